Source: an optimization exercise on an open RTL-to-GDS flow (aim: small area). Production flows keep margins and buffers that such runs may drop.
At most, simulation tests tie the RTL to the original design; equivalence was not proved.
Order is by start time. A run may have started before the one above it ended, and the first run may already hold edits.
The series may have gaps, and a smaller design here may also do less where the tests do not look.
The RTL of runs 1 and 4 was laid out without a check of its function.
No activity file was given, so power comes from the tool's default toggle rates.

==> flow/design.v <==
module multiplier3 (
    input           clk,
    input           rst,
    input [15:0]    instr,
    input [15:0]    A,
    input [15:0]    B,
    output [15:0]   product,
    output [1:0]    mul_status,
    output [15:0]   ex_instr_out
);
    reg [15:0]      m2_instr;
    reg [20:0]      m2_pp [3:0];
    reg [15:0]      ex_instr;
    reg [31:0]      ex_sum;
    assign mul_status[1] = (m2_instr != 16'd0);
    assign mul_status[0] = (ex_instr != 16'd0);
    assign ex_instr_out = ex_instr;
    assign product = (ex_sum > 16'hffff ? 16'hffff : ex_sum[15:0]);
    always @(posedge clk) begin
        if (rst == 1'b1) begin
            m2_instr <= 16'd0;
            ex_instr <= 16'd0;
        end else begin
            m2_instr <= instr;
            ex_instr <= m2_instr;
        end
        m2_pp[3] <= (((A & {16{B[15]}}) << 3) 
                    + ((A & {16{B[14]}}) << 2)
                    + ((A & {16{B[13]}}) << 1)
                    + ((A & {16{B[12]}})));
        m2_pp[2] <= (((A & {16{B[11]}}) << 3) 
                    + ((A & {16{B[10]}}) << 2)
                    + ((A & {16{B[9]}}) << 1)
                    + ((A & {16{B[8]}})));
        m2_pp[1] <= (((A & {16{B[7]}}) << 3) 
                    + ((A & {16{B[6]}}) << 2)
                    + ((A & {16{B[5]}}) << 1)
                    + ((A & {16{B[4]}})));
        m2_pp[0] <= (((A & {16{B[3]}}) << 3) 
                    + ((A & {16{B[2]}}) << 2)
                    + ((A & {16{B[1]}}) << 1)
                    + ((A & {16{B[0]}})));
        ex_sum <= (m2_pp[3] << 12) + (m2_pp[2] << 8)
                   + (m2_pp[1] << 4) + m2_pp[0];
    end
endmodule
module alu (
    input           clk,
    input           rst,
    input [15:0]    rs1_data,
    input [15:0]    rs2_data,
    input [15:0]    instr,
    input [15:0]    pc,
    output reg [15:0]   out,
    output [1:0]    alu_status,
    output [15:0]   ex_instr_out,
    output reg      br_taken,
    output reg [15:0]   br_target
);
    reg [15:0] alu_instr;
    wire [15:0] mul_instr;
    reg [15:0] A;
    reg [15:0] B;
    reg [3:0] opcode;
    reg sel;
    wire [15:0] mul_out;
    wire [1:0] mul_status;
    multiplier3 mul(
        .clk (clk),
        .rst (rst),
        .instr (mul_instr),
        .A (rs1_data),
        .B (rs2_data),
        .product (mul_out),
        .mul_status (mul_status),
        .ex_instr_out (ex_instr_out)
    );
    assign alu_status = mul_status;
    assign mul_instr = (instr[15:12] == 4'h5 ? instr : 4'd0);
    always @(*) begin
        sel = (alu_status != 2'b00 || instr[15:12] == 4'h5);
        alu_instr = instr;
        A = rs1_data;
        B = rs2_data;
        if (sel == 1'b1)  begin
            alu_instr = ex_instr_out;
        end
        opcode = alu_instr[15:12];
        if (opcode > 4'h5) begin
            B = alu_instr[7:4];
        end
        br_taken = 1'b0;
        br_target = 16'd0;
        out = 16'd0;
        if (opcode == 4'h0 || opcode == 4'h6 || opcode == 4'hb || opcode == 4'hc) begin
            out = A + B;
        end else if (opcode == 4'h1) begin
            out = A - B;
        end else if (opcode == 4'h2 || opcode == 4'h7) begin
            out = A & B;
        end else if (opcode == 4'h3 || opcode == 4'h8) begin
            out = A | B;
        end else if (opcode == 4'h4) begin
            out = A ^ B;
        end else if (opcode == 4'h9) begin
            out = A << B;
        end else if (opcode == 4'ha) begin
            out = A >> B;
        end else if (opcode == 4'h5) begin
            out = mul_out;
        end else if (opcode == 4'hd) begin
            out = 16'd0;
            if (rs1_data != rs2_data)
                br_taken = 1'b1;
            br_target = pc + {{12{instr[7]}}, instr[7:4]};
        end else if (opcode == 4'he) begin
            out = pc + 16'd1;
            br_taken = 1'b1;
            br_target = pc + {{8{instr[11]}}, instr[11:4]};
        end else if (opcode == 4'hf) begin
            out = pc + 16'd1;
            br_taken = 1'b1;
            br_target = A + {{12{instr[7]}}, instr[7:4]};
        end
    end
endmodule
module register_file(
    input clk,
    input rst,
    input [3:0]    rd_1,
    input [3:0]    rd_2,
    input [3:0]    wr,
    input [15:0]    wr_data,
    input           wr_en,
    output reg [15:0] rd_1_data,
    output reg [15:0] rd_2_data
);
    reg [15:0] gpr [15:0];
    integer i;
    always @(posedge clk) begin
        if (rst == 1'b1) begin
            rd_1_data <= 16'd0;
            rd_2_data <= 16'd0;
            for (i = 0; i < 16; i = i + 1) begin
                gpr[i] <= 16'd0;
            end
        end else begin
            rd_1_data <= gpr[rd_1];
            rd_2_data <= gpr[rd_2];
            if (wr_en == 1'b1 && wr != 4'd0) begin
                gpr[wr] <= wr_data;
            end
            gpr[4'd0] <= 16'd0;
        end
    end
endmodule
module hazard_control(
    input [15:0]   id_instr,
    input [3:0]    ex_rd,
    input [3:0]    mem_rd,
    input [3:0]    wb_rd,
    input [1:0]    alu_status,
    input [3:0]    m1_opcode,    
    input          fwd_r1_en,
    input          fwd_r2_en,
    output reg if_id_stall,
    output reg id_ex_stall
);
    wire [3:0] id_rs1;
    wire [3:0] id_rs2;
    assign id_rs1 = (id_instr[15:12] != 4'he ? id_instr[11:8] : 4'd0);
    assign id_rs2 = (id_instr[15:12] < 4'h6 ? id_instr[7:4] : (id_instr[15:13] == 3'b110 ? id_instr[3:0] : 4'd0));
    assign rs1_hazard = (id_rs1 != 4'd0 && (id_rs1 == ex_rd || id_rs1 == mem_rd || id_rs1 == wb_rd));
    assign rs2_hazard = (id_rs2 != 4'd0 && (id_rs2 == ex_rd || id_rs2 == mem_rd || id_rs2 == wb_rd));
    always @(*) begin
        if_id_stall = 1'b0;
        id_ex_stall = 1'b0;
        if (alu_status > 2'b01 || m1_opcode == 4'h5) begin
            if_id_stall = 1'b1;
            id_ex_stall = 1'b1;
        end else if ((rs1_hazard && fwd_r1_en == 1'b0) || (rs2_hazard && fwd_r2_en == 1'b0)) begin
            if_id_stall = 1'b1;
            id_ex_stall = 1'b1;
        end
        if (id_instr[15:12] == 4'hd || id_instr[15:12] == 4'he ||id_instr[15:12] == 4'hf) begin
            if_id_stall = 1'b1;
        end
    end
endmodule
module forward_control(
    input [15:0]   id_instr,
    input [15:0]   ex_instr,
    input [15:0]   mem_instr,
    input [3:0]   wb_dest,
    input          wb_en,
    input [15:0]   ex_data,
    input [15:0]   mem_data,
    input [15:0]   wb_data,
    output reg [15:0]   fwd_r1_data,
    output reg          fwd_r1_en,
    output reg [15:0]   fwd_r2_data,
    output reg          fwd_r2_en
);
    wire [3:0] id_rs1;
    wire [3:0] id_rs2;
    assign id_rs1 = (id_instr[15:12] != 4'he ? id_instr[11:8] : 4'd0);
    assign id_rs2 = (id_instr[15:12] < 4'h6 ? id_instr[7:4] : (id_instr[15:13] == 3'b110 ? id_instr[3:0] : 4'd0));
    wire [3:0] ex_dest;
    wire       ex_rdy;
    wire [3:0] mem_dest;
    wire       mem_rdy;
    assign ex_dest = (ex_instr[15:13] != 3'b110 ? ex_instr[3:0] : 4'd0);
    assign ex_rdy = (ex_instr[15:12] != 4'hb);
    assign mem_dest = (mem_instr[15:13] != 3'b110 ? mem_instr[3:0] : 4'd0);
    assign mem_rdy = (mem_instr[15:12] != 4'hb);
    always @(*) begin
        fwd_r1_en = 1'b0;
        fwd_r1_data = 4'd0;
        if (id_rs1 != 4'd0) begin
            if (id_rs1 == wb_dest && wb_en == 1'b1 && id_rs1 != mem_dest && id_rs1 != ex_dest) begin
                fwd_r1_data = wb_data;
                fwd_r1_en = 1'b1;
            end else if (id_rs1 == mem_dest && mem_rdy == 1'b1 && id_rs1 != ex_dest) begin
                fwd_r1_data = mem_data;
                fwd_r1_en = 1'b1;
            end else if (id_rs1 == ex_dest && ex_rdy == 1'b1) begin
                fwd_r1_data = ex_data;
                fwd_r1_en = 1'b1;
            end
        end
        fwd_r2_en = 1'b0;
        fwd_r2_data = 4'd0;
        if (id_rs2 != 4'd0) begin
            if (id_rs2 == wb_dest && wb_en == 1'b1 && id_rs2 != mem_dest && id_rs2 != ex_dest) begin
                fwd_r2_data = wb_data;
                fwd_r2_en = 1'b1;
            end else if (id_rs2 == mem_dest && mem_rdy == 1'b1 && id_rs2 != ex_dest) begin
                fwd_r2_data = mem_data;
                fwd_r2_en = 1'b1;
            end else if (id_rs2 == ex_dest && ex_rdy == 1'b1) begin
                fwd_r2_data = ex_data;
                fwd_r2_en = 1'b1;
            end
        end
    end
endmodule
module i_cache (
    input clk,
    input rst,
    input [15:0] rd_dest,
    input rd_en,
    input nop,
    input [15:0] imem_rdata,
    output reg [15:0] rd_out,
    output reg [15:0] pc_out
);
    always @(posedge clk) begin
        if (rst == 1'b1) begin
            rd_out <= 16'd0;
            pc_out <= 16'hffff;
        end else begin
            if (rd_en == 1'b1) begin
                rd_out <= imem_rdata;
                pc_out <= rd_dest;
            end
            if (nop == 1'b1) begin
                rd_out <= 16'd0;
            end
        end
    end
endmodule
module d_cache (
    input clk,
    input rst,
    input           rd_en,
    input [15:0]    dmem_rdata,
    output reg [15:0] rd_out
);
    always @(posedge clk) begin
        if (rst == 1'b1) begin
            rd_out <= 16'd0;
        end else if (rd_en == 1'b1) begin
            rd_out <= dmem_rdata;
        end
    end
endmodule
module manta_style (
    input clk,
    input rst,
    output [15:0] imem_addr,
    output        imem_re,
    input  [15:0] imem_rdata,
    output [15:0] dmem_addr,
    output        dmem_re,
    output        dmem_we,
    output [15:0] dmem_wdata,
    input  [15:0] dmem_rdata
);
    reg [15:0] pc;
    reg [15:0] id_instr;
    reg [15:0] id_pc;
    reg [3:0] id_rs1;
    reg [3:0] id_rs2;
    reg [3:0] id_wr;
    reg [15:0] id_wr_data;
    reg        id_wr_en;
    reg [15:0] ex_instr;
    reg [15:0] ex_pc;
    reg [15:0] ex_fwd_r1_data;
    reg        ex_fwd_r1_en;
    reg [15:0] ex_fwd_r2_data;
    reg        ex_fwd_r2_en;
    reg [15:0] ex_rs1_data;
    reg [15:0] ex_rs2_data;
    reg [15:0] ex_alu_out;
    reg [1:0]  alu_status;
    reg [15:0] alu_ex_instr;
    reg        br_taken;
    reg [15:0] br_target;
    reg [15:0] mem_instr;
    reg [15:0] mem_pc;
    reg [15:0] mem_rd_dest;
    reg        mem_rd_en;
    reg [15:0] mem_wr_dest;
    reg [15:0] mem_wr_data;
    reg        mem_wr_en;
    reg  [15:0] mem_alu_out;
    reg [15:0] mem_r2_data;
    reg [15:0] wb_instr;
    reg [15:0] wb_pc;
    reg [15:0] wb_mem_out;
    reg [15:0] wb_alu_out;
    reg [3:0]    hc_ex_rd;
    reg [3:0]    hc_mem_rd;
    reg [3:0]    hc_wb_rd;
    reg [3:0]    hc_m1_opcode;
    reg        if_id_stall;
    reg        id_ex_stall;
    wire        if_id_stall_wire;
    wire        id_ex_stall_wire;
    wire [15:0] id_instr_wire;
    wire [15:0] id_pc_wire;
    wire [15:0] ex_rs1_data_wire;
    wire [15:0] ex_rs2_data_wire;
    wire [15:0] ex_alu_out_wire;
    wire [1:0] alu_status_wire;
    wire [15:0] alu_ex_instr_wire;
    wire        br_taken_wire;
    wire [15:0] br_target_wire;
    wire [15:0] wb_mem_out_wire;
    wire [15:0] fwd_r1_data_wire;
    wire        fwd_r1_en_wire;
    wire [15:0] fwd_r2_data_wire;
    wire        fwd_r2_en_wire;
    hazard_control hc(
        .id_instr (id_instr),
        .ex_rd (hc_ex_rd),
        .mem_rd (hc_mem_rd),
        .wb_rd (hc_wb_rd),
        .alu_status (alu_status),
        .m1_opcode (ex_instr[15:12]),        
        .fwd_r1_en (fwd_r1_en_wire),
        .fwd_r2_en (fwd_r2_en_wire),
        .if_id_stall (if_id_stall_wire),
        .id_ex_stall (id_ex_stall_wire)
    );
    forward_control fc(
        .id_instr (id_instr),
        .ex_instr ((alu_status == 2'b00 && ex_instr[15:12] != 4'h5) ? ex_instr : alu_ex_instr),
        .mem_instr (mem_instr),
        .wb_dest (id_wr),
        .wb_en (id_wr_en),
        .ex_data (ex_alu_out_wire),
        .mem_data (mem_alu_out),
        .wb_data (id_wr_data),
        .fwd_r1_data (fwd_r1_data_wire),
        .fwd_r1_en (fwd_r1_en_wire),
        .fwd_r2_data (fwd_r2_data_wire),
        .fwd_r2_en (fwd_r2_en_wire)
    );
    i_cache icache(
        .clk (clk),
        .rst (rst),
        .rd_dest (pc),
        .rd_en (~if_id_stall),
        .nop (if_id_stall == 1'b1 && id_ex_stall == 1'b0),
        .imem_rdata (imem_rdata),
        .rd_out (id_instr_wire),
        .pc_out (id_pc_wire)
    );
    register_file rf(
        .clk (clk),
        .rst (rst),
        .rd_1 (id_rs1),
        .rd_2 (id_rs2),
        .wr (id_wr),
        .wr_data (id_wr_data),
        .wr_en (id_wr_en),
        .rd_1_data (ex_rs1_data_wire),
        .rd_2_data (ex_rs2_data_wire)
    );
    alu alu(
        .clk (clk),
        .rst (rst),
        .rs1_data (ex_rs1_data),
        .rs2_data (ex_rs2_data),
        .instr (ex_instr),
        .pc (ex_pc),
        .out (ex_alu_out_wire),
        .alu_status (alu_status_wire),
        .ex_instr_out (alu_ex_instr_wire),
        .br_taken (br_taken_wire),
        .br_target (br_target_wire)
    );
    d_cache dcache(
        .clk (clk),
        .rst (rst),
        .rd_en (mem_rd_en),
        .dmem_rdata (dmem_rdata),
        .rd_out (wb_mem_out_wire)
    );
    assign imem_addr = pc;
    assign imem_re = ~if_id_stall;
    assign dmem_addr = mem_rd_dest;
    assign dmem_re = mem_rd_en;
    assign dmem_we = mem_wr_en;
    assign dmem_wdata = mem_wr_data;
    always @(*) begin
        if_id_stall = if_id_stall_wire;
        id_ex_stall = id_ex_stall_wire;
        id_instr = id_instr_wire;
        id_pc = id_pc_wire;
        ex_rs1_data = ex_rs1_data_wire;
        ex_rs2_data = ex_rs2_data_wire;
        ex_alu_out = ex_alu_out_wire;
        alu_status = alu_status_wire;
        alu_ex_instr = alu_ex_instr_wire;
        br_taken = br_taken_wire;
        br_target = br_target_wire;
        if (if_id_stall != 1'b1) begin
            pc = id_pc + 1;
            if (br_taken == 1'b1) begin
                pc = br_target;
            end
        end else begin
            pc = id_pc;
        end
        id_rs1 = id_instr[11:8];
        id_rs2 = (id_instr[15:12] < 4'h6 ? id_instr[7:4] : (id_instr[15:13] == 3'b110 ? id_instr[3:0] : 4'd0));
        id_wr = wb_instr[3:0];
        id_wr_data = (wb_instr[15:12] != 4'hb ? wb_alu_out : wb_mem_out_wire);
        id_wr_en = (wb_instr[15:12] != 4'hc && wb_instr[15:12] != 4'hd ? 1'b1 : 1'b0);
        if (ex_fwd_r1_en == 1'b1) begin
            ex_rs1_data = ex_fwd_r1_data;
        end
        if (ex_fwd_r2_en == 1'b1) begin
            ex_rs2_data = ex_fwd_r2_data;
        end
        mem_rd_dest = mem_alu_out;
        mem_wr_dest = mem_alu_out;
        mem_wr_data = mem_r2_data;
        mem_rd_en = 1'b0;
        mem_wr_en = 1'b0;
        if (mem_instr[15:12] == 4'hb) begin
            mem_rd_en = 1'b1;
        end else if (mem_instr[15:12] == 4'hc) begin
            mem_wr_en = 1'b1;
        end
        hc_mem_rd = (mem_instr[15:13] != 3'b110 ? mem_instr[3:0] : 4'd0);
        hc_wb_rd = (wb_instr[15:13] != 3'b110 ? wb_instr[3:0] : 4'd0);
        hc_ex_rd = (alu_ex_instr[15:13] != 3'b110 ? alu_ex_instr[3:0] : 4'd0);
        if (alu_status == 2'b00 && ex_instr[15:12] != 4'h5) begin
            hc_ex_rd = (ex_instr[15:13] != 3'b110 ? ex_instr[3:0] : 4'd0);
        end
    end
    always @(posedge clk) begin
        if (rst == 1'b1) begin
            ex_pc <= 16'd0;
            ex_instr <= 16'd0;
            ex_fwd_r1_data <= 16'd0;
            ex_fwd_r1_en <= 1'b0;
            ex_fwd_r2_data <= 16'd0;
            ex_fwd_r2_en <= 1'b0;
            mem_instr <= 16'd0;
            mem_alu_out <= 16'd0;
            mem_r2_data <= 16'd0;
            wb_instr <= 16'd0;
            wb_alu_out <= 16'd0;
        end else begin
            ex_pc <= id_pc_wire;
            if (id_ex_stall != 1'b1) begin
                ex_instr <= id_instr;
            end else begin
                ex_instr <= 4'h0;
            end
            ex_fwd_r1_data <= fwd_r1_data_wire;
            ex_fwd_r1_en <= fwd_r1_en_wire;
            ex_fwd_r2_data <= fwd_r2_data_wire;
            ex_fwd_r2_en <= fwd_r2_en_wire;
            if (alu_status == 2'b00 && ex_instr[15:12] != 4'h5) begin
                mem_instr <= ex_instr;
            end else begin
                mem_instr <= alu_ex_instr;
            end
            mem_alu_out <= ex_alu_out;
            mem_r2_data <= ex_rs2_data;
            wb_instr <= mem_instr;
            wb_alu_out <= mem_alu_out;
        end
    end
endmodule
==> flow/run.sh <==
#!/bin/bash
# synth_recipe.tcl (not shown) runs the flow's synth.tcl, then flattens the netlist and writes it again
# the make line also repeats each setting of config.mk as NAME=value (left out here)
make -C /OpenROAD-flow-scripts/flow DESIGN_CONFIG=/design/flow/config.mk WORK_HOME=/design/flow/orfs CLKGATE_MAP_FILE= SYNTH_SCRIPT=/design/flow/synth_recipe.tcl finish
==> flow/config.mk <==
export PLATFORM = sky130hd
export DESIGN_NAME = manta_style
export DESIGN_NICKNAME = manta_style
export VERILOG_FILES = /design/flow/design.v
export SDC_FILE = /design/flow/constraint.sdc
export NUM_CORES = 4
export LEC_CHECK = 0
export CAP_MARGIN = 20
export CORE_MARGIN = 2
export CORE_UTILIZATION = 40
export PLACE_DENSITY = 0.6
export SLEW_MARGIN = 20
==> flow/constraint.sdc <==
create_clock -name core_clock -period 8.0 [get_ports {clk}]
set_input_delay 1.6000 -clock core_clock [delete_from_list [all_inputs] [get_ports {clk}]]
set_output_delay 1.6000 -clock core_clock [all_outputs]
set_load 0.01 [all_outputs]
==> impl_results.rst, run 1 <==
.. list-table::
   :header-rows: 1

   * - Metric
     - Value
   * - Clock transition at the registers of the reported paths
     - 0.06 ns
   * - CP Class
     - reg -> out
   * - Largest delay share family, worst path
     - buffers and inverters
   * - Master of the slowest instance on the critical path
     - sky130_fd_sc_hd__mux2i_1
   * - # DRC
     - 0
   * - Final hold slack
     - about 0.32 ns
   * - Buffer and inverter count on the worst path
     - 4
   * - # Post-CTS Setup Buffers
     - 0
   * - Tightest Pin Transition
     - 1.196 ns
   * - Final worst slack
     - just under 0.7 ns
   * - Aggregate negative setup slack
     - 0 ns
   * - Core region area
     - 99860 µm²
   * - Placement row count
     - 116
   * - Critical Path RT
     - 6.40 ns
   * - Total grt overflow
     - 0
   * - Synthesized netlist cell count
     - 4385
   * - Avg WL per Cell
     - 24.53 µm
   * - Num CTS Buffers
     - 72
   * - Top flop regs
     - rf.gpr x256, alu.mul.m2_pp x83, alu.mul.ex_sum x32
   * - Worst Setup SP
     - ex_fwd_r2_en$_SDFF_PP0_
   * - Number of flops mapped to enable cells by yosys
     - 240
   * - Highest ir drop seen on vdd
     - 0.1717 mV
   * - Crit path arrival time
     - 5.73 ns
   * - Destination of the worst register-to-register timing path
     - ex_fwd_r1_data[15]$_SDFF_PP0_
   * - Leak
     - 18.50 nW
   * - Cell types occupying the most area after synthesis
     - sky130_fd_sc_hd__dfxtp_1 (19%), sky130_fd_sc_hd__edfxtp_1 (18%), sky130_fd_sc_hd__ha_1 (7.6%), sky130_fd_sc_hd__fa_1 (7.3%), sky130_fd_sc_hd__nand2_1 (6.0%)
   * - Worst slack at placement
     - 1.462 ns
   * - Number of cells on the worst reg-to-reg path
     - 19
   * - Hold_buf cts
     - 0
   * - Count of buffers inserted at the top-level ports
     - 84
   * - Launch point of the worst reg-to-reg path
     - ex_fwd_r2_en$_SDFF_PP0_
   * - Predominant post-synthesis flop cell
     - sky130_fd_sc_hd__dfxtp_1
   * - Area of the die
     - 102900 µm²
   * - Register ranked first by flip-flop count
     - rf.gpr
   * - Min-Delay Startpoint
     - alu.mul.m2_pp[0][3]$_DFF_P_
   * - Maximum number of pins on one net before global-route repair
     - 71
   * - Hold-critical path endpoint
     - alu.mul.ex_sum[3]$_DFF_P_
   * - Clock latency reported for the late side of the worst-skew pair
     - 0.68 ns
   * - Async set-or-reset flop fraction in the synthesized netlist
     - 0%
   * - Most frequent CP cell
     - sky130_fd_sc_hd__nand2_1
   * - Run status
     - finished clean
   * - Synth-to-layout area growth
     - 12.28%
   * - Initial drt markers
     - 4009
   * - Relative slew slack
     - 20.07%
   * - Number of vias in the routed layout
     - 34150
   * - Number of routed nets with antenna violations
     - 0
   * - Wire length of the first global-routing pass
     - 212.3 mm
   * - Final period util
     - 91.57%
   * - Setup repair after global routing missed its margin
     - false
   * - Max-cap violations
     - 0
   * - Top cell type's share of synthesized area
     - between 10% and 20%
   * - Initial antenna violation count
     - 2
   * - Initial core utilization
     - 40.21%
   * - Drt total wl
     - 141.6 mm
   * - Final setup vio count
     - 0
   * - Number of max-slew violations in the final report
     - 0
   * - Worst hold path stage count
     - 0
   * - Final Hold Viols
     - 0
   * - Register bit count reported by yosys
     - a little over 600
   * - Number of gates on the worst path with buffers counted
     - 14
   * - Commonest cells after routing, fill and taps aside
     - sky130_fd_sc_hd__nand2_1 (640), sky130_fd_sc_hd__nor2_1 (538), sky130_fd_sc_hd__dfxtp_1 (371)
   * - Leading cell type in the layout, fill and taps excluded
     - sky130_fd_sc_hd__nand2_1
   * - Depth of the CTS H-tree
     - 3
   * - Worst Setup End Kind
     - output port
   * - Sequential element share of the synthesized area
     - 36.55%
   * - Areal power density over the cells
     - 227.5 nW/µm²
   * - Met1 capacity usage during global routing
     - 36.50%
   * - TritonCTS clock tree
     - built
   * - Hold Path Class
     - reg -> reg
   * - Total global-route track usage
     - 27.26%
   * - # resized after CTS
     - 0
   * - Area of the mapped netlist
     - ~40000 µm²
   * - Clock Sinks
     - 613
   * - Cell at the root of the clock tree
     - sky130_fd_sc_hd__clkbuf_16
   * - CP cell instances
     - buf_4 > mux2i_1 > inv_1 > ha_1 > nor4_1 > nand4_1 > nand2_1 > nand2_1 > nand2_1 > buf_4 > a221o_1 > o21ai_0 > a21oi_1 > clkdlybuf4s50_1
   * - Routed vias/inst
     - 5.917
   * - Most used routing layer
     - met2
   * - Global-route track usage on met2
     - between 40% and 50%
   * - Startpoint class of the critical path
     - flop
   * - Total I/O pin count
     - 85
   * - Slowest Stage Delay on Critical Path
     - 0.88 ns
   * - Number of warnings reported in the yosys synthesis log
     - 11
   * - Final critical delay including setup and external delays
     - approximately 7.3 ns
   * - Grt met3 use
     - 4.924%
   * - Vias in the first global route
     - 33180
   * - Number of distinct library cells after synthesis
     - ~120
   * - Fraction of layout instances using a drive strength above 1
     - 9.081%
   * - Cell type with the highest aggregate area in the netlist
     - sky130_fd_sc_hd__dfxtp_1
   * - # nets final
     - 4836
   * - Number of optimization iterations in the first detailed-route pass
     - 8
   * - Die outline width
     - 320.8 µm
   * - Post-synthesis average cell area
     - 9.156 µm²
   * - R2R setup slack
     - 1.18 ns
   * - Final GP Congestion
     - 0.9986
   * - DPL Wire Length
     - about 100 mm
   * - Clock skew after layout
     - 0.03448 ns
   * - Floorplan die height
     - 320.8 µm
   * - Crit-path max FO
     - 20
   * - Highest achievable clock rate
     - roughly 0.14 GHz
   * - Deepest clock path buffer count
     - 3
   * - Max reg flops
     - 256
## Yosys cell counts (80+ instances only)
cell type and instances:
sky130_fd_sc_hd__xnor2_1 105, sky130_fd_sc_hd__nand2_1 641, sky130_fd_sc_hd__mux4_2 80, sky130_fd_sc_hd__dfxtp_1 373
sky130_fd_sc_hd__edfxtp_1 240, sky130_fd_sc_hd__o21ai_0 130, sky130_fd_sc_hd__ha_1 243, sky130_fd_sc_hd__fa_1 147
sky130_fd_sc_hd__inv_1 239, sky130_fd_sc_hd__clkbuf_1 189, sky130_fd_sc_hd__a21oi_1 226, sky130_fd_sc_hd__nand3_1 134
sky130_fd_sc_hd__nor2_1 538
## metrics by stage
stage / power, mW / std cells / utilization (%) / instance area [µm²]
final: 10.26 / 5771 / 45.14 / 45080
after global routing: 10.74 / 5769 / 45.14 / 45070
after CTS: 10.29 / 5769 / 45.13 / 45070
after detailed placement: 6.752 / 5636 / 42.56 / 42500
after global placement: 6.744 / 5636 / 42.55 / 42490
after floorplan: 5.692 / 4402 / - / 40210
## report_power, final
group	internal, mW	leakage, nW	total, mW	switching, mW
Clock	2.07	1.26	3.52	1.44
Combinational	1.10	11.7	2.97	1.87
Sequential	3.55	5.54	3.76	0.215
Total	6.72	18.5	10.3	3.53
## logic make-up (layout without fill, tap and decap cells)
kind of cell               Yosys count  in the layout  synth area share, %
AOI/OAI and AO/OA                  870            870                15.06
xor gates and xnor gates           146            146                3.185
adders and majority gates          390            390                14.90
buffers and inverters              509            578                5.036
DFF                                613            613                36.55
muxes                              142            142                6.052
other                                1             20             0.009341
and+or+nand+nor                   1714           1714                19.20
## per-layer routing
metal,vias up,wire length (µm)
met5,-,23
met4,4,6348
met3,360,11490
met2,1592,64540
met1,16680,59150
li1,15520,-
## cell type report
type,count,area (µm²)
inverters,247,927.1
clock buffers,99,2150
repair buffers,198,1698
flip-flops and latches,613,14680
diodes,2,5.005
fillers,9610,54780
well taps,1298,1624
multi-input cells,3280,23570
clock inverters,34,422.9
## worst max-delay path by stage
stage | to
CTS | imem_addr[14]
global route | imem_addr[14]
floorplan | imem_addr[15]
detailed placement | imem_addr[14]
finish | imem_addr[14]
global placement | imem_addr[14]
## worst register-to-register path, stage by stage, from the launching register on
cell and delay, ns:
sky130_fd_sc_hd__dfxtp_1 0.41, sky130_fd_sc_hd__buf_4 0.32, sky130_fd_sc_hd__mux2i_1 0.89, sky130_fd_sc_hd__inv_1 0.61
sky130_fd_sc_hd__nand3_1 0.20, sky130_fd_sc_hd__o21a_1 0.64, sky130_fd_sc_hd__buf_4 0.33, sky130_fd_sc_hd__clkinv_1 0.11
sky130_fd_sc_hd__ha_1 0.30, sky130_fd_sc_hd__a211oi_1 0.26, sky130_fd_sc_hd__nor2_1 0.12, sky130_fd_sc_hd__o41a_1 0.38
sky130_fd_sc_hd__a311o_1 0.42, sky130_fd_sc_hd__o31ai_1 0.36, sky130_fd_sc_hd__o21ai_0 0.24, sky130_fd_sc_hd__a31oi_1 0.32
sky130_fd_sc_hd__o22ai_1 0.12, sky130_fd_sc_hd__o21ai_0 0.43, sky130_fd_sc_hd__a21o_1 0.18, sky130_fd_sc_hd__a21oi_1 0.06
==> run 2, diff against run 1 <==
==> flow/design.v (replaced) <==
module manta_style (
    input clk,
    input rst,
    output [15:0] imem_addr,
    output        imem_re,
    input  [15:0] imem_rdata,
    output [15:0] dmem_addr,
    output        dmem_re,
    output        dmem_we,
    output [15:0] dmem_wdata,
    input  [15:0] dmem_rdata
);
    reg [15:0] id_instr;
    reg [15:0] id_pc;
    reg [15:0] ex_instr;
    reg [1:0]  mul_cnt;      
    reg [15:0] mem_res;      
    reg [15:0] mem_wd;       
    reg [3:0]  mem_dest;     
    reg        mem_ld;
    reg        mem_st;
    reg [15:0] gpr [1:15];
    wire [3:0] id_op = id_instr[15:12];
    wire [3:0] id_a  = id_instr[11:8];
    wire [3:0] id_b  = id_instr[7:4];
    wire [3:0] id_c  = id_instr[3:0];
    wire [3:0] ex_op = ex_instr[15:12];
    wire [3:0] ex_a  = ex_instr[11:8];
    wire [3:0] ex_b  = ex_instr[7:4];
    wire [3:0] ex_c  = ex_instr[3:0];
    wire ex_mul   = (ex_op == 4'h5);
    wire mul_busy = ex_mul & ~mul_cnt[1];           
    wire ex_cd    = (ex_op[3:1] == 3'b110);         
    wire [3:0] ex_dest = ex_cd ? 4'd0 : ex_c;
    wire ex_ld    = (ex_op == 4'hb);
    wire ex_stw   = (ex_op == 4'hc);
    wire [3:0] hz_rs1 = (id_op != 4'he) ? id_a : 4'd0;
    wire [3:0] hz_rs2 = (id_op < 4'h6) ? id_b : ((id_op[3:1] == 3'b110) ? id_c : 4'd0);
    wire hz1 = (hz_rs1 != 4'd0) &&
               ((hz_rs1 == ex_dest && ex_ld) || (hz_rs1 == mem_dest && mem_ld && hz_rs1 != ex_dest));
    wire hz2 = (hz_rs2 != 4'd0) &&
               ((hz_rs2 == ex_dest && ex_ld) || (hz_rs2 == mem_dest && mem_ld && hz_rs2 != ex_dest));
    wire id_ex_stall = mul_busy | hz1 | hz2;
    wire id_branch   = (id_op == 4'hd) | (id_op == 4'he) | (id_op == 4'hf);
    wire if_id_stall = id_ex_stall | id_branch;
    wire [3:0] rs1 = ex_a;
    wire [3:0] rs2 = ex_op[3] ? ex_c : ex_b;
    wire [15:0] rf1 = (rs1 == 4'd0) ? 16'd0 : gpr[rs1];
    wire [15:0] rf2 = (rs2 == 4'd0) ? 16'd0 : gpr[rs2];
    wire [15:0] A = (mem_dest != 4'd0 && rs1 == mem_dest) ? mem_res : rf1;
    wire [15:0] B = (mem_dest != 4'd0 && rs2 == mem_dest) ? mem_res : rf2;
    wire [15:0] imm = {12'd0, ex_b};
    wire        is_sub = (ex_op == 4'h1);
    wire        pc_rel = (ex_op == 4'hd) | (ex_op == 4'he);
    reg  [15:0] add_b;
    always @(*) begin
        case (ex_op)
            4'h0:    add_b = B;
            4'h1:    add_b = ~B;
            4'hd:    add_b = {{12{ex_b[3]}}, ex_b};
            4'he:    add_b = {{8{ex_a[3]}}, ex_a, ex_b};
            4'hf:    add_b = {{12{ex_b[3]}}, ex_b};
            default: add_b = imm;
        endcase
    end
    wire [15:0] add_a = pc_rel ? id_pc : A;
    wire [15:0] sum = add_a + add_b + {15'd0, is_sub};
    wire [15:0] pc_inc = id_pc + 16'd1;
    wire [15:0] L = (ex_op < 4'h6) ? B : imm;
    wire [16:0] prod_lo = A * B;
    wire [15:0] b_ge;
    genvar gi;
    generate
        for (gi = 0; gi < 16; gi = gi + 1) begin : g_bge
            assign b_ge[gi] = |B[15:gi];
        end
    endgenerate
    wire [15:1] ovf_terms;
    generate
        for (gi = 1; gi < 16; gi = gi + 1) begin : g_ovf
            assign ovf_terms[gi] = A[gi] & b_ge[16 - gi];
        end
    endgenerate
    wire ovf = (|ovf_terms) | prod_lo[16];
    wire [15:0] mul_res = ovf ? 16'hffff : prod_lo[15:0];
    reg [15:0] res;
    always @(*) begin
        case (ex_op)
            4'h0, 4'h1, 4'h6, 4'hb, 4'hc: res = sum;
            4'h2, 4'h7: res = A & L;
            4'h3, 4'h8: res = A | L;
            4'h4:       res = A ^ B;
            4'h5:       res = mul_res;
            4'h9:       res = A << ex_b;
            4'ha:       res = A >> ex_b;
            default:    res = pc_inc;         
        endcase
    end
    wire br_taken = ((ex_op == 4'hd) && (A != B)) | (ex_op == 4'he) | (ex_op == 4'hf);
    assign imem_re   = ~if_id_stall;
    assign imem_addr = br_taken ? sum : pc_inc;
    assign dmem_addr  = mem_res;
    assign dmem_re    = mem_ld;
    assign dmem_we    = mem_st;
    assign dmem_wdata = mem_wd;
    wire [15:0] wr_data = mem_ld ? dmem_rdata : mem_res;
    always @(posedge clk) begin
        if (rst) begin
            id_instr <= 16'd0;
            id_pc    <= 16'hffff;
        end else begin
            if (!if_id_stall) begin
                id_instr <= imem_rdata;
                id_pc    <= imem_addr;
            end else if (!id_ex_stall) begin
                id_instr <= 16'd0;
            end
        end
    end
    always @(posedge clk) begin
        if (rst) begin
            ex_instr <= 16'd0;
            mul_cnt  <= 2'd0;
        end else if (mul_busy) begin
            mul_cnt  <= mul_cnt + 2'd1;
        end else begin
            ex_instr <= id_ex_stall ? 16'd0 : id_instr;
            mul_cnt  <= 2'd0;
        end
    end
    always @(posedge clk) begin
        mem_res <= res;
        mem_wd  <= B;
        if (rst || mul_busy) begin
            mem_dest <= 4'd0;
            mem_ld   <= 1'b0;
            mem_st   <= 1'b0;
        end else begin
            mem_dest <= ex_dest;
            mem_ld   <= ex_ld;
            mem_st   <= ex_stw;
        end
    end
    integer i;
    always @(posedge clk) begin
        for (i = 1; i < 16; i = i + 1) begin
            if (rst)
                gpr[i] <= 16'd0;
            else if (mem_dest == i[3:0])
                gpr[i] <= wr_data;
        end
    end
endmodule
==> run 2 against run 1 <==
Largest cell class unchanged; combinational power grew 23%; largest power group is now combinational logic; sequential power fell by 48%; first-iteration DRC count down 14%; cell count shrank 26%.
==> impl_results.rst, run 2 <==
.. list-table::
   :header-rows: 1

   * - Metric
     - Value
   * - Run status
     - finished clean
   * - Critical Path RT
     - 8.44 ns
   * - Clock skew after layout
     - 0.02506 ns
   * - Initial core utilization
     - 40.44%
   * - Sequential element share of the synthesized area
     - 26.31%
   * - Drt total wl
     - around 130 mm
   * - Number of optimization iterations in the first detailed-route pass
     - 6
   * - Clock transition at the registers of the reported paths
     - about 0.070 ns
   * - Top cell type's share of synthesized area
     - 26.31%
   * - Post-synthesis average cell area
     - 8.145 µm²
   * - Synth cell count leaders
     - sky130_fd_sc_hd__nor2_1 (427), sky130_fd_sc_hd__dfxtp_1 (328), sky130_fd_sc_hd__a211oi_1 (255), sky130_fd_sc_hd__nand2_1 (214), sky130_fd_sc_hd__clkbuf_1 (206)
   * - Share of power burned in the clock network
     - 25.4%
   * - Register bit count reported by yosys
     - around 330
   * - Leading cell type in the layout, fill and taps excluded
     - sky130_fd_sc_hd__buf_4
   * - Routed vias/inst
     - 6.273
   * - Max reg flops
     - 240
   * - Floorplan die height
     - 253.8 µm
   * - Depth of the CTS H-tree
     - 2
   * - Predominant post-synthesis flop cell
     - sky130_fd_sc_hd__dfxtp_1
   * - Initial drt markers
     - roughly 3400
   * - Total global-route track usage
     - 38.63%
   * - Crit-path max FO
     - 10
   * - Final GP Congestion
     - between 1 and 1.5
   * - Final setup vio count
     - 0
   * - Synth-to-layout area growth
     - 25.70%
   * - Cell at the root of the clock tree
     - sky130_fd_sc_hd__clkbuf_16
   * - Register ranked first by flip-flop count
     - gpr
   * - Startpoint class of the critical path
     - flop
   * - DPL Wire Length
     - 97.57 mm
   * - Max-cap violations
     - 0
   * - Cell type with the highest aggregate area in the netlist
     - sky130_fd_sc_hd__dfxtp_1
   * - Areal power density over the cells
     - between 200 and 250 nW/µm²
   * - Worst Setup End Kind
     - flop
   * - Synthesized netlist cell count
     - ~3100
   * - Number of max-slew violations in the final report
     - 0
   * - Total I/O pin count
     - 85
   * - Master of the slowest instance on the critical path
     - sky130_fd_sc_hd__fa_1
   * - Highest ir drop seen on vdd
     - around 0.16 mV
   * - Worst slack at placement
     - -0.4099 ns
   * - # DRC
     - 0
   * - Number of routed nets with antenna violations
     - 0
   * - Internal power contribution
     - 4.301 mW
   * - Hold Path Class
     - reg -> reg
   * - Setup repair after global routing missed its margin
     - true
   * - Number of distinct library cells after synthesis
     - 93
   * - Clock latency reported for the late side of the worst-skew pair
     - approximately 0.6 ns
   * - Final Hold Viols
     - 0
   * - Slowest Stage Delay on Critical Path
     - 0.57 ns
   * - Post-layout util
     - about half
   * - Largest delay share family, worst path
     - adder cells
   * - Number of vias in the routed layout
     - 26630
   * - Highest achievable clock rate
     - 0.1274 GHz
   * - Hold_buf cts
     - 0
   * - Num CTS Buffers
     - 41
   * - Overall power consumption
     - 7.498 mW
   * - Count of buffers inserted at the top-level ports
     - 84
   * - Tightest Pin Transition
     - 0.9972 ns
   * - CP Class
     - reg -> reg
   * - TritonCTS clock tree
     - built
   * - Relative slew slack
     - roughly 32%
   * - Area of the die
     - roughly 64000 µm²
   * - Number of warnings reported in the yosys synthesis log
     - 18
   * - Part of the total power dissipated in combinational logic
     - 48.7%
   * - Aggregate negative setup slack
     - 0 ns
   * - Final critical delay including setup and external delays
     - 7.848 ns
   * - Area of the mapped netlist
     - approximately 25000 µm²
   * - Clock Sinks
     - 328
   * - Wire length of the first global-routing pass
     - 180.1 mm
   * - Buffer and inverter count on the worst path
     - 5
   * - Maximum number of pins on one net before global-route repair
     - roughly 110
   * - Switching part of the total power
     - 42.63%
   * - Most frequent CP cell
     - sky130_fd_sc_hd__fa_1
   * - Die outline width
     - 253.8 µm
   * - Sequential power share
     - about a quarter
   * - Final period util
     - roughly 98%
   * - Placement row count
     - 91
   * - Crit path arrival time
     - ~8.3 ns
   * - Deepest clock path buffer count
     - 3
   * - Cell types occupying the most area after synthesis
     - sky130_fd_sc_hd__dfxtp_1 (26%), sky130_fd_sc_hd__fa_1 (7.7%), sky130_fd_sc_hd__a211oi_1 (7.7%), sky130_fd_sc_hd__nor2_1 (6.4%), sky130_fd_sc_hd__mux2i_1 (4.2%)
   * - Core region area
     - 61710 µm²
   * - Avg WL per Cell
     - 29.97 µm
   * - Initial antenna violation count
     - 2
   * - Number of flops mapped to enable cells by yosys
     - 0
   * - Final hold slack
     - 0.4103 ns
   * - Total grt overflow
     - 0
   * - Async set-or-reset flop fraction in the synthesized netlist
     - 0%
   * - Cell with the most instances after synthesis
     - sky130_fd_sc_hd__nor2_1
   * - Commonest cells after routing, fill and taps aside
     - sky130_fd_sc_hd__buf_4 (415), sky130_fd_sc_hd__nor2_1 (413), sky130_fd_sc_hd__dfxtp_1 (320)
   * - Leak
     - 12.00 nW
   * - Fraction of layout instances using a drive strength above 1
     - between 20% and 30%
   * - # nets final
     - 3581
   * - Vias in the first global route
     - 25320
   * - Final worst slack
     - 0.1517 ns
   * - Net Sw Power
     - 3.196 mW
## run 2: metal layers
layer  track usage [%]  share of wire, %  up-vias
met3             8.717                11      272
met1             54.95                44    13040
li1                  -                 -    11760
met5                 0                 0        -
met2             56.32                41     1554
met4             15.06               4.2        0
## run 2: final timing paths
path,startpoint,end,slack (ns),depth (start not counted)
max,ex_instr[15]$_SDFFE_PP0N_,mem_res[10]$_DFF_P_,0.15,29
min,mul_cnt[0]$_SDFF_PP0_,mul_cnt[0]$_SDFF_PP0_,0.41,1
max reg2reg,ex_instr[15]$_SDFFE_PP0N_,mem_res[10]$_DFF_P_,0.15,29
min reg2reg,mul_cnt[0]$_SDFF_PP0_,mul_cnt[0]$_SDFF_PP0_,0.41,1
## run 2: logic make-up after synthesis
kind of cell | share of synthesized area, %
AO/OA/AOI/OAI | 26.00
AND/OR/NAND/NOR | 17.99
XOR/XNOR | 3.484
adder cells (fa/ha/maj) | 11.65
flip-flops | 26.31
buffers and inverters | 6.973
multiplexers | 7.595
## run 2: power by group through the flow
stage / Sequential (mW) / Combinational, mW / Clock (mW)
finish: 1.94 / 3.65 / 1.90
detailed placement: 1.97 / 3.43 / 0
CTS: 1.94 / 3.47 / 1.92
global route: 1.95 / 3.86 / 1.99
global placement: 1.97 / 3.42 / 0
floorplan: 1.89 / 1.78 / 0
## run 2: through the flow
| step | cells | instance area [µm²] |
|---|---|---|
| floorplan | 3064 | 24960 |
| global placement | 4156 | 29480 |
| detailed placement | 4156 | 29480 |
| CTS | 4230 | 30960 |
| global route | 4244 | 31370 |
| finish | 4245 | 31370 |
## run 2: final cells by class
class                      instances  area (µm²)
fill                            6068       30340
multi-input combinational       2296       17120
sequential                       328        6586
timing repair buffer             535        4589
clock buffer                      54        1135
tap                              837        1047
inverter                         175       664.4
clock inverter                    19       225.2
antenna                            1       2.502
## run 2: repair_timing
item	in CTS	in global routing
setup buffers	1	13
setup endpoints to repair	24	24
gates cloned	0	1
gates resized for setup	36	73
pin swaps	4	27
==> run 3, diff against run 2 <==
--- a/flow/config.mk
+++ b/flow/config.mk
@@ -5,6 +5,7 @@
 export SDC_FILE = /design/flow/constraint.sdc
 export NUM_CORES = 4
 export LEC_CHECK = 0
+export ABC_AREA = 1
 export CAP_MARGIN = 20
 export CORE_MARGIN = 2
 export CORE_UTILIZATION = 40
==> run 3 against run 2 <==
Critical path depth increased by 4; fmax is 0.64% higher; global-route usage is 4.2 points lower; cell count is 7.6% higher; count of clock-buffer cells in the layout increased by 4; power is 50% higher; first-iteration DRC count shrank 12%; sequential power rose by 6%; die area shrank 2.8%; sequential share of layout area up 2.6 points; critical path type unchanged; critical endpoint is now mem_res[3]$_DFF_P_; largest cell class unchanged.
==> impl_results.rst, run 3 <==
.. list-table::
   :header-rows: 1

   * - Metric
     - Value
   * - Sequential element share of the synthesized area
     - 27.08%
   * - Clock latency reported for the late side of the worst-skew pair
     - around 0.60 ns
   * - Startpoint class of the critical path
     - flop
   * - Post-synthesis average cell area
     - 6.578 µm²
   * - Worst Setup End Kind
     - flop
   * - Number of optimization iterations in the first detailed-route pass
     - 14
   * - Deepest clock path buffer count
     - 3
   * - Part of the total power dissipated in combinational logic
     - 63.7%
   * - Predominant post-synthesis flop cell
     - sky130_fd_sc_hd__dfxtp_1
   * - Critical Path RT
     - 8.47 ns
   * - Leading cell type in the layout, fill and taps excluded
     - sky130_fd_sc_hd__nand2_1
   * - Max-cap violations
     - 0
   * - Total I/O pin count
     - 85
   * - Number of distinct library cells after synthesis
     - 59
   * - Commonest cells after routing, fill and taps aside
     - sky130_fd_sc_hd__nand2_1 (773), sky130_fd_sc_hd__inv_1 (489), sky130_fd_sc_hd__o21ai_0 (387)
   * - Grt met3 use
     - between 6 and 7%
   * - Aggregate negative setup slack
     - 0 ns
   * - Initial antenna violation count
     - 0
   * - Depth of the CTS H-tree
     - 2
   * - Synthesized netlist cell count
     - 3686
   * - Number of flops mapped to enable cells by yosys
     - 0
   * - Synth cell count leaders
     - sky130_fd_sc_hd__nand2_1 (779), sky130_fd_sc_hd__inv_1 (489), sky130_fd_sc_hd__o21ai_0 (400), sky130_fd_sc_hd__nor2_1 (364), sky130_fd_sc_hd__a21oi_1 (333)
   * - Floorplan die height
     - 250.2 µm
   * - Initial drt markers
     - 3020
   * - Initial core utilization
     - 40.32%
   * - Top cell type's share of synthesized area
     - 27.08%
   * - Die outline width
     - 250.2 µm
   * - Crit path arrival time
     - 8.27 ns
   * - Switching part of the total power
     - 53.38%
   * - Final setup vio count
     - 0
   * - Cell at the root of the clock tree
     - sky130_fd_sc_hd__clkbuf_16
   * - Final worst slack
     - 0.2015 ns
   * - # nets final
     - ~4000
   * - Hold Path Class
     - reg -> reg
   * - Areal power density over the cells
     - 403.2 nW/µm²
   * - Drt total wl
     - around 110 mm
   * - Setup repair after global routing missed its margin
     - true
   * - Met1 capacity usage during global routing
     - 46.40%
   * - Leak
     - 11.50 nW
   * - Core region area
     - 60130 µm²
   * - Internal power contribution
     - 5.233 mW
   * - Final GP Congestion
     - between 1 and 1.5
   * - # DRC
     - 0
   * - Highest ir drop seen on vdd
     - 0.2944 mV
   * - Clock transition at the registers of the reported paths
     - roughly 0.060 ns
   * - Final critical delay including setup and external delays
     - 7.799 ns
   * - Number of warnings reported in the yosys synthesis log
     - 18
   * - Avg WL per Cell
     - 24.02 µm
   * - Overall power consumption
     - 11.22 mW
   * - Register cell area after layout
     - 6569 µm²
   * - Share of power burned in the clock network
     - around 18%
   * - Run status
     - finished clean
   * - Global-route track usage on met2
     - 52.84%
   * - Master of the slowest instance on the critical path
     - sky130_fd_sc_hd__fa_1
   * - Area of the multi-input gates
     - 14970 µm²
   * - Count of buffers inserted at the top-level ports
     - between 80 and 90
   * - Number of routed nets with antenna violations
     - 0
   * - Highest achievable clock rate
     - between 0.1 and 0.15 GHz
   * - Relative slew slack
     - 22.67%
   * - Synth-to-layout area growth
     - 14.82%
   * - Clock skew after layout
     - 0.02517 ns
   * - Max reg flops
     - 240
   * - Vias in the first global route
     - 24360
   * - Routed vias/inst
     - approximately 5.7
   * - CP Class
     - reg -> reg
   * - Tightest Pin Transition
     - 1.160 ns
   * - Maximum number of pins on one net before global-route repair
     - 241
   * - Total grt overflow
     - 0
   * - Crit-path max FO
     - 16
   * - TritonCTS clock tree
     - built
   * - Cell with the most instances after synthesis
     - sky130_fd_sc_hd__nand2_1
   * - Num CTS Buffers
     - 41
   * - Clock Sinks
     - 328
   * - Slowest Stage Delay on Critical Path
     - 0.56 ns
   * - Area of the mapped netlist
     - around 24000 µm²
   * - Register bit count reported by yosys
     - 328
   * - Register ranked first by flip-flop count
     - gpr
   * - Async set-or-reset flop fraction in the synthesized netlist
     - 0%
   * - Worst slack at placement
     - 0.08061 ns
   * - Total global-route track usage
     - 34.46%
   * - Cell types occupying the most area after synthesis
     - sky130_fd_sc_hd__dfxtp_1 (27%), sky130_fd_sc_hd__nand2_1 (12%), sky130_fd_sc_hd__o21ai_0 (8.3%), sky130_fd_sc_hd__fa_1 (7.9%), sky130_fd_sc_hd__inv_1 (7.6%)
   * - Post-detailed-placement cell area
     - around 26000 µm²
   * - Placement row count
     - 90
   * - Number of vias in the routed layout
     - 26190
   * - Area of the die
     - 62600 µm²
   * - DPL Wire Length
     - about 84 mm
   * - Summed area of non-filler cells in the final layout
     - ~28000 µm²
   * - Final period util
     - 97.48%
   * - Count of non-filler cells in the finished layout
     - 4567
   * - Most used routing layer
     - met2
   * - Number of inserted filler cells in the final layout
     - 6377
   * - Fraction of layout instances using a drive strength above 1
     - under 10%
   * - Cell type with the highest aggregate area in the netlist
     - sky130_fd_sc_hd__dfxtp_1
   * - Net Sw Power
     - 5.992 mW
   * - Sequential power share
     - 18.3%
   * - Inst Count DP
     - 4490
   * - Wire length of the first global-routing pass
     - between 150 and 200 mm
   * - Number of max-slew violations in the final report
     - 0
   * - Final Hold Viols
     - 0
   * - Antenna diodes
     - 0
[run 3: final cells by class]
cell class / count / area share, %
multi-input combinational: 2640 / 53.76
sequential: 328 / 23.60
inverter: 525 / 7.106
timing repair buffer: 219 / 6.850
clock buffer: 58 / 4.310
tap: 782 / 3.515
clock inverter: 15 / 0.8630
[run 3: power groups by stage]
stage	registers, mW	logic (mW)	clock network, mW
after floorplan	1.99	4.29	0
after CTS	2.04	6.87	2.04
after detailed placement	2.07	6.83	0
final	2.05	7.15	2.02
after global routing	2.06	7.63	2.10
after global placement	2.07	6.85	0
[run 3: what timing repair did]
item / in CTS / in global routing
cloned: 0 / 0
gates resized for setup: 6 / 23
setup buffers: 0 / 2
hold buffers: 0 / 0
pin swaps: 0 / 2
setup endpoints to repair: 5 / 21
[run 3: final timing paths]
kind / startpoint / to / slack, ns / cells after the start
setup / recovery: ex_instr[9]$_SDFFE_PP0N_ / mem_res[3]$_DFF_P_ / 0.20 / 33
hold / removal: mul_cnt[0]$_SDFF_PP0_ / mul_cnt[0]$_SDFF_PP0_ / 0.42 / 1
setup reg to reg: ex_instr[9]$_SDFFE_PP0N_ / mem_res[3]$_DFF_P_ / 0.20 / 33
hold reg to reg: mul_cnt[0]$_SDFF_PP0_ / mul_cnt[0]$_SDFF_PP0_ / 0.42 / 1
[run 3: logic make-up after synthesis]
logic type	Yosys count	share of synthesized area [%]
AND/OR/NAND/NOR	1421	24.66
AO/OA/AOI/OAI	975	22.10
buffers and inverters	718	11.68
flip-flops	328	27.08
adder cells (fa/ha/maj)	170	11.75
XOR/XNOR	68	2.456
multiplexers	6	0.2786
[run 3: worst max-delay path, delay by kind of cell (launching register included)]
family                     cells  cell delay [ns]
adders and majority gates      7             3.26
and+or+nand+nor               13             2.15
AOI/OAI and AO/OA              6             0.98
buffers and inverters          7             0.85
DFF                            1             0.38
[run 3: per-layer routing]
metal / share of wire [%] / vias to the layer above
met2: 43 / 1437
met5: 0 / -
met4: 5.8 / 0
li1: - / 12170
met1: 42 / 12290
met3: 9.6 / 297
[run 3: metrics by stage]
step	utilization [%]	hold slack (ns)
floorplan	-	0.3925
global placement	43.67	0.3984
detailed placement	43.67	0.4040
CTS	46.09	0.4141
global route	46.29	0.4538
finish	46.29	0.4165
==> run 4, diff against run 3 <==
--- a/flow/design.v
+++ b/flow/design.v
@@ -141,13 +141,12 @@
             mem_st   <= ex_stw;
         end
     end
+    wire [15:0] wr_d = wr_data & {16{~rst}};
     integer i;
     always @(posedge clk) begin
         for (i = 1; i < 16; i = i + 1) begin
-            if (rst)
-                gpr[i] <= 16'd0;
-            else if (mem_dest == i[3:0])
-                gpr[i] <= wr_data;
+            if (rst || mem_dest == i[3:0])
+                gpr[i] <= wr_d;
         end
     end
 endmodule
==> run 4 against run 3 <==
Flip-flop and latch count unchanged; still clean; area after synthesis down 2.8%; sequential power up 24%; first-iteration DRC count down 7.5%; fmax up 0.39%; synthesized cell count down 19%; largest cell class unchanged; non-clock buffer count down 6; critical path type is now reg -> out; critical endpoint is now imem_addr[15].
==> impl_results.rst, run 4 <==
.. list-table::
   :header-rows: 1

   * - Metric
     - Value
   * - Run status
     - finished clean
   * - Synth-to-layout area growth
     - 16.02%
   * - Number of max-slew violations in the final report
     - 0
   * - Register bit count reported by yosys
     - 328
   * - Avg WL per Cell
     - between 20 and 30 µm
   * - CP Class
     - reg -> out
   * - Clock transition at the registers of the reported paths
     - 0.06 ns
   * - Final GP Congestion
     - 1.010
   * - Max reg flops
     - 240
   * - Initial drt markers
     - 2792
   * - Leading cell type in the layout, fill and taps excluded
     - sky130_fd_sc_hd__nand2_1
   * - Async set-or-reset flop fraction in the synthesized netlist
     - 0%
   * - Vias in the first global route
     - roughly 22000
   * - # DRC
     - 0
   * - Initial core utilization
     - 40.68%
   * - Part of the total power dissipated in combinational logic
     - 67.9%
   * - Met3 wire length
     - roughly 12 mm
   * - Number of warnings reported in the yosys synthesis log
     - 18
   * - Register ranked first by flip-flop count
     - gpr
   * - Synth cell count leaders
     - sky130_fd_sc_hd__nand2_1 (797), sky130_fd_sc_hd__inv_1 (400), sky130_fd_sc_hd__nor2_1 (340), sky130_fd_sc_hd__edfxtp_1 (240), sky130_fd_sc_hd__o21ai_0 (190)
   * - # nets final
     - 3357
   * - Area of the mapped netlist
     - 23560 µm²
   * - Crit path arrival time
     - 6.17 ns
   * - Number of optimization iterations in the first detailed-route pass
     - 6
   * - Num CTS Buffers
     - 39
   * - Sequential element share of the synthesized area
     - 38.07%
   * - R2R setup slack
     - 0.33 ns
   * - Final hold slack
     - 0.4171 ns
   * - Cell type with the highest aggregate area in the netlist
     - sky130_fd_sc_hd__edfxtp_1
   * - TritonCTS clock tree
     - built
   * - Clock skew after layout
     - between 0.02 and 0.025 ns
   * - Final Hold Viols
     - 0
   * - Deepest clock path buffer count
     - 3
   * - Slowest Stage Delay on Critical Path
     - 0.55 ns
   * - Top cell type's share of synthesized area
     - 30.59%
   * - Post-synthesis average cell area
     - 7.853 µm²
   * - Predominant post-synthesis flop cell
     - sky130_fd_sc_hd__edfxtp_1
   * - Clock latency reported for the late side of the worst-skew pair
     - 0.58 ns
   * - Worst Setup End Kind
     - output port
   * - Total grt overflow
     - 0
   * - Max layer used
     - met4
   * - Routed vias/inst
     - 5.764
   * - Routed length on met1
     - 47.72 mm
   * - Post-layout util
     - 47.19%
   * - Switching part of the total power
     - 54.87%
   * - Max-cap violations
     - 0
   * - Number of distinct library cells after synthesis
     - 61
   * - Areal power density over the cells
     - 507.1 nW/µm²
   * - Final period util
     - 97.11%
   * - Master of the slowest instance on the critical path
     - sky130_fd_sc_hd__clkdlybuf4s50_1
   * - Area of the die
     - 60850 µm²
   * - Share of power burned in the clock network
     - 13.8%
   * - Min-Delay Startpoint
     - mul_cnt[0]$_SDFF_PP0_
   * - Initial antenna violation count
     - 4
   * - Total global-route track usage
     - 34.83%
   * - Final setup vio count
     - 0
   * - Hold Path Class
     - reg -> reg
   * - Placement row count
     - 88
   * - Startpoint class of the critical path
     - flop
   * - Cell at the root of the clock tree
     - sky130_fd_sc_hd__clkbuf_16
   * - Routed wire length on met2
     - 43.37 mm
   * - Launch point of the worst reg-to-reg path
     - ex_instr[10]$_SDFFE_PP0N_
   * - Sequential power share
     - 18.3%
   * - Floorplan die height
     - 246.7 µm
   * - Number of cells on the worst reg-to-reg path
     - 33
   * - Number of flops mapped to enable cells by yosys
     - 240
   * - Die outline width
     - around 250 µm
   * - Worst hold path stage count
     - 1
   * - DPL Wire Length
     - 83.15 mm
   * - Net Sw Power
     - about 7.6 mW
   * - Tightest Pin Transition
     - 1.126 ns
   * - Drt total wl
     - 106.4 mm
   * - Post-detailed-placement cell area
     - 25840 µm²
   * - Fraction of layout instances using a drive strength above 1
     - 10.97%
   * - Number of routed nets with antenna violations
     - 0
   * - Clock Sinks
     - 328
   * - Wire length of the first global-routing pass
     - 151.5 mm
   * - Internal power contribution
     - roughly 6.3 mW
   * - Synthesized netlist cell count
     - 3000
   * - Number of vias in the routed layout
     - 22760
   * - Summed area of non-filler cells in the final layout
     - 27330 µm²
   * - Crit-path max FO
     - 9
   * - Relative slew slack
     - about a quarter
   * - Core region area
     - 57920 µm²
   * - Hold-critical path endpoint
     - mul_cnt[0]$_SDFF_PP0_
   * - Cell with the most instances after synthesis
     - sky130_fd_sc_hd__nand2_1
   * - Highest achievable clock rate
     - 0.1287 GHz
   * - Final critical delay including setup and external delays
     - 7.768 ns
   * - Cell types occupying the most area after synthesis
     - sky130_fd_sc_hd__edfxtp_1 (31%), sky130_fd_sc_hd__nand2_1 (13%), sky130_fd_sc_hd__fa_1 (8.2%), sky130_fd_sc_hd__dfxtp_1 (7.5%), sky130_fd_sc_hd__inv_1 (6.4%)
   * - Maximum number of pins on one net before global-route repair
     - 54
   * - Count of buffers inserted at the top-level ports
     - 84
   * - Most frequent CP cell
     - sky130_fd_sc_hd__nand2_1
   * - Destination of the worst register-to-register timing path
     - mem_res[7]$_DFF_P_
   * - Depth of the CTS H-tree
     - 2
   * - Commonest cells after routing, fill and taps aside
     - sky130_fd_sc_hd__nand2_1 (792), sky130_fd_sc_hd__inv_1 (398), sky130_fd_sc_hd__nor2_1 (334)
   * - Critical Path RT
     - 6.40 ns
   * - Hold_buf cts
     - 0
   * - Leak
     - 11.68 nW
   * - Total I/O pin count
     - 85
   * - Highest ir drop seen on vdd
     - 0.2200 mV
[run 4: stage by stage]
step / cells / total power [mW] / TNS [ns] / worst slack (ns)
6_report: 3949 / 13.86 / 0 / 0.2315
5_1_grt: 3947 / 14.61 / -0.001726 / -0.001726
4_1_cts: 3943 / 13.60 / 0 / 0.01329
3_5_place_dp: 3872 / 11.63 / 0 / 0.08568
3_3_place_gp: 3871 / 11.63 / 0 / 0.1192
2_1_floorplan: 3000 / 7.936 / 0 / 1.303
[run 4: critical path: cells and delay by family, from the launching register on]
family	cells	cell delay [ns]
and+or+nand+nor	16	2.20
DFF	1	0.41
buffers and inverters	4	1.10
adders and majority gates	1	0.43
AOI/OAI and AO/OA	7	1.19
xor gates and xnor gates	1	0.27
[run 4: repair_timing]
action,CTS,global route
resized for setup,10,17
endpoints found under the setup margin,3,20
pin swaps,1,2
setup buffers,1,2
[run 4: how the worst max path moves through the flow]
stage                     endpoint                 startpoint  depth (start not counted)  slack, ns
2_1_floorplan   mem_res[8]$_DFF_P_  ex_instr[15]$_SDFFE_PP0N_                         38       1.30
3_3_place_gp   mem_res[12]$_DFF_P_   ex_instr[8]$_SDFFE_PP0N_                         32       0.12
3_5_place_dp    mem_res[7]$_DFF_P_  ex_instr[15]$_SDFFE_PP0N_                         32       0.09
4_1_cts              imem_addr[14]  ex_instr[15]$_SDFFE_PP0N_                         31       0.01
5_1_grt              imem_addr[15]  ex_instr[15]$_SDFFE_PP0N_                         31     -0.002
6_report             imem_addr[15]  ex_instr[15]$_SDFFE_PP0N_                         29       0.23
[run 4: area by class of cell]
type,count,area (µm²)
well taps,765,957.2
inverters,437,1647
repair buffers,213,1846
multi-input cells,2134,12560
flip-flops and latches,328,8970
diodes,2,5.005
clock buffers,52,1115
fillers,5893,30580
clock inverters,18,234.0
[run 4: routing by layer]
layer | vias up | global-route usage, %
met3 | 180 | 8.248
li1 | 10150 | -
met4 | 0 | 10.40
met5 | - | 0
met2 | 1316 | 49.79
met1 | 11110 | 51.74
[run 4: cells by family (layout without fill, tap and decap cells)]
family / count (synthesis) / count (layout) / synth area share (%)
other: 0 / 2 / 0
AND/OR/NAND/NOR: 1382 / 1382 / 25.02
XOR/XNOR: 65 / 65 / 2.417
multiplexers: 2 / 2 / 0.08498
adder cells (fa/ha/maj): 170 / 170 / 12.09
buffers and inverters: 538 / 720 / 9.332
flip-flops: 328 / 328 / 38.07
AO/OA/AOI/OAI: 515 / 515 / 12.99
[run 4: power by group through the flow]
stage	registers, mW	clock network (mW)	logic (mW)
floorplan	2.44	0	5.50
global placement	2.55	0	9.07
detailed placement	2.56	0	9.08
CTS	2.52	1.93	9.14
global route	2.56	1.99	10.1
finish	2.54	1.91	9.42
==> run 5, diff against run 4 <==
--- a/flow/design.v
+++ b/flow/design.v
@@ -141,12 +141,13 @@
             mem_st   <= ex_stw;
         end
     end
-    wire [15:0] wr_d = wr_data & {16{~rst}};
     integer i;
     always @(posedge clk) begin
         for (i = 1; i < 16; i = i + 1) begin
-            if (rst || mem_dest == i[3:0])
-                gpr[i] <= wr_d;
+            if (rst)
+                gpr[i] <= 16'd0;
+            else if (mem_dest == i[3:0])
+                gpr[i] <= wr_data;
         end
     end
 endmodule
--- a/flow/config.mk
+++ b/flow/config.mk
@@ -8,6 +8,7 @@
 export ABC_AREA = 1
 export CAP_MARGIN = 20
 export CORE_MARGIN = 2
-export CORE_UTILIZATION = 40
-export PLACE_DENSITY = 0.6
+export CORE_UTILIZATION = 55
+export CTS_BUF_LIST = sky130_fd_sc_hd__clkbuf_4 sky130_fd_sc_hd__clkbuf_8
+export PLACE_DENSITY = 0.7
 export SLEW_MARGIN = 20
==> run 5 against run 4 <==
Design area up 0.17%; first-iteration DRC count up 62%; setup slack better by 0.015 ns; critical path depth down 2; fmax up 0.19%; via count up 21%; sequential share of layout area down 8.8 points; cell count up 11%; non-clock buffer count down 11; wire length about the same; largest power group unchanged.
==> impl_results.rst, run 5 <==
.. list-table::
   :header-rows: 1

   * - Metric
     - Value
   * - Run status
     - finished clean
   * - Internal power contribution
     - 5.089 mW
   * - Placement row count
     - between 70 and 80
   * - Switching part of the total power
     - between 50% and 60%
   * - TritonCTS clock tree
     - built
   * - Core region area
     - around 43000 µm²
   * - Hold Path Class
     - reg -> reg
   * - Clock transition at the registers of the reported paths
     - 0.06 ns
   * - Total grt overflow
     - 0
   * - Synthesized netlist cell count
     - 3686
   * - Total I/O pin count
     - 85
   * - Commonest cells after routing, fill and taps aside
     - sky130_fd_sc_hd__nand2_1 (768), sky130_fd_sc_hd__inv_1 (488), sky130_fd_sc_hd__o21ai_0 (389)
   * - Post-detailed-placement cell area
     - 25850 µm²
   * - Final critical delay including setup and external delays
     - 7.754 ns
   * - Final hold slack
     - 0.4130 ns
   * - Tightest Pin Transition
     - 1.133 ns
   * - Depth of the CTS H-tree
     - 2
   * - Worst slack at placement
     - 0.2242 ns
   * - Cell type with the highest aggregate area in the netlist
     - sky130_fd_sc_hd__dfxtp_1
   * - Inst Count DP
     - around 4300
   * - Die outline width
     - 214.0 µm
   * - Cell at the root of the clock tree
     - sky130_fd_sc_hd__clkbuf_8
   * - Register ranked first by flip-flop count
     - gpr
   * - Critical Path RT
     - roughly 6.4 ns
   * - Number of flops mapped to enable cells by yosys
     - 0
   * - Clock skew after layout
     - 0.03097 ns
   * - Sequential power share
     - 18.3%
   * - Deepest clock path buffer count
     - 3
   * - DPL Wire Length
     - 81.30 mm
   * - Clock Sinks
     - 328
   * - # DRC
     - 0
   * - Final worst slack
     - 0.2464 ns
   * - Area of the mapped netlist
     - ~24000 µm²
   * - Antenna diodes
     - 0
   * - Slowest Stage Delay on Critical Path
     - 0.61 ns
   * - Sequential element share of the synthesized area
     - 27.08%
   * - Number of routed nets with antenna violations
     - 0
   * - Fraction of layout instances using a drive strength above 1
     - a little under 10%
   * - Leading cell type in the layout, fill and taps excluded
     - sky130_fd_sc_hd__nand2_1
   * - Highest achievable clock rate
     - 0.1290 GHz
   * - Number of max-slew violations in the final report
     - 0
   * - Highest ir drop seen on vdd
     - 0.4224 mV
   * - Most frequent CP cell
     - sky130_fd_sc_hd__nand2_1
   * - Max-cap violations
     - 0
   * - Final Hold Viols
     - 0
   * - Startpoint class of the critical path
     - flop
   * - Relative slew slack
     - 24.29%
   * - Initial core utilization
     - 56.04%
   * - Share of power burned in the clock network
     - 16.2%
   * - Count of buffers inserted at the top-level ports
     - 84
   * - Number of vias in the routed layout
     - 27430
   * - Number of optimization iterations in the first detailed-route pass
     - 6
   * - Aggregate negative setup slack
     - 0 ns
   * - CP Class
     - reg -> out
   * - Clock latency reported for the late side of the worst-skew pair
     - approximately 0.68 ns
   * - Cell with the most instances after synthesis
     - sky130_fd_sc_hd__nand2_1
   * - Routed vias/inst
     - 6.261
   * - Post-layout util
     - 63.28%
   * - Vias in the first global route
     - about 26000
   * - Wire length of the first global-routing pass
     - 157.5 mm
   * - Predominant post-synthesis flop cell
     - sky130_fd_sc_hd__dfxtp_1
   * - Areal power density over the cells
     - ~410 nW/µm²
   * - Final setup vio count
     - 0
   * - Num CTS Buffers
     - 55
   * - Avg WL per Cell
     - between 20 and 25 µm
   * - Worst Setup End Kind
     - output port
   * - Master of the slowest instance on the critical path
     - sky130_fd_sc_hd__clkdlybuf4s50_1
   * - Area of the die
     - 45780 µm²
   * - Crit path arrival time
     - just over 6 ns
   * - Cell types occupying the most area after synthesis
     - sky130_fd_sc_hd__dfxtp_1 (27%), sky130_fd_sc_hd__nand2_1 (12%), sky130_fd_sc_hd__o21ai_0 (8.3%), sky130_fd_sc_hd__fa_1 (7.9%), sky130_fd_sc_hd__inv_1 (7.6%)
   * - Part of the total power dissipated in combinational logic
     - 65.5%
   * - Overall power consumption
     - between 10 and 15 mW
   * - Maximum number of pins on one net before global-route repair
     - 165
   * - Total global-route track usage
     - between 40% and 50%
   * - Top cell type's share of synthesized area
     - 27.08%
   * - Initial antenna violation count
     - 0
   * - Final GP Congestion
     - approximately 1.1
   * - Net Sw Power
     - 6.086 mW
   * - Crit-path max FO
     - 22
   * - Floorplan die height
     - 214.0 µm
   * - Number of inserted filler cells in the final layout
     - 4043
   * - Async set-or-reset flop fraction in the synthesized netlist
     - 0%
   * - Number of distinct library cells after synthesis
     - 59
   * - Post-synthesis average cell area
     - 6.578 µm²
   * - Register bit count reported by yosys
     - about 330
   * - Leak
     - about 11 nW
   * - # nets final
     - 3956
   * - Final period util
     - 96.92%
   * - Summed area of non-filler cells in the final layout
     - 27380 µm²
   * - Initial drt markers
     - 4523
   * - Synth-to-layout area growth
     - 12.92%
   * - Number of warnings reported in the yosys synthesis log
     - 18
   * - Max reg flops
     - 240
   * - Drt total wl
     - around 110 mm
   * - Count of non-filler cells in the finished layout
     - between 4000 and 5000
   * - Synth cell count leaders
     - sky130_fd_sc_hd__nand2_1 (779), sky130_fd_sc_hd__inv_1 (489), sky130_fd_sc_hd__o21ai_0 (400), sky130_fd_sc_hd__nor2_1 (364), sky130_fd_sc_hd__a21oi_1 (333)
run 5: repair_timing:
item | in CTS | in global routing
hold buffers | 0 | 0
setup buffers | 0 | 4
pin swaps | 0 | 2
resized for setup | 10 | 37
endpoints found under the setup margin | 5 | 30
run 5: final cells by class:
type	count	area (µm²)	area share, %
multi-input combinational	2640	14990	54.76
sequential	328	6570	24.00
inverter	525	1981	7.234
timing repair buffer	202	1780	6.503
clock buffer	79	1044	3.811
tap	585	732.0	2.673
clock inverter	22	280.3	1.024
run 5: worst paths after layout:
kind,start,end,slack (ns),cells after the start
max reg2reg,ex_instr[10]$_SDFFE_PP0N_,mem_res[4]$_DFF_P_,0.35,34
min,mul_cnt[0]$_SDFF_PP0_,mul_cnt[0]$_SDFF_PP0_,0.41,1
max,ex_instr[10]$_SDFFE_PP0N_,imem_addr[12],0.25,27
min reg2reg,mul_cnt[0]$_SDFF_PP0_,mul_cnt[0]$_SDFF_PP0_,0.41,1
run 5: power groups by stage:
stage | sequential [mW] | combinational [mW] | clock, mW
after global placement | 2.05 | 6.71 | 0
after global routing | 2.05 | 7.70 | 1.88
after floorplan | 1.99 | 4.29 | 0
final | 2.04 | 7.31 | 1.82
after CTS | 2.03 | 6.87 | 1.82
after detailed placement | 2.06 | 6.82 | 0
run 5: cells by family after synthesis:
| logic type | after synthesis | synth area share, % |
|---|---|---|
| AO/OA/AOI/OAI | 975 | 22.10 |
| XOR/XNOR | 68 | 2.456 |
| adder cells (fa/ha/maj) | 170 | 11.75 |
| buffers and inverters | 718 | 11.68 |
| flip-flops | 328 | 27.08 |
| multiplexers | 6 | 0.2786 |
| AND/OR/NAND/NOR | 1421 | 24.66 |
run 5: layer usage:
| layer | up-vias | wire [µm] | track usage (%) |
|---|---|---|---|
| li1 | 12140 | - | - |
| met1 | 12780 | 41550 | 62.80 |
| met2 | 2089 | 42700 | 64.78 |
| met3 | 426 | 16040 | 11.96 |
| met4 | 0 | 6011 | 20.91 |
| met5 | - | 0 | 0 |
run 5: critical path, delay by kind of cell, from the launching register on:
kind,cells,cell delay (ns)
AND/OR/NAND/NOR,12,1.62
buffers and inverters,6,1.49
AO/OA/AOI/OAI,7,1.30
flip-flops,1,0.47
adder cells (fa/ha/maj),1,0.46
XOR/XNOR,1,0.13
==> run 6, diff against run 5 <==
--- a/flow/design.v
+++ b/flow/design.v
@@ -45,8 +45,8 @@
     wire if_id_stall = id_ex_stall | id_branch;
     wire [3:0] rs1 = ex_a;
     wire [3:0] rs2 = ex_op[3] ? ex_c : ex_b;
-    wire [15:0] rf1 = (rs1 == 4'd0) ? 16'd0 : gpr[rs1];
-    wire [15:0] rf2 = (rs2 == 4'd0) ? 16'd0 : gpr[rs2];
+    wire [15:0] rf1 = (rs1 == 4'd0) ? 16'd0 : gpr[rs1[3:0]];
+    wire [15:0] rf2 = (rs2 == 4'd0) ? 16'd0 : gpr[rs2[3:0]];
     wire [15:0] A = (mem_dest != 4'd0 && rs1 == mem_dest) ? mem_res : rf1;
     wire [15:0] B = (mem_dest != 4'd0 && rs2 == mem_dest) ? mem_res : rf2;
     wire [15:0] imm = {12'd0, ex_b};
@@ -67,7 +67,457 @@
     wire [15:0] sum = add_a + add_b + {15'd0, is_sub};
     wire [15:0] pc_inc = id_pc + 16'd1;
     wire [15:0] L = (ex_op < 4'h6) ? B : imm;
-    wire [16:0] prod_lo = A * B;
+    wire pp1;
+    assign pp1 = (A[0] & B[13]) ^ (A[1] & B[12]);
+    wire pp2;
+    assign pp2 = (A[0] & B[13]) & (A[1] & B[12]);
+    wire pp3;
+    wire pp4;
+    assign pp3 = (A[0] & B[14]) ^ (A[1] & B[13]) ^ (A[2] & B[12]);
+    assign pp4 = ((A[0] & B[14]) & (A[1] & B[13])) | ((A[0] & B[14]) & (A[2] & B[12])) | ((A[1] & B[13]) & (A[2] & B[12]));
+    wire pp5;
+    assign pp5 = (A[3] & B[11]) ^ (A[4] & B[10]);
+    wire pp6;
+    assign pp6 = (A[3] & B[11]) & (A[4] & B[10]);
+    wire pp7;
+    wire pp8;
+    assign pp7 = (A[0] & B[15]) ^ (A[1] & B[14]) ^ (A[2] & B[13]);
+    assign pp8 = ((A[0] & B[15]) & (A[1] & B[14])) | ((A[0] & B[15]) & (A[2] & B[13])) | ((A[1] & B[14]) & (A[2] & B[13]));
+    wire pp9;
+    wire pp10;
+    assign pp9 = (A[3] & B[12]) ^ (A[4] & B[11]) ^ (A[5] & B[10]);
+    assign pp10 = ((A[3] & B[12]) & (A[4] & B[11])) | ((A[3] & B[12]) & (A[5] & B[10])) | ((A[4] & B[11]) & (A[5] & B[10]));
+    wire pp11;
+    assign pp11 = (A[6] & B[9]) ^ (A[7] & B[8]);
+    wire pp12;
+    assign pp12 = (A[6] & B[9]) & (A[7] & B[8]);
+    wire pp13;
+    assign pp13 = (A[1] & B[15]) ^ (A[2] & B[14]) ^ (A[3] & B[13]);
+    wire pp14;
+    assign pp14 = (A[4] & B[12]) ^ (A[5] & B[11]) ^ (A[6] & B[10]);
+    wire pp15;
+    assign pp15 = (A[7] & B[9]) ^ (A[8] & B[8]);
+    wire pp16;
+    assign pp16 = (A[0] & B[9]) ^ (A[1] & B[8]);
+    wire pp17;
+    assign pp17 = (A[0] & B[9]) & (A[1] & B[8]);
+    wire pp18;
+    wire pp19;
+    assign pp18 = (A[0] & B[10]) ^ (A[1] & B[9]) ^ (A[2] & B[8]);
+    assign pp19 = ((A[0] & B[10]) & (A[1] & B[9])) | ((A[0] & B[10]) & (A[2] & B[8])) | ((A[1] & B[9]) & (A[2] & B[8]));
+    wire pp20;
+    assign pp20 = (A[3] & B[7]) ^ (A[4] & B[6]);
+    wire pp21;
+    assign pp21 = (A[3] & B[7]) & (A[4] & B[6]);
+    wire pp22;
+    wire pp23;
+    assign pp22 = (A[0] & B[11]) ^ (A[1] & B[10]) ^ (A[2] & B[9]);
+    assign pp23 = ((A[0] & B[11]) & (A[1] & B[10])) | ((A[0] & B[11]) & (A[2] & B[9])) | ((A[1] & B[10]) & (A[2] & B[9]));
+    wire pp24;
+    wire pp25;
+    assign pp24 = (A[3] & B[8]) ^ (A[4] & B[7]) ^ (A[5] & B[6]);
+    assign pp25 = ((A[3] & B[8]) & (A[4] & B[7])) | ((A[3] & B[8]) & (A[5] & B[6])) | ((A[4] & B[7]) & (A[5] & B[6]));
+    wire pp26;
+    assign pp26 = (A[6] & B[5]) ^ (A[7] & B[4]);
+    wire pp27;
+    assign pp27 = (A[6] & B[5]) & (A[7] & B[4]);
+    wire pp28;
+    wire pp29;
+    assign pp28 = (A[0] & B[12]) ^ (A[1] & B[11]) ^ (A[2] & B[10]);
+    assign pp29 = ((A[0] & B[12]) & (A[1] & B[11])) | ((A[0] & B[12]) & (A[2] & B[10])) | ((A[1] & B[11]) & (A[2] & B[10]));
+    wire pp30;
+    wire pp31;
+    assign pp30 = (A[3] & B[9]) ^ (A[4] & B[8]) ^ (A[5] & B[7]);
+    assign pp31 = ((A[3] & B[9]) & (A[4] & B[8])) | ((A[3] & B[9]) & (A[5] & B[7])) | ((A[4] & B[8]) & (A[5] & B[7]));
+    wire pp32;
+    wire pp33;
+    assign pp32 = (A[6] & B[6]) ^ (A[7] & B[5]) ^ (A[8] & B[4]);
+    assign pp33 = ((A[6] & B[6]) & (A[7] & B[5])) | ((A[6] & B[6]) & (A[8] & B[4])) | ((A[7] & B[5]) & (A[8] & B[4]));
+    wire pp34;
+    assign pp34 = (A[9] & B[3]) ^ (A[10] & B[2]);
+    wire pp35;
+    assign pp35 = (A[9] & B[3]) & (A[10] & B[2]);
+    wire pp36;
+    wire pp37;
+    assign pp36 = pp1 ^ (A[2] & B[11]) ^ (A[3] & B[10]);
+    assign pp37 = (pp1 & (A[2] & B[11])) | (pp1 & (A[3] & B[10])) | ((A[2] & B[11]) & (A[3] & B[10]));
+    wire pp38;
+    wire pp39;
+    assign pp38 = (A[4] & B[9]) ^ (A[5] & B[8]) ^ (A[6] & B[7]);
+    assign pp39 = ((A[4] & B[9]) & (A[5] & B[8])) | ((A[4] & B[9]) & (A[6] & B[7])) | ((A[5] & B[8]) & (A[6] & B[7]));
+    wire pp40;
+    wire pp41;
+    assign pp40 = (A[7] & B[6]) ^ (A[8] & B[5]) ^ (A[9] & B[4]);
+    assign pp41 = ((A[7] & B[6]) & (A[8] & B[5])) | ((A[7] & B[6]) & (A[9] & B[4])) | ((A[8] & B[5]) & (A[9] & B[4]));
+    wire pp42;
+    wire pp43;
+    assign pp42 = (A[10] & B[3]) ^ (A[11] & B[2]) ^ (A[12] & B[1]);
+    assign pp43 = ((A[10] & B[3]) & (A[11] & B[2])) | ((A[10] & B[3]) & (A[12] & B[1])) | ((A[11] & B[2]) & (A[12] & B[1]));
+    wire pp44;
+    wire pp45;
+    assign pp44 = pp2 ^ pp3 ^ pp5;
+    assign pp45 = (pp2 & pp3) | (pp2 & pp5) | (pp3 & pp5);
+    wire pp46;
+    wire pp47;
+    assign pp46 = (A[5] & B[9]) ^ (A[6] & B[8]) ^ (A[7] & B[7]);
+    assign pp47 = ((A[5] & B[9]) & (A[6] & B[8])) | ((A[5] & B[9]) & (A[7] & B[7])) | ((A[6] & B[8]) & (A[7] & B[7]));
+    wire pp48;
+    wire pp49;
+    assign pp48 = (A[8] & B[6]) ^ (A[9] & B[5]) ^ (A[10] & B[4]);
+    assign pp49 = ((A[8] & B[6]) & (A[9] & B[5])) | ((A[8] & B[6]) & (A[10] & B[4])) | ((A[9] & B[5]) & (A[10] & B[4]));
+    wire pp50;
+    wire pp51;
+    assign pp50 = (A[11] & B[3]) ^ (A[12] & B[2]) ^ (A[13] & B[1]);
+    assign pp51 = ((A[11] & B[3]) & (A[12] & B[2])) | ((A[11] & B[3]) & (A[13] & B[1])) | ((A[12] & B[2]) & (A[13] & B[1]));
+    wire pp52;
+    wire pp53;
+    assign pp52 = pp4 ^ pp6 ^ pp7;
+    assign pp53 = (pp4 & pp6) | (pp4 & pp7) | (pp6 & pp7);
+    wire pp54;
+    wire pp55;
+    assign pp54 = pp9 ^ pp11 ^ (A[8] & B[7]);
+    assign pp55 = (pp9 & pp11) | (pp9 & (A[8] & B[7])) | (pp11 & (A[8] & B[7]));
+    wire pp56;
+    wire pp57;
+    assign pp56 = (A[9] & B[6]) ^ (A[10] & B[5]) ^ (A[11] & B[4]);
+    assign pp57 = ((A[9] & B[6]) & (A[10] & B[5])) | ((A[9] & B[6]) & (A[11] & B[4])) | ((A[10] & B[5]) & (A[11] & B[4]));
+    wire pp58;
+    wire pp59;
+    assign pp58 = (A[12] & B[3]) ^ (A[13] & B[2]) ^ (A[14] & B[1]);
+    assign pp59 = ((A[12] & B[3]) & (A[13] & B[2])) | ((A[12] & B[3]) & (A[14] & B[1])) | ((A[13] & B[2]) & (A[14] & B[1]));
+    wire pp60;
+    assign pp60 = pp8 ^ pp10 ^ pp12;
+    wire pp61;
+    assign pp61 = pp13 ^ pp14 ^ pp15;
+    wire pp62;
+    assign pp62 = (A[9] & B[7]) ^ (A[10] & B[6]) ^ (A[11] & B[5]);
+    wire pp63;
+    assign pp63 = (A[12] & B[4]) ^ (A[13] & B[3]) ^ (A[14] & B[2]);
+    wire pp64;
+    assign pp64 = (A[0] & B[6]) ^ (A[1] & B[5]);
+    wire pp65;
+    assign pp65 = (A[0] & B[6]) & (A[1] & B[5]);
+    wire pp66;
+    wire pp67;
+    assign pp66 = (A[0] & B[7]) ^ (A[1] & B[6]) ^ (A[2] & B[5]);
+    assign pp67 = ((A[0] & B[7]) & (A[1] & B[6])) | ((A[0] & B[7]) & (A[2] & B[5])) | ((A[1] & B[6]) & (A[2] & B[5]));
+    wire pp68;
+    assign pp68 = (A[3] & B[4]) ^ (A[4] & B[3]);
+    wire pp69;
+    assign pp69 = (A[3] & B[4]) & (A[4] & B[3]);
+    wire pp70;
+    wire pp71;
+    assign pp70 = (A[0] & B[8]) ^ (A[1] & B[7]) ^ (A[2] & B[6]);
+    assign pp71 = ((A[0] & B[8]) & (A[1] & B[7])) | ((A[0] & B[8]) & (A[2] & B[6])) | ((A[1] & B[7]) & (A[2] & B[6]));
+    wire pp72;
+    wire pp73;
+    assign pp72 = (A[3] & B[5]) ^ (A[4] & B[4]) ^ (A[5] & B[3]);
+    assign pp73 = ((A[3] & B[5]) & (A[4] & B[4])) | ((A[3] & B[5]) & (A[5] & B[3])) | ((A[4] & B[4]) & (A[5] & B[3]));
+    wire pp74;
+    assign pp74 = (A[6] & B[2]) ^ (A[7] & B[1]);
+    wire pp75;
+    assign pp75 = (A[6] & B[2]) & (A[7] & B[1]);
+    wire pp76;
+    wire pp77;
+    assign pp76 = pp16 ^ (A[2] & B[7]) ^ (A[3] & B[6]);
+    assign pp77 = (pp16 & (A[2] & B[7])) | (pp16 & (A[3] & B[6])) | ((A[2] & B[7]) & (A[3] & B[6]));
+    wire pp78;
+    wire pp79;
+    assign pp78 = (A[4] & B[5]) ^ (A[5] & B[4]) ^ (A[6] & B[3]);
+    assign pp79 = ((A[4] & B[5]) & (A[5] & B[4])) | ((A[4] & B[5]) & (A[6] & B[3])) | ((A[5] & B[4]) & (A[6] & B[3]));
+    wire pp80;
+    wire pp81;
+    assign pp80 = (A[7] & B[2]) ^ (A[8] & B[1]) ^ (A[9] & B[0]);
+    assign pp81 = ((A[7] & B[2]) & (A[8] & B[1])) | ((A[7] & B[2]) & (A[9] & B[0])) | ((A[8] & B[1]) & (A[9] & B[0]));
+    wire pp82;
+    wire pp83;
+    assign pp82 = pp17 ^ pp18 ^ pp20;
+    assign pp83 = (pp17 & pp18) | (pp17 & pp20) | (pp18 & pp20);
+    wire pp84;
+    wire pp85;
+    assign pp84 = (A[5] & B[5]) ^ (A[6] & B[4]) ^ (A[7] & B[3]);
+    assign pp85 = ((A[5] & B[5]) & (A[6] & B[4])) | ((A[5] & B[5]) & (A[7] & B[3])) | ((A[6] & B[4]) & (A[7] & B[3]));
+    wire pp86;
+    wire pp87;
+    assign pp86 = (A[8] & B[2]) ^ (A[9] & B[1]) ^ (A[10] & B[0]);
+    assign pp87 = ((A[8] & B[2]) & (A[9] & B[1])) | ((A[8] & B[2]) & (A[10] & B[0])) | ((A[9] & B[1]) & (A[10] & B[0]));
+    wire pp88;
+    wire pp89;
+    assign pp88 = pp19 ^ pp21 ^ pp22;
+    assign pp89 = (pp19 & pp21) | (pp19 & pp22) | (pp21 & pp22);
+    wire pp90;
+    wire pp91;
+    assign pp90 = pp24 ^ pp26 ^ (A[8] & B[3]);
+    assign pp91 = (pp24 & pp26) | (pp24 & (A[8] & B[3])) | (pp26 & (A[8] & B[3]));
+    wire pp92;
+    wire pp93;
+    assign pp92 = (A[9] & B[2]) ^ (A[10] & B[1]) ^ (A[11] & B[0]);
+    assign pp93 = ((A[9] & B[2]) & (A[10] & B[1])) | ((A[9] & B[2]) & (A[11] & B[0])) | ((A[10] & B[1]) & (A[11] & B[0]));
+    wire pp94;
+    wire pp95;
+    assign pp94 = pp23 ^ pp25 ^ pp27;
+    assign pp95 = (pp23 & pp25) | (pp23 & pp27) | (pp25 & pp27);
+    wire pp96;
+    wire pp97;
+    assign pp96 = pp28 ^ pp30 ^ pp32;
+    assign pp97 = (pp28 & pp30) | (pp28 & pp32) | (pp30 & pp32);
+    wire pp98;
+    wire pp99;
+    assign pp98 = pp34 ^ (A[11] & B[1]) ^ (A[12] & B[0]);
+    assign pp99 = (pp34 & (A[11] & B[1])) | (pp34 & (A[12] & B[0])) | ((A[11] & B[1]) & (A[12] & B[0]));
+    wire pp100;
+    wire pp101;
+    assign pp100 = pp29 ^ pp31 ^ pp33;
+    assign pp101 = (pp29 & pp31) | (pp29 & pp33) | (pp31 & pp33);
+    wire pp102;
+    wire pp103;
+    assign pp102 = pp35 ^ pp36 ^ pp38;
+    assign pp103 = (pp35 & pp36) | (pp35 & pp38) | (pp36 & pp38);
+    wire pp104;
+    wire pp105;
+    assign pp104 = pp40 ^ pp42 ^ (A[13] & B[0]);
+    assign pp105 = (pp40 & pp42) | (pp40 & (A[13] & B[0])) | (pp42 & (A[13] & B[0]));
+    wire pp106;
+    wire pp107;
+    assign pp106 = pp37 ^ pp39 ^ pp41;
+    assign pp107 = (pp37 & pp39) | (pp37 & pp41) | (pp39 & pp41);
+    wire pp108;
+    wire pp109;
+    assign pp108 = pp43 ^ pp44 ^ pp46;
+    assign pp109 = (pp43 & pp44) | (pp43 & pp46) | (pp44 & pp46);
+    wire pp110;
+    wire pp111;
+    assign pp110 = pp48 ^ pp50 ^ (A[14] & B[0]);
+    assign pp111 = (pp48 & pp50) | (pp48 & (A[14] & B[0])) | (pp50 & (A[14] & B[0]));
+    wire pp112;
+    wire pp113;
+    assign pp112 = pp45 ^ pp47 ^ pp49;
+    assign pp113 = (pp45 & pp47) | (pp45 & pp49) | (pp47 & pp49);
+    wire pp114;
+    wire pp115;
+    assign pp114 = pp51 ^ pp52 ^ pp54;
+    assign pp115 = (pp51 & pp52) | (pp51 & pp54) | (pp52 & pp54);
+    wire pp116;
+    wire pp117;
+    assign pp116 = pp56 ^ pp58 ^ (A[15] & B[0]);
+    assign pp117 = (pp56 & pp58) | (pp56 & (A[15] & B[0])) | (pp58 & (A[15] & B[0]));
+    wire pp118;
+    assign pp118 = pp53 ^ pp55 ^ pp57;
+    wire pp119;
+    assign pp119 = pp59 ^ pp60 ^ pp61;
+    wire pp120;
+    assign pp120 = pp62 ^ pp63 ^ (A[15] & B[1]);
+    wire pp121;
+    assign pp121 = (A[0] & B[4]) ^ (A[1] & B[3]);
+    wire pp122;
+    assign pp122 = (A[0] & B[4]) & (A[1] & B[3]);
+    wire pp123;
+    wire pp124;
+    assign pp123 = (A[0] & B[5]) ^ (A[1] & B[4]) ^ (A[2] & B[3]);
+    assign pp124 = ((A[0] & B[5]) & (A[1] & B[4])) | ((A[0] & B[5]) & (A[2] & B[3])) | ((A[1] & B[4]) & (A[2] & B[3]));
+    wire pp125;
+    assign pp125 = (A[3] & B[2]) ^ (A[4] & B[1]);
+    wire pp126;
+    assign pp126 = (A[3] & B[2]) & (A[4] & B[1]);
+    wire pp127;
+    wire pp128;
+    assign pp127 = pp64 ^ (A[2] & B[4]) ^ (A[3] & B[3]);
+    assign pp128 = (pp64 & (A[2] & B[4])) | (pp64 & (A[3] & B[3])) | ((A[2] & B[4]) & (A[3] & B[3]));
+    wire pp129;
+    wire pp130;
+    assign pp129 = (A[4] & B[2]) ^ (A[5] & B[1]) ^ (A[6] & B[0]);
+    assign pp130 = ((A[4] & B[2]) & (A[5] & B[1])) | ((A[4] & B[2]) & (A[6] & B[0])) | ((A[5] & B[1]) & (A[6] & B[0]));
+    wire pp131;
+    wire pp132;
+    assign pp131 = pp65 ^ pp66 ^ pp68;
+    assign pp132 = (pp65 & pp66) | (pp65 & pp68) | (pp66 & pp68);
+    wire pp133;
+    wire pp134;
+    assign pp133 = (A[5] & B[2]) ^ (A[6] & B[1]) ^ (A[7] & B[0]);
+    assign pp134 = ((A[5] & B[2]) & (A[6] & B[1])) | ((A[5] & B[2]) & (A[7] & B[0])) | ((A[6] & B[1]) & (A[7] & B[0]));
+    wire pp135;
+    wire pp136;
+    assign pp135 = pp67 ^ pp69 ^ pp70;
+    assign pp136 = (pp67 & pp69) | (pp67 & pp70) | (pp69 & pp70);
+    wire pp137;
+    wire pp138;
+    assign pp137 = pp72 ^ pp74 ^ (A[8] & B[0]);
+    assign pp138 = (pp72 & pp74) | (pp72 & (A[8] & B[0])) | (pp74 & (A[8] & B[0]));
+    wire pp139;
+    wire pp140;
+    assign pp139 = pp71 ^ pp73 ^ pp75;
+    assign pp140 = (pp71 & pp73) | (pp71 & pp75) | (pp73 & pp75);
+    wire pp141;
+    wire pp142;
+    assign pp141 = pp76 ^ pp78 ^ pp80;
+    assign pp142 = (pp76 & pp78) | (pp76 & pp80) | (pp78 & pp80);
+    wire pp143;
+    wire pp144;
+    assign pp143 = pp77 ^ pp79 ^ pp81;
+    assign pp144 = (pp77 & pp79) | (pp77 & pp81) | (pp79 & pp81);
+    wire pp145;
+    wire pp146;
+    assign pp145 = pp82 ^ pp84 ^ pp86;
+    assign pp146 = (pp82 & pp84) | (pp82 & pp86) | (pp84 & pp86);
+    wire pp147;
+    wire pp148;
+    assign pp147 = pp83 ^ pp85 ^ pp87;
+    assign pp148 = (pp83 & pp85) | (pp83 & pp87) | (pp85 & pp87);
+    wire pp149;
+    wire pp150;
+    assign pp149 = pp88 ^ pp90 ^ pp92;
+    assign pp150 = (pp88 & pp90) | (pp88 & pp92) | (pp90 & pp92);
+    wire pp151;
+    wire pp152;
+    assign pp151 = pp89 ^ pp91 ^ pp93;
+    assign pp152 = (pp89 & pp91) | (pp89 & pp93) | (pp91 & pp93);
+    wire pp153;
+    wire pp154;
+    assign pp153 = pp94 ^ pp96 ^ pp98;
+    assign pp154 = (pp94 & pp96) | (pp94 & pp98) | (pp96 & pp98);
+    wire pp155;
+    wire pp156;
+    assign pp155 = pp95 ^ pp97 ^ pp99;
+    assign pp156 = (pp95 & pp97) | (pp95 & pp99) | (pp97 & pp99);
+    wire pp157;
+    wire pp158;
+    assign pp157 = pp100 ^ pp102 ^ pp104;
+    assign pp158 = (pp100 & pp102) | (pp100 & pp104) | (pp102 & pp104);
+    wire pp159;
+    wire pp160;
+    assign pp159 = pp101 ^ pp103 ^ pp105;
+    assign pp160 = (pp101 & pp103) | (pp101 & pp105) | (pp103 & pp105);
+    wire pp161;
+    wire pp162;
+    assign pp161 = pp106 ^ pp108 ^ pp110;
+    assign pp162 = (pp106 & pp108) | (pp106 & pp110) | (pp108 & pp110);
+    wire pp163;
+    wire pp164;
+    assign pp163 = pp107 ^ pp109 ^ pp111;
+    assign pp164 = (pp107 & pp109) | (pp107 & pp111) | (pp109 & pp111);
+    wire pp165;
+    wire pp166;
+    assign pp165 = pp112 ^ pp114 ^ pp116;
+    assign pp166 = (pp112 & pp114) | (pp112 & pp116) | (pp114 & pp116);
+    wire pp167;
+    assign pp167 = pp113 ^ pp115 ^ pp117;
+    wire pp168;
+    assign pp168 = pp118 ^ pp119 ^ pp120;
+    wire pp169;
+    assign pp169 = (A[0] & B[3]) ^ (A[1] & B[2]);
+    wire pp170;
+    assign pp170 = (A[0] & B[3]) & (A[1] & B[2]);
+    wire pp171;
+    wire pp172;
+    assign pp171 = pp121 ^ (A[2] & B[2]) ^ (A[3] & B[1]);
+    assign pp172 = (pp121 & (A[2] & B[2])) | (pp121 & (A[3] & B[1])) | ((A[2] & B[2]) & (A[3] & B[1]));
+    wire pp173;
+    wire pp174;
+    assign pp173 = pp122 ^ pp123 ^ pp125;
+    assign pp174 = (pp122 & pp123) | (pp122 & pp125) | (pp123 & pp125);
+    wire pp175;
+    wire pp176;
+    assign pp175 = pp124 ^ pp126 ^ pp127;
+    assign pp176 = (pp124 & pp126) | (pp124 & pp127) | (pp126 & pp127);
+    wire pp177;
+    wire pp178;
+    assign pp177 = pp128 ^ pp130 ^ pp131;
+    assign pp178 = (pp128 & pp130) | (pp128 & pp131) | (pp130 & pp131);
+    wire pp179;
+    wire pp180;
+    assign pp179 = pp132 ^ pp134 ^ pp135;
+    assign pp180 = (pp132 & pp134) | (pp132 & pp135) | (pp134 & pp135);
+    wire pp181;
+    wire pp182;
+    assign pp181 = pp136 ^ pp138 ^ pp139;
+    assign pp182 = (pp136 & pp138) | (pp136 & pp139) | (pp138 & pp139);
+    wire pp183;
+    wire pp184;
+    assign pp183 = pp140 ^ pp142 ^ pp143;
+    assign pp184 = (pp140 & pp142) | (pp140 & pp143) | (pp142 & pp143);
+    wire pp185;
+    wire pp186;
+    assign pp185 = pp144 ^ pp146 ^ pp147;
+    assign pp186 = (pp144 & pp146) | (pp144 & pp147) | (pp146 & pp147);
+    wire pp187;
+    wire pp188;
+    assign pp187 = pp148 ^ pp150 ^ pp151;
+    assign pp188 = (pp148 & pp150) | (pp148 & pp151) | (pp150 & pp151);
+    wire pp189;
+    wire pp190;
+    assign pp189 = pp152 ^ pp154 ^ pp155;
+    assign pp190 = (pp152 & pp154) | (pp152 & pp155) | (pp154 & pp155);
+    wire pp191;
+    wire pp192;
+    assign pp191 = pp156 ^ pp158 ^ pp159;
+    assign pp192 = (pp156 & pp158) | (pp156 & pp159) | (pp158 & pp159);
+    wire pp193;
+    wire pp194;
+    assign pp193 = pp160 ^ pp162 ^ pp163;
+    assign pp194 = (pp160 & pp162) | (pp160 & pp163) | (pp162 & pp163);
+    wire pp195;
+    assign pp195 = pp164 ^ pp166 ^ pp167;
+    wire pp196;
+    assign pp196 = (A[0] & B[2]) ^ (A[1] & B[1]);
+    wire pp197;
+    assign pp197 = (A[0] & B[2]) & (A[1] & B[1]);
+    wire pp198;
+    wire pp199;
+    assign pp198 = pp169 ^ (A[2] & B[1]) ^ (A[3] & B[0]);
+    assign pp199 = (pp169 & (A[2] & B[1])) | (pp169 & (A[3] & B[0])) | ((A[2] & B[1]) & (A[3] & B[0]));
+    wire pp200;
+    wire pp201;
+    assign pp200 = pp170 ^ pp171 ^ (A[4] & B[0]);
+    assign pp201 = (pp170 & pp171) | (pp170 & (A[4] & B[0])) | (pp171 & (A[4] & B[0]));
+    wire pp202;
+    wire pp203;
+    assign pp202 = pp172 ^ pp173 ^ (A[5] & B[0]);
+    assign pp203 = (pp172 & pp173) | (pp172 & (A[5] & B[0])) | (pp173 & (A[5] & B[0]));
+    wire pp204;
+    wire pp205;
+    assign pp204 = pp174 ^ pp175 ^ pp129;
+    assign pp205 = (pp174 & pp175) | (pp174 & pp129) | (pp175 & pp129);
+    wire pp206;
+    wire pp207;
+    assign pp206 = pp176 ^ pp177 ^ pp133;
+    assign pp207 = (pp176 & pp177) | (pp176 & pp133) | (pp177 & pp133);
+    wire pp208;
+    wire pp209;
+    assign pp208 = pp178 ^ pp179 ^ pp137;
+    assign pp209 = (pp178 & pp179) | (pp178 & pp137) | (pp179 & pp137);
+    wire pp210;
+    wire pp211;
+    assign pp210 = pp180 ^ pp181 ^ pp141;
+    assign pp211 = (pp180 & pp181) | (pp180 & pp141) | (pp181 & pp141);
+    wire pp212;
+    wire pp213;
+    assign pp212 = pp182 ^ pp183 ^ pp145;
+    assign pp213 = (pp182 & pp183) | (pp182 & pp145) | (pp183 & pp145);
+    wire pp214;
+    wire pp215;
+    assign pp214 = pp184 ^ pp185 ^ pp149;
+    assign pp215 = (pp184 & pp185) | (pp184 & pp149) | (pp185 & pp149);
+    wire pp216;
+    wire pp217;
+    assign pp216 = pp186 ^ pp187 ^ pp153;
+    assign pp217 = (pp186 & pp187) | (pp186 & pp153) | (pp187 & pp153);
+    wire pp218;
+    wire pp219;
+    assign pp218 = pp188 ^ pp189 ^ pp157;
+    assign pp219 = (pp188 & pp189) | (pp188 & pp157) | (pp189 & pp157);
+    wire pp220;
+    wire pp221;
+    assign pp220 = pp190 ^ pp191 ^ pp161;
+    assign pp221 = (pp190 & pp191) | (pp190 & pp161) | (pp191 & pp161);
+    wire pp222;
+    wire pp223;
+    assign pp222 = pp192 ^ pp193 ^ pp165;
+    assign pp223 = (pp192 & pp193) | (pp192 & pp165) | (pp193 & pp165);
+    wire pp224;
+    assign pp224 = pp194 ^ pp195 ^ pp168;
+    wire [16:0] pp_r0 = {pp223, pp221, pp219, pp217, pp215, pp213, pp211, pp209, pp207, pp205, pp203, pp201, pp199, pp197, pp196, (A[0] & B[1]), (A[0] & B[0])};
+    wire [16:0] pp_r1 = {pp224, pp222, pp220, pp218, pp216, pp214, pp212, pp210, pp208, pp206, pp204, pp202, pp200, pp198, (A[2] & B[0]), (A[1] & B[0]), 1'b0};
+    wire [16:0] prod_lo = pp_r0 + pp_r1;
     wire [15:0] b_ge;
     genvar gi;
     generate
@@ -83,6 +533,17 @@
     endgenerate
     wire ovf = (|ovf_terms) | prod_lo[16];
     wire [15:0] mul_res = ovf ? 16'hffff : prod_lo[15:0];
+    wire        shr = ex_op[1];
+    wire [15:0] A_rev, shl_rev, shl_raw;
+    generate
+        for (gi = 0; gi < 16; gi = gi + 1) begin : g_rev
+            assign A_rev[gi] = A[15 - gi];
+            assign shl_rev[gi] = shl_raw[15 - gi];
+        end
+    endgenerate
+    wire [15:0] shl_in = shr ? A_rev : A;
+    assign shl_raw = shl_in << ex_b;
+    wire [15:0] shl_out = shr ? shl_rev : shl_raw;
     reg [15:0] res;
     always @(*) begin
         case (ex_op)
@@ -91,8 +552,7 @@
             4'h3, 4'h8: res = A | L;
             4'h4:       res = A ^ B;
             4'h5:       res = mul_res;
-            4'h9:       res = A << ex_b;
-            4'ha:       res = A >> ex_b;
+            4'h9, 4'ha: res = shl_out;
             default:    res = pc_inc;         
         endcase
     end
@@ -141,13 +601,12 @@
             mem_st   <= ex_stw;
         end
     end
+    wire [15:0] wr_d = wr_data & {16{~rst}};
     integer i;
     always @(posedge clk) begin
         for (i = 1; i < 16; i = i + 1) begin
-            if (rst)
-                gpr[i] <= 16'd0;
-            else if (mem_dest == i[3:0])
-                gpr[i] <= wr_data;
+            if (rst || mem_dest == i[3:0])
+                gpr[i] <= wr_d;
         end
     end
 endmodule
--- a/flow/config.mk
+++ b/flow/config.mk
@@ -8,7 +8,8 @@
 export ABC_AREA = 1
 export CAP_MARGIN = 20
 export CORE_MARGIN = 2
-export CORE_UTILIZATION = 55
-export CTS_BUF_LIST = sky130_fd_sc_hd__clkbuf_4 sky130_fd_sc_hd__clkbuf_8
-export PLACE_DENSITY = 0.7
+export CORE_UTILIZATION = 40
+export CTS_CLUSTER_DIAMETER = 100
+export CTS_CLUSTER_SIZE = 30
+export PLACE_DENSITY = 0.6
 export SLEW_MARGIN = 20
==> run 6 against run 5 <==
Utilization shrank 17 points; power increased by 15%; sequential share of layout area is 9.9 points higher; wire length decreased by 5.0%; critical path depth grew 3; global-route usage down 12 points; combinational power up 23%; register-to-register slack better by 0.16 ns; still clean; largest cell class unchanged; clock power shrank 29%; area after synthesis is 3.8% lower; critical endpoint is now imem_addr[14]; via count decreased by 18%; setup slack improved by 0.079 ns.
==> impl_results.rst, run 6 <==
.. list-table::
   :header-rows: 1

   * - Metric
     - Value
   * - Clock skew after layout
     - 0.03851 ns
   * - Most frequent CP cell
     - sky130_fd_sc_hd__nand2_1
   * - Register bit count reported by yosys
     - 328
   * - Num CTS Buffers
     - 20
   * - Synth-to-layout area growth
     - 13.47%
   * - Hold Path Class
     - reg -> reg
   * - Initial core utilization
     - 40.43%
   * - Number of max-slew violations in the final report
     - 0
   * - Aggregate negative setup slack
     - 0 ns
   * - Leak
     - 11.56 nW
   * - Wire length of the first global-routing pass
     - 145.6 mm
   * - Synthesized netlist cell count
     - 3083
   * - Total global-route track usage
     - 33.30%
   * - Setup repair after global routing missed its margin
     - false
   * - Register ranked first by flip-flop count
     - gpr
   * - Depth of the CTS H-tree
     - 1
   * - Worst Setup End Kind
     - output port
   * - Tightest Pin Transition
     - 1.002 ns
   * - Cell at the root of the clock tree
     - sky130_fd_sc_hd__clkbuf_16
   * - Maximum number of pins on one net before global-route repair
     - just over 50
   * - Post-detailed-placement cell area
     - 25610 µm²
   * - Number of routed nets with antenna violations
     - 0
   * - Worst slack at placement
     - 0.4989 ns
   * - Predominant post-synthesis flop cell
     - sky130_fd_sc_hd__edfxtp_1
   * - Clock Sinks
     - 328
   * - Commonest cells after routing, fill and taps aside
     - sky130_fd_sc_hd__nand2_1 (1023), sky130_fd_sc_hd__nor2_1 (386), sky130_fd_sc_hd__inv_1 (285)
   * - Clock transition at the registers of the reported paths
     - 0.11 ns
   * - Count of buffers inserted at the top-level ports
     - 84
   * - DPL Wire Length
     - between 70 and 80 mm
   * - Sequential element share of the synthesized area
     - 38.45%
   * - Inst Count DP
     - 3953
   * - Fraction of layout instances using a drive strength above 1
     - 9.805%
   * - Cell with the most instances after synthesis
     - sky130_fd_sc_hd__nand2_1
   * - Core region area
     - just under 60000 µm²
   * - Number of flops mapped to enable cells by yosys
     - 240
   * - Antenna diodes
     - 0
   * - Final GP Congestion
     - 1.028
   * - Floorplan die height
     - 245.5 µm
   * - Avg WL per Cell
     - around 25 µm
   * - Areal power density over the cells
     - 485.7 nW/µm²
   * - Deepest clock path buffer count
     - 3
   * - Clock latency reported for the late side of the worst-skew pair
     - 0.60 ns
   * - Hold_buf cts
     - 0
   * - Area of the die
     - 60270 µm²
   * - Routed vias/inst
     - 5.657
   * - Drt total wl
     - slightly above 100 mm
   * - Die outline width
     - 245.5 µm
   * - # nets final
     - 3391
   * - Top cell type's share of synthesized area
     - 30.89%
   * - Cell type with the highest aggregate area in the netlist
     - sky130_fd_sc_hd__edfxtp_1
   * - Placement row count
     - slightly below 90
   * - Number of optimization iterations in the first detailed-route pass
     - 6
   * - Slowest Stage Delay on Critical Path
     - 0.58 ns
   * - Total grt overflow
     - 0
   * - Cell types occupying the most area after synthesis
     - sky130_fd_sc_hd__edfxtp_1 (31%), sky130_fd_sc_hd__nand2_1 (16%), sky130_fd_sc_hd__fa_1 (8.1%), sky130_fd_sc_hd__dfxtp_1 (7.6%), sky130_fd_sc_hd__nor2_1 (6.3%)
   * - Overall power consumption
     - ~13 mW
   * - Final worst slack
     - 0.3254 ns
   * - Vias in the first global route
     - 21460
   * - Final Hold Viols
     - 0
   * - Relative slew slack
     - approximately a third
   * - Master of the slowest instance on the critical path
     - sky130_fd_sc_hd__nor2_4
   * - Async set-or-reset flop fraction in the synthesized netlist
     - 0%
   * - Final hold slack
     - approximately 0.43 ns
   * - Max reg flops
     - 240
   * - CP Class
     - reg -> out
   * - Leading cell type in the layout, fill and taps excluded
     - sky130_fd_sc_hd__nand2_1
   * - Highest ir drop seen on vdd
     - roughly 0.38 mV
   * - Crit path arrival time
     - roughly 6 ns
   * - Initial antenna violation count
     - 3
   * - Highest achievable clock rate
     - 0.1303 GHz
   * - Post-layout util
     - 45.88%
   * - Synth cell count leaders
     - sky130_fd_sc_hd__nand2_1 (1025), sky130_fd_sc_hd__nor2_1 (390), sky130_fd_sc_hd__inv_1 (285), sky130_fd_sc_hd__edfxtp_1 (240), sky130_fd_sc_hd__o21ai_0 (143)
   * - Max-cap violations
     - 0
   * - Summed area of non-filler cells in the final layout
     - 26470 µm²
   * - Post-synthesis average cell area
     - 7.566 µm²
   * - Count of non-filler cells in the finished layout
     - 3988
   * - Critical Path RT
     - 6.40 ns
   * - Final period util
     - between 90% and 100%
   * - Number of distinct library cells after synthesis
     - 60
   * - Initial drt markers
     - 2974
   * - Final setup vio count
     - 0
   * - Startpoint class of the critical path
     - flop
   * - TritonCTS clock tree
     - built
   * - Final critical delay including setup and external delays
     - ~7.7 ns
   * - Area of the mapped netlist
     - 23330 µm²
   * - Run status
     - finished clean
   * - # DRC
     - 0
   * - Number of vias in the routed layout
     - about 23000
   * - Total I/O pin count
     - 85
   * - Crit-path max FO
     - 16
   * - Number of warnings reported in the yosys synthesis log
     - 18
-- run 6: cell families (layout without fill, tap and decap cells) --
family,after synthesis,after routing,share of synthesized area [%]
simple gates,1671,1671,29.31
flops,328,328,38.45
buf+inv,435,575,7.708
fa+ha+maj,147,147,10.91
compound gates,430,430,10.92
xor+xnor,72,72,2.703
-- run 6: worst max-delay path: cells and delay by family (launching register included) --
kind	cells	cell delay, ns
adders and majority gates	2	0.54
xor gates and xnor gates	1	0.17
DFF	1	0.36
and+or+nand+nor	13	1.95
AOI/OAI and AO/OA	10	1.48
buffers and inverters	4	0.96
-- run 6: path summary, 6_finish.rpt --
| kind | endpoint | startpoint | slack, ns | depth (start not counted) |
|---|---|---|---|---|
| min | mul_cnt[0]$_SDFF_PP0_ | mul_cnt[0]$_SDFF_PP0_ | 0.43 | 1 |
| min reg2reg | mul_cnt[0]$_SDFF_PP0_ | mul_cnt[0]$_SDFF_PP0_ | 0.43 | 1 |
| max | imem_addr[14] | ex_instr[15]$_SDFFE_PP0N_ | 0.33 | 30 |
| max reg2reg | mem_res[8]$_DFF_P_ | ex_instr[11]$_SDFFE_PP0N_ | 0.51 | 30 |
-- run 6: cell type report --
type / instances / area (µm²)
fill: 5833 / 31220
timing repair buffer: 221 / 1902
inverter: 319 / 1197
multi-input combinational: 2320 / 12680
clock buffer: 22 / 529.3
tap: 765 / 957.2
sequential: 328 / 8969
clock inverter: 13 / 234.0
-- run 6: timing repair --
item                       in CTS  in global routing
setup endpoints to repair       1                 20
resized for setup               1                 23
setup buffers                   0                  0
pin swaps                       0                  0
-- run 6: power by group --
part / switching [mW] / internal [mW]
logic: 6.33 / 2.69
registers: 0.284 / 2.25
clock network: 0.730 / 0.570
total: 7.34 / 5.51
-- run 6: per-layer routing --
metal,GRT usage [%],share of wire [%]
met1,49.29,44
met2,48.16,41
met3,6.875,11
met4,10.87,3.7
met5,0,0.024
==> run 7, diff against run 6 <==
--- a/flow/config.mk
+++ b/flow/config.mk
@@ -6,10 +6,9 @@
 export NUM_CORES = 4
 export LEC_CHECK = 0
 export ABC_AREA = 1
-export CAP_MARGIN = 20
+export CAP_MARGIN = 10
 export CORE_MARGIN = 2
 export CORE_UTILIZATION = 40
-export CTS_CLUSTER_DIAMETER = 100
-export CTS_CLUSTER_SIZE = 30
+export GPL_TIMING_DRIVEN = 0
 export PLACE_DENSITY = 0.6
-export SLEW_MARGIN = 20
+export SLEW_MARGIN = 10
==> run 7 against run 6 <==
Setup slack got worse by 0.062 ns; global-route usage down 0.67 points; critical path depth down 3; area after synthesis unchanged; combinational power is 0.8% higher; die area unchanged; clock power up 42%; worst hold slack got worse by 0.0099 ns; via count rose by 2.5%; register-to-register slack worse by 0.15 ns; largest power group unchanged.
==> impl_results.rst, run 7 <==
.. list-table::
   :header-rows: 1

   * - Metric
     - Value
   * - Highest achievable clock rate
     - 0.1293 GHz
   * - Floorplan die height
     - 245.5 µm
   * - Number of warnings reported in the yosys synthesis log
     - 18
   * - Max reg flops
     - 240
   * - Leading cell type in the layout, fill and taps excluded
     - sky130_fd_sc_hd__nand2_1
   * - Tightest Pin Transition
     - 1.224 ns
   * - Routed vias/inst
     - approximately 5.7
   * - Total grt overflow
     - 0
   * - Clock transition at the registers of the reported paths
     - 0.06 ns
   * - Leak
     - around 12 nW
   * - Cell type with the highest aggregate area in the netlist
     - sky130_fd_sc_hd__edfxtp_1
   * - Number of optimization iterations in the first detailed-route pass
     - 6
   * - Fraction of layout instances using a drive strength above 1
     - between 10% and 20%
   * - # DRC
     - 0
   * - Cell types occupying the most area after synthesis
     - sky130_fd_sc_hd__edfxtp_1 (31%), sky130_fd_sc_hd__nand2_1 (16%), sky130_fd_sc_hd__fa_1 (8.1%), sky130_fd_sc_hd__dfxtp_1 (7.6%), sky130_fd_sc_hd__nor2_1 (6.3%)
   * - Hold_buf cts
     - 0
   * - Cell at the root of the clock tree
     - sky130_fd_sc_hd__clkbuf_16
   * - Startpoint class of the critical path
     - flop
   * - Synth cell count leaders
     - sky130_fd_sc_hd__nand2_1 (1025), sky130_fd_sc_hd__nor2_1 (390), sky130_fd_sc_hd__inv_1 (285), sky130_fd_sc_hd__edfxtp_1 (240), sky130_fd_sc_hd__o21ai_0 (143)
   * - Avg WL per Cell
     - between 20 and 25 µm
   * - Max-cap violations
     - 0
   * - Highest ir drop seen on vdd
     - 0.2725 mV
   * - Number of inserted filler cells in the final layout
     - 5728
   * - Deepest clock path buffer count
     - 3
   * - Commonest cells after routing, fill and taps aside
     - sky130_fd_sc_hd__nand2_1 (1020), sky130_fd_sc_hd__nor2_1 (374), sky130_fd_sc_hd__inv_1 (281)
   * - Final setup vio count
     - 0
   * - Critical Path RT
     - about 6.4 ns
   * - Core region area
     - around 58000 µm²
   * - Hold Path Class
     - reg -> reg
   * - Clock latency reported for the late side of the worst-skew pair
     - 0.61 ns
   * - Clock Sinks
     - 328
   * - Antenna diodes
     - 0
   * - Total I/O pin count
     - 85
   * - Worst slack at placement
     - -1.777 ns
   * - Maximum number of pins on one net before global-route repair
     - 17
   * - Summed area of non-filler cells in the final layout
     - 27540 µm²
   * - Post-detailed-placement cell area
     - 25430 µm²
   * - Crit path arrival time
     - 6.14 ns
   * - Async set-or-reset flop fraction in the synthesized netlist
     - 0%
   * - Vias in the first global route
     - roughly 22000
   * - Total global-route track usage
     - 32.62%
   * - Number of vias in the routed layout
     - about 23000
   * - Number of max-slew violations in the final report
     - 0
   * - Synth-to-layout area growth
     - 18.05%
   * - Die outline width
     - 245.5 µm
   * - Post-synthesis average cell area
     - 7.566 µm²
   * - Initial drt markers
     - 3081
   * - Drt total wl
     - about 100 mm
   * - Placement row count
     - 88
   * - Register ranked first by flip-flop count
     - gpr
   * - Predominant post-synthesis flop cell
     - sky130_fd_sc_hd__edfxtp_1
   * - Inst Count DP
     - about 3900
   * - Number of routed nets with antenna violations
     - 0
   * - Final worst slack
     - 0.2631 ns
   * - Cell with the most instances after synthesis
     - sky130_fd_sc_hd__nand2_1
   * - Number of flops mapped to enable cells by yosys
     - 240
   * - Area of the mapped netlist
     - 23330 µm²
   * - Sequential element share of the synthesized area
     - about two fifths
   * - # nets final
     - 3435
   * - Clock skew after layout
     - 0.05429 ns
   * - Initial core utilization
     - between 40% and 50%
   * - Synthesized netlist cell count
     - 3083
   * - Run status
     - finished clean
   * - Depth of the CTS H-tree
     - 2
   * - Num CTS Buffers
     - 40
   * - Area of the die
     - 60270 µm²
   * - Final Hold Viols
     - 0
   * - Final critical delay including setup and external delays
     - 7.737 ns
   * - Crit-path max FO
     - 10
   * - Areal power density over the cells
     - 488.4 nW/µm²
   * - Top cell type's share of synthesized area
     - 30.89%
   * - Number of distinct library cells after synthesis
     - 60
   * - Final period util
     - 96.71%
   * - Register cell area after layout
     - about 9000 µm²
   * - Final GP Congestion
     - 0.9936
   * - Relative slew slack
     - between 15 and 20%
   * - Count of buffers inserted at the top-level ports
     - 84
   * - CP Class
     - reg -> out
   * - Register bit count reported by yosys
     - roughly 330
   * - DPL Wire Length
     - 77.11 mm
   * - Initial antenna violation count
     - 0
   * - Wire length of the first global-routing pass
     - 143.5 mm
   * - Area of the multi-input gates
     - 13020 µm²
   * - Count of non-filler cells in the finished layout
     - 4051
   * - TritonCTS clock tree
     - built
   * - Worst Setup End Kind
     - output port
-- run 7: cell counts after synthesis --
No cell type changed its count.
-- run 7: worst paths after layout --
path / end / cells after the start / startpoint / slack, ns
setup / recovery: imem_addr[10] / 27 / ex_instr[15]$_SDFFE_PP0N_ / 0.26
setup reg to reg: mem_res[12]$_DFF_P_ / 34 / ex_instr[10]$_SDFFE_PP0N_ / 0.36
hold reg to reg: mul_cnt[0]$_SDFF_PP0_ / 1 / mul_cnt[0]$_SDFF_PP0_ / 0.42
hold / removal: mul_cnt[0]$_SDFF_PP0_ / 1 / mul_cnt[0]$_SDFF_PP0_ / 0.42
-- run 7: per-layer routing --
layer | vias up | share of wire, % | track usage, %
met5 | - | 0 | 0
met4 | 0 | 2.7 | 8.895
met3 | 175 | 11 | 5.948
met2 | 1372 | 42 | 48.25
met1 | 11210 | 44 | 48.58
li1 | 10350 | - | -
-- run 7: cell type report --
class | count | share of cell area (%)
Clock buffer | 52 | 3.871
Timing Repair Buffer | 134 | 4.920
Tap cell | 765 | 3.476
Clock inverter | 22 | 0.9314
Inverter | 319 | 4.443
Multi-Input combinational cell | 2320 | 47.29
Buffer | 111 | 2.476
Sequential cell | 328 | 32.59
-- run 7: power breakdown --
part / internal [mW] / switching [mW] / leakage [nW]
sequential: 2.26 / 0.257 / 3.20
combinational: 2.71 / 6.38 / 8.07
clock: 1.06 / 0.792 / 0.643
total: 6.03 / 7.43 / 11.9
-- run 7: critical path, cell delays in order (launching register included) --
cell                              delay, ns
sky130_fd_sc_hd__dfxtp_2               0.34
sky130_fd_sc_hd__buf_6                 0.15
sky130_fd_sc_hd__nand2_1               0.12
sky130_fd_sc_hd__nand2_4               0.12
sky130_fd_sc_hd__nor2_2                0.40
sky130_fd_sc_hd__nand2_2               0.25
sky130_fd_sc_hd__o21ai_0               0.26
sky130_fd_sc_hd__a2111oi_2             0.08
sky130_fd_sc_hd__nand3_1               0.11
sky130_fd_sc_hd__o2111ai_1             0.13
sky130_fd_sc_hd__o21a_2                0.21
sky130_fd_sc_hd__nor2_1                0.14
sky130_fd_sc_hd__a221oi_2              0.07
sky130_fd_sc_hd__fa_2                  0.41
sky130_fd_sc_hd__fa_1                  0.47
sky130_fd_sc_hd__nor2_1                0.13
sky130_fd_sc_hd__nor2_1                0.09
sky130_fd_sc_hd__o21ai_2               0.17
sky130_fd_sc_hd__nand3_1               0.10
sky130_fd_sc_hd__nand2_1               0.11
sky130_fd_sc_hd__a21oi_1               0.09
sky130_fd_sc_hd__o21bai_1              0.18
sky130_fd_sc_hd__buf_4                 0.13
sky130_fd_sc_hd__nor2_1                0.03
sky130_fd_sc_hd__nor2_1                0.45
sky130_fd_sc_hd__nand2_1               0.13
sky130_fd_sc_hd__nand2_1               0.11
sky130_fd_sc_hd__clkdlybuf4s50_1       0.54
-- run 7: timing repair --
item / in CTS / in global routing
setup buffers: 8 / 27
pin swaps: 5 / 17
setup endpoints to repair: 26 / 21
resized for setup: 67 / 87
-- run 7: cell families (layout without fill, tap and decap cells) --
| family | count (synthesis) | count (layout) | synth area share [%] |
|---|---|---|---|
| simple gates | 1671 | 1671 | 29.31 |
| buf+inv | 435 | 638 | 7.708 |
| compound gates | 430 | 430 | 10.92 |
| flops | 328 | 328 | 38.45 |
| fa+ha+maj | 147 | 147 | 10.91 |
| xor+xnor | 72 | 72 | 2.703 |
-- run 7: metrics by stage --
stage	power (mW)	hold slack (ns)	utilization, %	setup TNS (ns)
2_1_floorplan	7.707	0.3925	-	0
3_3_place_gp	10.93	0.4007	43.55	-26.22
3_5_place_dp	11.00	0.4033	44.07	-27.03
4_1_cts	13.04	0.4126	46.86	-0.01135
5_1_grt	14.19	0.4592	47.73	-0.005460
6_report	13.45	0.4161	47.73	0
==> run 8, diff against run 7 <==
==> flow/flow/run.sh (new file) <==
#!/bin/bash
# Layout flow: the standard flow (standard.sh) unchanged except that the
# ports are buffered with buf_1 cells instead of the flow's default buffer.
# ORFS's own logs stay in orfs/logs; make's output goes to standard.log.
set -euo pipefail
bash standard.sh "BUFFER_PORTS_ARGS=-buffer_cell sky130_fd_sc_hd__buf_1" finish > standard.log 2>&1
==> flow/standard.sh (new file) <==
#!/bin/bash
# synth_recipe.tcl (not shown) runs the flow's synth.tcl, then flattens the netlist and writes it again
# the make line also repeats each setting of config.mk as NAME=value (left out here)
make -C /OpenROAD-flow-scripts/flow DESIGN_CONFIG=/design/flow/config.mk WORK_HOME=/design/flow/orfs CLKGATE_MAP_FILE= SYNTH_SCRIPT=/design/flow/synth_recipe.tcl "${@:-finish}"
--- a/flow/config.mk
+++ b/flow/config.mk
@@ -6,9 +6,8 @@
 export NUM_CORES = 4
 export LEC_CHECK = 0
 export ABC_AREA = 1
-export CAP_MARGIN = 10
+export CAP_MARGIN = 20
 export CORE_MARGIN = 2
 export CORE_UTILIZATION = 40
-export GPL_TIMING_DRIVEN = 0
 export PLACE_DENSITY = 0.6
-export SLEW_MARGIN = 10
+export SLEW_MARGIN = 20
removed: flow/run.sh
==> run 8 against run 7 <==
Clock power decreased by 5%; critical path depth increased by 6; sequential share of layout area grew 1.6 points; register-to-register slack hardly changed; largest power group unchanged.
==> impl_results.rst, run 8 <==
.. list-table::
   :header-rows: 1

   * - Metric
     - Value
   * - Run status
     - finished clean
   * - Buffer and inverter count on the worst path
     - 6
   * - Number of max-slew violations in the final report
     - 0
   * - Switching part of the total power
     - 55.56%
   * - Die outline width
     - about 250 µm
   * - Overall power consumption
     - 12.75 mW
   * - Final period util
     - 95.66%
   * - Hold_buf cts
     - 0
   * - Final hold slack
     - 0.4181 ns
   * - Sequential power share
     - 19.9%
   * - Total global-route track usage
     - 30.58%
   * - Number of flops mapped to enable cells by yosys
     - 240
   * - Commonest cells after routing, fill and taps aside
     - sky130_fd_sc_hd__nand2_1 (1025), sky130_fd_sc_hd__nor2_1 (385), sky130_fd_sc_hd__inv_1 (284)
   * - Deepest clock path buffer count
     - 3
   * - Register ranked first by flip-flop count
     - gpr
   * - TritonCTS clock tree
     - built
   * - Max-cap violations
     - 0
   * - Largest delay share family, worst path
     - adder cells
   * - Number of distinct library cells after synthesis
     - 60
   * - Net Sw Power
     - 7.085 mW
   * - Share of power burned in the clock network
     - 13.8%
   * - Relative slew slack
     - 25.13%
   * - Total I/O pin count
     - 85
   * - Avg WL per Cell
     - around 23 µm
   * - Total grt overflow
     - 0
   * - Area of the multi-input gates
     - 12690 µm²
   * - Max reg flops
     - 240
   * - Initial core utilization
     - 40.43%
   * - Floorplan die height
     - 245.5 µm
   * - Cell types occupying the most area after synthesis
     - sky130_fd_sc_hd__edfxtp_1 (31%), sky130_fd_sc_hd__nand2_1 (16%), sky130_fd_sc_hd__fa_1 (8.1%), sky130_fd_sc_hd__dfxtp_1 (7.6%), sky130_fd_sc_hd__nor2_1 (6.3%)
   * - Master of the slowest instance on the critical path
     - sky130_fd_sc_hd__fa_1
   * - Final setup vio count
     - 0
   * - Synth cell count leaders
     - sky130_fd_sc_hd__nand2_1 (1025), sky130_fd_sc_hd__nor2_1 (390), sky130_fd_sc_hd__inv_1 (285), sky130_fd_sc_hd__edfxtp_1 (240), sky130_fd_sc_hd__o21ai_0 (143)
   * - Final GP Congestion
     - approximately 1
   * - Tightest Pin Transition
     - 1.123 ns
   * - Predominant post-synthesis flop cell
     - sky130_fd_sc_hd__edfxtp_1
   * - Placement row count
     - between 80 and 90
   * - Count of buffers inserted at the top-level ports
     - 84
   * - Startpoint class of the critical path
     - flop
   * - Most frequent CP cell
     - sky130_fd_sc_hd__nand2_1
   * - Sequential element share of the synthesized area
     - 38.45%
   * - Vias in the first global route
     - 20880
   * - Cell with the most instances after synthesis
     - sky130_fd_sc_hd__nand2_1
   * - Clock Sinks
     - 328
   * - DPL Wire Length
     - ~68 mm
   * - Core region area
     - 57700 µm²
   * - Worst slack at placement
     - roughly 0.33 ns
   * - Clock transition at the registers of the reported paths
     - 0.06 ns
   * - Register cell area after layout
     - 8971 µm²
   * - Setup repair after global routing missed its margin
     - false
   * - # DRC
     - 0
   * - CP Class
     - reg -> reg
   * - Hold Path Class
     - reg -> reg
   * - Clock latency reported for the late side of the worst-skew pair
     - 0.59 ns
   * - Routed vias/inst
     - about 5.6
   * - Worst Setup End Kind
     - flop
   * - Fraction of layout instances using a drive strength above 1
     - 9.768%
   * - Slowest Stage Delay on Critical Path
     - 0.54 ns
   * - Number of routed nets with antenna violations
     - 0
   * - Aggregate negative setup slack
     - 0 ns
   * - # nets final
     - between 3000 and 4000
   * - Cell type with the highest aggregate area in the netlist
     - sky130_fd_sc_hd__edfxtp_1
   * - Wire length of the first global-routing pass
     - 135.4 mm
   * - Number of inserted filler cells in the final layout
     - between 5000 and 6000
   * - Num CTS Buffers
     - 39
   * - Leak
     - 11.47 nW
   * - Crit-path max FO
     - 27
   * - Maximum number of pins on one net before global-route repair
     - 43
   * - Area of the mapped netlist
     - between 20000 and 25000 µm²
   * - Final Hold Viols
     - 0
   * - Clock skew after layout
     - 0.02456 ns
   * - Internal power contribution
     - 5.667 mW
   * - Leading cell type in the layout, fill and taps excluded
     - sky130_fd_sc_hd__nand2_1
   * - Crit path arrival time
     - between 8 and 9 ns
   * - Depth of the CTS H-tree
     - 2
   * - Number of vias in the routed layout
     - 22270
   * - Drt total wl
     - 92.95 mm
   * - Areal power density over the cells
     - 486.1 nW/µm²
   * - Number of warnings reported in the yosys synthesis log
     - 18
   * - Area of the die
     - 60270 µm²
   * - Initial drt markers
     - 3018
   * - Top cell type's share of synthesized area
     - between 30 and 40%
   * - Number of optimization iterations in the first detailed-route pass
     - 6
   * - Final critical delay including setup and external delays
     - 7.653 ns
   * - Part of the total power dissipated in combinational logic
     - 66.3%
   * - Register bit count reported by yosys
     - 328
   * - Initial antenna violation count
     - 1
   * - Async set-or-reset flop fraction in the synthesized netlist
     - 0%
   * - Highest ir drop seen on vdd
     - 0.2492 mV
   * - Post-synthesis average cell area
     - 7.566 µm²
   * - Final worst slack
     - 0.3470 ns
   * - Critical Path RT
     - 8.50 ns
   * - Synth-to-layout area growth
     - 12.45%
   * - Synthesized netlist cell count
     - roughly 3100
   * - Cell at the root of the clock tree
     - sky130_fd_sc_hd__clkbuf_16
   * - Highest achievable clock rate
     - around 0.13 GHz
==> run 8: cell counts after synthesis <==
No cell type changed its count.
==> run 8: final cells by class <==
cell class	count	share of cell area (%)
clock inverter	19	0.7584
clock buffer	49	3.940
sequential	328	34.20
timing repair buffer	200	4.522
antenna	1	0.009539
tap	765	3.649
inverter	319	4.565
multi-input combinational	2320	48.36
==> run 8: final timing paths <==
path                             startpoint               endpoint  slack (ns)  cells after the start
setup / recovery  ex_instr[11]$_SDFFE_PP0N_     mem_res[6]$_DFF_P_        0.35                     33
hold / removal        mul_cnt[0]$_SDFF_PP0_  mul_cnt[0]$_SDFF_PP0_        0.42                      1
setup reg to reg  ex_instr[11]$_SDFFE_PP0N_     mem_res[6]$_DFF_P_        0.35                     33
hold reg to reg       mul_cnt[0]$_SDFF_PP0_  mul_cnt[0]$_SDFF_PP0_        0.42                      1
==> run 8: timing repair <==
action / 4_1_cts / 5_1_grt
setup buffers: 0 / 6
setup endpoints to repair: 0 / 22
hold endpoints to repair: 0 / 0
gates resized for setup: 0 / 17
==> run 8: kinds of logic after synthesis <==
| group | synth area share (%) |
|---|---|
| compound gates | 10.92 |
| xor+xnor | 2.703 |
| fa+ha+maj | 10.91 |
| buf+inv | 7.708 |
| flops | 38.45 |
| simple gates | 29.31 |
==> run 8: power groups by stage <==
stage               Clock (mW)  Sequential (mW)  Combinational, mW
global route              1.83             2.57               9.06
global placement             0             2.56               8.09
finish                    1.75             2.54               8.46
detailed placement           0             2.56               8.10
CTS                       1.76             2.53               8.13
floorplan                    0             2.45               5.25
==> run 8: metal layers <==
layer  vias to the layer above  share of wire (%)  global-route usage (%)
met5                         -                  0                       0
met4                         0                5.1                   14.28
met3                       253                 12                   7.203
met2                      1409                 40                   43.31
met1                     10370                 42                   43.80
li1                      10230                  -                       -
==> run 8: through the flow <==
| stage | cell area (µm²) | cells | utilization (%) |
|---|---|---|---|
| 6_report | 26230 | 4001 | 45.47 |
| 4_1_cts | 26110 | 3993 | 45.25 |
| 3_5_place_dp | 24870 | 3925 | 43.11 |
| 3_3_place_gp | 24870 | 3925 | 43.10 |
| 2_1_floorplan | 23330 | 3083 | - |
| 5_1_grt | 26230 | 4000 | 45.46 |
==> run 9, diff against run 8 <==
==> flow/design.v (replaced) <==
module multiplier3 (
    input  [15:0] A,
    input  [15:0] B,
    input  [1:0]  step,
    input  [16:0] acc_in,
    output [16:0] acc_out
);
    wire [16:0] Ash = step[1] ? {A[4:0], 12'd0} : (step[0] ? {A[10:0], 6'd0} : {1'b0, A});
    wire [5:0]  Bc  = step[1] ? {2'b00, B[15:12]} : (step[0] ? B[11:6] : B[5:0]);
    wire mt1;
    assign mt1 = (Ash[5] & Bc[0]) ^ (Ash[4] & Bc[1]);
    wire mt2;
    assign mt2 = (Ash[5] & Bc[0]) & (Ash[4] & Bc[1]);
    wire mt3;
    assign mt3 = (Ash[6] & Bc[0]) ^ (Ash[5] & Bc[1]) ^ (Ash[4] & Bc[2]);
    wire mt4;
    assign mt4 = ((Ash[6] & Bc[0]) & (Ash[5] & Bc[1])) | ((Ash[6] & Bc[0]) & (Ash[4] & Bc[2])) | ((Ash[5] & Bc[1]) & (Ash[4] & Bc[2]));
    wire mt5;
    assign mt5 = (Ash[7] & Bc[0]) ^ (Ash[6] & Bc[1]) ^ (Ash[5] & Bc[2]);
    wire mt6;
    assign mt6 = ((Ash[7] & Bc[0]) & (Ash[6] & Bc[1])) | ((Ash[7] & Bc[0]) & (Ash[5] & Bc[2])) | ((Ash[6] & Bc[1]) & (Ash[5] & Bc[2]));
    wire mt7;
    assign mt7 = (Ash[8] & Bc[0]) ^ (Ash[7] & Bc[1]) ^ (Ash[6] & Bc[2]);
    wire mt8;
    assign mt8 = ((Ash[8] & Bc[0]) & (Ash[7] & Bc[1])) | ((Ash[8] & Bc[0]) & (Ash[6] & Bc[2])) | ((Ash[7] & Bc[1]) & (Ash[6] & Bc[2]));
    wire mt9;
    assign mt9 = (Ash[9] & Bc[0]) ^ (Ash[8] & Bc[1]) ^ (Ash[7] & Bc[2]);
    wire mt10;
    assign mt10 = ((Ash[9] & Bc[0]) & (Ash[8] & Bc[1])) | ((Ash[9] & Bc[0]) & (Ash[7] & Bc[2])) | ((Ash[8] & Bc[1]) & (Ash[7] & Bc[2]));
    wire mt11;
    assign mt11 = (Ash[10] & Bc[0]) ^ (Ash[9] & Bc[1]) ^ (Ash[8] & Bc[2]);
    wire mt12;
    assign mt12 = ((Ash[10] & Bc[0]) & (Ash[9] & Bc[1])) | ((Ash[10] & Bc[0]) & (Ash[8] & Bc[2])) | ((Ash[9] & Bc[1]) & (Ash[8] & Bc[2]));
    wire mt13;
    assign mt13 = (Ash[11] & Bc[0]) ^ (Ash[10] & Bc[1]) ^ (Ash[9] & Bc[2]);
    wire mt14;
    assign mt14 = ((Ash[11] & Bc[0]) & (Ash[10] & Bc[1])) | ((Ash[11] & Bc[0]) & (Ash[9] & Bc[2])) | ((Ash[10] & Bc[1]) & (Ash[9] & Bc[2]));
    wire mt15;
    assign mt15 = (Ash[12] & Bc[0]) ^ (Ash[11] & Bc[1]) ^ (Ash[10] & Bc[2]);
    wire mt16;
    assign mt16 = ((Ash[12] & Bc[0]) & (Ash[11] & Bc[1])) | ((Ash[12] & Bc[0]) & (Ash[10] & Bc[2])) | ((Ash[11] & Bc[1]) & (Ash[10] & Bc[2]));
    wire mt17;
    assign mt17 = (Ash[13] & Bc[0]) ^ (Ash[12] & Bc[1]) ^ (Ash[11] & Bc[2]);
    wire mt18;
    assign mt18 = ((Ash[13] & Bc[0]) & (Ash[12] & Bc[1])) | ((Ash[13] & Bc[0]) & (Ash[11] & Bc[2])) | ((Ash[12] & Bc[1]) & (Ash[11] & Bc[2]));
    wire mt19;
    assign mt19 = (Ash[14] & Bc[0]) ^ (Ash[13] & Bc[1]) ^ (Ash[12] & Bc[2]);
    wire mt20;
    assign mt20 = ((Ash[14] & Bc[0]) & (Ash[13] & Bc[1])) | ((Ash[14] & Bc[0]) & (Ash[12] & Bc[2])) | ((Ash[13] & Bc[1]) & (Ash[12] & Bc[2]));
    wire mt21;
    assign mt21 = (Ash[15] & Bc[0]) ^ (Ash[14] & Bc[1]) ^ (Ash[13] & Bc[2]);
    wire mt22;
    assign mt22 = ((Ash[15] & Bc[0]) & (Ash[14] & Bc[1])) | ((Ash[15] & Bc[0]) & (Ash[13] & Bc[2])) | ((Ash[14] & Bc[1]) & (Ash[13] & Bc[2]));
    wire mt23;
    assign mt23 = (Ash[16] & Bc[0]) ^ (Ash[15] & Bc[1]) ^ (Ash[14] & Bc[2]);
    wire mt24;
    assign mt24 = (Ash[3] & Bc[0]) ^ (Ash[2] & Bc[1]);
    wire mt25;
    assign mt25 = (Ash[3] & Bc[0]) & (Ash[2] & Bc[1]);
    wire mt26;
    assign mt26 = (Ash[4] & Bc[0]) ^ (Ash[3] & Bc[1]) ^ (Ash[2] & Bc[2]);
    wire mt27;
    assign mt27 = ((Ash[4] & Bc[0]) & (Ash[3] & Bc[1])) | ((Ash[4] & Bc[0]) & (Ash[2] & Bc[2])) | ((Ash[3] & Bc[1]) & (Ash[2] & Bc[2]));
    wire mt28;
    assign mt28 = (Ash[1] & Bc[3]) ^ (Ash[0] & Bc[4]);
    wire mt29;
    assign mt29 = (Ash[1] & Bc[3]) & (Ash[0] & Bc[4]);
    wire mt30;
    assign mt30 = mt1 ^ (Ash[3] & Bc[2]) ^ (Ash[2] & Bc[3]);
    wire mt31;
    assign mt31 = (mt1 & (Ash[3] & Bc[2])) | (mt1 & (Ash[2] & Bc[3])) | ((Ash[3] & Bc[2]) & (Ash[2] & Bc[3]));
    wire mt32;
    assign mt32 = (Ash[1] & Bc[4]) ^ (Ash[0] & Bc[5]) ^ acc_in[5];
    wire mt33;
    assign mt33 = ((Ash[1] & Bc[4]) & (Ash[0] & Bc[5])) | ((Ash[1] & Bc[4]) & acc_in[5]) | ((Ash[0] & Bc[5]) & acc_in[5]);
    wire mt34;
    assign mt34 = mt2 ^ mt3 ^ (Ash[3] & Bc[3]);
    wire mt35;
    assign mt35 = (mt2 & mt3) | (mt2 & (Ash[3] & Bc[3])) | (mt3 & (Ash[3] & Bc[3]));
    wire mt36;
    assign mt36 = (Ash[2] & Bc[4]) ^ (Ash[1] & Bc[5]) ^ acc_in[6];
    wire mt37;
    assign mt37 = ((Ash[2] & Bc[4]) & (Ash[1] & Bc[5])) | ((Ash[2] & Bc[4]) & acc_in[6]) | ((Ash[1] & Bc[5]) & acc_in[6]);
    wire mt38;
    assign mt38 = mt4 ^ mt5 ^ (Ash[4] & Bc[3]);
    wire mt39;
    assign mt39 = (mt4 & mt5) | (mt4 & (Ash[4] & Bc[3])) | (mt5 & (Ash[4] & Bc[3]));
    wire mt40;
    assign mt40 = (Ash[3] & Bc[4]) ^ (Ash[2] & Bc[5]) ^ acc_in[7];
    wire mt41;
    assign mt41 = ((Ash[3] & Bc[4]) & (Ash[2] & Bc[5])) | ((Ash[3] & Bc[4]) & acc_in[7]) | ((Ash[2] & Bc[5]) & acc_in[7]);
    wire mt42;
    assign mt42 = mt6 ^ mt7 ^ (Ash[5] & Bc[3]);
    wire mt43;
    assign mt43 = (mt6 & mt7) | (mt6 & (Ash[5] & Bc[3])) | (mt7 & (Ash[5] & Bc[3]));
    wire mt44;
    assign mt44 = (Ash[4] & Bc[4]) ^ (Ash[3] & Bc[5]) ^ acc_in[8];
    wire mt45;
    assign mt45 = ((Ash[4] & Bc[4]) & (Ash[3] & Bc[5])) | ((Ash[4] & Bc[4]) & acc_in[8]) | ((Ash[3] & Bc[5]) & acc_in[8]);
    wire mt46;
    assign mt46 = mt8 ^ mt9 ^ (Ash[6] & Bc[3]);
    wire mt47;
    assign mt47 = (mt8 & mt9) | (mt8 & (Ash[6] & Bc[3])) | (mt9 & (Ash[6] & Bc[3]));
    wire mt48;
    assign mt48 = (Ash[5] & Bc[4]) ^ (Ash[4] & Bc[5]) ^ acc_in[9];
    wire mt49;
    assign mt49 = ((Ash[5] & Bc[4]) & (Ash[4] & Bc[5])) | ((Ash[5] & Bc[4]) & acc_in[9]) | ((Ash[4] & Bc[5]) & acc_in[9]);
    wire mt50;
    assign mt50 = mt10 ^ mt11 ^ (Ash[7] & Bc[3]);
    wire mt51;
    assign mt51 = (mt10 & mt11) | (mt10 & (Ash[7] & Bc[3])) | (mt11 & (Ash[7] & Bc[3]));
    wire mt52;
    assign mt52 = (Ash[6] & Bc[4]) ^ (Ash[5] & Bc[5]) ^ acc_in[10];
    wire mt53;
    assign mt53 = ((Ash[6] & Bc[4]) & (Ash[5] & Bc[5])) | ((Ash[6] & Bc[4]) & acc_in[10]) | ((Ash[5] & Bc[5]) & acc_in[10]);
    wire mt54;
    assign mt54 = mt12 ^ mt13 ^ (Ash[8] & Bc[3]);
    wire mt55;
    assign mt55 = (mt12 & mt13) | (mt12 & (Ash[8] & Bc[3])) | (mt13 & (Ash[8] & Bc[3]));
    wire mt56;
    assign mt56 = (Ash[7] & Bc[4]) ^ (Ash[6] & Bc[5]) ^ acc_in[11];
    wire mt57;
    assign mt57 = ((Ash[7] & Bc[4]) & (Ash[6] & Bc[5])) | ((Ash[7] & Bc[4]) & acc_in[11]) | ((Ash[6] & Bc[5]) & acc_in[11]);
    wire mt58;
    assign mt58 = mt14 ^ mt15 ^ (Ash[9] & Bc[3]);
    wire mt59;
    assign mt59 = (mt14 & mt15) | (mt14 & (Ash[9] & Bc[3])) | (mt15 & (Ash[9] & Bc[3]));
    wire mt60;
    assign mt60 = (Ash[8] & Bc[4]) ^ (Ash[7] & Bc[5]) ^ acc_in[12];
    wire mt61;
    assign mt61 = ((Ash[8] & Bc[4]) & (Ash[7] & Bc[5])) | ((Ash[8] & Bc[4]) & acc_in[12]) | ((Ash[7] & Bc[5]) & acc_in[12]);
    wire mt62;
    assign mt62 = mt16 ^ mt17 ^ (Ash[10] & Bc[3]);
    wire mt63;
    assign mt63 = (mt16 & mt17) | (mt16 & (Ash[10] & Bc[3])) | (mt17 & (Ash[10] & Bc[3]));
    wire mt64;
    assign mt64 = (Ash[9] & Bc[4]) ^ (Ash[8] & Bc[5]) ^ acc_in[13];
    wire mt65;
    assign mt65 = ((Ash[9] & Bc[4]) & (Ash[8] & Bc[5])) | ((Ash[9] & Bc[4]) & acc_in[13]) | ((Ash[8] & Bc[5]) & acc_in[13]);
    wire mt66;
    assign mt66 = mt18 ^ mt19 ^ (Ash[11] & Bc[3]);
    wire mt67;
    assign mt67 = (mt18 & mt19) | (mt18 & (Ash[11] & Bc[3])) | (mt19 & (Ash[11] & Bc[3]));
    wire mt68;
    assign mt68 = (Ash[10] & Bc[4]) ^ (Ash[9] & Bc[5]) ^ acc_in[14];
    wire mt69;
    assign mt69 = ((Ash[10] & Bc[4]) & (Ash[9] & Bc[5])) | ((Ash[10] & Bc[4]) & acc_in[14]) | ((Ash[9] & Bc[5]) & acc_in[14]);
    wire mt70;
    assign mt70 = mt20 ^ mt21 ^ (Ash[12] & Bc[3]);
    wire mt71;
    assign mt71 = (mt20 & mt21) | (mt20 & (Ash[12] & Bc[3])) | (mt21 & (Ash[12] & Bc[3]));
    wire mt72;
    assign mt72 = (Ash[11] & Bc[4]) ^ (Ash[10] & Bc[5]) ^ acc_in[15];
    wire mt73;
    assign mt73 = ((Ash[11] & Bc[4]) & (Ash[10] & Bc[5])) | ((Ash[11] & Bc[4]) & acc_in[15]) | ((Ash[10] & Bc[5]) & acc_in[15]);
    wire mt74;
    assign mt74 = mt22 ^ mt23 ^ (Ash[13] & Bc[3]);
    wire mt75;
    assign mt75 = (Ash[12] & Bc[4]) ^ (Ash[11] & Bc[5]) ^ acc_in[16];
    wire mt76;
    assign mt76 = (Ash[2] & Bc[0]) ^ (Ash[1] & Bc[1]);
    wire mt77;
    assign mt77 = (Ash[2] & Bc[0]) & (Ash[1] & Bc[1]);
    wire mt78;
    assign mt78 = mt24 ^ (Ash[1] & Bc[2]) ^ (Ash[0] & Bc[3]);
    wire mt79;
    assign mt79 = (mt24 & (Ash[1] & Bc[2])) | (mt24 & (Ash[0] & Bc[3])) | ((Ash[1] & Bc[2]) & (Ash[0] & Bc[3]));
    wire mt80;
    assign mt80 = mt25 ^ mt26 ^ mt28;
    wire mt81;
    assign mt81 = (mt25 & mt26) | (mt25 & mt28) | (mt26 & mt28);
    wire mt82;
    assign mt82 = mt27 ^ mt29 ^ mt30;
    wire mt83;
    assign mt83 = (mt27 & mt29) | (mt27 & mt30) | (mt29 & mt30);
    wire mt84;
    assign mt84 = mt31 ^ mt33 ^ mt34;
    wire mt85;
    assign mt85 = (mt31 & mt33) | (mt31 & mt34) | (mt33 & mt34);
    wire mt86;
    assign mt86 = mt35 ^ mt37 ^ mt38;
    wire mt87;
    assign mt87 = (mt35 & mt37) | (mt35 & mt38) | (mt37 & mt38);
    wire mt88;
    assign mt88 = mt39 ^ mt41 ^ mt42;
    wire mt89;
    assign mt89 = (mt39 & mt41) | (mt39 & mt42) | (mt41 & mt42);
    wire mt90;
    assign mt90 = mt43 ^ mt45 ^ mt46;
    wire mt91;
    assign mt91 = (mt43 & mt45) | (mt43 & mt46) | (mt45 & mt46);
    wire mt92;
    assign mt92 = mt47 ^ mt49 ^ mt50;
    wire mt93;
    assign mt93 = (mt47 & mt49) | (mt47 & mt50) | (mt49 & mt50);
    wire mt94;
    assign mt94 = mt51 ^ mt53 ^ mt54;
    wire mt95;
    assign mt95 = (mt51 & mt53) | (mt51 & mt54) | (mt53 & mt54);
    wire mt96;
    assign mt96 = mt55 ^ mt57 ^ mt58;
    wire mt97;
    assign mt97 = (mt55 & mt57) | (mt55 & mt58) | (mt57 & mt58);
    wire mt98;
    assign mt98 = mt59 ^ mt61 ^ mt62;
    wire mt99;
    assign mt99 = (mt59 & mt61) | (mt59 & mt62) | (mt61 & mt62);
    wire mt100;
    assign mt100 = mt63 ^ mt65 ^ mt66;
    wire mt101;
    assign mt101 = (mt63 & mt65) | (mt63 & mt66) | (mt65 & mt66);
    wire mt102;
    assign mt102 = mt67 ^ mt69 ^ mt70;
    wire mt103;
    assign mt103 = (mt67 & mt69) | (mt67 & mt70) | (mt69 & mt70);
    wire mt104;
    assign mt104 = mt71 ^ mt73 ^ mt74;
    wire mt105;
    assign mt105 = (Ash[1] & Bc[0]) ^ (Ash[0] & Bc[1]);
    wire mt106;
    assign mt106 = (Ash[1] & Bc[0]) & (Ash[0] & Bc[1]);
    wire mt107;
    assign mt107 = mt76 ^ (Ash[0] & Bc[2]) ^ acc_in[2];
    wire mt108;
    assign mt108 = (mt76 & (Ash[0] & Bc[2])) | (mt76 & acc_in[2]) | ((Ash[0] & Bc[2]) & acc_in[2]);
    wire mt109;
    assign mt109 = mt77 ^ mt78 ^ acc_in[3];
    wire mt110;
    assign mt110 = (mt77 & mt78) | (mt77 & acc_in[3]) | (mt78 & acc_in[3]);
    wire mt111;
    assign mt111 = mt79 ^ mt80 ^ acc_in[4];
    wire mt112;
    assign mt112 = (mt79 & mt80) | (mt79 & acc_in[4]) | (mt80 & acc_in[4]);
    wire mt113;
    assign mt113 = mt81 ^ mt82 ^ mt32;
    wire mt114;
    assign mt114 = (mt81 & mt82) | (mt81 & mt32) | (mt82 & mt32);
    wire mt115;
    assign mt115 = mt83 ^ mt84 ^ mt36;
    wire mt116;
    assign mt116 = (mt83 & mt84) | (mt83 & mt36) | (mt84 & mt36);
    wire mt117;
    assign mt117 = mt85 ^ mt86 ^ mt40;
    wire mt118;
    assign mt118 = (mt85 & mt86) | (mt85 & mt40) | (mt86 & mt40);
    wire mt119;
    assign mt119 = mt87 ^ mt88 ^ mt44;
    wire mt120;
    assign mt120 = (mt87 & mt88) | (mt87 & mt44) | (mt88 & mt44);
    wire mt121;
    assign mt121 = mt89 ^ mt90 ^ mt48;
    wire mt122;
    assign mt122 = (mt89 & mt90) | (mt89 & mt48) | (mt90 & mt48);
    wire mt123;
    assign mt123 = mt91 ^ mt92 ^ mt52;
    wire mt124;
    assign mt124 = (mt91 & mt92) | (mt91 & mt52) | (mt92 & mt52);
    wire mt125;
    assign mt125 = mt93 ^ mt94 ^ mt56;
    wire mt126;
    assign mt126 = (mt93 & mt94) | (mt93 & mt56) | (mt94 & mt56);
    wire mt127;
    assign mt127 = mt95 ^ mt96 ^ mt60;
    wire mt128;
    assign mt128 = (mt95 & mt96) | (mt95 & mt60) | (mt96 & mt60);
    wire mt129;
    assign mt129 = mt97 ^ mt98 ^ mt64;
    wire mt130;
    assign mt130 = (mt97 & mt98) | (mt97 & mt64) | (mt98 & mt64);
    wire mt131;
    assign mt131 = mt99 ^ mt100 ^ mt68;
    wire mt132;
    assign mt132 = (mt99 & mt100) | (mt99 & mt68) | (mt100 & mt68);
    wire mt133;
    assign mt133 = mt101 ^ mt102 ^ mt72;
    wire mt134;
    assign mt134 = (mt101 & mt102) | (mt101 & mt72) | (mt102 & mt72);
    wire mt135;
    assign mt135 = mt103 ^ mt104 ^ mt75;
    wire [16:0] mt_r0 = {mt134, mt132, mt130, mt128, mt126, mt124, mt122, mt120, mt118, mt116, mt114, mt112, mt110, mt108, mt106, mt105, (Ash[0] & Bc[0])};
    wire [16:0] mt_r1 = {mt135, mt133, mt131, mt129, mt127, mt125, mt123, mt121, mt119, mt117, mt115, mt113, mt111, mt109, mt107, acc_in[1], acc_in[0]};
    assign acc_out = mt_r0 + mt_r1;
endmodule
module manta_style (
    input clk,
    input rst,
    output [15:0] imem_addr,
    output        imem_re,
    input  [15:0] imem_rdata,
    output [15:0] dmem_addr,
    output        dmem_re,
    output        dmem_we,
    output [15:0] dmem_wdata,
    input  [15:0] dmem_rdata
);
    reg [15:0] id_instr;
    reg [15:0] id_pc;
    reg [15:0] ex_instr;
    reg [1:0]  mul_cnt;      
    reg [15:0] mem_res;      
    reg [15:0] mem_wd;       
    reg [3:0]  mem_dest;     
    reg        mem_ld;
    reg        mem_st;
    reg [15:0] gpr [1:15];
    wire [3:0] id_op = id_instr[15:12];
    wire [3:0] id_a  = id_instr[11:8];
    wire [3:0] id_b  = id_instr[7:4];
    wire [3:0] id_c  = id_instr[3:0];
    wire [3:0] ex_op = ex_instr[15:12];
    wire [3:0] ex_a  = ex_instr[11:8];
    wire [3:0] ex_b  = ex_instr[7:4];
    wire [3:0] ex_c  = ex_instr[3:0];
    wire ex_mul   = (ex_op == 4'h5);
    wire mul_busy = ex_mul & ~mul_cnt[1];           
    wire ex_cd    = (ex_op[3:1] == 3'b110);         
    wire [3:0] ex_dest = ex_cd ? 4'd0 : ex_c;
    wire ex_ld    = (ex_op == 4'hb);
    wire ex_stw   = (ex_op == 4'hc);
    wire [3:0] hz_rs1 = (id_op != 4'he) ? id_a : 4'd0;
    wire [3:0] hz_rs2 = (id_op < 4'h6) ? id_b : ((id_op[3:1] == 3'b110) ? id_c : 4'd0);
    wire hz1 = (hz_rs1 != 4'd0) &&
               ((hz_rs1 == ex_dest && ex_ld) || (hz_rs1 == mem_dest && mem_ld && hz_rs1 != ex_dest));
    wire hz2 = (hz_rs2 != 4'd0) &&
               ((hz_rs2 == ex_dest && ex_ld) || (hz_rs2 == mem_dest && mem_ld && hz_rs2 != ex_dest));
    wire id_ex_stall = mul_busy | hz1 | hz2;
    wire id_branch   = (id_op == 4'hd) | (id_op == 4'he) | (id_op == 4'hf);
    wire if_id_stall = id_ex_stall | id_branch;
    wire [3:0] rs1 = ex_a;
    wire [3:0] rs2 = ex_op[3] ? ex_c : ex_b;
    wire [15:0] rf1 = (rs1 == 4'd0) ? 16'd0 : gpr[rs1[3:0]];
    wire [15:0] rf2 = (rs2 == 4'd0) ? 16'd0 : gpr[rs2[3:0]];
    wire [15:0] A = (mem_dest != 4'd0 && rs1 == mem_dest) ? mem_res : rf1;
    wire [15:0] B = (mem_dest != 4'd0 && rs2 == mem_dest) ? mem_res : rf2;
    wire [15:0] imm = {12'd0, ex_b};
    wire        is_sub = (ex_op == 4'h1);
    wire        pc_rel = (ex_op == 4'hd) | (ex_op == 4'he);
    reg  [15:0] add_b;
    always @(*) begin
        case (ex_op)
            4'h0:    add_b = B;
            4'h1:    add_b = ~B;
            4'hd:    add_b = {{12{ex_b[3]}}, ex_b};
            4'he:    add_b = {{8{ex_a[3]}}, ex_a, ex_b};
            4'hf:    add_b = {{12{ex_b[3]}}, ex_b};
            default: add_b = imm;
        endcase
    end
    wire [15:0] add_a = pc_rel ? id_pc : A;
    wire [15:0] sum = add_a + add_b + {15'd0, is_sub};
    wire [15:0] pc_inc = id_pc + 16'd1;
    wire [15:0] L = (ex_op < 4'h6) ? B : imm;
    reg         mul_acc16;
    wire [16:0] acc_in = (mul_cnt == 2'd0) ? 17'd0 : {mul_acc16, mem_res};
    wire [16:0] acc_out;
    multiplier3 mul (.A(A), .B(B), .step(mul_cnt), .acc_in(acc_in), .acc_out(acc_out));
    wire [15:0] b_ge;
    genvar gi;
    generate
        for (gi = 0; gi < 16; gi = gi + 1) begin : g_bge
            assign b_ge[gi] = |B[15:gi];
        end
    endgenerate
    wire [15:1] ovf_terms;
    generate
        for (gi = 1; gi < 16; gi = gi + 1) begin : g_ovf
            assign ovf_terms[gi] = A[gi] & b_ge[16 - gi];
        end
    endgenerate
    wire ovf = (|ovf_terms) | acc_out[16];
    wire [15:0] mul_res = (mul_cnt[1] & ovf) ? 16'hffff : acc_out[15:0];
    wire        shr = ex_op[1];
    wire [15:0] A_rev, shl_rev, shl_raw;
    generate
        for (gi = 0; gi < 16; gi = gi + 1) begin : g_rev
            assign A_rev[gi] = A[15 - gi];
            assign shl_rev[gi] = shl_raw[15 - gi];
        end
    endgenerate
    wire [15:0] shl_in = shr ? A_rev : A;
    assign shl_raw = shl_in << ex_b;
    wire [15:0] shl_out = shr ? shl_rev : shl_raw;
    reg [15:0] res;
    always @(*) begin
        case (ex_op)
            4'h0, 4'h1, 4'h6, 4'hb, 4'hc: res = sum;
            4'h2, 4'h7: res = A & L;
            4'h3, 4'h8: res = A | L;
            4'h4:       res = A ^ B;
            4'h5:       res = mul_res;
            4'h9, 4'ha: res = shl_out;
            default:    res = pc_inc;         
        endcase
    end
    wire br_taken = ((ex_op == 4'hd) && (A != B)) | (ex_op == 4'he) | (ex_op == 4'hf);
    assign imem_re   = ~if_id_stall;
    assign imem_addr = br_taken ? sum : pc_inc;
    assign dmem_addr  = mem_res;
    assign dmem_re    = mem_ld;
    assign dmem_we    = mem_st;
    assign dmem_wdata = mem_wd;
    wire [15:0] wr_data = mem_ld ? dmem_rdata : mem_res;
    always @(posedge clk) begin
        if (rst) begin
            id_instr <= 16'd0;
            id_pc    <= 16'hffff;
        end else begin
            if (!if_id_stall) begin
                id_instr <= imem_rdata;
                id_pc    <= imem_addr;
            end else if (!id_ex_stall) begin
                id_instr <= 16'd0;
            end
        end
    end
    always @(posedge clk) begin
        if (rst) begin
            ex_instr <= 16'd0;
            mul_cnt  <= 2'd0;
        end else if (mul_busy) begin
            mul_cnt  <= mul_cnt + 2'd1;
        end else begin
            ex_instr <= id_ex_stall ? 16'd0 : id_instr;
            mul_cnt  <= 2'd0;
        end
    end
    always @(posedge clk) begin
        mem_res   <= res;
        mul_acc16 <= acc_out[16];
        mem_wd  <= B;
        if (rst || mul_busy) begin
            mem_dest <= 4'd0;
            mem_ld   <= 1'b0;
            mem_st   <= 1'b0;
        end else begin
            mem_dest <= ex_dest;
            mem_ld   <= ex_ld;
            mem_st   <= ex_stw;
        end
    end
    wire [15:0] wr_d = wr_data & {16{~rst}};
    integer i;
    always @(posedge clk) begin
        for (i = 1; i < 16; i = i + 1) begin
            if (rst || mem_dest == i[3:0])
                gpr[i] <= wr_d;
        end
    end
endmodule
--- a/flow/config.mk
+++ b/flow/config.mk
@@ -9,5 +9,7 @@
 export CAP_MARGIN = 20
 export CORE_MARGIN = 2
 export CORE_UTILIZATION = 40
+export CTS_CLUSTER_DIAMETER = 100
+export CTS_CLUSTER_SIZE = 24
 export PLACE_DENSITY = 0.6
 export SLEW_MARGIN = 20
==> run 9 against run 8 <==
Setup slack better by 0.044 ns; combinational power decreased by 14%; largest power group unchanged; flip-flop and latch count grew 1; cell count is 1.8% lower; highest routed layer unchanged; still clean; worst hold slack improved by 0.051 ns.
==> impl_results.rst, run 9 <==
.. list-table::
   :header-rows: 1

   * - Metric
     - Value
   * - Final critical delay including setup and external delays
     - 7.609 ns
   * - Post-synthesis average cell area
     - 7.470 µm²
   * - Clock skew after layout
     - 0.04984 ns
   * - Relative slew slack
     - 27.43%
   * - Final setup vio count
     - 0
   * - Final hold slack
     - around 0.47 ns
   * - Register ranked first by flip-flop count
     - gpr
   * - Total grt overflow
     - 0
   * - Number of warnings reported in the yosys synthesis log
     - 18
   * - Initial core utilization
     - 40.25%
   * - Crit path arrival time
     - 8.06 ns
   * - Post-detailed-placement cell area
     - around 24000 µm²
   * - Die outline width
     - around 240 µm
   * - Number of flops mapped to enable cells by yosys
     - 240
   * - Total global-route track usage
     - a little under a third
   * - Number of max-slew violations in the final report
     - 0
   * - Clock Sinks
     - 329
   * - Total I/O pin count
     - 85
   * - CP Class
     - reg -> reg
   * - Switching part of the total power
     - 55.45%
   * - Max reg flops
     - 240
   * - Deepest clock path buffer count
     - 3
   * - Summed area of non-filler cells in the final layout
     - 25120 µm²
   * - Share of power burned in the clock network
     - 10.9%
   * - Avg WL per Cell
     - 23.39 µm
   * - Vias in the first global route
     - 20520
   * - Top cell type's share of synthesized area
     - 31.87%
   * - Wire length of the first global-routing pass
     - 133.9 mm
   * - Tightest Pin Transition
     - 1.085 ns
   * - Clock transition at the registers of the reported paths
     - 0.09 ns
   * - Fraction of layout instances using a drive strength above 1
     - 10.19%
   * - Crit-path max FO
     - 16
   * - Leading cell type in the layout, fill and taps excluded
     - sky130_fd_sc_hd__nand2_1
   * - Antenna diodes
     - 0
   * - DPL Wire Length
     - 70.55 mm
   * - Areal power density over the cells
     - around 440 nW/µm²
   * - Setup repair after global routing missed its margin
     - false
   * - Area of the mapped netlist
     - 22610 µm²
   * - Number of routed nets with antenna violations
     - 0
   * - Final period util
     - 95.11%
   * - Register bit count reported by yosys
     - between 300 and 400
   * - Internal power contribution
     - 4.915 mW
   * - Initial drt markers
     - roughly 2100
   * - Number of distinct library cells after synthesis
     - 52
   * - Cell types occupying the most area after synthesis
     - sky130_fd_sc_hd__edfxtp_1 (32%), sky130_fd_sc_hd__nand2_1 (18%), sky130_fd_sc_hd__dfxtp_1 (7.9%), sky130_fd_sc_hd__fa_1 (5.6%), sky130_fd_sc_hd__nor2_1 (5.5%)
   * - Predominant post-synthesis flop cell
     - sky130_fd_sc_hd__edfxtp_1
   * - Routed vias/inst
     - approximately 5.5
   * - Async set-or-reset flop fraction in the synthesized netlist
     - 0%
   * - Critical Path RT
     - 8.45 ns
   * - Inst Count DP
     - 3885
   * - Sequential element share of the synthesized area
     - 39.75%
   * - Startpoint class of the critical path
     - flop
   * - Count of buffers inserted at the top-level ports
     - 84
   * - Floorplan die height
     - 241.8 µm
   * - Number of optimization iterations in the first detailed-route pass
     - 6
   * - Net Sw Power
     - 6.119 mW
   * - Leak
     - 11.02 nW
   * - Hold Path Class
     - reg -> reg
   * - Core region area
     - 56170 µm²
   * - Aggregate negative setup slack
     - 0 ns
   * - Area of the die
     - 58440 µm²
   * - Final worst slack
     - approximately 0.39 ns
   * - Highest achievable clock rate
     - 0.1314 GHz
   * - Final Hold Viols
     - 0
   * - Max-cap violations
     - 0
   * - Worst slack at placement
     - between 0.2 and 0.3 ns
   * - Worst Setup End Kind
     - flop
   * - Clock latency reported for the late side of the worst-skew pair
     - 0.60 ns
   * - Count of non-filler cells in the finished layout
     - 3927
   * - Cell type with the highest aggregate area in the netlist
     - sky130_fd_sc_hd__edfxtp_1
   * - Synth cell count leaders
     - sky130_fd_sc_hd__nand2_1 (1078), sky130_fd_sc_hd__nor2_1 (333), sky130_fd_sc_hd__inv_1 (281), sky130_fd_sc_hd__edfxtp_1 (240), sky130_fd_sc_hd__o21ai_0 (151)
   * - Cell with the most instances after synthesis
     - sky130_fd_sc_hd__nand2_1
   * - Initial antenna violation count
     - 0
   * - Post-layout util
     - 44.72%
   * - Run status
     - finished clean
   * - Overall power consumption
     - 11.03 mW
   * - Drt total wl
     - slightly above 90 mm
   * - Most frequent CP cell
     - sky130_fd_sc_hd__nand2_1
   * - Depth of the CTS H-tree
     - 1
   * - Master of the slowest instance on the critical path
     - sky130_fd_sc_hd__fa_1
   * - Synthesized netlist cell count
     - 3027
   * - TritonCTS clock tree
     - built
   * - Slowest Stage Delay on Critical Path
     - 0.55 ns
   * - Number of vias in the routed layout
     - between 20000 and 25000
   * - Highest ir drop seen on vdd
     - 0.3952 mV
   * - Final GP Congestion
     - 1.005
   * - Number of inserted filler cells in the final layout
     - 5794
   * - Placement row count
     - 87
   * - # nets final
     - 3294
   * - Part of the total power dissipated in combinational logic
     - 66.3%
   * - Commonest cells after routing, fill and taps aside
     - sky130_fd_sc_hd__nand2_1 (1076), sky130_fd_sc_hd__nor2_1 (332), sky130_fd_sc_hd__inv_1 (279)
   * - Sequential power share
     - between 20% and 30%
   * - # DRC
     - 0
   * - Cell at the root of the clock tree
     - sky130_fd_sc_hd__clkbuf_16
   * - Synth-to-layout area growth
     - 11.08%
   * - Maximum number of pins on one net before global-route repair
     - 62
   * - Num CTS Buffers
     - 21
run 9: cell count changes in the layout (fill, tap and decap cells not counted), moves of 16 or more:
cell / previous run / this run
sky130_fd_sc_hd__ha_1: 53 / 37
sky130_fd_sc_hd__nand2_1: 1025 / 1076
sky130_fd_sc_hd__nand2_2: 23 / 41
sky130_fd_sc_hd__nor2_1: 385 / 332
sky130_fd_sc_hd__o21ai_2: 18 / 34
sky130_fd_sc_hd__clkbuf_16: 39 / 22
sky130_fd_sc_hd__fa_1: 94 / 63
run 9: final cells by class:
class,count,area [µm²],area share [%]
timing repair buffer,212,1314,5.231
sequential,329,8990,35.79
clock inverter,11,128.9,0.5131
tap,756,945.9,3.766
inverter,294,1107,4.409
multi-input combinational,2302,12080,48.08
clock buffer,23,554.3,2.207
run 9: power by group through the flow:
stage / combinational [mW] / clock, mW / sequential [mW]
final: 7.31 / 1.20 / 2.52
after global routing: 7.89 / 1.27 / 2.55
after CTS: 7.16 / 1.22 / 2.51
after detailed placement: 7.13 / 0 / 2.55
after global placement: 7.10 / 0 / 2.55
after floorplan: 4.56 / 0 / 2.45
run 9: final timing paths:
check	slack, ns	start	to	cells after the start
worst max-delay path	0.39	ex_instr[9]$_SDFFE_PP0N_	mem_res[2]$_DFF_P_	36
worst min-delay path	0.47	mul_cnt[0]$_SDFF_PP0_	mul_cnt[0]$_SDFF_PP0_	1
worst max register to register	0.39	ex_instr[9]$_SDFFE_PP0N_	mem_res[2]$_DFF_P_	36
worst min register to register	0.47	mul_cnt[0]$_SDFF_PP0_	mul_cnt[0]$_SDFF_PP0_	1
run 9: kinds of logic after synthesis:
family | Yosys count | synth area share, %
fa+ha+maj | 100 | 7.625
mux | 2 | 0.08854
compound gates | 421 | 10.90
flops | 329 | 39.75
buf+inv | 396 | 7.415
xor+xnor | 71 | 2.750
simple gates | 1708 | 31.46
run 9: metal layers:
metal / routed length, µm / up-vias / GRT usage [%] / part of all wire [%]
met5: 0 / - / 0 / 0
met4: 4451 / 0 / 13.33 / 4.8
met3: 7863 / 206 / 4.684 / 8.6
met2: 41790 / 1092 / 49.49 / 45
met1: 37750 / 10220 / 40.65 / 41
li1: - / 10040 / - / -
run 9: critical path: cells and delay by family (launching register included):
family,cells,cell delay [ns]
and+or+nand+nor,19,2.18
AOI/OAI and AO/OA,7,1.64
DFF,1,0.39
adders and majority gates,5,2.36
buffers and inverters,5,0.87
run 9: repair_timing:
action | CTS | global route
resized for setup | 0 | 15
buffers inserted | 0 | 7
endpoints found under the setup margin | 0 | 18
hold buffers | 0 | 0
==> run 10, diff against run 9 <==
--- a/flow/config.mk
+++ b/flow/config.mk
@@ -8,8 +8,8 @@
 export ABC_AREA = 1
 export CAP_MARGIN = 20
 export CORE_MARGIN = 2
-export CORE_UTILIZATION = 40
+export CORE_UTILIZATION = 60
 export CTS_CLUSTER_DIAMETER = 100
 export CTS_CLUSTER_SIZE = 24
-export PLACE_DENSITY = 0.6
+export PLACE_DENSITY = 0.75
 export SLEW_MARGIN = 20
==> run 10 against run 9 <==
Synthesized cell count stayed put; area after synthesis stayed put; setup slack worse by 0.12 ns; fmax is 1.6% lower; worst hold slack worse by 0.0043 ns; non-clock buffer count is 31 lower; critical path depth is 9 lower; sequential power hardly changed; design area is 2.8% lower; critical path type is now reg -> out; critical endpoint is now imem_addr[14]; largest cell class unchanged.
==> impl_results.rst, run 10 <==
.. list-table::
   :header-rows: 1

   * - Metric
     - Value
   * - Run status
     - finished clean
   * - DPL Wire Length
     - 65.87 mm
   * - Placement row count
     - 71
   * - Highest ir drop seen on vdd
     - 0.2445 mV
   * - Startpoint class of the critical path
     - flop
   * - Routed vias/inst
     - 6.194
   * - Sequential power share
     - 23.5%
   * - Clock transition at the registers of the reported paths
     - 0.11 ns
   * - Count of buffers inserted at the top-level ports
     - 84
   * - Max reg flops
     - 240
   * - Clock Sinks
     - 329
   * - Hold Path Class
     - reg -> reg
   * - Post-layout util
     - 65.29%
   * - Number of flops mapped to enable cells by yosys
     - 240
   * - # nets final
     - about 3300
   * - Initial drt markers
     - slightly above 3000
   * - Destination of the worst register-to-register timing path
     - mem_res[2]$_DFF_P_
   * - Summed area of non-filler cells in the final layout
     - ~24000 µm²
   * - Worst hold path stage count
     - 1
   * - Async set-or-reset flop fraction in the synthesized netlist
     - 0%
   * - Leading cell type in the layout, fill and taps excluded
     - sky130_fd_sc_hd__nand2_1
   * - Number of cells on the worst reg-to-reg path
     - 38
   * - Total global-route track usage
     - 44.28%
   * - Aggregate negative setup slack
     - 0 ns
   * - Cell with the most instances after synthesis
     - sky130_fd_sc_hd__nand2_1
   * - # DRC
     - 0
   * - Avg WL per Cell
     - around 24 µm
   * - Sequential element share of the synthesized area
     - 39.75%
   * - CP Class
     - reg -> out
   * - Highest achievable clock rate
     - 0.1294 GHz
   * - # Post-CTS Setup Buffers
     - 0
   * - Clock skew after layout
     - 0.03125 ns
   * - Deepest clock path buffer count
     - 3
   * - Floorplan die height
     - just under 200 µm
   * - Register ranked first by flip-flop count
     - gpr
   * - Max-cap violations
     - 0
   * - Drt total wl
     - 86.52 mm
   * - Share of power burned in the clock network
     - between 10% and 20%
   * - Final critical delay including setup and external delays
     - 7.730 ns
   * - Initial antenna violation count
     - 2
   * - Switching part of the total power
     - 55.56%
   * - R2R setup slack
     - about 0.39 ns
   * - Worst Setup End Kind
     - output port
   * - Number of max-slew violations in the final report
     - 0
   * - Part of the total power dissipated in combinational logic
     - 66.4%
   * - Synth-to-layout area growth
     - 8.002%
   * - Total grt overflow
     - 0
   * - Post-detailed-placement cell area
     - 23800 µm²
   * - Wire length of the first global-routing pass
     - 128.9 mm
   * - Cell types occupying the most area after synthesis
     - sky130_fd_sc_hd__edfxtp_1 (32%), sky130_fd_sc_hd__nand2_1 (18%), sky130_fd_sc_hd__dfxtp_1 (7.9%), sky130_fd_sc_hd__fa_1 (5.6%), sky130_fd_sc_hd__nor2_1 (5.5%)
   * - Top cell type's share of synthesized area
     - 31.87%
   * - Net Sw Power
     - ~6.0 mW
   * - Inst Count DP
     - 3617
   * - Initial core utilization
     - between 60% and 70%
   * - # resized after CTS
     - 0
   * - Clock latency reported for the late side of the worst-skew pair
     - ~0.58 ns
   * - Final setup vio count
     - 0
   * - Critical Path RT
     - around 6.4 ns
   * - Crit-path max FO
     - 7
   * - Synthesized netlist cell count
     - 3027
   * - Number of optimization iterations in the first detailed-route pass
     - 6
   * - Post-synthesis average cell area
     - 7.470 µm²
   * - Number of routed nets with antenna violations
     - 0
   * - Area of the mapped netlist
     - 22610 µm²
   * - Internal power contribution
     - 4.797 mW
   * - Final period util
     - 96.63%
   * - Final GP Congestion
     - 1.065
   * - Vias in the first global route
     - roughly 22000
   * - TritonCTS clock tree
     - built
   * - Number of vias in the routed layout
     - 22620
   * - Min-Delay Startpoint
     - mul_cnt[0]$_SDFF_PP0_
   * - Hold-critical path endpoint
     - mul_cnt[0]$_SDFF_PP0_
   * - Die outline width
     - 198.1 µm
   * - Maximum number of pins on one net before global-route repair
     - 62
   * - Cell type with the highest aggregate area in the netlist
     - sky130_fd_sc_hd__edfxtp_1
   * - Final Hold Viols
     - 0
   * - Register bit count reported by yosys
     - 329
   * - Number of warnings reported in the yosys synthesis log
     - 18
   * - Crit path arrival time
     - 6.13 ns
   * - Total I/O pin count
     - 85
   * - Predominant post-synthesis flop cell
     - sky130_fd_sc_hd__edfxtp_1
   * - Area of the die
     - between 30000 and 40000 µm²
   * - Setup repair after global routing missed its margin
     - false
   * - Fraction of layout instances using a drive strength above 1
     - under 10%
   * - Leak
     - 10.80 nW
   * - Commonest cells after routing, fill and taps aside
     - sky130_fd_sc_hd__nand2_1 (1078), sky130_fd_sc_hd__nor2_1 (328), sky130_fd_sc_hd__inv_1 (281)
   * - Core region area
     - 37400 µm²
   * - Relative slew slack
     - roughly a quarter
   * - Areal power density over the cells
     - 442.1 nW/µm²
   * - Number of distinct library cells after synthesis
     - 52
   * - Launch point of the worst reg-to-reg path
     - ex_instr[9]$_SDFFE_PP0N_
   * - Synth cell count leaders
     - sky130_fd_sc_hd__nand2_1 (1078), sky130_fd_sc_hd__nor2_1 (333), sky130_fd_sc_hd__inv_1 (281), sky130_fd_sc_hd__edfxtp_1 (240), sky130_fd_sc_hd__o21ai_0 (151)
   * - Depth of the CTS H-tree
     - 1
   * - Tightest Pin Transition
     - ~1.1 ns
   * - Count of non-filler cells in the finished layout
     - around 3700
   * - Cell at the root of the clock tree
     - sky130_fd_sc_hd__clkbuf_16
   * - Hold_buf cts
     - 0
   * - Num CTS Buffers
     - 19
[run 10: kinds of logic after synthesis]
logic type	share of synthesized area (%)
XOR/XNOR	2.750
buffers and inverters	7.415
AND/OR/NAND/NOR	31.46
multiplexers	0.08854
AO/OA/AOI/OAI	10.90
flip-flops	39.75
adder cells (fa/ha/maj)	7.625
[run 10: final cells by class]
type | instances | area, µm²
diodes | 1 | 2.502
clock buffers | 27 | 505.5
clock inverters | 7 | 87.58
fillers | 3300 | 12980
inverters | 294 | 1104
multi-input cells | 2302 | 12020
flip-flops and latches | 329 | 8991
well taps | 511 | 639.4
repair buffers | 181 | 1069
[run 10: worst max path at each step]
| stage | from | to | slack (ns) | depth (start not counted) |
|---|---|---|---|---|
| after global placement | ex_instr[9]$_SDFFE_PP0N_ | mem_res[4]$_DFF_P_ | 0.72 | 38 |
| after CTS | ex_instr[15]$_SDFFE_PP0N_ | imem_addr[14] | 0.32 | 28 |
| final | ex_instr[9]$_SDFFE_PP0N_ | imem_addr[14] | 0.27 | 27 |
| after global routing | ex_instr[9]$_SDFFE_PP0N_ | imem_addr[14] | 0.03 | 26 |
| after floorplan | ex_instr[5]$_SDFFE_PP0N_ | mem_res[8]$_DFF_P_ | 1.64 | 43 |
| after detailed placement | ex_instr[15]$_SDFFE_PP0N_ | mem_res[3]$_DFF_P_ | 0.64 | 40 |
[run 10: critical path: stages, from the launching register on]
cell,delay [ns]
sky130_fd_sc_hd__dfxtp_1,0.40
sky130_fd_sc_hd__inv_1,0.26
sky130_fd_sc_hd__nand2_1,0.21
sky130_fd_sc_hd__nor2_2,0.44
sky130_fd_sc_hd__buf_4,0.28
sky130_fd_sc_hd__nand2_1,0.07
sky130_fd_sc_hd__nand4_1,0.10
sky130_fd_sc_hd__nor2_1,0.07
sky130_fd_sc_hd__nand2_1,0.08
sky130_fd_sc_hd__nand2_1,0.08
sky130_fd_sc_hd__nand2_1,0.22
sky130_fd_sc_hd__o21ai_0,0.20
sky130_fd_sc_hd__fa_1,0.55
sky130_fd_sc_hd__fa_1,0.50
sky130_fd_sc_hd__nor2_1,0.13
sky130_fd_sc_hd__nor2_1,0.07
sky130_fd_sc_hd__o21ai_0,0.25
sky130_fd_sc_hd__a21oi_1,0.11
sky130_fd_sc_hd__o21bai_1,0.20
sky130_fd_sc_hd__nand2_1,0.08
sky130_fd_sc_hd__a21oi_1,0.13
sky130_fd_sc_hd__nor2_1,0.07
sky130_fd_sc_hd__o21ai_0,0.28
sky130_fd_sc_hd__a31oi_1,0.16
sky130_fd_sc_hd__xor2_1,0.20
sky130_fd_sc_hd__nand3_1,0.09
sky130_fd_sc_hd__and2_1,0.19
sky130_fd_sc_hd__buf_1,0.12
[run 10: stage by stage]
step,hold slack [ns],worst slack [ns],total power [mW]
2_1_floorplan,0.4136,1.639,7.014
3_3_place_gp,0.4242,0.7231,9.312
3_5_place_dp,0.4381,0.6394,9.407
4_1_cts,0.4565,0.3211,10.49
5_1_grt,0.4883,0.03377,11.36
6_report,0.4648,0.2696,10.80
[run 10: layer usage]
| layer | track usage (%) | wire [µm] | vias to the layer above |
|---|---|---|---|
| met3 | 10.39 | 10810 | 418 |
| met4 | 28.99 | 6986 | 2 |
| met2 | 69.84 | 37930 | 1649 |
| met1 | 54.55 | 30780 | 10550 |
| met5 | 0 | 13 | - |
| li1 | - | - | 10000 |
[run 10: power by group through the flow]
stage	Combinational (mW)	Sequential (mW)	Clock, mW
6_report	7.17	2.54	1.09
2_1_floorplan	4.56	2.45	0
5_1_grt	7.66	2.56	1.13
3_5_place_dp	6.85	2.55	0
3_3_place_gp	6.77	2.55	0
4_1_cts	6.89	2.52	1.08
==> run 11, diff against run 10 <==
--- a/flow/config.mk
+++ b/flow/config.mk
@@ -9,7 +9,8 @@
 export CAP_MARGIN = 20
 export CORE_MARGIN = 2
 export CORE_UTILIZATION = 60
-export CTS_CLUSTER_DIAMETER = 100
-export CTS_CLUSTER_SIZE = 24
+export CTS_BUF_LIST = sky130_fd_sc_hd__clkbuf_8
+export CTS_CLUSTER_DIAMETER = 60
+export CTS_CLUSTER_SIZE = 16
 export PLACE_DENSITY = 0.75
 export SLEW_MARGIN = 20
==> run 11 against run 10 <==
Register-to-register slack better by 0.03 ns; via count grew 0.22%; area after synthesis unchanged; global-route usage grew 0.26 points; highest routed layer unchanged.
==> impl_results.rst, run 11 <==
.. list-table::
   :header-rows: 1

   * - Metric
     - Value
   * - Run status
     - finished clean
   * - Aggregate negative setup slack
     - 0 ns
   * - Number of optimization iterations in the first detailed-route pass
     - 8
   * - Leading cell type in the layout, fill and taps excluded
     - sky130_fd_sc_hd__nand2_1
   * - Total grt overflow
     - 0
   * - Core region area
     - 37400 µm²
   * - Die outline width
     - 198.1 µm
   * - Highest ir drop seen on vdd
     - 0.2692 mV
   * - Total I/O pin count
     - 85
   * - Final worst slack
     - 0.2852 ns
   * - Global-route track usage on met2
     - 69.72%
   * - Commonest cells after routing, fill and taps aside
     - sky130_fd_sc_hd__nand2_1 (1077), sky130_fd_sc_hd__nor2_1 (328), sky130_fd_sc_hd__inv_1 (289)
   * - Max-cap violations
     - 0
   * - Final period util
     - 96.44%
   * - Final critical delay including setup and external delays
     - 7.715 ns
   * - # DRC
     - 0
   * - Initial drt markers
     - between 2000 and 3000
   * - Crit-path max FO
     - 11
   * - R2R setup slack
     - 0.42 ns
   * - Post-layout util
     - between 60% and 70%
   * - Hold Path Class
     - reg -> reg
   * - Slowest Stage Delay on Critical Path
     - roughly 0.54 ns
   * - Register bit count reported by yosys
     - 329
   * - Number of routed nets with antenna violations
     - 0
   * - Cell types occupying the most area after synthesis
     - sky130_fd_sc_hd__edfxtp_1 (32%), sky130_fd_sc_hd__nand2_1 (18%), sky130_fd_sc_hd__dfxtp_1 (7.9%), sky130_fd_sc_hd__fa_1 (5.6%), sky130_fd_sc_hd__nor2_1 (5.5%)
   * - Deepest clock path buffer count
     - 3
   * - Drt total wl
     - 86.98 mm
   * - Clock transition at the registers of the reported paths
     - 0.11 ns
   * - Startpoint class of the critical path
     - flop
   * - Cell at the root of the clock tree
     - sky130_fd_sc_hd__clkbuf_8
   * - Avg WL per Cell
     - around 24 µm
   * - Number of max-slew violations in the final report
     - 0
   * - Number of warnings reported in the yosys synthesis log
     - 18
   * - Synthesized netlist cell count
     - 3027
   * - Setup repair after global routing missed its margin
     - false
   * - Initial antenna violation count
     - 2
   * - # nets final
     - 3281
   * - Number of vias in the routed layout
     - 22670
   * - Cell with the most instances after synthesis
     - sky130_fd_sc_hd__nand2_1
   * - Post-detailed-placement cell area
     - between 20000 and 25000 µm²
   * - Final Hold Viols
     - 0
   * - Final setup vio count
     - 0
   * - Last element of the critical path
     - imem_addr[14]
   * - Overall power consumption
     - around 11 mW
   * - Grt met3 use
     - 10.29%
   * - Num CTS Buffers
     - 30
   * - Synth cell count leaders
     - sky130_fd_sc_hd__nand2_1 (1078), sky130_fd_sc_hd__nor2_1 (333), sky130_fd_sc_hd__inv_1 (281), sky130_fd_sc_hd__edfxtp_1 (240), sky130_fd_sc_hd__o21ai_0 (151)
   * - Final GP Congestion
     - about 1.1
   * - Worst Setup End Kind
     - output port
   * - Sequential element share of the synthesized area
     - 39.75%
   * - Hold_buf cts
     - 0
   * - Met1 capacity usage during global routing
     - 55.69%
   * - Clock skew after layout
     - 0.06131 ns
   * - Antenna diodes
     - 0
   * - Critical Path RT
     - 6.40 ns
   * - Number of cells on the worst reg-to-reg path
     - 40
   * - Worst Setup SP
     - ex_instr[10]$_SDFFE_PP0N_
   * - Post-synthesis average cell area
     - approximately 7.5 µm²
   * - Number of distinct library cells after synthesis
     - 52
   * - Top cell type's share of synthesized area
     - 31.87%
   * - Clock latency reported for the late side of the worst-skew pair
     - 0.73 ns
   * - Async set-or-reset flop fraction in the synthesized netlist
     - 0%
   * - Area of the mapped netlist
     - 22610 µm²
   * - Clock Sinks
     - 329
   * - Tightest Pin Transition
     - approximately 1.1 ns
   * - Maximum number of pins on one net before global-route repair
     - 62
   * - Relative slew slack
     - 23.69%
   * - Max reg flops
     - between 200 and 250
   * - Count of buffers inserted at the top-level ports
     - 84
   * - DPL Wire Length
     - roughly 66 mm
   * - Destination of the worst register-to-register timing path
     - mem_res[0]$_DFF_P_
   * - Highest achievable clock rate
     - 0.1296 GHz
   * - TritonCTS clock tree
     - built
   * - Routed vias/inst
     - 6.157
   * - Vias in the first global route
     - 21490
   * - Initial core utilization
     - 60.46%
   * - Total global-route track usage
     - ~45%
   * - Launch point of the worst reg-to-reg path
     - ex_instr[9]$_SDFFE_PP0N_
   * - Wire length of the first global-routing pass
     - 129.1 mm
   * - Number of flops mapped to enable cells by yosys
     - between 200 and 250
   * - Largest delay share family, worst path
     - simple AND/OR/NAND/NOR gates
   * - Areal power density over the cells
     - approximately 440 nW/µm²
   * - Register ranked first by flip-flop count
     - gpr
   * - Depth of the CTS H-tree
     - 1
   * - Cell type with the highest aggregate area in the netlist
     - sky130_fd_sc_hd__edfxtp_1
   * - Worst slack at placement
     - between 0.6 and 0.7 ns
   * - Synth-to-layout area growth
     - 8.871%
   * - Number of gates on the worst path with buffers counted
     - 27
   * - Master of the slowest instance on the critical path
     - sky130_fd_sc_hd__fa_1
   * - Floorplan die height
     - 198.1 µm
   * - Most frequent CP cell
     - sky130_fd_sc_hd__nand2_1
   * - Buffer and inverter count on the worst path
     - 3
   * - Area of the die
     - between 30000 and 40000 µm²
   * - Worst hold path stage count
     - 1
   * - Fraction of layout instances using a drive strength above 1
     - 9.745%
   * - Most used routing layer
     - met2
   * - Number of inserted filler cells in the final layout
     - 3316
   * - Predominant post-synthesis flop cell
     - sky130_fd_sc_hd__edfxtp_1
   * - Crit path arrival time
     - 6.11 ns
   * - Summed area of non-filler cells in the final layout
     - 24620 µm²
   * - Leak
     - around 11 nW
   * - Placement row count
     - 71
   * - CP Class
     - reg -> out
## run 11: cell counts after synthesis
No cell type changed its count.
## run 11: worst min path at each step
stage	endpoint	from	slack [ns]
4_1_cts	mul_cnt[0]$_SDFF_PP0_	mul_cnt[0]$_SDFF_PP0_	0.45
6_report	mul_cnt[0]$_SDFF_PP0_	mul_cnt[0]$_SDFF_PP0_	0.46
3_5_place_dp	mul_cnt[0]$_SDFF_PP0_	mul_cnt[0]$_SDFF_PP0_	0.44
5_1_grt	mul_cnt[0]$_SDFF_PP0_	mul_cnt[0]$_SDFF_PP0_	0.48
3_3_place_gp	mul_cnt[0]$_SDFF_PP0_	mul_cnt[0]$_SDFF_PP0_	0.42
2_1_floorplan	mul_cnt[0]$_SDFF_PP0_	mul_cnt[0]$_SDFF_PP0_	0.41
## run 11: metrics by stage
step,instances,hold WS [ns]
after floorplan,3027,0.4136
after global placement,3617,0.4242
after detailed placement,3617,0.4381
after CTS,3673,0.4546
after global routing,3682,0.4850
final,3682,0.4615
## run 11: area by class of cell
class / instances / area [µm²] / area share (%)
tap: 511 / 639.4 / 2.597
clock buffer: 31 / 426.7 / 1.733
multi-input combinational: 2302 / 12050 / 48.95
clock inverter: 25 / 266.5 / 1.083
inverter: 294 / 1107 / 4.498
timing repair buffer: 190 / 1136 / 4.615
sequential: 329 / 8991 / 36.53
## run 11: kinds of logic after synthesis
group | Yosys count | synth area share (%)
AOI/OAI and AO/OA | 421 | 10.90
xor gates and xnor gates | 71 | 2.750
adders and majority gates | 100 | 7.625
buffers and inverters | 396 | 7.415
DFF | 329 | 39.75
muxes | 2 | 0.08854
and+or+nand+nor | 1708 | 31.46
## run 11: repair_timing
item | 4_1_cts | 5_1_grt
setup endpoints to repair | 0 | 19
setup buffers | 0 | 9
gates resized for setup | 0 | 9
## run 11: per-layer routing
metal	share of wire, %	routed length, µm	up-vias
met5	0.015	13	-
met4	7.7	6738	2
met3	12	10700	419
met2	44	38070	1626
met1	36	31460	10580
li1	-	-	10050
## run 11: worst register-to-register path, delay by kind of cell (launching register included)
family	cells	cell delay [ns]
buffers and inverters	6	1.04
flip-flops	1	0.49
AND/OR/NAND/NOR	22	2.32
AO/OA/AOI/OAI	7	1.30
adder cells (fa/ha/maj)	5	2.31
## run 11: power breakdown
part	internal [mW]	switching (mW)	total, mW
Combinational	2.09	5.11	7.21
Sequential	2.25	0.291	2.54
Clock	0.504	0.672	1.18
Total	4.85	6.08	10.9
==> run 12, diff against run 11 <==
==> flow/design.v (replaced) <==
module multiplier3 (
    input  [15:0] A,
    input  [15:0] B,
    input  [1:0]  step,
    input  [10:0] acc,
    output [16:0] acc_out
);
    wire [5:0]  Bc     = step[1] ? B[5:0] : (step[0] ? B[11:6] : {2'b00, B[15:12]});
    wire [16:0] acc_in = (step == 2'd0) ? 17'd0 : {acc, 6'd0};
    wire mt1;
    assign mt1 = (A[6] & Bc[0]) ^ (A[5] & Bc[1]);
    wire mt2;
    assign mt2 = (A[6] & Bc[0]) & (A[5] & Bc[1]);
    wire mt3;
    assign mt3 = (A[7] & Bc[0]) ^ (A[6] & Bc[1]) ^ (A[5] & Bc[2]);
    wire mt4;
    assign mt4 = ((A[7] & Bc[0]) & (A[6] & Bc[1])) | ((A[7] & Bc[0]) & (A[5] & Bc[2])) | ((A[6] & Bc[1]) & (A[5] & Bc[2]));
    wire mt5;
    assign mt5 = (A[8] & Bc[0]) ^ (A[7] & Bc[1]) ^ (A[6] & Bc[2]);
    wire mt6;
    assign mt6 = ((A[8] & Bc[0]) & (A[7] & Bc[1])) | ((A[8] & Bc[0]) & (A[6] & Bc[2])) | ((A[7] & Bc[1]) & (A[6] & Bc[2]));
    wire mt7;
    assign mt7 = (A[9] & Bc[0]) ^ (A[8] & Bc[1]) ^ (A[7] & Bc[2]);
    wire mt8;
    assign mt8 = ((A[9] & Bc[0]) & (A[8] & Bc[1])) | ((A[9] & Bc[0]) & (A[7] & Bc[2])) | ((A[8] & Bc[1]) & (A[7] & Bc[2]));
    wire mt9;
    assign mt9 = (A[10] & Bc[0]) ^ (A[9] & Bc[1]) ^ (A[8] & Bc[2]);
    wire mt10;
    assign mt10 = ((A[10] & Bc[0]) & (A[9] & Bc[1])) | ((A[10] & Bc[0]) & (A[8] & Bc[2])) | ((A[9] & Bc[1]) & (A[8] & Bc[2]));
    wire mt11;
    assign mt11 = (A[11] & Bc[0]) ^ (A[10] & Bc[1]) ^ (A[9] & Bc[2]);
    wire mt12;
    assign mt12 = ((A[11] & Bc[0]) & (A[10] & Bc[1])) | ((A[11] & Bc[0]) & (A[9] & Bc[2])) | ((A[10] & Bc[1]) & (A[9] & Bc[2]));
    wire mt13;
    assign mt13 = (A[12] & Bc[0]) ^ (A[11] & Bc[1]) ^ (A[10] & Bc[2]);
    wire mt14;
    assign mt14 = ((A[12] & Bc[0]) & (A[11] & Bc[1])) | ((A[12] & Bc[0]) & (A[10] & Bc[2])) | ((A[11] & Bc[1]) & (A[10] & Bc[2]));
    wire mt15;
    assign mt15 = (A[13] & Bc[0]) ^ (A[12] & Bc[1]) ^ (A[11] & Bc[2]);
    wire mt16;
    assign mt16 = ((A[13] & Bc[0]) & (A[12] & Bc[1])) | ((A[13] & Bc[0]) & (A[11] & Bc[2])) | ((A[12] & Bc[1]) & (A[11] & Bc[2]));
    wire mt17;
    assign mt17 = (A[14] & Bc[0]) ^ (A[13] & Bc[1]) ^ (A[12] & Bc[2]);
    wire mt18;
    assign mt18 = ((A[14] & Bc[0]) & (A[13] & Bc[1])) | ((A[14] & Bc[0]) & (A[12] & Bc[2])) | ((A[13] & Bc[1]) & (A[12] & Bc[2]));
    wire mt19;
    assign mt19 = (A[15] & Bc[0]) ^ (A[14] & Bc[1]) ^ (A[13] & Bc[2]);
    wire mt20;
    assign mt20 = ((A[15] & Bc[0]) & (A[14] & Bc[1])) | ((A[15] & Bc[0]) & (A[13] & Bc[2])) | ((A[14] & Bc[1]) & (A[13] & Bc[2]));
    wire mt21;
    assign mt21 = (A[15] & Bc[1]) ^ (A[14] & Bc[2]);
    wire mt22;
    assign mt22 = (A[4] & Bc[0]) ^ (A[3] & Bc[1]);
    wire mt23;
    assign mt23 = (A[4] & Bc[0]) & (A[3] & Bc[1]);
    wire mt24;
    assign mt24 = (A[5] & Bc[0]) ^ (A[4] & Bc[1]) ^ (A[3] & Bc[2]);
    wire mt25;
    assign mt25 = ((A[5] & Bc[0]) & (A[4] & Bc[1])) | ((A[5] & Bc[0]) & (A[3] & Bc[2])) | ((A[4] & Bc[1]) & (A[3] & Bc[2]));
    wire mt26;
    assign mt26 = (A[2] & Bc[3]) ^ (A[1] & Bc[4]);
    wire mt27;
    assign mt27 = (A[2] & Bc[3]) & (A[1] & Bc[4]);
    wire mt28;
    assign mt28 = mt1 ^ (A[4] & Bc[2]) ^ (A[3] & Bc[3]);
    wire mt29;
    assign mt29 = (mt1 & (A[4] & Bc[2])) | (mt1 & (A[3] & Bc[3])) | ((A[4] & Bc[2]) & (A[3] & Bc[3]));
    wire mt30;
    assign mt30 = (A[2] & Bc[4]) ^ (A[1] & Bc[5]) ^ acc_in[6];
    wire mt31;
    assign mt31 = ((A[2] & Bc[4]) & (A[1] & Bc[5])) | ((A[2] & Bc[4]) & acc_in[6]) | ((A[1] & Bc[5]) & acc_in[6]);
    wire mt32;
    assign mt32 = mt2 ^ mt3 ^ (A[4] & Bc[3]);
    wire mt33;
    assign mt33 = (mt2 & mt3) | (mt2 & (A[4] & Bc[3])) | (mt3 & (A[4] & Bc[3]));
    wire mt34;
    assign mt34 = (A[3] & Bc[4]) ^ (A[2] & Bc[5]) ^ acc_in[7];
    wire mt35;
    assign mt35 = ((A[3] & Bc[4]) & (A[2] & Bc[5])) | ((A[3] & Bc[4]) & acc_in[7]) | ((A[2] & Bc[5]) & acc_in[7]);
    wire mt36;
    assign mt36 = mt4 ^ mt5 ^ (A[5] & Bc[3]);
    wire mt37;
    assign mt37 = (mt4 & mt5) | (mt4 & (A[5] & Bc[3])) | (mt5 & (A[5] & Bc[3]));
    wire mt38;
    assign mt38 = (A[4] & Bc[4]) ^ (A[3] & Bc[5]) ^ acc_in[8];
    wire mt39;
    assign mt39 = ((A[4] & Bc[4]) & (A[3] & Bc[5])) | ((A[4] & Bc[4]) & acc_in[8]) | ((A[3] & Bc[5]) & acc_in[8]);
    wire mt40;
    assign mt40 = mt6 ^ mt7 ^ (A[6] & Bc[3]);
    wire mt41;
    assign mt41 = (mt6 & mt7) | (mt6 & (A[6] & Bc[3])) | (mt7 & (A[6] & Bc[3]));
    wire mt42;
    assign mt42 = (A[5] & Bc[4]) ^ (A[4] & Bc[5]) ^ acc_in[9];
    wire mt43;
    assign mt43 = ((A[5] & Bc[4]) & (A[4] & Bc[5])) | ((A[5] & Bc[4]) & acc_in[9]) | ((A[4] & Bc[5]) & acc_in[9]);
    wire mt44;
    assign mt44 = mt8 ^ mt9 ^ (A[7] & Bc[3]);
    wire mt45;
    assign mt45 = (mt8 & mt9) | (mt8 & (A[7] & Bc[3])) | (mt9 & (A[7] & Bc[3]));
    wire mt46;
    assign mt46 = (A[6] & Bc[4]) ^ (A[5] & Bc[5]) ^ acc_in[10];
    wire mt47;
    assign mt47 = ((A[6] & Bc[4]) & (A[5] & Bc[5])) | ((A[6] & Bc[4]) & acc_in[10]) | ((A[5] & Bc[5]) & acc_in[10]);
    wire mt48;
    assign mt48 = mt10 ^ mt11 ^ (A[8] & Bc[3]);
    wire mt49;
    assign mt49 = (mt10 & mt11) | (mt10 & (A[8] & Bc[3])) | (mt11 & (A[8] & Bc[3]));
    wire mt50;
    assign mt50 = (A[7] & Bc[4]) ^ (A[6] & Bc[5]) ^ acc_in[11];
    wire mt51;
    assign mt51 = ((A[7] & Bc[4]) & (A[6] & Bc[5])) | ((A[7] & Bc[4]) & acc_in[11]) | ((A[6] & Bc[5]) & acc_in[11]);
    wire mt52;
    assign mt52 = mt12 ^ mt13 ^ (A[9] & Bc[3]);
    wire mt53;
    assign mt53 = (mt12 & mt13) | (mt12 & (A[9] & Bc[3])) | (mt13 & (A[9] & Bc[3]));
    wire mt54;
    assign mt54 = (A[8] & Bc[4]) ^ (A[7] & Bc[5]) ^ acc_in[12];
    wire mt55;
    assign mt55 = ((A[8] & Bc[4]) & (A[7] & Bc[5])) | ((A[8] & Bc[4]) & acc_in[12]) | ((A[7] & Bc[5]) & acc_in[12]);
    wire mt56;
    assign mt56 = mt14 ^ mt15 ^ (A[10] & Bc[3]);
    wire mt57;
    assign mt57 = (mt14 & mt15) | (mt14 & (A[10] & Bc[3])) | (mt15 & (A[10] & Bc[3]));
    wire mt58;
    assign mt58 = (A[9] & Bc[4]) ^ (A[8] & Bc[5]) ^ acc_in[13];
    wire mt59;
    assign mt59 = ((A[9] & Bc[4]) & (A[8] & Bc[5])) | ((A[9] & Bc[4]) & acc_in[13]) | ((A[8] & Bc[5]) & acc_in[13]);
    wire mt60;
    assign mt60 = mt16 ^ mt17 ^ (A[11] & Bc[3]);
    wire mt61;
    assign mt61 = (mt16 & mt17) | (mt16 & (A[11] & Bc[3])) | (mt17 & (A[11] & Bc[3]));
    wire mt62;
    assign mt62 = (A[10] & Bc[4]) ^ (A[9] & Bc[5]) ^ acc_in[14];
    wire mt63;
    assign mt63 = ((A[10] & Bc[4]) & (A[9] & Bc[5])) | ((A[10] & Bc[4]) & acc_in[14]) | ((A[9] & Bc[5]) & acc_in[14]);
    wire mt64;
    assign mt64 = mt18 ^ mt19 ^ (A[12] & Bc[3]);
    wire mt65;
    assign mt65 = (mt18 & mt19) | (mt18 & (A[12] & Bc[3])) | (mt19 & (A[12] & Bc[3]));
    wire mt66;
    assign mt66 = (A[11] & Bc[4]) ^ (A[10] & Bc[5]) ^ acc_in[15];
    wire mt67;
    assign mt67 = ((A[11] & Bc[4]) & (A[10] & Bc[5])) | ((A[11] & Bc[4]) & acc_in[15]) | ((A[10] & Bc[5]) & acc_in[15]);
    wire mt68;
    assign mt68 = mt20 ^ mt21 ^ (A[13] & Bc[3]);
    wire mt69;
    assign mt69 = (A[12] & Bc[4]) ^ (A[11] & Bc[5]) ^ acc_in[16];
    wire mt70;
    assign mt70 = (A[3] & Bc[0]) ^ (A[2] & Bc[1]);
    wire mt71;
    assign mt71 = (A[3] & Bc[0]) & (A[2] & Bc[1]);
    wire mt72;
    assign mt72 = mt22 ^ (A[2] & Bc[2]) ^ (A[1] & Bc[3]);
    wire mt73;
    assign mt73 = (mt22 & (A[2] & Bc[2])) | (mt22 & (A[1] & Bc[3])) | ((A[2] & Bc[2]) & (A[1] & Bc[3]));
    wire mt74;
    assign mt74 = mt23 ^ mt24 ^ mt26;
    wire mt75;
    assign mt75 = (mt23 & mt24) | (mt23 & mt26) | (mt24 & mt26);
    wire mt76;
    assign mt76 = mt25 ^ mt27 ^ mt28;
    wire mt77;
    assign mt77 = (mt25 & mt27) | (mt25 & mt28) | (mt27 & mt28);
    wire mt78;
    assign mt78 = mt29 ^ mt31 ^ mt32;
    wire mt79;
    assign mt79 = (mt29 & mt31) | (mt29 & mt32) | (mt31 & mt32);
    wire mt80;
    assign mt80 = mt33 ^ mt35 ^ mt36;
    wire mt81;
    assign mt81 = (mt33 & mt35) | (mt33 & mt36) | (mt35 & mt36);
    wire mt82;
    assign mt82 = mt37 ^ mt39 ^ mt40;
    wire mt83;
    assign mt83 = (mt37 & mt39) | (mt37 & mt40) | (mt39 & mt40);
    wire mt84;
    assign mt84 = mt41 ^ mt43 ^ mt44;
    wire mt85;
    assign mt85 = (mt41 & mt43) | (mt41 & mt44) | (mt43 & mt44);
    wire mt86;
    assign mt86 = mt45 ^ mt47 ^ mt48;
    wire mt87;
    assign mt87 = (mt45 & mt47) | (mt45 & mt48) | (mt47 & mt48);
    wire mt88;
    assign mt88 = mt49 ^ mt51 ^ mt52;
    wire mt89;
    assign mt89 = (mt49 & mt51) | (mt49 & mt52) | (mt51 & mt52);
    wire mt90;
    assign mt90 = mt53 ^ mt55 ^ mt56;
    wire mt91;
    assign mt91 = (mt53 & mt55) | (mt53 & mt56) | (mt55 & mt56);
    wire mt92;
    assign mt92 = mt57 ^ mt59 ^ mt60;
    wire mt93;
    assign mt93 = (mt57 & mt59) | (mt57 & mt60) | (mt59 & mt60);
    wire mt94;
    assign mt94 = mt61 ^ mt63 ^ mt64;
    wire mt95;
    assign mt95 = (mt61 & mt63) | (mt61 & mt64) | (mt63 & mt64);
    wire mt96;
    assign mt96 = mt65 ^ mt67 ^ mt68;
    wire mt97;
    assign mt97 = (A[2] & Bc[0]) ^ (A[1] & Bc[1]);
    wire mt98;
    assign mt98 = (A[2] & Bc[0]) & (A[1] & Bc[1]);
    wire mt99;
    assign mt99 = mt70 ^ (A[1] & Bc[2]) ^ (A[0] & Bc[3]);
    wire mt100;
    assign mt100 = (mt70 & (A[1] & Bc[2])) | (mt70 & (A[0] & Bc[3])) | ((A[1] & Bc[2]) & (A[0] & Bc[3]));
    wire mt101;
    assign mt101 = mt71 ^ mt72 ^ (A[0] & Bc[4]);
    wire mt102;
    assign mt102 = (mt71 & mt72) | (mt71 & (A[0] & Bc[4])) | (mt72 & (A[0] & Bc[4]));
    wire mt103;
    assign mt103 = mt73 ^ mt74 ^ (A[0] & Bc[5]);
    wire mt104;
    assign mt104 = (mt73 & mt74) | (mt73 & (A[0] & Bc[5])) | (mt74 & (A[0] & Bc[5]));
    wire mt105;
    assign mt105 = mt75 ^ mt76 ^ mt30;
    wire mt106;
    assign mt106 = (mt75 & mt76) | (mt75 & mt30) | (mt76 & mt30);
    wire mt107;
    assign mt107 = mt77 ^ mt78 ^ mt34;
    wire mt108;
    assign mt108 = (mt77 & mt78) | (mt77 & mt34) | (mt78 & mt34);
    wire mt109;
    assign mt109 = mt79 ^ mt80 ^ mt38;
    wire mt110;
    assign mt110 = (mt79 & mt80) | (mt79 & mt38) | (mt80 & mt38);
    wire mt111;
    assign mt111 = mt81 ^ mt82 ^ mt42;
    wire mt112;
    assign mt112 = (mt81 & mt82) | (mt81 & mt42) | (mt82 & mt42);
    wire mt113;
    assign mt113 = mt83 ^ mt84 ^ mt46;
    wire mt114;
    assign mt114 = (mt83 & mt84) | (mt83 & mt46) | (mt84 & mt46);
    wire mt115;
    assign mt115 = mt85 ^ mt86 ^ mt50;
    wire mt116;
    assign mt116 = (mt85 & mt86) | (mt85 & mt50) | (mt86 & mt50);
    wire mt117;
    assign mt117 = mt87 ^ mt88 ^ mt54;
    wire mt118;
    assign mt118 = (mt87 & mt88) | (mt87 & mt54) | (mt88 & mt54);
    wire mt119;
    assign mt119 = mt89 ^ mt90 ^ mt58;
    wire mt120;
    assign mt120 = (mt89 & mt90) | (mt89 & mt58) | (mt90 & mt58);
    wire mt121;
    assign mt121 = mt91 ^ mt92 ^ mt62;
    wire mt122;
    assign mt122 = (mt91 & mt92) | (mt91 & mt62) | (mt92 & mt62);
    wire mt123;
    assign mt123 = mt93 ^ mt94 ^ mt66;
    wire mt124;
    assign mt124 = (mt93 & mt94) | (mt93 & mt66) | (mt94 & mt66);
    wire mt125;
    assign mt125 = mt95 ^ mt96 ^ mt69;
    wire [16:0] mt_r0 = {mt124, mt122, mt120, mt118, mt116, mt114, mt112, mt110, mt108, mt106, mt104, mt102, mt100, mt98, mt97, (A[1] & Bc[0]), (A[0] & Bc[0])};
    wire [16:0] mt_r1 = {mt125, mt123, mt121, mt119, mt117, mt115, mt113, mt111, mt109, mt107, mt105, mt103, mt101, mt99, (A[0] & Bc[2]), (A[0] & Bc[1]), 1'b0};
    assign acc_out = mt_r0 + mt_r1;
endmodule
module manta_style (
    input clk,
    input rst,
    output [15:0] imem_addr,
    output        imem_re,
    input  [15:0] imem_rdata,
    output [15:0] dmem_addr,
    output        dmem_re,
    output        dmem_we,
    output [15:0] dmem_wdata,
    input  [15:0] dmem_rdata
);
    reg [15:0] id_instr;
    reg [15:0] id_pc;
    reg [15:0] ex_instr;
    reg [1:0]  mul_cnt;      
    reg [15:0] mem_res;      
    reg [15:0] mem_wd;       
    reg [3:0]  mem_dest;     
    reg        mem_ld;
    reg        mem_st;
    reg [15:0] gpr [1:15];
    wire [3:0] id_op = id_instr[15:12];
    wire [3:0] id_a  = id_instr[11:8];
    wire [3:0] id_b  = id_instr[7:4];
    wire [3:0] id_c  = id_instr[3:0];
    wire [3:0] ex_op = ex_instr[15:12];
    wire [3:0] ex_a  = ex_instr[11:8];
    wire [3:0] ex_b  = ex_instr[7:4];
    wire [3:0] ex_c  = ex_instr[3:0];
    wire ex_mul   = (ex_op == 4'h5);
    wire mul_busy = ex_mul & ~mul_cnt[1];           
    wire ex_cd    = (ex_op[3:1] == 3'b110);         
    wire [3:0] ex_dest = ex_cd ? 4'd0 : ex_c;
    wire ex_ld    = (ex_op == 4'hb);
    wire ex_stw   = (ex_op == 4'hc);
    wire [3:0] hz_rs1 = (id_op != 4'he) ? id_a : 4'd0;
    wire [3:0] hz_rs2 = (id_op < 4'h6) ? id_b : ((id_op[3:1] == 3'b110) ? id_c : 4'd0);
    wire hz1 = (hz_rs1 != 4'd0) &&
               ((hz_rs1 == ex_dest && ex_ld) || (hz_rs1 == mem_dest && mem_ld && hz_rs1 != ex_dest));
    wire hz2 = (hz_rs2 != 4'd0) &&
               ((hz_rs2 == ex_dest && ex_ld) || (hz_rs2 == mem_dest && mem_ld && hz_rs2 != ex_dest));
    wire id_ex_stall = mul_busy | hz1 | hz2;
    wire id_branch   = (id_op == 4'hd) | (id_op == 4'he) | (id_op == 4'hf);
    wire if_id_stall = id_ex_stall | id_branch;
    wire [3:0] rs1 = ex_a;
    wire [3:0] rs2 = ex_op[3] ? ex_c : ex_b;
    wire [15:0] rf1 = (rs1 == 4'd0) ? 16'd0 : gpr[rs1[3:0]];
    wire [15:0] rf2 = (rs2 == 4'd0) ? 16'd0 : gpr[rs2[3:0]];
    wire [15:0] A = (mem_dest != 4'd0 && rs1 == mem_dest) ? mem_res : rf1;
    wire [15:0] B = (mem_dest != 4'd0 && rs2 == mem_dest) ? mem_res : rf2;
    wire [15:0] imm = {12'd0, ex_b};
    wire        is_sub = (ex_op == 4'h1);
    wire        pc_rel = (ex_op == 4'hd) | (ex_op == 4'he);
    reg  [15:0] add_b;
    always @(*) begin
        case (ex_op)
            4'h0:    add_b = B;
            4'h1:    add_b = ~B;
            4'hd:    add_b = {{12{ex_b[3]}}, ex_b};
            4'he:    add_b = {{8{ex_a[3]}}, ex_a, ex_b};
            4'hf:    add_b = {{12{ex_b[3]}}, ex_b};
            default: add_b = imm;
        endcase
    end
    wire [15:0] add_a = pc_rel ? id_pc : A;
    wire [15:0] sum = add_a + add_b + {15'd0, is_sub};
    wire [15:0] pc_inc = id_pc + 16'd1;
    wire [15:0] L = (ex_op < 4'h6) ? B : imm;
    wire [16:0] acc_out;
    multiplier3 mul (.A(A), .B(B), .step(mul_cnt), .acc(mem_res[10:0]), .acc_out(acc_out));
    wire [15:0] b_ge;
    genvar gi;
    generate
        for (gi = 0; gi < 16; gi = gi + 1) begin : g_bge
            assign b_ge[gi] = |B[15:gi];
        end
    endgenerate
    wire [15:1] ovf_terms;
    generate
        for (gi = 1; gi < 16; gi = gi + 1) begin : g_ovf
            assign ovf_terms[gi] = A[gi] & b_ge[16 - gi];
        end
    endgenerate
    wire ovf = (|ovf_terms) | acc_out[16];
    wire [15:0] mul_res = (mul_cnt[1] & ovf) ? 16'hffff : acc_out[15:0];
    wire        shr = ex_op[1];
    wire [15:0] A_rev, shl_rev, shl_raw;
    generate
        for (gi = 0; gi < 16; gi = gi + 1) begin : g_rev
            assign A_rev[gi] = A[15 - gi];
            assign shl_rev[gi] = shl_raw[15 - gi];
        end
    endgenerate
    wire [15:0] shl_in = shr ? A_rev : A;
    assign shl_raw = shl_in << ex_b;
    reg [15:0] res;
    always @(*) begin
        case (ex_op)
            4'h0, 4'h1, 4'h6, 4'hb, 4'hc: res = sum;
            4'h2, 4'h7: res = A & L;
            4'h3, 4'h8: res = A | L;
            4'h4:       res = A ^ B;
            4'h5:       res = mul_res;
            4'h9, 4'ha: res = shr ? shl_rev : shl_raw;
            default:    res = pc_inc;         
        endcase
    end
    wire br_taken = ((ex_op == 4'hd) && (A != B)) | (ex_op == 4'he) | (ex_op == 4'hf);
    assign imem_re   = ~if_id_stall;
    assign imem_addr = br_taken ? sum : pc_inc;
    assign dmem_addr  = mem_res;
    assign dmem_re    = mem_ld;
    assign dmem_we    = mem_st;
    assign dmem_wdata = mem_wd;
    wire [15:0] wr_data = mem_ld ? dmem_rdata : mem_res;
    always @(posedge clk) begin
        if (rst) begin
            id_instr <= 16'd0;
            id_pc    <= 16'hffff;
        end else begin
            if (!if_id_stall) begin
                id_instr <= imem_rdata;
                id_pc    <= imem_addr;
            end else if (!id_ex_stall) begin
                id_instr <= 16'd0;
            end
        end
    end
    always @(posedge clk) begin
        if (rst) begin
            ex_instr <= 16'd0;
            mul_cnt  <= 2'd0;
        end else if (mul_busy) begin
            mul_cnt  <= mul_cnt + 2'd1;
        end else begin
            ex_instr <= id_ex_stall ? 16'd0 : id_instr;
            mul_cnt  <= 2'd0;
        end
    end
    always @(posedge clk) begin
        mem_res <= res;
        mem_wd  <= B;
        if (rst || mul_busy) begin
            mem_dest <= 4'd0;
            mem_ld   <= 1'b0;
            mem_st   <= 1'b0;
        end else begin
            mem_dest <= ex_dest;
            mem_ld   <= ex_ld;
            mem_st   <= ex_stw;
        end
    end
    wire [15:0] wr_d = wr_data & {16{~rst}};
    integer i;
    always @(posedge clk) begin
        for (i = 1; i < 16; i = i + 1) begin
            if (rst || mem_dest == i[3:0])
                gpr[i] <= wr_d;
        end
    end
endmodule
--- a/flow/config.mk
+++ b/flow/config.mk
@@ -9,8 +9,7 @@
 export CAP_MARGIN = 20
 export CORE_MARGIN = 2
 export CORE_UTILIZATION = 60
-export CTS_BUF_LIST = sky130_fd_sc_hd__clkbuf_8
-export CTS_CLUSTER_DIAMETER = 60
-export CTS_CLUSTER_SIZE = 16
+export CTS_CLUSTER_DIAMETER = 100
+export CTS_CLUSTER_SIZE = 24
 export PLACE_DENSITY = 0.75
 export SLEW_MARGIN = 20
==> run 12 against run 11 <==
Setup slack gained 0.0062 ns; flip-flop and latch count decreased by 1; critical endpoint is now imem_addr[13]; clock power fell by 9%; via count fell by 3.0%; critical path depth fell by 3; sequential power hardly changed; register-to-register slack improved by 0.28 ns; largest power group unchanged; combinational power fell by 1%; cell count decreased by 7.3%; synthesized cell count shrank 5.6%; design area shrank 4.8%.
==> impl_results.rst, run 12 <==
.. list-table::
   :header-rows: 1

   * - Metric
     - Value
   * - Hold Path Class
     - reg -> reg
   * - Predominant post-synthesis flop cell
     - sky130_fd_sc_hd__edfxtp_1
   * - TritonCTS clock tree
     - built
   * - Max-cap violations
     - 0
   * - Deepest clock path buffer count
     - 3
   * - Relative slew slack
     - 17.97%
   * - Drt total wl
     - 86.28 mm
   * - DPL Wire Length
     - 64.49 mm
   * - Crit path arrival time
     - 6.11 ns
   * - Area of the mapped netlist
     - 21860 µm²
   * - Die outline width
     - 194.9 µm
   * - Inst Count DP
     - 3386
   * - Leading cell type in the layout, fill and taps excluded
     - sky130_fd_sc_hd__nand2_1
   * - Final worst slack
     - 0.2914 ns
   * - Final GP Congestion
     - 1.092
   * - Final period util
     - 96.36%
   * - Leak
     - 10.27 nW
   * - Register bit count reported by yosys
     - about 330
   * - Clock skew after layout
     - 0.03208 ns
   * - Count of non-filler cells in the finished layout
     - approximately 3400
   * - Synth cell count leaders
     - sky130_fd_sc_hd__nand2_1 (905), sky130_fd_sc_hd__nor2_1 (302), sky130_fd_sc_hd__inv_1 (283), sky130_fd_sc_hd__edfxtp_1 (240), sky130_fd_sc_hd__nand3_1 (179)
   * - Synthesized netlist cell count
     - around 2900
   * - Number of optimization iterations in the first detailed-route pass
     - 7
   * - Setup repair after global routing missed its margin
     - false
   * - Aggregate negative setup slack
     - 0 ns
   * - Worst slack at placement
     - 0.6319 ns
   * - Number of flops mapped to enable cells by yosys
     - 240
   * - Area of the die
     - 37980 µm²
   * - Final Hold Viols
     - 0
   * - Startpoint class of the critical path
     - flop
   * - Master of the slowest instance on the critical path
     - sky130_fd_sc_hd__a21boi_1
   * - Largest delay share family, worst path
     - compound AO/OA/AOI/OAI gates
   * - Floorplan die height
     - approximately 190 µm
   * - Cell types occupying the most area after synthesis
     - sky130_fd_sc_hd__edfxtp_1 (33%), sky130_fd_sc_hd__nand2_1 (16%), sky130_fd_sc_hd__dfxtp_1 (8.1%), sky130_fd_sc_hd__fa_1 (5.3%), sky130_fd_sc_hd__nor2_1 (5.2%)
   * - Buffer and inverter count on the worst path
     - 3
   * - Cell type with the highest aggregate area in the netlist
     - sky130_fd_sc_hd__edfxtp_1
   * - Clock latency reported for the late side of the worst-skew pair
     - 0.57 ns
   * - CP cell instances
     - nand2_1 > inv_1 > nand2_1 > inv_2 > nand2_1 > nand2_1 > a221oi_1 > nand4_1 > a21boi_1 > o21ai_0 > ha_1 > a21o_1 > a31oi_1 > o21ai_1 > a21oi_1 > o21ai_0 > a21oi_1 > o21bai_1 > nand2_1 > nand2_1 > a21oi_1 > xor2_1 > o21ai_1 > buf_1
   * - # DRC
     - 0
   * - Sequential element share of the synthesized area
     - 41.03%
   * - Routed vias/inst
     - 6.444
   * - Wire length of the first global-routing pass
     - 128.0 mm
   * - Overall power consumption
     - 10.79 mW
   * - Total global-route track usage
     - 45.15%
   * - Number of routed nets with antenna violations
     - 0
   * - Slowest Stage Delay on Critical Path
     - 0.66 ns
   * - Number of distinct library cells after synthesis
     - 53
   * - Post-detailed-placement cell area
     - 22850 µm²
   * - Most frequent CP cell
     - sky130_fd_sc_hd__nand2_1
   * - Clock transition at the registers of the reported paths
     - roughly 0.11 ns
   * - Commonest cells after routing, fill and taps aside
     - sky130_fd_sc_hd__nand2_1 (905), sky130_fd_sc_hd__nor2_1 (299), sky130_fd_sc_hd__inv_1 (282)
   * - Total grt overflow
     - 0
   * - Run status
     - finished clean
   * - Final critical delay including setup and external delays
     - 7.709 ns
   * - Count of buffers inserted at the top-level ports
     - 84
   * - Critical Path RT
     - about 6.4 ns
   * - Tightest Pin Transition
     - 1.230 ns
   * - Number of vias in the routed layout
     - 22000
   * - Initial antenna violation count
     - 2
   * - # nets final
     - 3075
   * - Placement row count
     - 69
   * - Depth of the CTS H-tree
     - 1
   * - Fraction of layout instances using a drive strength above 1
     - 7.453%
   * - Num CTS Buffers
     - 19
   * - Synth-to-layout area growth
     - 7.235%
   * - Final hold slack
     - 0.4487 ns
   * - Cell at the root of the clock tree
     - sky130_fd_sc_hd__clkbuf_16
   * - Worst Setup End Kind
     - output port
   * - Summed area of non-filler cells in the final layout
     - 23440 µm²
   * - Highest ir drop seen on vdd
     - 0.5648 mV
   * - Initial core utilization
     - between 60% and 70%
   * - Register ranked first by flip-flop count
     - gpr
   * - Crit-path max FO
     - 14
   * - CP Class
     - reg -> out
   * - Clock Sinks
     - approximately 330
   * - Core region area
     - ~36000 µm²
   * - Areal power density over the cells
     - ~460 nW/µm²
   * - Final setup vio count
     - 0
   * - Async set-or-reset flop fraction in the synthesized netlist
     - 0%
   * - Total I/O pin count
     - 85
   * - Initial drt markers
     - between 4000 and 5000
   * - Cell with the most instances after synthesis
     - sky130_fd_sc_hd__nand2_1
   * - Number of warnings reported in the yosys synthesis log
     - 18
   * - Post-synthesis average cell area
     - 7.651 µm²
   * - Max reg flops
     - 240
   * - Avg WL per Cell
     - 25.27 µm
   * - Top cell type's share of synthesized area
     - 32.97%
   * - Post-layout util
     - 65.59%
   * - Highest achievable clock rate
     - 0.1297 GHz
   * - Vias in the first global route
     - 20770
   * - R2R setup slack
     - 0.70 ns
   * - Maximum number of pins on one net before global-route repair
     - 42
   * - Number of max-slew violations in the final report
     - 0
[run 12: cell types whose count changed after synthesis, sizes merged, moves of 13 or more]
cell / before / now
nand3: 148 / 181
a21oi: 138 / 168
a22o: 3 / 16
nand2: 1130 / 943
o21ai: 189 / 162
a221oi: 3 / 18
nor2: 366 / 321
[run 12: path summary, 6_finish.rpt]
check	startpoint	cells past startpoint	end
worst max-delay path	ex_instr[10]$_SDFFE_PP0N_	24	imem_addr[13]
worst min-delay path	mul_cnt[0]$_SDFF_PP0_	1	mul_cnt[0]$_SDFF_PP0_
worst max register to register	ex_instr[4]$_SDFFE_PP0N_	37	mem_res[14]$_DFF_P_
worst min register to register	mul_cnt[0]$_SDFF_PP0_	1	mul_cnt[0]$_SDFF_PP0_
[run 12: logic make-up (layout without fill, tap and decap cells)]
group | Yosys count | in the layout | synth area share [%]
XOR/XNOR | 70 | 70 | 2.805
flip-flops | 328 | 328 | 41.03
AO/OA/AOI/OAI | 447 | 447 | 12.05
adder cells (fa/ha/maj) | 94 | 94 | 7.372
buffers and inverters | 403 | 498 | 7.801
AND/OR/NAND/NOR | 1515 | 1515 | 28.94
other | 0 | 1 | 0
[run 12: where the power goes]
part           switching (mW)  internal [mW]  leakage (nW)
Sequential              0.314           2.25          3.20
Combinational            5.13           2.01          6.81
Clock                   0.620          0.454         0.270
[run 12: routing by layer]
layer	vias up	share of wire (%)	track usage (%)
li1	9583	-	-
met3	325	17	12.42
met5	-	0.014	0
met4	2	4.9	17.44
met2	1883	41	66.07
met1	10210	37	63.92
[run 12: repair_timing]
action                                  4_1_cts  5_1_grt
endpoints found under the setup margin        0       10
buffers inserted                              0        0
hold endpoints to repair                      0        0
hold buffers                                  0        0
gates resized for setup                       0        9
[run 12: layout make-up]
type / count / area (µm²)
diodes: 1 / 2.502
flip-flops and latches: 328 / 8971
inverters: 304 / 1151
repair buffers: 168 / 945.9
clock buffers: 21 / 483.0
well taps: 461 / 576.8
multi-input cells: 2126 / 11240
clock inverters: 5 / 73.82
fillers: 3110 / 12300

## what the ideal ports hide
In the flow no input, the clock included, has a driving cell. The finished layouts below were timed again as built, in two steps.
Step 1, drivers: a clkbuf_16 drives clk and a buf_2 each remaining input, both assumed.
Step 2 adds t to the input delays and takes it off the output delays; t is the mean of the earliest and latest rising clock arrival at the registers after step 1. Input paths then give back, and output paths get back, about the clock's delay inside the block.
Three values: ideal, step 1, step 2; two values: the first two.
run | shift t [ns] | setup slack, ns | worst register clock-pin slew, ns
run 1 | 0.722 | 0.674 / 0.610 / 1.180 | 0.07 / 0.07
run 2 | 0.653 | 0.152 / 0.114 / 0.152 | 0.07 / 0.07
run 3 | 0.658 | 0.201 / 0.201 / 0.201 | 0.07 / 0.07
run 4 | 0.627 | 0.232 / 0.175 / 0.334 | 0.06 / 0.06
run 5 | 0.724 | 0.246 / 0.190 / 0.351 | 0.07 / 0.07
run 6 | 0.633 | 0.325 / 0.269 / 0.510 | 0.12 / 0.12
run 7 | 0.643 | 0.263 / 0.204 / 0.363 | 0.07 / 0.07
run 8 | 0.647 | 0.347 / 0.343 / 0.347 | 0.06 / 0.06
run 9 | 0.633 | 0.391 / 0.363 / 0.391 | 0.10 / 0.10
run 10 | 0.617 | 0.270 / 0.213 / 0.386 | 0.11 / 0.11
run 11 | 0.750 | 0.285 / 0.231 / 0.419 | 0.11 / 0.11
run 12 | 0.614 | 0.291 / 0.234 / 0.700 | 0.11 / 0.11
After both steps every run listed still meets setup and hold.
